Background: an optimization exercise with open tools, aiming at small area. Do not read the settings as production practice. Where RTL was checked, it was by simulation tests only, not by an equivalence proof against the original. The runs stand in the order in which they began. Some may have run side by side, so a run need not build on the results above it, and the first need not be the original design. The series may have gaps, and a smaller design here may also do less where the tests do not look. The RTL of run 15 was laid out without a check of its function.

==> flow/design.v <==
module axi4_slave #(
    parameter int          NUM_REGS   = 4     ,
    parameter integer      ID_WIDTH   = 4     ,
    parameter integer      ADDR_WIDTH = 32    ,
    parameter integer      DATA_WIDTH = 32    ,
    parameter logic [31:0] BASE_ADDR  = 32'h0
)(
    input  logic                     ACLK,
    input  logic                     ARESETN,
    input  logic [ID_WIDTH-1:0]       S_AXI_AWID     ,
    input  logic [ADDR_WIDTH-1:0]     S_AXI_AWADDR   ,
    input  logic [7:0]                S_AXI_AWLEN    ,
    input  logic [2:0]                S_AXI_AWSIZE   ,
    input  logic [1:0]                S_AXI_AWBURST  ,
    input  logic                      S_AXI_AWVALID  ,
    output logic                      S_AXI_AWREADY  ,
    input  logic [DATA_WIDTH-1:0]     S_AXI_WDATA    ,
    input  logic [(DATA_WIDTH/8)-1:0] S_AXI_WSTRB    ,
    input  logic                      S_AXI_WLAST    ,
    input  logic                      S_AXI_WVALID   ,
    output logic                      S_AXI_WREADY   ,
    output logic [ID_WIDTH-1:0]       S_AXI_BID      ,
    output logic [1:0]                S_AXI_BRESP    ,
    output logic                      S_AXI_BVALID   ,
    input  logic                      S_AXI_BREADY   ,
    input  logic [ID_WIDTH-1:0  ]     S_AXI_ARID     ,
    input  logic [ADDR_WIDTH-1:0]     S_AXI_ARADDR   ,
    input  logic [7:0]                S_AXI_ARLEN    ,
    input  logic [2:0]                S_AXI_ARSIZE   ,
    input  logic [1:0]                S_AXI_ARBURST  ,
    input  logic                      S_AXI_ARVALID  ,
    output logic                      S_AXI_ARREADY  ,
    output logic [ID_WIDTH-1:0  ]     S_AXI_RID      ,
    output logic [DATA_WIDTH-1:0]     S_AXI_RDATA    ,
    output logic [1:0]                S_AXI_RRESP    ,
    output logic                      S_AXI_RLAST    ,
    output logic                      S_AXI_RVALID   ,
    input  logic                      S_AXI_RREADY   ,
    output logic                      write_en        ,
    output logic                      read_en
);
localparam ADDR_LSB     = $clog2(DATA_WIDTH / 8);
localparam ADDR_INDEX_W = $clog2(NUM_REGS);
logic [DATA_WIDTH-1:0] regfile [NUM_REGS-1:0];  
logic [ADDR_INDEX_W-1:0] write_ptr;
typedef enum logic [1:0] {
    WR_IDLE,     
    WR_WAIT,     
    WR_DATA,     
    WR_RESP      
} wr_state_t;
wr_state_t wr_state, wr_next;
logic awc_hs, wc_hs; 
logic [ADDR_WIDTH-1:0]      addr_latch     ;
logic [ID_WIDTH-1:0]        awid_latch     ;
logic [7:0]  awlen_latch    ;
logic [2:0]  awsize_latch   ;
logic [1:0]  awburst_latch  ;
logic [DATA_WIDTH-1:0]      wdata_latch    ; 
logic [(DATA_WIDTH/8)-1:0]  wstrb_latch    ;
logic                       wlast_latch    ;
logic [ADDR_WIDTH-1:0]      awaddr_latch   ;
logic [11:0] wr_transfer_size, wr_wrap_start, wr_transfer_size_latch, wr_wrap_start_latch, wr_wrap_end, wr_wrap_end_latch;
assign wr_transfer_size = (awlen_latch + 1)*(2**awsize_latch);
assign wr_wrap_start    = (S_AXI_AWADDR/ wr_transfer_size) * wr_transfer_size;
assign wr_wrap_end      = wr_wrap_start + wr_transfer_size;
logic [7:0] wr_beat_count;  
logic awaddr_err, wstrb_err, wr_burst_err;
always_comb begin
    wr_next = wr_state;  
    case(wr_state)
        WR_IDLE : if (S_AXI_AWVALID || S_AXI_WVALID)                          wr_next = WR_WAIT;
        WR_WAIT : if (awc_hs && wc_hs)                                        wr_next = WR_DATA;
        WR_DATA : if (S_AXI_WLAST || wstrb_err || awaddr_err || wr_burst_err) wr_next = WR_RESP;
        WR_RESP : if (S_AXI_BREADY)                                           wr_next = WR_IDLE;
    endcase
end
always_ff @(posedge ACLK or negedge ARESETN) begin
    if (!ARESETN)
        wr_state <= WR_IDLE;
    else
        wr_state <= wr_next;
end
always_ff @(posedge ACLK or negedge ARESETN) begin
    if (!ARESETN) begin
        S_AXI_AWREADY          <=  0    ;
        awc_hs                 <= '0    ;
        awid_latch             <= '0    ;
        awlen_latch            <= '0    ;
        awsize_latch           <= '0    ;
        awburst_latch          <= '0    ;
        awaddr_err             <= '0    ;
        wr_burst_err           <= '0    ;
        S_AXI_WREADY           <=  0    ;
        wr_beat_count          <=  0    ;
        write_ptr              <= '0    ;  
        wc_hs                  <= '0    ;
        wr_transfer_size_latch <= '0    ;
        wr_wrap_start_latch    <= '0    ;
        wr_wrap_end_latch      <= '0    ;
        wstrb_err              <= '0    ;
        S_AXI_BID              <= '0    ;
        S_AXI_BVALID           <= '0    ;
        S_AXI_BRESP            <= 2'b00 ;
        for (int r = 0; r < NUM_REGS; r++)
            regfile[r]         <= '0    ;
    end
    else begin
        case(wr_state)
            WR_IDLE: begin
                S_AXI_AWREADY          <= '0;
                S_AXI_WREADY           <= '0;
                awc_hs                 <= '0;
                awid_latch             <= '0;
                awlen_latch            <= '0;
                awsize_latch           <= '0;
                awburst_latch          <= '0;
                write_ptr              <= '0;
                wr_transfer_size_latch <= '0;
                wr_wrap_start_latch    <= '0;
                wr_wrap_end_latch      <= '0;
                S_AXI_BID              <= '0;
                S_AXI_BRESP            <= '0;
                S_AXI_BVALID           <= '0;
                awaddr_err             <= '0;
                wr_burst_err           <= '0;
                wstrb_err              <= '0;
            end
            WR_WAIT: begin
                if(S_AXI_AWVALID) begin
                    S_AXI_AWREADY          <= 1'b1              ;
                    awc_hs                 <= 1'b1              ;
                    awid_latch             <= S_AXI_AWID        ;
                    awlen_latch            <= S_AXI_AWLEN       ;
                    awsize_latch           <= S_AXI_AWSIZE      ;
                    awburst_latch          <= S_AXI_AWBURST     ;
                    awaddr_latch           <= S_AXI_AWADDR      ;
                    write_ptr              <= S_AXI_AWADDR[4:2] ;
                    wr_transfer_size_latch <= wr_transfer_size  ;
                    wr_wrap_start_latch    <= wr_wrap_start     ;
                    wr_wrap_end_latch      <= wr_wrap_end       ;
                end
                S_AXI_WREADY <= 1'b1;
                if(S_AXI_WVALID) begin
                    wc_hs        <= 1'b1;
                end
            end
            WR_DATA: begin
                S_AXI_AWREADY <= 1'b0;  
                if(!(wstrb_err || awaddr_err || wr_burst_err) && wr_beat_count < awlen_latch + 1) begin
                    for (int i = 0; i < DATA_WIDTH/8; i++) begin
                        if (S_AXI_WSTRB[i])
                            regfile[write_ptr][8*i +: 8] <= S_AXI_WDATA[8*i +: 8];
                    end
                    wr_beat_count <= wr_beat_count + 1;
                    case(awburst_latch)  
                        2'b00: write_ptr <= write_ptr;       
                        2'b01: begin
                            if(write_ptr >= awlen_latch) begin
                                awaddr_err <= 1'b1;
                            end
                            else begin
                                write_ptr <= write_ptr + 1;   
                            end
                        end
                        2'b10: begin                         
                            if (write_ptr + 1 == wr_wrap_end_latch) begin
                                write_ptr <= wr_wrap_start_latch;
                            end
                            else begin
                                write_ptr <= write_ptr + 1;
                            end
                        end
                        2'b11:  wr_burst_err <= 1'b1;   
                    endcase
                end
                if(S_AXI_WSTRB == '0) begin
                    wstrb_err <= 1'b1;
                end
                if (wr_beat_count == 0) begin
                    if(!(awaddr_latch[1:0] == 2'b00)) begin
                        awaddr_err <= 1'b1;
                    end
                end
                if(wr_beat_count > 0) begin
                    if (write_ptr < awaddr_latch[ADDR_LSB +: ADDR_INDEX_W] || write_ptr > awaddr_latch[ADDR_LSB +: ADDR_INDEX_W] + (1 << ADDR_INDEX_W) - 1) begin
                        awaddr_err <=1'b1;
                    end
                end
            end
            WR_RESP: begin
                wr_beat_count <= '0;
                S_AXI_WREADY  <= 1'b0;
                S_AXI_BVALID  <= 1'b1;
                S_AXI_BID     <= awid_latch;
                S_AXI_BRESP  <= (awaddr_err)                ? 2'b11 :   
                                (wstrb_err || wr_burst_err) ? 2'b10 :   
                                                              2'b00 ;   
                if (S_AXI_BREADY && S_AXI_BVALID) begin
                    awc_hs        <= 1'b0;
                    wc_hs         <= 1'b0;
                    S_AXI_BVALID  <= 1'b0;
                    write_ptr     <= '0;
                end
            end
        endcase
    end
end
typedef enum logic [1:0] {
    RD_IDLE,     
    RD_WAIT,     
    RD_DATA      
} rd_state_t;
rd_state_t rd_state, rd_next;
logic ar_hs;
logic [7:0] rd_beat_count;
logic ar_err, r_burst_err;
always_comb begin
    rd_next = rd_state;
    case(rd_state)
        RD_IDLE: if (S_AXI_ARVALID)                               rd_next = RD_WAIT;
        RD_WAIT: if (ar_hs )                                      rd_next = RD_DATA;
        RD_DATA: if (rd_beat_count == 0 || ar_err || r_burst_err) rd_next = RD_IDLE;
    endcase
end
always_ff @(posedge ACLK or negedge ARESETN) begin
    if(!ARESETN) begin
        rd_state <= RD_IDLE;
    end
    else begin
        rd_state <= rd_next;
    end
end
logic [ADDR_INDEX_W-1:0] read_ptr;
logic [ADDR_WIDTH-1:0]  arid_latch    ;
logic [7:0]             arlen_latch   ;
logic [2:0]             arsize_latch  ;
logic [ADDR_WIDTH-1:0]  araddr_latch  ;
logic [1:0]             arburst_latch ;
logic                   rd_complete   ;
logic [11:0] rd_transfer_size, rd_wrap_start, rd_transfer_size_latch, rd_wrap_start_latch, rd_wrap_end, rd_wrap_end_latch;
assign rd_transfer_size = (arlen_latch + 1)*(2**arsize_latch);
assign rd_wrap_start    = (S_AXI_ARADDR/ rd_transfer_size) * rd_transfer_size;
assign rd_wrap_end      = rd_wrap_start + rd_transfer_size;
always_ff @(posedge ACLK or negedge ARESETN) begin
    if(!ARESETN) begin
        S_AXI_ARREADY <=  0   ;
        S_AXI_RID     <= '0   ;
        S_AXI_RDATA   <= '0   ;
        S_AXI_RRESP   <= 2'b00;
        S_AXI_RLAST   <=  0   ;
        S_AXI_RVALID  <=  0   ;
        read_ptr      <= '0   ;
        ar_hs         <=  0   ;
    end
    else begin
        case(rd_state)
            RD_IDLE: begin
                S_AXI_ARREADY          <=  0;
                S_AXI_RLAST            <=  0;
                S_AXI_RVALID           <=  0;
                ar_hs                  <=  0;
                arid_latch             <= '0;
                arlen_latch            <= '0;
                arsize_latch           <= '0;
                araddr_latch           <= '0;
                r_burst_err            <= '0;
                ar_err                 <= '0;
                arburst_latch          <= '0;
                read_ptr               <= '0;
                rd_beat_count          <= '0;
                rd_transfer_size_latch <= '0;
                rd_wrap_start_latch    <= '0;
                rd_wrap_end_latch      <= '0;
            end
            RD_WAIT: begin
                S_AXI_ARREADY          <= 1'b1              ;
                ar_hs                  <= 1'b1              ;
                arid_latch             <= S_AXI_ARID        ;
                arlen_latch            <= S_AXI_ARLEN       ;
                araddr_latch           <= S_AXI_ARADDR      ;
                arsize_latch           <= S_AXI_ARSIZE      ;
                arburst_latch          <= S_AXI_ARBURST     ;
                read_ptr               <= S_AXI_ARADDR[4:2] ;
                rd_beat_count          <= arlen_latch + 1   ;
                rd_transfer_size_latch <= rd_transfer_size  ;
                rd_wrap_start_latch    <= rd_wrap_start     ;   
                rd_wrap_end_latch      <= rd_wrap_end       ;
            end
            RD_DATA: begin
                S_AXI_ARREADY          <= 1'b0;
                if (rd_beat_count == arlen_latch + 1 && !(araddr_latch[1:0] == 2'b00)) begin
                    ar_err <= 1'b1;
                    if (S_AXI_RREADY) begin
                        S_AXI_RVALID <= 1'b1;
                        S_AXI_RLAST  <= 1'b1;
                        S_AXI_RID    <= arid_latch;
                        S_AXI_RRESP  <= 2'b11;
                    end
                end
                else if (rd_beat_count == arlen_latch && (read_ptr < araddr_latch[4:2] || read_ptr > araddr_latch[4:2] + 7)) begin
                    ar_err <= 1'b1;
                    if (S_AXI_RREADY) begin
                        S_AXI_RVALID <= 1'b1;
                        S_AXI_RLAST  <= 1'b1;
                        S_AXI_RID    <= arid_latch;
                        S_AXI_RRESP  <= 2'b11;
                    end
                end
                else if (arburst_latch == 2'b11) begin
                    r_burst_err <= 1'b1;
                    if (S_AXI_RREADY) begin
                        S_AXI_RVALID <= 1'b1;
                        S_AXI_RLAST  <= 1'b1;
                        S_AXI_RID    <= arid_latch;
                        S_AXI_RRESP  <= 2'b01;
                    end
                end
                else begin
                    if(rd_beat_count > 1 && S_AXI_RREADY) begin
                        S_AXI_RVALID <= 1'b1;
                        S_AXI_RDATA  <= regfile[read_ptr];
                        S_AXI_RID    <= arid_latch;
                        case(arburst_latch)
                            2'b00: read_ptr <= read_ptr;         
                            2'b01: 
                                if(read_ptr >= arlen_latch) begin
                                    ar_err <= 1'b1;
                                end
                                else begin 
                                read_ptr <= read_ptr + 1;     
                                end
                            2'b10:                               
                                if (read_ptr + 1 == rd_wrap_end_latch) begin
                                    read_ptr <= rd_wrap_start_latch;
                                end
                                else begin
                                    read_ptr <= read_ptr + 1;
                                end
                        endcase
                        rd_beat_count <= rd_beat_count - 1;
                    end
                    else if (rd_beat_count == 1 && S_AXI_RREADY) begin
                        S_AXI_RVALID <= 1'b1;
                        S_AXI_RLAST  <= 1'b1;
                        S_AXI_RDATA  <= regfile[read_ptr];
                        S_AXI_RID    <= arid_latch;
                        S_AXI_RRESP  <= (ar_err)      ? 2'b11 :   
                                        (r_burst_err) ? 2'b10 :   
                                                        2'b00 ;   
                        rd_beat_count <= 0;
                    end
                end
            end
        endcase
    end
end
assign write_en = awc_hs && wc_hs;
assign read_en  = ar_hs;
endmodule
==> flow/run.sh <==
#!/bin/bash
# synth_recipe.tcl (not shown) runs the flow's synth.tcl, then flattens the netlist and writes it again
# the make line also repeats each setting of config.mk as NAME=value (left out here)
make -C /OpenROAD-flow-scripts/flow DESIGN_CONFIG=/design/flow/config.mk WORK_HOME=/design/flow/orfs CLKGATE_MAP_FILE= SYNTH_SCRIPT=/design/flow/synth_recipe.tcl finish
==> flow/config.mk <==
export PLATFORM = sky130hd
export DESIGN_NAME = axi4_slave
export DESIGN_NICKNAME = axi4_slave
export VERILOG_FILES = /design/flow/design.v
export SDC_FILE = /design/flow/constraint.sdc
export NUM_CORES = 4
export LEC_CHECK = 0
export CAP_MARGIN = 20
export CORE_MARGIN = 2
export CORE_UTILIZATION = 40
export PLACE_DENSITY = 0.6
export SLEW_MARGIN = 20
==> flow/constraint.sdc <==
create_clock -name core_clock -period 200.0 [get_ports {ACLK}]
set_input_delay 40.0000 -clock core_clock [delete_from_list [all_inputs] [get_ports {ACLK}]]
set_output_delay 40.0000 -clock core_clock [all_outputs]
set_load 0.01 [all_outputs]
==> results of run 1 <==
metrics by stage:
stage | cells | hold slack [ns]
after floorplan | 8209 | 0.434
after global placement | 10225 | 0.459
after detailed placement | 10225 | 0.470
after CTS | 10279 | 0.484
after global routing | 10282 | 0.495
final | 10285 | 0.478
kinds of logic after synthesis:
family                   synth area share
buffers and inverters              0.0475
AND/OR/NAND/NOR                     0.246
flip-flops                          0.116
AO/OA/AOI/OAI                       0.268
adder cells (fa/ha/maj)             0.208
XOR/XNOR                           0.0557
multiplexers                       0.0586
tightest hold or removal path, delay by kind of cell, from the launching register on:
family | cells | cell delay (ns)
flops | 1 | 0.34
compound gates | 1 | 0.06
simple gates | 1 | 0.04
how the worst min path moves through the flow:
stage | to | slack [ns] | start
3_3_place_gp | S_AXI_RID[3]$_DFFE_PN0P_ | 0.46 | arid_latch[3]$_SDFFCE_PN0P_
6_report | S_AXI_RDATA[9]$_DFFE_PN0P_ | 0.48 | S_AXI_RDATA[9]$_DFFE_PN0P_
2_1_floorplan | wr_wrap_end_latch[5]$_DFFE_PN0P_ | 0.43 | wr_wrap_end_latch[5]$_DFFE_PN0P_
3_5_place_dp | S_AXI_RID[0]$_DFFE_PN0P_ | 0.47 | arid_latch[0]$_SDFFCE_PN0P_
4_1_cts | S_AXI_RID[0]$_DFFE_PN0P_ | 0.48 | arid_latch[0]$_SDFFCE_PN0P_
cell usage in the layout (no fill, tap or decap), types with 50 or more instances in the layout:
master                            synthesis  final
sky130_fd_sc_hd__ha_1                   802    798
sky130_fd_sc_hd__nor2_1                 794    793
sky130_fd_sc_hd__nand2_1                770    770
sky130_fd_sc_hd__a21oi_1                516    515
sky130_fd_sc_hd__nor3_1                 497    495
sky130_fd_sc_hd__inv_1                  421    421
sky130_fd_sc_hd__o21a_1                 415    414
sky130_fd_sc_hd__o21ai_0                359    359
sky130_fd_sc_hd__xnor2_1                259    258
sky130_fd_sc_hd__mux2_2                 251    251
sky130_fd_sc_hd__dfrtp_1                231    231
sky130_fd_sc_hd__o31ai_1                202    202
sky130_fd_sc_hd__clkdlybuf4s50_1          0    192
sky130_fd_sc_hd__nand3_1                167    167
sky130_fd_sc_hd__fa_1                   150    150
sky130_fd_sc_hd__a21o_1                 138    138
sky130_fd_sc_hd__xor2_1                 131    131
sky130_fd_sc_hd__and2_1                 118    118
sky130_fd_sc_hd__or2_2                  113    112
sky130_fd_sc_hd__nand2b_1               102    100
sky130_fd_sc_hd__nand4_1                 83     83
sky130_fd_sc_hd__or3_1                   74     74
sky130_fd_sc_hd__mux2i_1                 73     73
sky130_fd_sc_hd__o211ai_1                67     67
sky130_fd_sc_hd__nor2b_1                 64     64
sky130_fd_sc_hd__a31oi_1                 64     64
sky130_fd_sc_hd__buf_4                   25     63
sky130_fd_sc_hd__and3_1                  62     62
sky130_fd_sc_hd__a211oi_1                58     58
sky130_fd_sc_hd__edfxtp_1                50     50
routing by layer:
metal | global-route usage | share of wire
met4 | 0.0436 | 0.017
met5 | 0 | 0.00033
met3 | 0.0193 | 0.052
met2 | 0.372 | 0.44
met1 | 0.336 | 0.49
sequential cells by signal, indices dropped and copies added, names as in the netlist, 8 cells and up:
signal,count
regfile,128
S_AXI_RDATA,32
rd_wrap_end_latch,12
wr_wrap_end_latch,12
arlen_latch,8
awlen_latch,8
rd_beat_count,8
wr_beat_count,8
area by class of cell:
type,count,share of cell area
Antenna cell,6,0.000222
Clock inverter,15,0.00311
Multi-Input combinational cell,7198,0.779
Tap cell,2058,0.0381
Sequential cell,281,0.108
Clock buffer,39,0.0122
Inverter,431,0.0239
Timing Repair Buffer,257,0.0360
==> metrics.md, run 1 <==
| Metric | Value |
|---|---|
| Run status | `complete, no violations` |
| Worst EP required | `200.41 ns` |
| Final RePlAce weighted congestion | `0.930` |
| Critical path destination | `rd_wrap_end_latch[11]$_SDFFCE_PN0P_` |
| Crit path time final | `151.81 ns` |
| Clock-pin slew on the worst setup and hold paths | `0.07 ns` |
| Area grow syn2layout | `7.61%` |
| HPWL after detailed placement | `152 mm` |
| Proportion of layout cells with a drive suffix above 1 | `0.0870` |
| Number of fill cells in the layout | `15792` |
| Combined area of the multi-input logic cells | `52600 sq um` |
| Number of nets still failing antenna checks after routing | `0` |
| Total core area | `156000 sq um` |
| Leftover overflow at the end of global routing | `0` |
| Vias in the first global route | `58952` |
| Starting density of the core | `0.403` |
| Type of the worst min-delay path | `flip-flop to flip-flop` |
| Cell area after placement | `66500 sq um` |
| Upper clock frequency limit | `6.59 MHz` |
| Total number of H-tree levels | `1` |
| Rel. slew slack | `0.253` |
| Proportion of netlist area held by the largest area contributor | `0.160` |
| Post-CTS setup buffer count | `0` |
| Final clock skew | `0.0243 ns` |
| Chip Width | `400 um` |
| Via count of the routed design | `61266` |
| Number of buffers inserted for hold repair after clock tree synthesis | `0` |
| Slowest cell on the critical path | `sky130_fd_sc_hd__nor3_2` |
| Reported max-cap violation count | `0` |
| Clock tree from TritonCTS | `yes` |
| Final Worst Setup Slack | `48.19 ns` |
| Share of flip-flops with an asynchronous set or reset after synthesis | `0.822` |
| Nature of the critical path startpoint | `input pin` |
| Net count of the finished layout | `9292` |
| Vias/cell | `5.96` |
| Skew-Pair Late Insertion Delay | `0.58 ns` |
| Initial drt markers | `4401` |
| IO Port Bufs | `193` |
| Actual slew at the worst max-slew pin | `1.10 ns` |
| Post-synthesis sequential element count | `281` |
| Category of cells accounting for the largest share of critical-path delay | `compound AO/OA/AOI/OAI gates` |
| Fin util | `0.433` |
| Maximum number of pins on one net before global-route repair | `125` |
| Kind of capture point of the worst setup path | `flip-flop` |
| Number of clock sinks | `281` |
| Drt drc | `0` |
| Fraction of the yosys area taken by sequential cells | `0.116` |
| Die area | `160000 sq um` |
| Synth Instances | `8209` |
| Total standard cell area after synthesis | `62800 sq um` |
| Number of stages on the worst setup path | `482` |
| Unrepaired setup endpoints after global routing | `no` |
| Critical path start-end classification | `input pin to flip-flop` |
| Largest stage delay on the critical path | `0.92 ns` |
| Number of hold violations in the final report | `0` |
| Final setup violation count | `0` |
| Max Fanout on Critical Path | `35` |
| Design Area, Final | `67600 sq um` |
| Library cell occupying the most area in the post-synthesis netlist | `sky130_fd_sc_hd__ha_1` |
| Bufs and invs on worst path | `23` |
| Routed WL | `191 mm` |
| I/O pins | `194` |
| Synth top area cells | `sky130_fd_sc_hd__ha_1 16%, sky130_fd_sc_hd__dfrtp_1 9.2%, sky130_fd_sc_hd__o21a_1 5.0%` |
| YS warnings | `2` |
| Wire length of the first global-routing pass | `313 mm` |
| R2R Path Start | `arlen_latch[0]$_SDFFCE_PN0P_` |
| Resized Gates After CTS | `0` |
| EDFF count, synth | `50` |
| Distinct cell type count after synthesis | `159` |
| Final setup TNS | `0 ns` |
| Avg Inst Size Synth | `7.65 sq um` |
| Net count after synthesis | `9303` |
| Top cell by count, worst path | `sky130_fd_sc_hd__o21a_1` |
| Buffer depth of the longest clock path | `3` |
| Final Max Tran Viols | `0` |
| Arrival time of data at the critical path endpoint | `152.22 ns` |
| Number of cells on the worst hold path | `2` |
| Sequential cell area | `7280 sq um` |
| R2r setup slk | `81.71 ns` |
| Worst reg2reg path depth | `499` |
| Row count | `145` |
| Most used flip-flop cell after synthesis | `sky130_fd_sc_hd__dfrtp_1` |
| Most frequent cells after synthesis | `802 x sky130_fd_sc_hd__ha_1, 794 x sky130_fd_sc_hd__nor2_1, 770 x sky130_fd_sc_hd__nand2_1` |
| Portion of the clock cycle consumed by the worst path in the final layout | `0.759` |
| Root Buffer | `sky130_fd_sc_hd__clkbuf_16` |
| Initial antenna violation count | `12` |
| First-pass detailed-route iteration total | `6` |
| Most numerous cell in the Yosys netlist | `sky130_fd_sc_hd__ha_1` |
| Die Span Y | `400 um` |
| Number of buffers created by CTS | `29` |
| WL per Instance | `18.6 um` |
| Overall global routing resource usage | `0.231` |
| Launching element of the worst setup path | `S_AXI_ARADDR[31]` |
| Pre-CTS setup slack | `48.95 ns` |
| Worst flop-to-flop path endpoint | `rd_wrap_end_latch[11]$_SDFFCE_PN0P_` |
Power of run 1 is left out: the tool's default activity adds up to more than one toggle a clock period on the data nets, which glitch-free logic cannot reach.
==> inputs of run 2 (changes only) <==
==> flow/design.v (replaced) <==
module axi4_slave #(
    parameter int          NUM_REGS   = 4     ,
    parameter integer      ID_WIDTH   = 4     ,
    parameter integer      ADDR_WIDTH = 32    ,
    parameter integer      DATA_WIDTH = 32    ,
    parameter logic [31:0] BASE_ADDR  = 32'h0
)(
    input  logic                     ACLK,
    input  logic                     ARESETN,
    input  logic [ID_WIDTH-1:0]       S_AXI_AWID     ,
    input  logic [ADDR_WIDTH-1:0]     S_AXI_AWADDR   ,
    input  logic [7:0]                S_AXI_AWLEN    ,
    input  logic [2:0]                S_AXI_AWSIZE   ,
    input  logic [1:0]                S_AXI_AWBURST  ,
    input  logic                      S_AXI_AWVALID  ,
    output logic                      S_AXI_AWREADY  ,
    input  logic [DATA_WIDTH-1:0]     S_AXI_WDATA    ,
    input  logic [(DATA_WIDTH/8)-1:0] S_AXI_WSTRB    ,
    input  logic                      S_AXI_WLAST    ,
    input  logic                      S_AXI_WVALID   ,
    output logic                      S_AXI_WREADY   ,
    output logic [ID_WIDTH-1:0]       S_AXI_BID      ,
    output logic [1:0]                S_AXI_BRESP    ,
    output logic                      S_AXI_BVALID   ,
    input  logic                      S_AXI_BREADY   ,
    input  logic [ID_WIDTH-1:0  ]     S_AXI_ARID     ,
    input  logic [ADDR_WIDTH-1:0]     S_AXI_ARADDR   ,
    input  logic [7:0]                S_AXI_ARLEN    ,
    input  logic [2:0]                S_AXI_ARSIZE   ,
    input  logic [1:0]                S_AXI_ARBURST  ,
    input  logic                      S_AXI_ARVALID  ,
    output logic                      S_AXI_ARREADY  ,
    output logic [ID_WIDTH-1:0  ]     S_AXI_RID      ,
    output logic [DATA_WIDTH-1:0]     S_AXI_RDATA    ,
    output logic [1:0]                S_AXI_RRESP    ,
    output logic                      S_AXI_RLAST    ,
    output logic                      S_AXI_RVALID   ,
    input  logic                      S_AXI_RREADY   ,
    output logic                      write_en        ,
    output logic                      read_en
);
function automatic [7:0] inc8(input [7:0] a);
    logic c;
    c = 1'b1;
    for (int k = 0; k < 8; k++) begin
        inc8[k] = a[k] ^ c;
        c = c & a[k];
    end
endfunction
function automatic [7:0] dec8(input [7:0] a);
    logic b;
    b = 1'b1;
    for (int k = 0; k < 8; k++) begin
        dec8[k] = a[k] ^ b;
        b = b & ~a[k];
    end
endfunction
function automatic gt8(input [7:0] a, input [7:0] b);
    logic g;
    g = 1'b0;
    for (int k = 0; k < 8; k++)
        g = (a[k] & ~b[k]) | (~(a[k] ^ b[k]) & g);
    gt8 = g;
endfunction
logic [31:0] regfile [4];
localparam logic [1:0] WR_IDLE = 2'd0, WR_WAIT = 2'd1, WR_DATA = 2'd2, WR_RESP = 2'd3;
logic [1:0] wr_state;
logic       awc_hs, wc_hs, b_out;
logic       awaddr_err, wstrb_err, wr_burst_err;
logic [3:0] awid_q;
logic [7:0] awlen_q;
logic [1:0] awsize_q, awburst_q;
logic [3:0] awaddr_q;
logic [1:0] write_ptr;
logic [2:0] wr_wend;
logic [1:0] wr_wstart;
logic [7:0] wr_beat;
wire w_idle = (wr_state == WR_IDLE);
wire w_wait = (wr_state == WR_WAIT);
wire w_data = (wr_state == WR_DATA);
wire w_resp = (wr_state == WR_RESP);
wire w_err  = awaddr_err | wstrb_err | wr_burst_err;
wire w_ok   = ~w_err & ~gt8(wr_beat, awlen_q);
wire w_lat  = w_wait & S_AXI_AWVALID;
logic [2:0] aw_wend;
logic [1:0] aw_wstart;
axi4_slave_wrap u_wwrap (
    .A(S_AXI_AWADDR), .L(awc_hs ? awlen_q : 8'd0), .S(awc_hs ? awsize_q : 2'd0),
    .wend(aw_wend), .wstart(aw_wstart)
);
always_ff @(posedge ACLK or negedge ARESETN) begin
    if (!ARESETN) begin
        wr_state      <= WR_IDLE;
        S_AXI_AWREADY <= 1'b0;
        S_AXI_WREADY  <= 1'b0;
        S_AXI_BVALID  <= 1'b0;
        awc_hs        <= 1'b0;
        wc_hs         <= 1'b0;
        b_out         <= 1'b0;
    end else begin
        b_out <= w_resp;
        case (wr_state)
            WR_IDLE: begin
                if (S_AXI_AWVALID || S_AXI_WVALID) wr_state <= WR_WAIT;
                S_AXI_AWREADY <= 1'b0;
                S_AXI_WREADY  <= 1'b0;
                S_AXI_BVALID  <= 1'b0;
                awc_hs        <= 1'b0;
            end
            WR_WAIT: begin
                if (awc_hs && wc_hs) wr_state <= WR_DATA;
                if (S_AXI_AWVALID) begin
                    S_AXI_AWREADY <= 1'b1;
                    awc_hs        <= 1'b1;
                end
                S_AXI_WREADY <= 1'b1;
                if (S_AXI_WVALID) wc_hs <= 1'b1;
            end
            WR_DATA: begin
                if (S_AXI_WLAST || w_err) wr_state <= WR_RESP;
                S_AXI_AWREADY <= 1'b0;
            end
            WR_RESP: begin
                if (S_AXI_BREADY) wr_state <= WR_IDLE;
                S_AXI_WREADY <= 1'b0;
                S_AXI_BVALID <= ~(S_AXI_BREADY & S_AXI_BVALID);
                if (S_AXI_BREADY && S_AXI_BVALID) begin
                    awc_hs <= 1'b0;
                    wc_hs  <= 1'b0;
                end
            end
        endcase
    end
end
always_ff @(posedge ACLK) begin
    if (w_idle) begin
        awaddr_err   <= 1'b0;
        wstrb_err    <= 1'b0;
        wr_burst_err <= 1'b0;
        wr_beat      <= 8'd0;
    end
    if (w_lat) begin
        awid_q    <= S_AXI_AWID;
        awlen_q   <= S_AXI_AWLEN;
        awsize_q  <= S_AXI_AWSIZE[1:0];
        awburst_q <= S_AXI_AWBURST;
        awaddr_q  <= S_AXI_AWADDR[3:0];
        write_ptr <= S_AXI_AWADDR[3:2];
        wr_wend   <= aw_wend;
        wr_wstart <= aw_wstart;
    end
    if (w_data) begin
        if (w_ok) begin
            wr_beat <= inc8(wr_beat);
            case (awburst_q)
                2'b01: begin
                    if (~gt8(awlen_q, {6'd0, write_ptr})) awaddr_err <= 1'b1;
                    else                              write_ptr  <= write_ptr + 2'd1;
                end
                2'b10: begin
                    if ({write_ptr == 2'd3, write_ptr + 2'd1} == wr_wend) write_ptr <= wr_wstart;
                    else                                     write_ptr <= write_ptr + 2'd1;
                end
                2'b11: wr_burst_err <= 1'b1;
                default: ;
            endcase
        end
        if (S_AXI_WSTRB == 4'd0) wstrb_err <= 1'b1;
        if (wr_beat == 8'd0) begin
            if (awaddr_q[1:0] != 2'b00) awaddr_err <= 1'b1;
        end else begin
            if ((~write_ptr[1] & awaddr_q[3]) | ((write_ptr[1] ~^ awaddr_q[3]) & ~write_ptr[0] & awaddr_q[2])) awaddr_err <= 1'b1;
        end
    end
end
always_ff @(posedge ACLK or negedge ARESETN) begin
    if (!ARESETN) begin
        for (int r = 0; r < 4; r++) regfile[r] <= '0;
    end else if (w_data && w_ok) begin
        for (int i = 0; i < 4; i++)
            if (S_AXI_WSTRB[i]) regfile[write_ptr][8*i +: 8] <= S_AXI_WDATA[8*i +: 8];
    end
end
assign S_AXI_BID   = b_out ? awid_q : 4'd0;
assign S_AXI_BRESP = ~b_out     ? 2'b00 :
                     awaddr_err ? 2'b11 :
                     (wstrb_err | wr_burst_err) ? 2'b10 : 2'b00;
assign write_en = awc_hs & wc_hs;
localparam logic [1:0] RD_IDLE = 2'd0, RD_WAIT = 2'd1, RD_DATA = 2'd2;
logic [1:0] rd_state;
logic       ar_hs;
logic [3:0] arid_q;
logic [7:0] arlen_q;
logic [1:0] arsize_q, arburst_q;
logic [4:0] araddr_q;
logic [1:0] read_ptr;
logic [2:0] rd_wend;
logic [1:0] rd_wstart;
logic [7:0] rd_beat;
logic       ar_err, r_burst_err;
wire r_idle = (rd_state == RD_IDLE);
wire r_wait = (rd_state == RD_WAIT);
wire r_data = (rd_state == RD_DATA);
wire c1 = (rd_beat == inc8(arlen_q)) && (arlen_q != 8'hff) && (araddr_q[1:0] != 2'b00);
wire c2 = ~c1 && (rd_beat == arlen_q) && (araddr_q[4] || (~read_ptr[1] & araddr_q[3]) | ((read_ptr[1] ~^ araddr_q[3]) & ~read_ptr[0] & araddr_q[2]));
wire c3 = ~c1 && ~c2 && (arburst_q == 2'b11);
wire cn = ~c1 && ~c2 && ~c3;
wire r_beat = cn && S_AXI_RREADY && (rd_beat != 8'd0);
logic [2:0] ar_wend;
logic [1:0] ar_wstart;
axi4_slave_wrap u_rwrap (
    .A(S_AXI_ARADDR), .L(arlen_q), .S(arsize_q),
    .wend(ar_wend), .wstart(ar_wstart)
);
always_ff @(posedge ACLK or negedge ARESETN) begin
    if (!ARESETN) begin
        rd_state      <= RD_IDLE;
        S_AXI_ARREADY <= 1'b0;
        ar_hs         <= 1'b0;
        S_AXI_RID     <= '0;
        S_AXI_RDATA   <= '0;
        S_AXI_RRESP   <= 2'b00;
        S_AXI_RLAST   <= 1'b0;
        S_AXI_RVALID  <= 1'b0;
    end else begin
        case (rd_state)
            RD_IDLE: begin
                if (S_AXI_ARVALID) rd_state <= RD_WAIT;
                S_AXI_ARREADY <= 1'b0;
                S_AXI_RLAST   <= 1'b0;
                S_AXI_RVALID  <= 1'b0;
                ar_hs         <= 1'b0;
            end
            RD_WAIT: begin
                if (ar_hs) rd_state <= RD_DATA;
                S_AXI_ARREADY <= 1'b1;
                ar_hs         <= 1'b1;
            end
            RD_DATA: begin
                if (rd_beat == 8'd0 || ar_err || r_burst_err) rd_state <= RD_IDLE;
                S_AXI_ARREADY <= 1'b0;
                if (S_AXI_RREADY) begin
                    if (c1 || c2 || c3) begin
                        S_AXI_RVALID <= 1'b1;
                        S_AXI_RLAST  <= 1'b1;
                        S_AXI_RID    <= arid_q;
                        S_AXI_RRESP  <= c3 ? 2'b01 : 2'b11;
                    end else if (rd_beat != 8'd0) begin
                        S_AXI_RVALID <= 1'b1;
                        S_AXI_RDATA  <= regfile[read_ptr];
                        S_AXI_RID    <= arid_q;
                        if (rd_beat == 8'd1) begin
                            S_AXI_RLAST <= 1'b1;
                            S_AXI_RRESP <= ar_err ? 2'b11 : r_burst_err ? 2'b10 : 2'b00;
                        end
                    end
                end
            end
            default: ;
        endcase
    end
end
always_ff @(posedge ACLK) begin
    if (r_idle) ar_err <= 1'b0;
    r_burst_err <= r_data && c3;
    if (r_wait) begin
        arid_q    <= S_AXI_ARID;
        arlen_q   <= S_AXI_ARLEN;
        araddr_q  <= S_AXI_ARADDR[4:0];
        arburst_q <= S_AXI_ARBURST;
        read_ptr  <= S_AXI_ARADDR[3:2];
        rd_beat   <= inc8(arlen_q);
        rd_wend   <= ar_wend;
        rd_wstart <= ar_wstart;
        if (!ar_hs) arsize_q <= S_AXI_ARSIZE[1:0];
    end
    if (r_data) begin
        if (c1 || c2) ar_err <= 1'b1;
        if (r_beat) begin
            rd_beat <= dec8(rd_beat);
            if (rd_beat != 8'd1) begin
                case (arburst_q)
                    2'b01: begin
                        if (~gt8(arlen_q, {6'd0, read_ptr})) ar_err   <= 1'b1;
                        else                             read_ptr <= read_ptr + 2'd1;
                    end
                    2'b10: begin
                        if ({read_ptr == 2'd3, read_ptr + 2'd1} == rd_wend) read_ptr <= rd_wstart;
                        else                                    read_ptr <= read_ptr + 2'd1;
                    end
                    default: ;
                endcase
            end
        end
    end
end
assign read_en = ar_hs;
endmodule
module axi4_slave_wrap (
    input  logic [31:0] A,
    input  logic [7:0]  L,
    input  logic [1:0]  S,
    output logic [2:0]  wend,
    output logic [1:0]  wstart
);
    function automatic [7:0] dstep(input [7:0] R, input b, input [7:0] Lv, input integer w);
        logic [8:0] R2, s, nl;
        logic c;
        R2 = {R, b};
        for (int k = 0; k < 9; k++)
            if (k > w) R2[k] = 1'b0;
        nl = ~{1'b0, Lv};
        c  = 1'b0;                        
        for (int k = 0; k < 9; k++) begin
            s[k] = R2[k] ^ nl[k] ^ c;
            c    = (R2[k] & nl[k]) | (R2[k] & c) | (nl[k] & c);
        end
        dstep = c ? s[7:0] : R2[7:0];     
        for (int k = 0; k < 8; k++)
            if (k > w) dstep[k] = 1'b0;
    endfunction
    logic [7:0] r [0:30];
    always_comb begin
        r[0] = 8'd0;
        for (int i = 0; i < 30; i++)
            r[i+1] = dstep(r[i], A[31-i], L, i);
    end
    wire [7:0] r1 = dstep(r[30], A[1], L, 8);
    wire [7:0] r0 = dstep(r1, A[0], L, 8);
    wire [7:0] rm = (S == 2'd0) ? r0 : (S == 2'd1) ? r1 : r[30];
    wire [11:0] X  = (S == 2'd0) ? A[11:0] : (S == 2'd1) ? {1'b0, A[11:1]} : {2'b0, A[11:2]};
    logic [11:0] Y;
    logic [7:0]  n;
    always_comb begin
        logic c;
        logic [7:0] nr;
        nr = ~rm;
        c  = 1'b1;
        for (int k = 0; k < 8; k++) begin           
            n[k] = L[k] ^ nr[k] ^ c;
            c    = (L[k] & nr[k]) | (L[k] & c) | (nr[k] & c);
        end
        c = 1'b1;
        for (int k = 0; k < 12; k++) begin          
            logic nk;
            nk   = (k < 8) ? n[k] : 1'b0;
            Y[k] = X[k] ^ nk ^ c;
            c    = (X[k] & nk) | (X[k] & c) | (nk & c);
        end
    end
    wire [1:0] Z = X[1:0] - rm[1:0];
    always_comb begin
        wend   = 3'd0;
        wstart = 2'd0;
        case (S)
            2'd0: if (Y[11:3] == 9'd0 && Y[2:0] != 3'd0 && (Y[2:0] == 3'd4 || !Y[2]))
                                                     begin wend = Y[2:0];         wstart = Z; end
            2'd1: if (Y[10:2] == 9'd0 && Y[1:0] != 2'd0 && Y[1:0] != 2'd3)
                                                     begin wend = {Y[1:0], 1'b0}; wstart = {Z[0], 1'b0}; end
            default: if (Y[9:0] == 10'd1)            begin wend = 3'd4;           wstart = 2'd0; end
        endcase
    end
endmodule
==> run 2 against run 1 <==
  * Core utilization grew 2.1 points
  * Area after synthesis shrank 51%
  * Design area shrank 48%
  * Sequential share of layout area grew 7.9 points
  * Synthesized cell count shrank 64%
  * Critical path depth shrank 99
  * Register-to-register slack gained 19 ns
  * Cell count shrank 59%
  * First-iteration DRC count shrank 74%
  * Global-route usage shrank 3.7 points
  * Via count shrank 62%
  * Critical endpoint is now rd_wstart[1]$_DFFE_PP_
==> metrics.md, run 2 <==
| Metric | Value |
|---|---|
| Crit path time final | `138.88 ns` |
| Net count after synthesis | `3675` |
| Leftover overflow at the end of global routing | `0` |
| Number of nets still failing antenna checks after routing | `0` |
| Total standard cell area after synthesis | `31000 sq um` |
| Worst reg2reg path depth | `383` |
| Synth Instances | `2985` |
| Post-synthesis sequential element count | `256` |
| Area grow syn2layout | `12.7%` |
| Total number of H-tree levels | `1` |
| Actual slew at the worst max-slew pin | `0.989 ns` |
| Synth top area cells | `sky130_fd_sc_hd__fa_1 27%, sky130_fd_sc_hd__dfrtp_1 15%, sky130_fd_sc_hd__mux2_2 11%` |
| Die area | `79800 sq um` |
| Chip Width | `283 um` |
| Drt drc | `0` |
| Startpoint of the tightest hold check path | `wr_burst_err$_DFF_P_` |
| R2r setup slk | `100.33 ns` |
| Routed wl met2 | `37.3 mm` |
| Nature of the critical path startpoint | `input pin` |
| Net count of the finished layout | `3833` |
| EDFF count, synth | `51` |
| Largest stage delay on the critical path | `0.61 ns` |
| Most common cell after layout, fill and taps aside | `sky130_fd_sc_hd__fa_1` |
| Overall global routing resource usage | `0.194` |
| Fraction of the yosys area taken by sequential cells | `0.211` |
| Worst flop-to-flop path endpoint | `rd_wstart[1]$_DFFE_PP_` |
| Rel. slew slack | `0.341` |
| Skew-Pair Late Insertion Delay | `0.58 ns` |
| Clock-pin slew on the worst setup and hold paths | `0.06 ns` |
| Final clock skew | `0.0298 ns` |
| YS warnings | `4` |
| Critical path start-end classification | `input pin to flip-flop` |
| Proportion of netlist area held by the largest area contributor | `0.270` |
| Root Buffer | `sky130_fd_sc_hd__clkbuf_16` |
| Worst EP required | `200.41 ns` |
| Highest routed layer | `met5` |
| HPWL after detailed placement | `58.0 mm` |
| Hold path endpoint | `wr_burst_err$_DFF_P_` |
| IO Port Bufs | `191` |
| Vias/cell | `5.51` |
| WL per Instance | `18.1 um` |
| Final RePlAce weighted congestion | `0.855` |
| Top cell by count, worst path | `sky130_fd_sc_hd__fa_1` |
| Most frequent cells after synthesis | `418 x sky130_fd_sc_hd__fa_1, 297 x sky130_fd_sc_hd__mux2_2, 294 x sky130_fd_sc_hd__nand2_1` |
| Total core area | `77100 sq um` |
| Max reg flops | `128` |
| Vias in the first global route | `23641` |
| Library cell occupying the most area in the post-synthesis netlist | `sky130_fd_sc_hd__fa_1` |
| Share of flip-flops with an asynchronous set or reset after synthesis | `0.703` |
| Number of buffers inserted for hold repair after clock tree synthesis | `0` |
| Final Max Tran Viols | `0` |
| Buffer depth of the longest clock path | `3` |
| Row count | `102` |
| Commonest cells after routing, fill and taps aside | `418 x sky130_fd_sc_hd__fa_1, 297 x sky130_fd_sc_hd__mux2_2, 292 x sky130_fd_sc_hd__nand2_1, 242 x sky130_fd_sc_hd__inv_1, 192 x sky130_fd_sc_hd__nor2_1` |
| Post-CTS setup buffer count | `0` |
| Slowest cell on the critical path | `sky130_fd_sc_hd__or4_1` |
| Register containing the most flip-flops in the final layout | `regfile` |
| Kind of capture point of the worst setup path | `flip-flop` |
| Clock tree from TritonCTS | `yes` |
| Distinct cell type count after synthesis | `127` |
| Number of hold violations in the final report | `0` |
| Most used flip-flop cell after synthesis | `sky130_fd_sc_hd__dfrtp_1` |
| Number of cells on the worst hold path | `2` |
| Max Fanout on Critical Path | `19` |
| Portion of the clock cycle consumed by the worst path in the final layout | `0.694` |
| Most numerous cell in the Yosys netlist | `sky130_fd_sc_hd__fa_1` |
| Reported max-cap violation count | `0` |
| Upper clock frequency limit | `7.20 MHz` |
| Final setup TNS | `0 ns` |
| Avg Inst Size Synth | `10.4 sq um` |
| Type of the worst min-delay path | `flip-flop to flip-flop` |
| Starting density of the core | `0.403` |
| Initial antenna violation count | `7` |
| Initial drt markers | `1158` |
| R2R Path Start | `arlen_q[4]$_DFFE_PP_` |
| I/O pins | `194` |
| First-pass detailed-route iteration total | `6` |
| Arrival time of data at the critical path endpoint | `139.29 ns` |
| Run status | `complete, no violations` |
| DRT met1 WL | `34.1 mm` |
| Number of clock sinks | `256` |
| Final setup violation count | `0` |
| Unrepaired setup endpoints after global routing | `no` |
| Proportion of layout cells with a drive suffix above 1 | `0.161` |
| Routed WL | `76.0 mm` |
| Largest registers | `regfile x128, S_AXI_RDATA x32` |
| Via count of the routed design | `23163` |
| Maximum number of pins on one net before global-route repair | `110` |
| Die Span Y | `283 um` |
| Number of buffers created by CTS | `28` |
| Resized Gates After CTS | `0` |
| Wire length of the first global-routing pass | `126 mm` |
| Detail Route met3 WL | `3.35 mm` |
[run 2: layer usage]
metal	GRT usage	vias up
li1	-	10990
met1	0.264	11649
met2	0.332	429
met3	0.0268	87
met4	0.0330	8
met5	0	-
[run 2: cell type report]
| cell class | instances | area (sq um) |
|---|---|---|
| tap | 1040 | 1300 |
| inverter | 253 | 951 |
| clock inverter | 5 | 58.8 |
| fill | 7470 | 42100 |
| clock buffer | 45 | 805 |
| antenna | 3 | 7.51 |
| multi-input combinational | 2374 | 23100 |
| sequential | 256 | 6540 |
| timing repair buffer | 230 | 2210 |
[run 2: how the worst max path moves through the flow]
stage | from | endpoint | slack [ns]
2_1_floorplan | S_AXI_ARADDR[31] | rd_wstart[1]$_DFFE_PP_ | 67.40
3_3_place_gp | S_AXI_ARADDR[31] | rd_wstart[1]$_DFFE_PP_ | 60.97
3_5_place_dp | S_AXI_ARADDR[31] | rd_wstart[1]$_DFFE_PP_ | 60.46
4_1_cts | S_AXI_ARADDR[31] | rd_wstart[1]$_DFFE_PP_ | 60.84
5_1_grt | S_AXI_ARADDR[31] | rd_wstart[1]$_DFFE_PP_ | 55.45
6_report | S_AXI_ARADDR[31] | rd_wstart[1]$_DFFE_PP_ | 61.12
[run 2: cells by family after synthesis]
kind of cell | share of synthesized area
AO/OA/AOI/OAI | 0.151
XOR/XNOR | 0.00988
adder cells (fa/ha/maj) | 0.322
buffers and inverters | 0.0455
flip-flops | 0.211
multiplexers | 0.142
AND/OR/NAND/NOR | 0.119
[run 2: critical path, delay by kind of cell]
family	cells	cell delay (ns)
AO/OA/AOI/OAI	42	7.38
buffers and inverters	64	5.39
AND/OR/NAND/NOR	46	8.99
adder cells (fa/ha/maj)	206	69.98
multiplexers	25	7.45
[run 2: per-stage QoR]
step | instances | instance area (sq um) | utilization | worst slack (ns) | hold WS, ns
3_5_place_dp | 4153 | 34100 | 0.442 | 60.46 | 0.449
6_report | 4206 | 35000 | 0.454 | 61.12 | 0.458
5_1_grt | 4206 | 35000 | 0.454 | 55.45 | 0.490
3_3_place_gp | 4153 | 34100 | 0.442 | 60.97 | 0.442
4_1_cts | 4203 | 35000 | 0.454 | 60.84 | 0.456
2_1_floorplan | 2985 | 31000 | - | 67.40 | 0.430
Power of run 2 is left out for the same reason.
==> inputs of run 3 (changes only) <==
--- a/flow/design.v
+++ b/flow/design.v
@@ -71,8 +71,6 @@
 logic [7:0] awlen_q;
 logic [1:0] awsize_q, awburst_q;
-logic [3:0] awaddr_q;
+logic [11:0] awaddr_q;
 logic [1:0] write_ptr;
-logic [2:0] wr_wend;
-logic [1:0] wr_wstart;
 logic [7:0] wr_beat;
 wire w_idle = (wr_state == WR_IDLE);
@@ -83,9 +81,10 @@
 wire w_ok   = ~w_err & ~gt8(wr_beat, awlen_q);
 wire w_lat  = w_wait & S_AXI_AWVALID;
-logic [2:0] aw_wend;
-logic [1:0] aw_wstart;
+logic [2:0] wr_wend;
+logic [1:0] wr_wstart;
 axi4_slave_wrap u_wwrap (
+    .ACLK(ACLK), .load(w_lat), .first(w_wait),
     .A(S_AXI_AWADDR), .L(awc_hs ? awlen_q : 8'd0), .S(awc_hs ? awsize_q : 2'd0),
-    .wend(aw_wend), .wstart(aw_wstart)
+    .A_q(awaddr_q), .wend(wr_wend), .wstart(wr_wstart)
 );
 always_ff @(posedge ACLK or negedge ARESETN) begin
@@ -145,8 +144,5 @@
         awsize_q  <= S_AXI_AWSIZE[1:0];
         awburst_q <= S_AXI_AWBURST;
-        awaddr_q  <= S_AXI_AWADDR[3:0];
         write_ptr <= S_AXI_AWADDR[3:2];
-        wr_wend   <= aw_wend;
-        wr_wstart <= aw_wstart;
     end
     if (w_data) begin
@@ -193,8 +189,6 @@
 logic [7:0] arlen_q;
 logic [1:0] arsize_q, arburst_q;
-logic [4:0] araddr_q;
+logic [11:0] araddr_q;
 logic [1:0] read_ptr;
-logic [2:0] rd_wend;
-logic [1:0] rd_wstart;
 logic [7:0] rd_beat;
 logic       ar_err, r_burst_err;
@@ -207,9 +201,10 @@
 wire cn = ~c1 && ~c2 && ~c3;
 wire r_beat = cn && S_AXI_RREADY && (rd_beat != 8'd0);
-logic [2:0] ar_wend;
-logic [1:0] ar_wstart;
+logic [2:0] rd_wend;
+logic [1:0] rd_wstart;
 axi4_slave_wrap u_rwrap (
+    .ACLK(ACLK), .load(r_wait), .first(r_wait),
     .A(S_AXI_ARADDR), .L(arlen_q), .S(arsize_q),
-    .wend(ar_wend), .wstart(ar_wstart)
+    .A_q(araddr_q), .wend(rd_wend), .wstart(rd_wstart)
 );
 always_ff @(posedge ACLK or negedge ARESETN) begin
@@ -267,10 +262,7 @@
         arid_q    <= S_AXI_ARID;
         arlen_q   <= S_AXI_ARLEN;
-        araddr_q  <= S_AXI_ARADDR[4:0];
         arburst_q <= S_AXI_ARBURST;
         read_ptr  <= S_AXI_ARADDR[3:2];
         rd_beat   <= inc8(arlen_q);
-        rd_wend   <= ar_wend;
-        rd_wstart <= ar_wstart;
         if (!ar_hs) arsize_q <= S_AXI_ARSIZE[1:0];
     end
@@ -298,7 +290,11 @@
 endmodule
 module axi4_slave_wrap (
+    input  logic        ACLK,
+    input  logic        load,
+    input  logic        first,
     input  logic [31:0] A,
     input  logic [7:0]  L,
     input  logic [1:0]  S,
+    output logic [11:0] A_q,
     output logic [2:0]  wend,
     output logic [1:0]  wstart
@@ -320,14 +316,30 @@
             if (k > w) dstep[k] = 1'b0;
     endfunction
-    logic [7:0] r [0:30];
+    logic [7:0] R_q, L_q;
+    logic [1:0] S_q;
+    logic [7:0] h [0:8];
+    always_comb begin
+        h[0] = 8'd0;
+        for (int i = 0; i < 8; i++)
+            h[i+1] = dstep(h[i], A[31-i], L, i);
+    end
+    wire [11:0] bits = first ? A[23:12] : A_q;
+    wire [7:0]  Lsel = first ? L : L_q;
+    logic [7:0] r [0:12];
     always_comb begin
-        r[0] = 8'd0;
-        for (int i = 0; i < 30; i++)
-            r[i+1] = dstep(r[i], A[31-i], L, i);
-    end
-    wire [7:0] r1 = dstep(r[30], A[1], L, 8);
-    wire [7:0] r0 = dstep(r1, A[0], L, 8);
-    wire [7:0] rm = (S == 2'd0) ? r0 : (S == 2'd1) ? r1 : r[30];
-    wire [11:0] X  = (S == 2'd0) ? A[11:0] : (S == 2'd1) ? {1'b0, A[11:1]} : {2'b0, A[11:2]};
+        r[0] = first ? h[8] : R_q;
+        for (int i = 0; i < 12; i++)
+            r[i+1] = dstep(r[i], bits[11-i], Lsel, 8);
+    end
+    always_ff @(posedge ACLK) begin
+        if (load) begin
+            R_q <= r[12];
+            A_q <= A[11:0];
+            L_q <= L;
+            S_q <= S;
+        end
+    end
+    wire [7:0]  rm = (S_q == 2'd0) ? r[12] : (S_q == 2'd1) ? r[11] : r[10];
+    wire [11:0] X  = (S_q == 2'd0) ? A_q : (S_q == 2'd1) ? {1'b0, A_q[11:1]} : {2'b0, A_q[11:2]};
     logic [11:0] Y;
     logic [7:0]  n;
@@ -338,6 +350,6 @@
         c  = 1'b1;
         for (int k = 0; k < 8; k++) begin           
-            n[k] = L[k] ^ nr[k] ^ c;
-            c    = (L[k] & nr[k]) | (L[k] & c) | (nr[k] & c);
+            n[k] = L_q[k] ^ nr[k] ^ c;
+            c    = (L_q[k] & nr[k]) | (L_q[k] & c) | (nr[k] & c);
         end
         c = 1'b1;
@@ -353,5 +365,5 @@
         wend   = 3'd0;
         wstart = 2'd0;
-        case (S)
+        case (S_q)
             2'd0: if (Y[11:3] == 9'd0 && Y[2:0] != 3'd0 && (Y[2:0] == 3'd4 || !Y[2]))
                                                      begin wend = Y[2:0];         wstart = Z; end
==> run 3 against run 2 <==
  * Non-clock buffer count fell by 9
  * Worst hold slack worse by 0.040 ns
  * Critical path depth fell by 153
  * Clock-buffer cell count is 12 higher
  * Die area decreased by 16%
  * Worst setup slack improved by 30 ns
  * Sequential share of layout area rose by 6.9 points
  * Critical path type unchanged
  * Highest routed layer unchanged
  * Still clean on timing, DRC and antenna
  * Area after synthesis is 16% lower
  * Flip-flop and latch count is 41 higher
==> metrics.md, run 3 <==
| Metric | Value |
|---|---|
| Run status | `complete, no violations` |
| Most common cell after layout, fill and taps aside | `sky130_fd_sc_hd__fa_1` |
| HPWL after detailed placement | `51.6 mm` |
| Clock-pin slew on the worst setup and hold paths | `0.06 ns` |
| EDFF count, synth | `84` |
| Proportion of layout cells with a drive suffix above 1 | `0.152` |
| Root Buffer | `sky130_fd_sc_hd__clkbuf_16` |
| Number of buffers created by CTS | `37` |
| Post-CTS setup buffer count | `0` |
| Chip Width | `259 um` |
| Critical path start-end classification | `input pin to flip-flop` |
| Number of clock sinks | `297` |
| Rel. slew slack | `0.323` |
| Initial drt markers | `1168` |
| Number of buffers inserted for hold repair after clock tree synthesis | `0` |
| Maximum number of pins on one net before global-route repair | `100` |
| Vias/cell | `5.53` |
| Type of the worst min-delay path | `flip-flop to flip-flop` |
| Largest stage delay on the critical path | `0.83 ns` |
| Overall global routing resource usage | `0.205` |
| Net count after synthesis | `2974` |
| Kind of capture point of the worst setup path | `flip-flop` |
| Synth top area cells | `sky130_fd_sc_hd__fa_1 19%, sky130_fd_sc_hd__dfrtp_1 17%, sky130_fd_sc_hd__mux2_2 10%` |
| Commonest cells after routing, fill and taps aside | `248 x sky130_fd_sc_hd__fa_1, 233 x sky130_fd_sc_hd__nand2_1, 233 x sky130_fd_sc_hd__mux2_2, 210 x sky130_fd_sc_hd__inv_1, 190 x sky130_fd_sc_hd__clkdlybuf4s50_1` |
| Largest registers | `regfile x128, S_AXI_RDATA x32` |
| Final setup TNS | `0 ns` |
| Synth Instances | `2478` |
| Nature of the critical path startpoint | `input pin` |
| Area grow syn2layout | `15.9%` |
| Clock tree from TritonCTS | `yes` |
| Max reg flops | `128` |
| Die area | `66900 sq um` |
| Most numerous cell in the Yosys netlist | `sky130_fd_sc_hd__fa_1` |
| Number of fill cells in the layout | `6003` |
| Leftover overflow at the end of global routing | `0` |
| Wire length of the first global-routing pass | `110 mm` |
| Row count | `93` |
| Final setup violation count | `0` |
| Placed insts | `3454` |
| Final RePlAce weighted congestion | `0.886` |
| First-pass detailed-route iteration total | `8` |
| Post-synthesis sequential element count | `297` |
| Non-filler instance count after layout | `3522` |
| Skew-Pair Late Insertion Delay | `0.56 ns` |
| I/O pins | `194` |
| Max Fanout on Critical Path | `15` |
| Fraction of the yosys area taken by sequential cells | `0.296` |
| Total number of H-tree levels | `2` |
| Worst EP required | `200.42 ns` |
| Starting density of the core | `0.404` |
| Most frequent cells after synthesis | `248 x sky130_fd_sc_hd__fa_1, 233 x sky130_fd_sc_hd__mux2_2, 233 x sky130_fd_sc_hd__nand2_1` |
| Slowest cell on the critical path | `sky130_fd_sc_hd__nor4_1` |
| WL per Instance | `19.4 um` |
| Buffer depth of the longest clock path | `3` |
| Actual slew at the worst max-slew pin | `1.01 ns` |
| Library cell occupying the most area in the post-synthesis netlist | `sky130_fd_sc_hd__fa_1` |
| Most used flip-flop cell after synthesis | `sky130_fd_sc_hd__dfrtp_1` |
| Avg Inst Size Synth | `10.5 sq um` |
| Routed WL | `68.2 mm` |
| Arrival time of data at the critical path endpoint | `109.28 ns` |
| Reported max-cap violation count | `0` |
| Top cell by count, worst path | `sky130_fd_sc_hd__fa_1` |
| Upper clock frequency limit | `9.19 MHz` |
| IO Port Bufs | `191` |
| Die Span Y | `259 um` |
| Total standard cell area after synthesis | `25900 sq um` |
| Proportion of netlist area held by the largest area contributor | `0.191` |
| Drt drc | `0` |
| Total core area | `64200 sq um` |
| Number of hold violations in the final report | `0` |
| Initial antenna violation count | `4` |
| Share of flip-flops with an asynchronous set or reset after synthesis | `0.606` |
| Unrepaired setup endpoints after global routing | `no` |
| Resized Gates After CTS | `0` |
| Vias in the first global route | `20376` |
| YS warnings | `5` |
| Portion of the clock cycle consumed by the worst path in the final layout | `0.544` |
| Cell area after placement | `28800 sq um` |
| Design Area, Final | `30100 sq um` |
| Crit path time final | `108.86 ns` |
| Number of nets still failing antenna checks after routing | `0` |
| Register containing the most flip-flops in the final layout | `regfile` |
| Net count of the finished layout | `3134` |
| Final clock skew | `0.0259 ns` |
| Via count of the routed design | `19470` |
| Final Max Tran Viols | `0` |
| Distinct cell type count after synthesis | `114` |
run 3: routing by layer:
layer	vias to the layer above	share of wire	routed length (um)	global-route usage
li1	9131	-	-	-
met1	9749	0.45	30400	0.274
met2	457	0.48	32500	0.341
met3	127	0.044	2980	0.0290
met4	6	0.034	2310	0.0745
met5	-	0.00050	34	0
run 3: cell families (layout without fill, tap and decap cells):
family | count (synthesis) | after routing | synth area share
buffers and inverters | 314 | 502 | 0.0476
adder cells (fa/ha/maj) | 356 | 356 | 0.243
multiplexers | 344 | 344 | 0.145
AND/OR/NAND/NOR | 606 | 606 | 0.109
flip-flops | 297 | 297 | 0.296
XOR/XNOR | 36 | 36 | 0.0122
AO/OA/AOI/OAI | 525 | 525 | 0.147
other | 0 | 1 | 0
run 3: layout make-up:
cell class	instances	area, sq um	area share
Antenna cell	1	2.50	0.0000833
Clock buffer	57	1080	0.0361
Clock inverter	10	184	0.00612
Inverter	214	805	0.0268
Multi-Input combinational cell	1867	17100	0.568
Sequential cell	297	7690	0.256
Tap cell	855	1070	0.0356
Timing Repair Buffer	221	2140	0.0713
run 3: per-stage QoR:
step                setup slack, ns  hold WS (ns)   util
detailed placement            90.69         0.405  0.448
finish                        91.14         0.418  0.468
global placement              91.45         0.406  0.448
global route                  86.96         0.425  0.468
CTS                           91.08         0.417  0.468
floorplan                     97.54         0.400      -
run 3: path summary, 6_finish.rpt:
kind                                            start                          end  slack, ns  depth (start not counted)
worst min-delay path            arsize_q[1]$_DFFE_PP_     u_rwrap.S_q[1]$_DFFE_PP_       0.42                          0
worst max-delay path                 S_AXI_AWADDR[31]         write_ptr[1]$_DFF_P_      91.14                        230
min in group asynchronous                     ARESETN  S_AXI_RDATA[13]$_DFFE_PN0P_      39.54                          1
max in group asynchronous                     ARESETN   regfile[2][21]$_DFFE_PN0P_     159.21                          2
worst min register to register  arsize_q[1]$_DFFE_PP_     u_rwrap.S_q[1]$_DFFE_PP_       0.42                          0
worst max register to register     awc_hs$_DFFE_PN0P_         write_ptr[1]$_DFF_P_     129.60                        230
run 3: critical path, delay by kind of cell:
| kind | cells | cell delay [ns] |
|---|---|---|
| simple gates | 27 | 6.53 |
| buf+inv | 30 | 2.53 |
| fa+ha+maj | 125 | 45.80 |
| mux | 16 | 5.24 |
| compound gates | 32 | 9.03 |
Power of run 3 is left out for the same reason.
==> inputs of run 4 (changes only) <==
--- a/flow/design.v
+++ b/flow/design.v
@@ -63,15 +63,23 @@
     gt8 = g;
 endfunction
+function automatic lt2(input [1:0] a, input [1:0] b);
+    lt2 = (~a[1] & b[1]) | ((a[1] ~^ b[1]) & ~a[0] & b[0]);
+endfunction
 logic [31:0] regfile [4];
+logic [3:0]  reg_ok;
 localparam logic [1:0] WR_IDLE = 2'd0, WR_WAIT = 2'd1, WR_DATA = 2'd2, WR_RESP = 2'd3;
-logic [1:0] wr_state;
-logic       awc_hs, wc_hs, b_out;
-logic       awaddr_err, wstrb_err, wr_burst_err;
-logic [3:0] awid_q;
-logic [7:0] awlen_q;
-logic [1:0] awsize_q, awburst_q;
+logic [1:0]  wr_state;
+logic        awc_hs, wc_hs, b_out;
+logic        awaddr_err, wstrb_err, wr_burst_err;
+logic [3:0]  awid_q;
+logic [7:0]  awlen_q;        
+logic [1:0]  awsize_q, awburst_q;
+logic [7:0]  wdiv_l;         
+logic [1:0]  wdiv_s;         
 logic [11:0] awaddr_q;
-logic [1:0] write_ptr;
-logic [7:0] wr_beat;
+logic [1:0]  write_ptr;
+logic [7:0]  wr_beat;
+logic [2:0]  wr_wend;
+logic [1:0]  wr_wstart;
 wire w_idle = (wr_state == WR_IDLE);
 wire w_wait = (wr_state == WR_WAIT);
@@ -81,9 +89,10 @@
 wire w_ok   = ~w_err & ~gt8(wr_beat, awlen_q);
 wire w_lat  = w_wait & S_AXI_AWVALID;
-logic [2:0] wr_wend;
-logic [1:0] wr_wstart;
+wire w_we   = w_data & w_ok;
+wire [7:0] aw_l = awc_hs ? awlen_q  : 8'd0;
+wire [1:0] aw_s = awc_hs ? awsize_q : 2'd0;
 axi4_slave_wrap u_wwrap (
     .ACLK(ACLK), .load(w_lat), .first(w_wait),
-    .A(S_AXI_AWADDR), .L(awc_hs ? awlen_q : 8'd0), .S(awc_hs ? awsize_q : 2'd0),
+    .A(S_AXI_AWADDR), .L(w_wait ? aw_l : wdiv_l), .S(wdiv_s),
     .A_q(awaddr_q), .wend(wr_wend), .wstart(wr_wstart)
 );
@@ -144,4 +153,6 @@
         awsize_q  <= S_AXI_AWSIZE[1:0];
         awburst_q <= S_AXI_AWBURST;
+        wdiv_l    <= aw_l;
+        wdiv_s    <= aw_s;
         write_ptr <= S_AXI_AWADDR[3:2];
     end
@@ -152,9 +163,9 @@
                 2'b01: begin
                     if (~gt8(awlen_q, {6'd0, write_ptr})) awaddr_err <= 1'b1;
-                    else                              write_ptr  <= write_ptr + 2'd1;
+                    else                                  write_ptr  <= write_ptr + 2'd1;
                 end
                 2'b10: begin
                     if ({write_ptr == 2'd3, write_ptr + 2'd1} == wr_wend) write_ptr <= wr_wstart;
-                    else                                     write_ptr <= write_ptr + 2'd1;
+                    else                                                  write_ptr <= write_ptr + 2'd1;
                 end
                 2'b11: wr_burst_err <= 1'b1;
@@ -166,14 +177,17 @@
             if (awaddr_q[1:0] != 2'b00) awaddr_err <= 1'b1;
         end else begin
-            if ((~write_ptr[1] & awaddr_q[3]) | ((write_ptr[1] ~^ awaddr_q[3]) & ~write_ptr[0] & awaddr_q[2])) awaddr_err <= 1'b1;
+            if (lt2(write_ptr, awaddr_q[3:2])) awaddr_err <= 1'b1;
         end
     end
 end
 always_ff @(posedge ACLK or negedge ARESETN) begin
-    if (!ARESETN) begin
-        for (int r = 0; r < 4; r++) regfile[r] <= '0;
-    end else if (w_data && w_ok) begin
+    if (!ARESETN)  reg_ok            <= 4'd0;
+    else if (w_we) reg_ok[write_ptr] <= 1'b1;
+end
+always_ff @(posedge ACLK) begin
+    if (w_we) begin
         for (int i = 0; i < 4; i++)
-            if (S_AXI_WSTRB[i]) regfile[write_ptr][8*i +: 8] <= S_AXI_WDATA[8*i +: 8];
+            if (S_AXI_WSTRB[i] || !reg_ok[write_ptr])
+                regfile[write_ptr][8*i +: 8] <= S_AXI_WSTRB[i] ? S_AXI_WDATA[8*i +: 8] : 8'h00;
     end
 end
@@ -184,23 +198,24 @@
 assign write_en = awc_hs & wc_hs;
 localparam logic [1:0] RD_IDLE = 2'd0, RD_WAIT = 2'd1, RD_DATA = 2'd2;
-logic [1:0] rd_state;
-logic       ar_hs;
-logic [3:0] arid_q;
-logic [7:0] arlen_q;
-logic [1:0] arsize_q, arburst_q;
+logic [1:0]  rd_state;
+logic        ar_hs;
+logic [3:0]  arid_q;
+logic [7:0]  arlen_q;        
+logic [7:0]  arlen2_q;       
+logic [1:0]  arsize_q, arburst_q;
 logic [11:0] araddr_q;
-logic [1:0] read_ptr;
-logic [7:0] rd_beat;
-logic       ar_err, r_burst_err;
+logic [1:0]  read_ptr;
+logic [2:0]  rd_wend;
+logic [1:0]  rd_wstart;
+logic [7:0]  rd_beat;
+logic        ar_err, r_burst_err;
 wire r_idle = (rd_state == RD_IDLE);
 wire r_wait = (rd_state == RD_WAIT);
 wire r_data = (rd_state == RD_DATA);
-wire c1 = (rd_beat == inc8(arlen_q)) && (arlen_q != 8'hff) && (araddr_q[1:0] != 2'b00);
-wire c2 = ~c1 && (rd_beat == arlen_q) && (araddr_q[4] || (~read_ptr[1] & araddr_q[3]) | ((read_ptr[1] ~^ araddr_q[3]) & ~read_ptr[0] & araddr_q[2]));
+wire c1 = (rd_beat == inc8(arlen2_q)) && (arlen2_q != 8'hff) && (araddr_q[1:0] != 2'b00);
+wire c2 = ~c1 && (rd_beat == arlen2_q) && (araddr_q[4] || lt2(read_ptr, araddr_q[3:2]));
 wire c3 = ~c1 && ~c2 && (arburst_q == 2'b11);
 wire cn = ~c1 && ~c2 && ~c3;
 wire r_beat = cn && S_AXI_RREADY && (rd_beat != 8'd0);
-logic [2:0] rd_wend;
-logic [1:0] rd_wstart;
 axi4_slave_wrap u_rwrap (
     .ACLK(ACLK), .load(r_wait), .first(r_wait),
@@ -208,4 +223,5 @@
     .A_q(araddr_q), .wend(rd_wend), .wstart(rd_wstart)
 );
+wire [31:0] rd_word = reg_ok[read_ptr] ? regfile[read_ptr] : 32'd0;
 always_ff @(posedge ACLK or negedge ARESETN) begin
     if (!ARESETN) begin
@@ -243,5 +259,5 @@
                     end else if (rd_beat != 8'd0) begin
                         S_AXI_RVALID <= 1'b1;
-                        S_AXI_RDATA  <= regfile[read_ptr];
+                        S_AXI_RDATA  <= rd_word;
                         S_AXI_RID    <= arid_q;
                         if (rd_beat == 8'd1) begin
@@ -261,9 +277,13 @@
     if (r_wait) begin
         arid_q    <= S_AXI_ARID;
-        arlen_q   <= S_AXI_ARLEN;
         arburst_q <= S_AXI_ARBURST;
         read_ptr  <= S_AXI_ARADDR[3:2];
-        rd_beat   <= inc8(arlen_q);
-        if (!ar_hs) arsize_q <= S_AXI_ARSIZE[1:0];
+        if (!ar_hs) begin
+            arlen_q  <= S_AXI_ARLEN;
+            arsize_q <= S_AXI_ARSIZE[1:0];
+        end else begin
+            arlen2_q <= S_AXI_ARLEN;
+            rd_beat  <= inc8(arlen_q);
+        end
     end
     if (r_data) begin
@@ -274,10 +294,10 @@
                 case (arburst_q)
                     2'b01: begin
-                        if (~gt8(arlen_q, {6'd0, read_ptr})) ar_err   <= 1'b1;
-                        else                             read_ptr <= read_ptr + 2'd1;
+                        if (~gt8(arlen2_q, {6'd0, read_ptr})) ar_err   <= 1'b1;
+                        else                                  read_ptr <= read_ptr + 2'd1;
                     end
                     2'b10: begin
                         if ({read_ptr == 2'd3, read_ptr + 2'd1} == rd_wend) read_ptr <= rd_wstart;
-                        else                                    read_ptr <= read_ptr + 2'd1;
+                        else                                                read_ptr <= read_ptr + 2'd1;
                     end
                     default: ;
@@ -316,6 +336,5 @@
             if (k > w) dstep[k] = 1'b0;
     endfunction
-    logic [7:0] R_q, L_q;
-    logic [1:0] S_q;
+    logic [7:0] R_q;
     logic [7:0] h [0:8];
     always_comb begin
@@ -325,10 +344,9 @@
     end
     wire [11:0] bits = first ? A[23:12] : A_q;
-    wire [7:0]  Lsel = first ? L : L_q;
     logic [7:0] r [0:12];
     always_comb begin
         r[0] = first ? h[8] : R_q;
         for (int i = 0; i < 12; i++)
-            r[i+1] = dstep(r[i], bits[11-i], Lsel, 8);
+            r[i+1] = dstep(r[i], bits[11-i], L, 8);
     end
     always_ff @(posedge ACLK) begin
@@ -336,10 +354,8 @@
             R_q <= r[12];
             A_q <= A[11:0];
-            L_q <= L;
-            S_q <= S;
         end
     end
-    wire [7:0]  rm = (S_q == 2'd0) ? r[12] : (S_q == 2'd1) ? r[11] : r[10];
-    wire [11:0] X  = (S_q == 2'd0) ? A_q : (S_q == 2'd1) ? {1'b0, A_q[11:1]} : {2'b0, A_q[11:2]};
+    wire [7:0]  rm = (S == 2'd0) ? r[12] : (S == 2'd1) ? r[11] : r[10];
+    wire [11:0] X  = (S == 2'd0) ? A_q : (S == 2'd1) ? {1'b0, A_q[11:1]} : {2'b0, A_q[11:2]};
     logic [11:0] Y;
     logic [7:0]  n;
@@ -350,6 +366,6 @@
         c  = 1'b1;
         for (int k = 0; k < 8; k++) begin           
-            n[k] = L_q[k] ^ nr[k] ^ c;
-            c    = (L_q[k] & nr[k]) | (L_q[k] & c) | (nr[k] & c);
+            n[k] = L[k] ^ nr[k] ^ c;
+            c    = (L[k] & nr[k]) | (L[k] & c) | (nr[k] & c);
         end
         c = 1'b1;
@@ -365,5 +381,5 @@
         wend   = 3'd0;
         wstart = 2'd0;
-        case (S_q)
+        case (S)
             2'd0: if (Y[11:3] == 9'd0 && Y[2:0] != 3'd0 && (Y[2:0] == 3'd4 || !Y[2]))
                                                      begin wend = Y[2:0];         wstart = Z; end
==> flow/flow/run.sh (new file) <==
#!/bin/bash
# Standard layout, logged.
bash standard.sh > standard.log 2>&1
==> flow/standard.sh (new file) <==
#!/bin/bash
# synth_recipe.tcl (not shown) runs the flow's synth.tcl, then flattens the netlist and writes it again
# the make line also repeats each setting of config.mk as NAME=value (left out here)
make -C /OpenROAD-flow-scripts/flow DESIGN_CONFIG=/design/flow/config.mk WORK_HOME=/design/flow/orfs CLKGATE_MAP_FILE= SYNTH_SCRIPT=/design/flow/synth_recipe.tcl "${@:-finish}"
removed: flow/run.sh
==> run 4 against run 3 <==
  * Still clean
  * Flip-flop and latch count increased by 2
  * Register-to-register slack improved by 4.6 ns
  * Clock skew fell by 0.0078 ns
  * Global-route usage decreased by 0.36 points
  * Synthesized cell count decreased by 4.9%
  * Sequential share of layout area is 2.8 points higher
  * Worst hold slack improved by 0.056 ns
  * Wire length fell by 1.9%
  * Cell count down 3.0%
  * Worst setup slack gained 5.1 ns
  * Largest cell class unchanged
==> metrics.md, run 4 <==
| Metric | Value |
|---|---|
| Run status | `complete, no violations` |
| Multiplexer area fraction after synthesis | `0.113` |
| Slowest cell on the critical path | `sky130_fd_sc_hd__or3_1` |
| Reported max-cap violation count | `0` |
| Initial drt markers | `1320` |
| R2r setup slk | `134.23 ns` |
| Final Max Tran Viols | `0` |
| Die area | `66700 sq um` |
| Arrival time of data at the critical path endpoint | `104.21 ns` |
| WL per Instance | `19.6 um` |
| Fraction of the yosys area taken by sequential cells | `0.327` |
| Distinct cell type count after synthesis | `108` |
| Overall global routing resource usage | `0.202` |
| Share of flip-flops with an asynchronous set or reset after synthesis | `0.187` |
| Initial antenna violation count | `9` |
| R2R Path Start | `wr_state[1]$_DFFE_PN0P_` |
| Wire length of the first global-routing pass | `107 mm` |
| Max reg flops | `128` |
| Resized Gates After CTS | `0` |
| Final setup violation count | `0` |
| Nature of the critical path startpoint | `input pin` |
| Vias/cell | `5.57` |
| Routed WL | `66.9 mm` |
| IO Port Bufs | `191` |
| Net count after synthesis | `2856` |
| Critical path start-end classification | `input pin to flip-flop` |
| Final RePlAce weighted congestion | `0.885` |
| Worst flop-to-flop path endpoint | `write_ptr[1]$_DFF_P_` |
| YS warnings | `4` |
| Root Buffer | `sky130_fd_sc_hd__clkbuf_16` |
| Proportion of netlist area held by the largest area contributor | `0.253` |
| Maximum number of pins on one net before global-route repair | `65` |
| Number of clock sinks | `299` |
| Net count of the finished layout | `3030` |
| Synthesized-area fraction occupied by ao, oa, aoi and oai cells | `0.136` |
| Most used flip-flop cell after synthesis | `sky130_fd_sc_hd__edfxtp_1` |
| Synthesized-area fraction occupied by xor and xnor cells | `0.0115` |
| Register containing the most flip-flops in the final layout | `regfile` |
| Drt drc | `0` |
| Combinational family with the most area after synthesis | `adder cells` |
| Skew-Pair Late Insertion Delay | `0.56 ns` |
| Row count | `93` |
| Library cell occupying the most area in the post-synthesis netlist | `sky130_fd_sc_hd__edfxtp_1` |
| Rel. slew slack | `0.253` |
| Number of fill cells in the layout | `5987` |
| Number of buffers inserted for hold repair after clock tree synthesis | `0` |
| Via count of the routed design | `19027` |
| I/O pins | `194` |
| Avg Inst Size Synth | `11.0 sq um` |
| Max Fanout on Critical Path | `17` |
| Number of stages on the worst setup path | `239` |
| Type of the worst min-delay path | `flip-flop to flip-flop` |
| Bufs and invs on worst path | `36` |
| Die Span Y | `258 um` |
| Final setup TNS | `0 ns` |
| Upper clock frequency limit | `9.64 MHz` |
| Worst reg2reg path depth | `242` |
| Number of buffers created by CTS | `34` |
| Most numerous cell in the Yosys netlist | `sky130_fd_sc_hd__fa_1` |
| Post-CTS setup buffer count | `0` |
| Launching element of the worst setup path | `S_AXI_AWADDR[31]` |
| Proportion of layout cells with a drive suffix above 1 | `0.120` |
| Largest stage delay on the critical path | `0.63 ns` |
| Worst EP required | `200.43 ns` |
| Leftover overflow at the end of global routing | `0` |
| First-pass detailed-route iteration total | `5` |
| Area grow syn2layout | `15.3%` |
| Number of hold violations in the final report | `0` |
| Buffer depth of the longest clock path | `3` |
| Synth top area cells | `sky130_fd_sc_hd__edfxtp_1 25%, sky130_fd_sc_hd__fa_1 19%, sky130_fd_sc_hd__dfrtp_1 5.4%` |
| HPWL after detailed placement | `51.7 mm` |
| Unrepaired setup endpoints after global routing | `no` |
| Portion of the clock cycle consumed by the worst path in the final layout | `0.519` |
| Adder-cell share of the synthesized area | `0.245` |
| Final clock skew | `0.0181 ns` |
| EDFF count, synth | `218` |
| Total number of H-tree levels | `2` |
| Commonest cells after routing, fill and taps aside | `249 x sky130_fd_sc_hd__fa_1, 242 x sky130_fd_sc_hd__nand2_1, 218 x sky130_fd_sc_hd__edfxtp_1, 190 x sky130_fd_sc_hd__clkdlybuf4s50_1, 182 x sky130_fd_sc_hd__inv_1` |
| Sequential cell area | `8450 sq um` |
| Kind of capture point of the worst setup path | `flip-flop` |
| Actual slew at the worst max-slew pin | `1.12 ns` |
| Largest registers | `regfile x128, S_AXI_RDATA x32` |
| Clock tree from TritonCTS | `yes` |
| Most frequent cells after synthesis | `249 x sky130_fd_sc_hd__fa_1, 242 x sky130_fd_sc_hd__nand2_1, 218 x sky130_fd_sc_hd__edfxtp_1` |
| Combined area of the multi-input logic cells | `16400 sq um` |
| Starting density of the core | `0.402` |
| Crit path time final | `103.78 ns` |
| Post-synthesis sequential element count | `299` |
| Vias in the first global route | `19449` |
| Critical path destination | `write_ptr[1]$_DFF_P_` |
| Synth Instances | `2357` |
| Category of cells accounting for the largest share of critical-path delay | `adder cells` |
| Basic-gate share of the synthesized area counting and, or, nand and nor cells | `0.127` |
| Total core area | `64200 sq um` |
| Number of nets still failing antenna checks after routing | `0` |
| Most common cell after layout, fill and taps aside | `sky130_fd_sc_hd__fa_1` |
| Chip Width | `258 um` |
| Total standard cell area after synthesis | `25900 sq um` |
| Top cell by count, worst path | `sky130_fd_sc_hd__fa_1` |
| Clock-pin slew on the worst setup and hold paths | `0.06 ns` |
==> run 4: changes by cell type after synthesis, moves of 14 or more <==
cell / previous run / this run
sky130_fd_sc_hd__a21oi_1: 108 / 79
sky130_fd_sc_hd__a222oi_1: 32 / 0
sky130_fd_sc_hd__and2_1: 20 / 56
sky130_fd_sc_hd__clkbuf_1: 71 / 54
sky130_fd_sc_hd__dfrtp_1: 180 / 56
sky130_fd_sc_hd__edfxtp_1: 84 / 218
sky130_fd_sc_hd__inv_1: 211 / 183
sky130_fd_sc_hd__mux2_2: 233 / 116
sky130_fd_sc_hd__mux2i_1: 106 / 83
sky130_fd_sc_hd__mux4_2: 0 / 34
sky130_fd_sc_hd__nor2_1: 162 / 127
sky130_fd_sc_hd__o31ai_1: 6 / 20
==> run 4: worst min-delay path, stage by stage (launching register included) <==
cell	delay, ns
sky130_fd_sc_hd__dfxtp_1	0.31
sky130_fd_sc_hd__inv_1	0.05
sky130_fd_sc_hd__o21ai_0	0.06
==> run 4: logic make-up (layout without fill, tap and decap cells) <==
group | after synthesis | in the layout
AO/OA/AOI/OAI | 496 | 496
other | 0 | 3
multiplexers | 234 | 234
AND/OR/NAND/NOR | 668 | 668
XOR/XNOR | 34 | 34
adder cells (fa/ha/maj) | 358 | 358
flip-flops | 299 | 299
buffers and inverters | 268 | 468
==> run 4: metal layers <==
| metal | vias up | global-route usage | wire (um) |
|---|---|---|---|
| met4 | 6 | 0.0519 | 1450 |
| met2 | 490 | 0.329 | 31500 |
| met5 | - | 0 | 38 |
| met3 | 94 | 0.0361 | 3950 |
| li1 | 8877 | - | - |
| met1 | 9560 | 0.279 | 29900 |
==> run 4: cell type report <==
type	count	area share
well taps	855	0.0359
clock inverters	13	0.00474
inverters	185	0.0233
repair buffers	221	0.0715
clock buffers	49	0.0318
multi-input cells	1790	0.549
flip-flops and latches	299	0.283
diodes	3	0.000252
==> run 4: worst min path at each step <==
stage / startpoint / end / depth (start not counted)
5_1_grt: ar_err$_DFF_P_ / S_AXI_RRESP[0]$_DFFE_PN0P_ / 2
6_report: wstrb_err$_DFF_P_ / wstrb_err$_DFF_P_ / 2
3_5_place_dp: wstrb_err$_DFF_P_ / wstrb_err$_DFF_P_ / 2
4_1_cts: wstrb_err$_DFF_P_ / wstrb_err$_DFF_P_ / 2
2_1_floorplan: wstrb_err$_DFF_P_ / wstrb_err$_DFF_P_ / 2
3_3_place_gp: wr_burst_err$_DFF_P_ / wr_burst_err$_DFF_P_ / 2
==> run 4: through the flow <==
stage          setup WS [ns]  hold WS, ns   util  cells  instance area, sq um
2_1_floorplan         101.54        0.430      -   2357                 25900
3_3_place_gp           96.65        0.448  0.447   3350                 28700
3_5_place_dp           96.01        0.466  0.447   3350                 28700
4_1_cts                96.48        0.477  0.464   3412                 29800
5_1_grt                92.74        0.496  0.464   3412                 29800
6_report               96.22        0.474  0.464   3415                 29800
Power of run 4 is left out for the same reason.
==> inputs of run 5 (changes only) <==
==> flow/flow/run.sh (replaced) <==
#!/bin/bash
# Standard layout, with the smallest buffer on each port.
export BUFFER_PORTS_ARGS="-buffer_cell sky130_fd_sc_hd__buf_1"
bash standard.sh > standard.log 2>&1
==> run 5 against run 4 <==
  * Still clean on timing, DRC and antenna
  * Design area decreased by 4.0%
  * Critical path depth unchanged
  * Maximum frequency increased by 0.46%
  * First-iteration DRC count decreased by 2.1%
  * Core utilization decreased by 1.8 points
  * Global-route usage increased by 0.17 points
  * Cell count about the same
  * Clock skew increased by 0.0069 ns
  * Largest cell class unchanged
==> metrics.md, run 5 <==
| Metric | Value |
|---|---|
| Run status | `complete, no violations` |
| Row count | `93` |
| Via count of the routed design | `19119` |
| Final setup violation count | `0` |
| Starting density of the core | `0.402` |
| Resized Gates After CTS | `0` |
| Largest registers | `regfile x128, S_AXI_RDATA x32` |
| Most common cell after layout, fill and taps aside | `sky130_fd_sc_hd__fa_1` |
| Clock-pin slew on the worst setup and hold paths | `0.06 ns` |
| Buffer depth of the longest clock path | `3` |
| Most used flip-flop cell after synthesis | `sky130_fd_sc_hd__edfxtp_1` |
| Net count after synthesis | `2856` |
| Post-CTS setup buffer count | `0` |
| Worst flop-to-flop path endpoint | `write_ptr[1]$_DFF_P_` |
| Fraction of the yosys area taken by sequential cells | `0.327` |
| Reported max-cap violation count | `0` |
| Root Buffer | `sky130_fd_sc_hd__clkbuf_16` |
| Clock tree from TritonCTS | `yes` |
| Hold path endpoint | `wr_burst_err$_DFF_P_` |
| Startpoint of the tightest hold check path | `wr_burst_err$_DFF_P_` |
| Commonest cells after routing, fill and taps aside | `249 x sky130_fd_sc_hd__fa_1, 242 x sky130_fd_sc_hd__nand2_1, 218 x sky130_fd_sc_hd__edfxtp_1, 190 x sky130_fd_sc_hd__buf_1, 182 x sky130_fd_sc_hd__inv_1` |
| Die Span Y | `258 um` |
| Crit path time final | `103.31 ns` |
| Overall global routing resource usage | `0.203` |
| I/O pins | `194` |
| Actual slew at the worst max-slew pin | `1.03 ns` |
| Synth Instances | `2357` |
| Vias/cell | `5.60` |
| Final RePlAce weighted congestion | `0.900` |
| Rel. slew slack | `0.312` |
| Number of buffers created by CTS | `34` |
| Final setup TNS | `0 ns` |
| Total standard cell area after synthesis | `25900 sq um` |
| Nature of the critical path startpoint | `input pin` |
| IO Port Bufs | `191` |
| Largest stage delay on the critical path | `0.63 ns` |
| Placed insts | `3349` |
| Drt drc | `0` |
| Chip Width | `258 um` |
| EDFF count, synth | `218` |
| Arrival time of data at the critical path endpoint | `103.73 ns` |
| Final clock skew | `0.0250 ns` |
| Total core area | `64200 sq um` |
| Post-synthesis sequential element count | `299` |
| Most frequent cells after synthesis | `249 x sky130_fd_sc_hd__fa_1, 242 x sky130_fd_sc_hd__nand2_1, 218 x sky130_fd_sc_hd__edfxtp_1` |
| Fin util | `0.446` |
| Skew-Pair Late Insertion Delay | `0.56 ns` |
| Kind of capture point of the worst setup path | `flip-flop` |
| Leftover overflow at the end of global routing | `0` |
| Bufs and invs on worst path | `36` |
| Number of nets still failing antenna checks after routing | `0` |
| Category of cells accounting for the largest share of critical-path delay | `adder cells` |
| Max Fanout on Critical Path | `17` |
| WL per Instance | `19.7 um` |
| Number of stages on the worst setup path | `239` |
| Register containing the most flip-flops in the final layout | `regfile` |
| R2R Path Start | `wr_state[1]$_DFFE_PN0P_` |
| Final Max Tran Viols | `0` |
| Routed WL | `67.3 mm` |
| Portion of the clock cycle consumed by the worst path in the final layout | `0.517` |
| First-pass detailed-route iteration total | `5` |
| Worst reg2reg path depth | `242` |
| Worst EP required | `200.42 ns` |
| Type of the worst min-delay path | `flip-flop to flip-flop` |
| Wire length of the first global-routing pass | `109 mm` |
| Vias in the first global route | `19962` |
| Max reg flops | `128` |
| Synth top area cells | `sky130_fd_sc_hd__edfxtp_1 25%, sky130_fd_sc_hd__fa_1 19%, sky130_fd_sc_hd__dfrtp_1 5.4%` |
| Initial antenna violation count | `4` |
| Number of cells on the worst hold path | `2` |
| Net count of the finished layout | `3029` |
| Critical path start-end classification | `input pin to flip-flop` |
| Proportion of layout cells with a drive suffix above 1 | `0.120` |
| Total number of H-tree levels | `2` |
| Area grow syn2layout | `10.7%` |
| R2r setup slk | `134.05 ns` |
| Number of fill cells in the layout | `6087` |
| Die area | `66700 sq um` |
| Top cell by count, worst path | `sky130_fd_sc_hd__fa_1` |
| Most numerous cell in the Yosys netlist | `sky130_fd_sc_hd__fa_1` |
| Share of flip-flops with an asynchronous set or reset after synthesis | `0.187` |
| Library cell occupying the most area in the post-synthesis netlist | `sky130_fd_sc_hd__edfxtp_1` |
| Distinct cell type count after synthesis | `108` |
| Avg Inst Size Synth | `11.0 sq um` |
| Initial drt markers | `1292` |
| Upper clock frequency limit | `9.68 MHz` |
| Non-filler instance count after layout | `3412` |
| Unrepaired setup endpoints after global routing | `no` |
| YS warnings | `4` |
| Maximum number of pins on one net before global-route repair | `84` |
| Number of hold violations in the final report | `0` |
| Slowest cell on the critical path | `sky130_fd_sc_hd__or4_1` |
| Proportion of netlist area held by the largest area contributor | `0.253` |
| Number of buffers inserted for hold repair after clock tree synthesis | `0` |
| HPWL after detailed placement | `51.6 mm` |
| Number of clock sinks | `299` |
## run 5: cell counts after synthesis
Identical to the previous run, type by type.
## run 5: through the flow
step | area (sq um) | hold slack (ns) | worst slack [ns]
after floorplan | 25900 | 0.430 | 101.54
after global placement | 27500 | 0.444 | 97.22
after detailed placement | 27500 | 0.456 | 96.46
after CTS | 28600 | 0.465 | 96.92
after global routing | 28600 | 0.501 | 93.29
final | 28600 | 0.461 | 96.69
## run 5: cell families (layout without fill, tap and decap cells)
kind of cell	count (synthesis)	count (layout)	share of synthesized area
and+or+nand+nor	668	668	0.127
AOI/OAI and AO/OA	496	496	0.136
adders and majority gates	358	358	0.245
DFF	299	299	0.327
buffers and inverters	268	467	0.0408
muxes	234	234	0.113
xor gates and xnor gates	34	34	0.0115
other	0	1	0
## run 5: worst register-to-register path: cells and delay by family (launching register included)
family                   cells  cell delay (ns)
AND/OR/NAND/NOR             30             7.41
AO/OA/AOI/OAI               34             8.10
flip-flops                   1             0.42
buffers and inverters       37             3.13
adder cells (fa/ha/maj)    123            41.19
multiplexers                17             5.43
XOR/XNOR                     1             0.15
## run 5: how the worst max path moves through the flow
stage / endpoint / slack (ns) / start
global placement: write_ptr[1]$_DFF_P_ / 97.22 / S_AXI_AWADDR[31]
detailed placement: write_ptr[1]$_DFF_P_ / 96.46 / S_AXI_AWADDR[31]
global route: write_ptr[1]$_DFF_P_ / 93.29 / S_AXI_AWADDR[31]
finish: write_ptr[1]$_DFF_P_ / 96.69 / S_AXI_AWADDR[31]
CTS: write_ptr[1]$_DFF_P_ / 96.92 / S_AXI_AWADDR[31]
floorplan: write_ptr[1]$_DFF_P_ / 101.54 / S_AXI_AWADDR[31]
## run 5: routing by layer
layer	share of wire	GRT usage	wire length (um)
met2	0.47	0.328	31400
met4	0.030	0.0620	2010
met1	0.44	0.281	29900
met3	0.059	0.0357	4010
met5	0.00039	0	26
## run 5: area by class of cell
class	instances	area (sq um)	area share
Clock buffer	54	1020	0.0356
Inverter	185	696	0.0243
Timing Repair Buffer	220	936	0.0327
Multi-Input combinational cell	1790	16400	0.572
Tap cell	855	1070	0.0374
Sequential cell	299	8450	0.295
Clock inverter	8	88.8	0.00310
Antenna cell	1	2.50	0.0000874
Power of run 5 is left out for the same reason.
==> inputs of run 6 (changes only) <==
==> flow/flow/run.sh (replaced) <==
#!/bin/bash
# Standard ORFS layout with three changes, each tool logging to its own file:
#  - synthesis maps the logic with an area-oriented ABC script (flow/abc_area.script)
#    instead of ORFS's delay-oriented one; everything else in synthesis is unchanged,
#    so the registers are the standard synthesis's;
#  - each port gets the smallest buffer (buf_1) instead of clkdlybuf4s50_1;
#  - the clock tree uses smaller clock buffers and no dummy loads.
set -e
HERE=$(pwd)
rm -rf scripts_area
cp -r "$FLOW_HOME/scripts" scripts_area
cp flow/abc_area.script scripts_area/abc_speed.script
export SCRIPTS_DIR=$HERE/scripts_area
export BUFFER_PORTS_ARGS="-buffer_cell sky130_fd_sc_hd__buf_1"
export CTS_ARGS="-sink_clustering_enable -repair_clock_nets -dont_use_dummy_load -buf_list sky130_fd_sc_hd__clkbuf_8 -sink_clustering_size 20 -sink_clustering_max_diameter 60"
bash standard.sh > standard.log 2>&1
==> flow/flow/abc_area.script (new file) <==
strash
balance
rewrite
refactor
balance
rewrite
rewrite -z
balance
refactor -z
rewrite -z
balance
dch -f
amap -m
topo
==> run 6 against run 5 <==
  * Design area shrank 16%
  * Synthesized cell count shrank 23%
  * Die area shrank 16%
  * Via count shrank 16%
  * Core utilization grew 0.15 points
  * Critical path depth shrank 8
  * First-iteration DRC count shrank 26%
  * Clock skew grew 0.096 ns
  * Area after synthesis shrank 16%
==> metrics.md, run 6 <==
| Metric | Value |
|---|---|
| Top cell by count, worst path | `sky130_fd_sc_hd__fa_1` |
| Total standard cell area after synthesis | `21700 sq um` |
| Root Buffer | `sky130_fd_sc_hd__clkbuf_8` |
| Kind of capture point of the worst setup path | `flip-flop` |
| Final setup violation count | `0` |
| R2r setup slk | `137.09 ns` |
| Proportion of layout cells with a drive suffix above 1 | `0.0394` |
| Total core area | `53700 sq um` |
| Buffer depth of the longest clock path | `3` |
| Synth top area cells | `sky130_fd_sc_hd__edfxtp_1 30%, sky130_fd_sc_hd__fa_1 23%, sky130_fd_sc_hd__dfrtp_1 6.5%` |
| Library cell occupying the most area in the post-synthesis netlist | `sky130_fd_sc_hd__edfxtp_1` |
| Post-CTS setup buffer count | `0` |
| Type of the worst min-delay path | `flip-flop to flip-flop` |
| Max Fanout on Critical Path | `10` |
| Number of nets still failing antenna checks after routing | `0` |
| Critical path destination | `write_ptr[0]$_DFF_P_` |
| Die Span Y | `237 um` |
| First-pass detailed-route iteration total | `7` |
| Multiplexer area fraction after synthesis | `0.00104` |
| Nature of the critical path startpoint | `input pin` |
| Fraction of met2 tracks used by global routing | `0.341` |
| Most frequent cells after synthesis | `249 x sky130_fd_sc_hd__fa_1, 238 x sky130_fd_sc_hd__clkinv_1, 218 x sky130_fd_sc_hd__edfxtp_1` |
| Register containing the most flip-flops in the final layout | `regfile` |
| Actual slew at the worst max-slew pin | `1.07 ns` |
| Max reg flops | `128` |
| Basic-gate share of the synthesized area counting and, or, nand and nor cells | `0.0691` |
| Net count of the finished layout | `2580` |
| Slowest cell on the critical path | `sky130_fd_sc_hd__a2111oi_0` |
| Clock-pin slew on the worst setup and hold paths | `0.09 ns` |
| EDFF count, synth | `218` |
| Reported max-cap violation count | `0` |
| Vias in the first global route | `16620` |
| R2R Path Start | `wr_state[1]$_DFFE_PN0P_` |
| Overall global routing resource usage | `0.201` |
| Number of cells on the worst hold path | `2` |
| Worst EP required | `200.55 ns` |
| Total number of H-tree levels | `1` |
| Via count of the routed design | `16040` |
| Wire length of the first global-routing pass | `90.0 mm` |
| Net count after synthesis | `2316` |
| Drt drc | `0` |
| Worst reg2reg path depth | `234` |
| Starting density of the core | `0.403` |
| I/O pins | `194` |
| Number of buffers created by CTS | `29` |
| Run status | `complete, no violations` |
| Global routing met1 resource utilization | `0.268` |
| Final setup TNS | `0 ns` |
| Upper clock frequency limit | `10.1 MHz` |
| Area grow syn2layout | `10.8%` |
| Skew-Pair Late Insertion Delay | `0.67 ns` |
| Commonest cells after routing, fill and taps aside | `249 x sky130_fd_sc_hd__fa_1, 235 x sky130_fd_sc_hd__clkinv_1, 218 x sky130_fd_sc_hd__edfxtp_1, 190 x sky130_fd_sc_hd__buf_1, 131 x sky130_fd_sc_hd__nor2_1` |
| Routing usage on met3 | `0.0329` |
| Adder-cell share of the synthesized area | `0.292` |
| Global route hottest layer | `met2` |
| Largest stage delay on the critical path | `0.67 ns` |
| Leftover overflow at the end of global routing | `0` |
| Number of hold violations in the final report | `0` |
| Routed WL | `55.2 mm` |
| Most common cell after layout, fill and taps aside | `sky130_fd_sc_hd__fa_1` |
| Vias/cell | `5.77` |
| Number of fill cells in the layout | `4963` |
| Synthesized-area fraction occupied by ao, oa, aoi and oai cells | `0.206` |
| Resized Gates After CTS | `0` |
| Clock tree from TritonCTS | `yes` |
| Initial drt markers | `952` |
| IO Port Bufs | `191` |
| Post-synthesis sequential element count | `299` |
| HPWL after detailed placement | `40.6 mm` |
| Chip Width | `237 um` |
| Worst flop-to-flop path endpoint | `write_ptr[0]$_DFF_P_` |
| Launching element of the worst setup path | `S_AXI_AWADDR[31]` |
| Final Max Tran Viols | `0` |
| Avg Inst Size Synth | `11.9 sq um` |
| Final RePlAce weighted congestion | `0.870` |
| Cell area after placement | `23600 sq um` |
| Row count | `85` |
| WL per Instance | `19.9 um` |
| Final clock skew | `0.121 ns` |
| Share of flip-flops with an asynchronous set or reset after synthesis | `0.187` |
| Design Area, Final | `24000 sq um` |
| Distinct cell type count after synthesis | `52` |
| Maximum number of pins on one net before global-route repair | `71` |
| Unrepaired setup endpoints after global routing | `no` |
| Number of clock sinks | `299` |
| Fraction of the yosys area taken by sequential cells | `0.390` |
| Portion of the clock cycle consumed by the worst path in the final layout | `0.497` |
| Combined area of the multi-input logic cells | `12400 sq um` |
| Critical path start-end classification | `input pin to flip-flop` |
| Arrival time of data at the critical path endpoint | `99.86 ns` |
| Sequential cell area | `8450 sq um` |
| Most used flip-flop cell after synthesis | `sky130_fd_sc_hd__edfxtp_1` |
| Proportion of netlist area held by the largest area contributor | `0.302` |
| Most numerous cell in the Yosys netlist | `sky130_fd_sc_hd__fa_1` |
| Initial antenna violation count | `8` |
| Synth Instances | `1817` |
| Number of buffers inserted for hold repair after clock tree synthesis | `0` |
| YS warnings | `4` |
| Die area | `56000 sq um` |
| Largest registers | `regfile x128, S_AXI_RDATA x32` |
| Crit path time final | `99.31 ns` |
| Fin util | `0.447` |
| Combinational family with the most area after synthesis | `adder cells` |
| Synthesized-area fraction occupied by xor and xnor cells | `0.000808` |
| Rel. slew slack | `0.285` |
[run 6: critical path, delay by kind of cell]
kind / cells / cell delay, ns
fa+ha+maj: 123 / 39.76
compound gates: 38 / 8.17
buf+inv: 53 / 6.43
simple gates: 16 / 5.06
mux: 1 / 0.38
[run 6: how the worst min path moves through the flow]
stage                                from                         end  slack (ns)
6_report       S_AXI_RDATA[4]$_DFFE_PN0P_  S_AXI_RDATA[4]$_DFFE_PN0P_        0.48
5_1_grt        S_AXI_RDATA[4]$_DFFE_PN0P_  S_AXI_RDATA[4]$_DFFE_PN0P_        0.51
4_1_cts        S_AXI_RDATA[4]$_DFFE_PN0P_  S_AXI_RDATA[4]$_DFFE_PN0P_        0.49
3_5_place_dp   S_AXI_RDATA[4]$_DFFE_PN0P_  S_AXI_RDATA[4]$_DFFE_PN0P_        0.46
3_3_place_gp          arid_q[1]$_DFFE_PP_    S_AXI_RID[1]$_DFFE_PN0P_        0.46
2_1_floorplan           wstrb_err$_DFF_P_           wstrb_err$_DFF_P_        0.44
[run 6: cell type report]
type	instances	share of cell area
Multi-Input combinational cell	1280	0.515
Sequential cell	299	0.352
Timing Repair Buffer	233	0.0428
Inverter	238	0.0372
Tap cell	696	0.0363
Clock buffer	29	0.0166
Antenna cell	3	0.000313
[run 6: cell families after synthesis]
group                    after synthesis
AO/OA/AOI/OAI                        586
XOR/XNOR                               2
adder cells (fa/ha/maj)              357
buffers and inverters                238
flip-flops                           299
multiplexers                           2
AND/OR/NAND/NOR                      333
[run 6: stage by stage]
stage | instances | hold WS (ns) | setup WS, ns
floorplan | 1817 | 0.443 | 103.20
CTS | 2773 | 0.486 | 100.75
detailed placement | 2744 | 0.463 | 100.22
global placement | 2744 | 0.458 | 101.22
finish | 2778 | 0.479 | 100.69
global route | 2778 | 0.506 | 96.89
[run 6: per-layer routing]
metal / routed length, um / share of wire / vias up
li1: - / - / 7467
met1: 23700 / 0.43 / 8032
met2: 27100 / 0.49 / 441
met3: 2930 / 0.053 / 90
met4: 1350 / 0.024 / 10
met5: 69 / 0.0012 / -
Power of run 6 is left out for the same reason.
==> inputs of run 7 (changes only) <==
--- a/flow/design.v
+++ b/flow/design.v
@@ -213,5 +213,6 @@
 wire r_wait = (rd_state == RD_WAIT);
 wire r_data = (rd_state == RD_DATA);
-wire c1 = (rd_beat == inc8(arlen2_q)) && (arlen2_q != 8'hff) && (araddr_q[1:0] != 2'b00);
+wire [7:0] rd_beat_m1 = dec8(rd_beat);
+wire c1 = (rd_beat_m1 == arlen2_q) && (rd_beat != 8'd0) && (araddr_q[1:0] != 2'b00);
 wire c2 = ~c1 && (rd_beat == arlen2_q) && (araddr_q[4] || lt2(read_ptr, araddr_q[3:2]));
 wire c3 = ~c1 && ~c2 && (arburst_q == 2'b11);
@@ -290,5 +291,5 @@
         if (c1 || c2) ar_err <= 1'b1;
         if (r_beat) begin
-            rd_beat <= dec8(rd_beat);
+            rd_beat <= rd_beat_m1;
             if (rd_beat != 8'd1) begin
                 case (arburst_q)
@@ -356,11 +357,12 @@
         end
     end
-    wire [7:0]  rm = (S == 2'd0) ? r[12] : (S == 2'd1) ? r[11] : r[10];
-    wire [11:0] X  = (S == 2'd0) ? A_q : (S == 2'd1) ? {1'b0, A_q[11:1]} : {2'b0, A_q[11:2]};
-    logic [11:0] Y;
-    logic [7:0]  n;
+    wire [7:0] rm = (S == 2'd0) ? r[12] : (S == 2'd1) ? r[11] : r[10];
+    wire [7:0] X8 = (S == 2'd0) ? A_q[7:0] : (S == 2'd1) ? A_q[8:1] : A_q[9:2];
+    wire hz = (S == 2'd0) ? (A_q[11:8] == 4'h0) : (S == 2'd1) ? (A_q[11:9] == 3'h0) : (A_q[11:10] == 2'h0);
+    wire ho = (S == 2'd0) ? (A_q[11:8] == 4'hf) : (S == 2'd1) ? (A_q[11:9] == 3'h7) : (A_q[11:10] == 2'h3);
+    logic [8:0] s9;
     always_comb begin
         logic c;
-        logic [7:0] nr;
+        logic [7:0] n, nr;
         nr = ~rm;
         c  = 1'b1;
@@ -370,22 +372,26 @@
         end
         c = 1'b1;
-        for (int k = 0; k < 12; k++) begin          
-            logic nk;
-            nk   = (k < 8) ? n[k] : 1'b0;
-            Y[k] = X[k] ^ nk ^ c;
-            c    = (X[k] & nk) | (X[k] & c) | (nk & c);
+        for (int k = 0; k < 8; k++) begin           
+            s9[k] = X8[k] ^ n[k] ^ c;
+            c     = (X8[k] & n[k]) | (X8[k] & c) | (n[k] & c);
         end
+        s9[8] = c;
     end
-    wire [1:0] Z = X[1:0] - rm[1:0];
+    wire lo_ok = (s9[7:3] == 5'd0) &&
+                 ((S == 2'd0) ? (s9[2:0] != 3'd0 && (!s9[2] || s9[1:0] == 2'd0)) :
+                  (S == 2'd1) ? (!s9[2] && s9[1:0] != 2'd0 && s9[1:0] != 2'd3) :
+                                (s9[2:0] == 3'd1));
+    wire hit = lo_ok && ((hz && !s9[8]) || (ho && s9[8]));
+    wire [1:0] Z = X8[1:0] - rm[1:0];
     always_comb begin
         wend   = 3'd0;
         wstart = 2'd0;
-        case (S)
-            2'd0: if (Y[11:3] == 9'd0 && Y[2:0] != 3'd0 && (Y[2:0] == 3'd4 || !Y[2]))
-                                                     begin wend = Y[2:0];         wstart = Z; end
-            2'd1: if (Y[10:2] == 9'd0 && Y[1:0] != 2'd0 && Y[1:0] != 2'd3)
-                                                     begin wend = {Y[1:0], 1'b0}; wstart = {Z[0], 1'b0}; end
-            default: if (Y[9:0] == 10'd1)            begin wend = 3'd4;           wstart = 2'd0; end
-        endcase
+        if (hit) begin
+            case (S)
+                2'd0:    begin wend = s9[2:0];         wstart = Z;            end
+                2'd1:    begin wend = {s9[1:0], 1'b0}; wstart = {Z[0], 1'b0}; end
+                default: begin wend = 3'd4;            wstart = 2'd0;         end
+            endcase
+        end
     end
 endmodule
--- a/flow/flow/run.sh
+++ b/flow/flow/run.sh
@@ -13,4 +13,4 @@
 export SCRIPTS_DIR=$HERE/scripts_area
 export BUFFER_PORTS_ARGS="-buffer_cell sky130_fd_sc_hd__buf_1"
-export CTS_ARGS="-sink_clustering_enable -repair_clock_nets -dont_use_dummy_load -buf_list sky130_fd_sc_hd__clkbuf_8 -sink_clustering_size 20 -sink_clustering_max_diameter 60"
+export CTS_ARGS="-sink_clustering_enable -repair_clock_nets -dont_use_dummy_load -buf_list sky130_fd_sc_hd__clkbuf_16 -sink_clustering_size 40 -sink_clustering_max_diameter 60"
 bash standard.sh > standard.log 2>&1
==> run 7 against run 6 <==
  * Worst setup slack improved by 0.21 ns
  * Flip-flop and latch count unchanged
  * Worst hold slack worse by 0.0035 ns
  * Clock skew decreased by 0.038 ns
  * Sequential share of layout area increased by 0.17 points
  * Clock-buffer cell count decreased by 5
  * Synthesized cell count shrank 3.7%
  * Via count shrank 1.6%
  * Cell count shrank 2.8%
  * Register-to-register slack improved by 1.3 ns
  * Maximum frequency is 0.21% higher
  * Critical path type unchanged
  * Critical endpoint is now write_ptr[1]$_DFF_P_
==> metrics.md, run 7 <==
| Metric | Value |
|---|---|
| Run status | `complete, no violations` |
| Die area | `55200 sq um` |
| Largest stage delay on the critical path | `0.83 ns` |
| Total number of H-tree levels | `1` |
| Routing usage on met3 | `0.0263` |
| Fraction of met2 tracks used by global routing | `0.332` |
| Global routing met1 resource utilization | `0.274` |
| Most numerous cell in the Yosys netlist | `sky130_fd_sc_hd__fa_1` |
| Proportion of netlist area held by the largest area contributor | `0.307` |
| Initial antenna violation count | `5` |
| Register containing the most flip-flops in the final layout | `regfile` |
| Number of nets still failing antenna checks after routing | `0` |
| Library cell occupying the most area in the post-synthesis netlist | `sky130_fd_sc_hd__edfxtp_1` |
| Drt drc | `0` |
| Upper clock frequency limit | `10.1 MHz` |
| Top cell by count, worst path | `sky130_fd_sc_hd__fa_1` |
| Initial drt markers | `1059` |
| Max reg flops | `128` |
| Multiplexer area fraction after synthesis | `0.000527` |
| Wire length of the first global-routing pass | `88.9 mm` |
| WL per Instance | `20.4 um` |
| Global route hottest layer | `met2` |
| Total standard cell area after synthesis | `21400 sq um` |
| Max Fanout on Critical Path | `10` |
| I/O pins | `194` |
| Synthesized-area fraction occupied by ao, oa, aoi and oai cells | `0.213` |
| Reported max-cap violation count | `0` |
| Final setup TNS | `0 ns` |
| Post-synthesis sequential element count | `299` |
| Final Max Tran Viols | `0` |
| Type of the worst min-delay path | `flip-flop to flip-flop` |
| Unrepaired setup endpoints after global routing | `no` |
| Buffer depth of the longest clock path | `3` |
| Cell area after placement | `23300 sq um` |
| Post-CTS setup buffer count | `0` |
| Distinct cell type count after synthesis | `47` |
| Crit path time final | `99.10 ns` |
| Slowest cell on the critical path | `sky130_fd_sc_hd__a2111oi_0` |
| Basic-gate share of the synthesized area counting and, or, nand and nor cells | `0.0611` |
| Design Area, Final | `23900 sq um` |
| Overall global routing resource usage | `0.199` |
| Actual slew at the worst max-slew pin | `1.13 ns` |
| Die Span Y | `235 um` |
| Synth top area cells | `sky130_fd_sc_hd__edfxtp_1 31%, sky130_fd_sc_hd__fa_1 23%, sky130_fd_sc_hd__dfrtp_1 6.6%` |
| Rel. slew slack | `0.249` |
| Area grow syn2layout | `11.9%` |
| Category of cells accounting for the largest share of critical-path delay | `adder cells` |
| Fin Hold WS | `0.476 ns` |
| Total core area | `52700 sq um` |
| Starting density of the core | `0.405` |
| Final clock skew | `0.0826 ns` |
| Largest registers | `regfile x128, S_AXI_RDATA x32` |
| Number of hold violations in the final report | `0` |
| Portion of the clock cycle consumed by the worst path in the final layout | `0.496` |
| IO Port Bufs | `191` |
| Vias in the first global route | `15968` |
| Share of flip-flops with an asynchronous set or reset after synthesis | `0.187` |
| Maximum number of pins on one net before global-route repair | `71` |
| Nature of the critical path startpoint | `input pin` |
| Number of buffers inserted for hold repair after clock tree synthesis | `0` |
| Kind of capture point of the worst setup path | `flip-flop` |
| EDFF count, synth | `218` |
| First-pass detailed-route iteration total | `6` |
| Routed WL | `55.0 mm` |
| Clock-pin slew on the worst setup and hold paths | `0.08 ns` |
| Fraction of the yosys area taken by sequential cells | `0.396` |
| Critical path start-end classification | `input pin to flip-flop` |
| Root Buffer | `sky130_fd_sc_hd__clkbuf_16` |
| Leftover overflow at the end of global routing | `0` |
| Most used flip-flop cell after synthesis | `sky130_fd_sc_hd__edfxtp_1` |
| Net count after synthesis | `2239` |
| Resized Gates After CTS | `0` |
| Via count of the routed design | `15779` |
| Clock tree from TritonCTS | `yes` |
| Row count | `84` |
| Bufs and invs on worst path | `49` |
| Proportion of layout cells with a drive suffix above 1 | `0.0384` |
| Commonest cells after routing, fill and taps aside | `249 x sky130_fd_sc_hd__fa_1, 218 x sky130_fd_sc_hd__edfxtp_1, 216 x sky130_fd_sc_hd__clkinv_1, 190 x sky130_fd_sc_hd__buf_1, 121 x sky130_fd_sc_hd__o22a_1` |
| Final setup violation count | `0` |
| HPWL after detailed placement | `40.5 mm` |
| Most frequent cells after synthesis | `249 x sky130_fd_sc_hd__fa_1, 219 x sky130_fd_sc_hd__clkinv_1, 218 x sky130_fd_sc_hd__edfxtp_1` |
| Synth Instances | `1750` |
| Synthesized-area fraction occupied by xor and xnor cells | `0.000410` |
| Chip Width | `235 um` |
| Avg Inst Size Synth | `12.2 sq um` |
| YS warnings | `4` |
| Adder-cell share of the synthesized area | `0.291` |
| Combinational family with the most area after synthesis | `adder cells` |
| Number of fill cells in the layout | `4819` |
| Net count of the finished layout | `2498` |
| Most common cell after layout, fill and taps aside | `sky130_fd_sc_hd__fa_1` |
| Vias/cell | `5.85` |
| Worst EP required | `200.46 ns` |
| Number of buffers created by CTS | `24` |
| Arrival time of data at the critical path endpoint | `99.56 ns` |
| Number of clock sinks | `299` |
| Skew-Pair Late Insertion Delay | `0.58 ns` |
| Final RePlAce weighted congestion | `0.907` |
run 7: logic make-up after synthesis:
group,Yosys count
flops,299
mux,1
buf+inv,219
fa+ha+maj,347
compound gates,592
xor+xnor,1
simple gates,291
run 7: through the flow:
step / cells / util / setup WS (ns)
2_1_floorplan: 1750 / - / 104.00
3_3_place_gp: 2668 / 0.442 / 101.74
3_5_place_dp: 2668 / 0.442 / 100.37
4_1_cts: 2692 / 0.453 / 100.80
5_1_grt: 2698 / 0.454 / 97.17
6_report: 2699 / 0.454 / 100.90
run 7: area by class of cell:
type / instances / area [sq um] / share of cell area
antenna: 4 / 10.0 / 0.000419
clock buffer: 24 / 601 / 0.0251
inverter: 219 / 822 / 0.0344
multi-input combinational: 1232 / 12100 / 0.508
sequential: 299 / 8450 / 0.354
tap: 688 / 861 / 0.0360
timing repair buffer: 233 / 1030 / 0.0429
run 7: worst paths after layout:
| check | start | to | slack, ns | depth (start not counted) |
|---|---|---|---|---|
| setup / recovery | S_AXI_AWADDR[31] | write_ptr[1]$_DFF_P_ | 100.90 | 226 |
| hold reg to reg | S_AXI_RDATA[7]$_DFFE_PN0P_ | S_AXI_RDATA[7]$_DFFE_PN0P_ | 0.48 | 2 |
| min in group asynchronous | ARESETN | S_AXI_RDATA[13]$_DFFE_PN0P_ | 39.62 | 2 |
| setup reg to reg | wr_state[1]$_DFFE_PN0P_ | write_ptr[1]$_DFF_P_ | 138.44 | 230 |
| hold / removal | S_AXI_RDATA[7]$_DFFE_PN0P_ | S_AXI_RDATA[7]$_DFFE_PN0P_ | 0.48 | 2 |
| max in group asynchronous | ARESETN | S_AXI_RDATA[28]$_DFFE_PN0P_ | 159.75 | 2 |
run 7: worst reg2reg max path, delay by kind of cell (launching register included):
kind	cells	cell delay, ns
adders and majority gates	121	38.10
AOI/OAI and AO/OA	42	10.61
buffers and inverters	52	6.88
and+or+nand+nor	14	5.02
DFF	1	0.41
muxes	1	0.39
run 7: per-layer routing:
layer  wire length [um]  vias to the layer above
li1                   -                     7273
met1              24000                     7948
met2              26600                      479
met3               2950                       77
met4               1390                        2
met5                 13                        -
Power of run 7 is left out for the same reason.
==> inputs of run 8 (changes only) <==
--- a/flow/flow/run.sh
+++ b/flow/flow/run.sh
@@ -13,4 +13,4 @@
 export SCRIPTS_DIR=$HERE/scripts_area
 export BUFFER_PORTS_ARGS="-buffer_cell sky130_fd_sc_hd__buf_1"
-export CTS_ARGS="-sink_clustering_enable -repair_clock_nets -dont_use_dummy_load -buf_list sky130_fd_sc_hd__clkbuf_16 -sink_clustering_size 40 -sink_clustering_max_diameter 60"
+export CTS_ARGS="-sink_clustering_enable -repair_clock_nets -dont_use_dummy_load -buf_list sky130_fd_sc_hd__clkbuf_8 -sink_clustering_size 20 -sink_clustering_max_diameter 60"
 bash standard.sh > standard.log 2>&1
==> run 8 against run 7 <==
  * Critical path depth did not move
  * Flip-flop and latch count did not move
  * Worst hold slack improved by 0.0089 ns
  * Still clean
  * Clock-buffer cell count rose by 1
==> metrics.md, run 8 <==
| Metric | Value |
|---|---|
| Run status | `complete, no violations` |
| Number of hold violations in the final report | `0` |
| Crit path time final | `99.09 ns` |
| First-pass detailed-route iteration total | `6` |
| Number of clock sinks | `299` |
| Overall global routing resource usage | `0.199` |
| Critical path destination | `write_ptr[1]$_DFF_P_` |
| Pre-CTS setup slack | `100.37 ns` |
| R2r setup slk | `138.36 ns` |
| Worst flop-to-flop path endpoint | `write_ptr[1]$_DFF_P_` |
| Avg Inst Size Synth | `12.2 sq um` |
| Most numerous cell in the Yosys netlist | `sky130_fd_sc_hd__fa_1` |
| Largest stage delay on the critical path | `0.85 ns` |
| WL per Instance | `20.3 um` |
| Synth top area cells | `sky130_fd_sc_hd__edfxtp_1 31%, sky130_fd_sc_hd__fa_1 23%, sky130_fd_sc_hd__dfrtp_1 6.6%` |
| Final setup violation count | `0` |
| Top cell by count, worst path | `sky130_fd_sc_hd__fa_1` |
| Drt drc | `0` |
| Actual slew at the worst max-slew pin | `1.15 ns` |
| Arrival time of data at the critical path endpoint | `99.64 ns` |
| I/O pins | `194` |
| Total core area | `52700 sq um` |
| Buffer depth of the longest clock path | `3` |
| Fraction of the yosys area taken by sequential cells | `0.396` |
| Wire length of the first global-routing pass | `89.0 mm` |
| Number of fill cells in the layout | `4844` |
| Distinct cell type count after synthesis | `47` |
| Max reg flops | `128` |
| Post-synthesis sequential element count | `299` |
| Final Worst Setup Slack | `100.91 ns` |
| Via count of the routed design | `15695` |
| Number of buffers inserted for hold repair after clock tree synthesis | `0` |
| Share of flip-flops with an asynchronous set or reset after synthesis | `0.187` |
| Largest registers | `regfile x128, S_AXI_RDATA x32` |
| Die area | `55200 sq um` |
| R2R Path Start | `wr_state[1]$_DFFE_PN0P_` |
| Leftover overflow at the end of global routing | `0` |
| Final clock skew | `0.116 ns` |
| Nature of the critical path startpoint | `input pin` |
| Max Fanout on Critical Path | `10` |
| Proportion of layout cells with a drive suffix above 1 | `0.0388` |
| Row count | `84` |
| Proportion of netlist area held by the largest area contributor | `0.307` |
| Initial drt markers | `1106` |
| Most used flip-flop cell after synthesis | `sky130_fd_sc_hd__edfxtp_1` |
| Starting density of the core | `0.405` |
| Clock tree from TritonCTS | `yes` |
| Launching element of the worst setup path | `S_AXI_AWADDR[31]` |
| Clock-pin slew on the worst setup and hold paths | `0.11 ns` |
| Resized Gates After CTS | `0` |
| Kind of capture point of the worst setup path | `flip-flop` |
| Net count of the finished layout | `2499` |
| IO Port Bufs | `191` |
| Upper clock frequency limit | `10.1 MHz` |
| Final RePlAce weighted congestion | `0.907` |
| Unrepaired setup endpoints after global routing | `no` |
| Reported max-cap violation count | `0` |
| Final setup TNS | `0 ns` |
| Root Buffer | `sky130_fd_sc_hd__clkbuf_8` |
| YS warnings | `4` |
| Synth Instances | `1750` |
| Post-CTS setup buffer count | `0` |
| Most frequent cells after synthesis | `249 x sky130_fd_sc_hd__fa_1, 219 x sky130_fd_sc_hd__clkinv_1, 218 x sky130_fd_sc_hd__edfxtp_1` |
| Maximum number of pins on one net before global-route repair | `71` |
| Critical path start-end classification | `input pin to flip-flop` |
| Number of nets still failing antenna checks after routing | `0` |
| Worst reg2reg path depth | `230` |
| Final Max Tran Viols | `0` |
| Register containing the most flip-flops in the final layout | `regfile` |
| Vias/cell | `5.81` |
| Rel. slew slack | `0.235` |
| Chip Width | `235 um` |
| Vias in the first global route | `15976` |
| Portion of the clock cycle consumed by the worst path in the final layout | `0.495` |
| Total standard cell area after synthesis | `21400 sq um` |
| EDFF count, synth | `218` |
| Skew-Pair Late Insertion Delay | `0.65 ns` |
| Library cell occupying the most area in the post-synthesis netlist | `sky130_fd_sc_hd__edfxtp_1` |
| Type of the worst min-delay path | `flip-flop to flip-flop` |
| Number of buffers created by CTS | `25` |
| Startpoint of the tightest hold check path | `S_AXI_RDATA[29]$_DFFE_PN0P_` |
| Commonest cells after routing, fill and taps aside | `249 x sky130_fd_sc_hd__fa_1, 218 x sky130_fd_sc_hd__edfxtp_1, 216 x sky130_fd_sc_hd__clkinv_1, 190 x sky130_fd_sc_hd__buf_1, 121 x sky130_fd_sc_hd__o22a_1` |
| Total number of H-tree levels | `1` |
| Most common cell after layout, fill and taps aside | `sky130_fd_sc_hd__fa_1` |
| Net count after synthesis | `2239` |
| Area grow syn2layout | `10.7%` |
| Slowest cell on the critical path | `sky130_fd_sc_hd__a221oi_1` |
| Routed WL | `54.9 mm` |
| HPWL after detailed placement | `40.5 mm` |
| Worst EP required | `200.54 ns` |
| Die Span Y | `235 um` |
| Initial antenna violation count | `4` |
## run 8: routing by layer
layer  global-route usage  vias to the layer above  routed length, um
li1                     -                     7262                  -
met1                0.274                     7875              23900
met2                0.331                      472              26500
met3               0.0280                       84               2980
met4               0.0552                        2               1440
met5                    0                        -                 13
## run 8: worst max-delay path, delay by kind of cell
| kind | cells | cell delay [ns] |
|---|---|---|
| AOI/OAI and AO/OA | 41 | 10.15 |
| adders and majority gates | 121 | 38.08 |
| buffers and inverters | 49 | 6.11 |
| muxes | 1 | 0.39 |
| and+or+nand+nor | 14 | 4.82 |
## run 8: how the worst min path moves through the flow
| stage | to | slack, ns | depth (start not counted) |
|---|---|---|---|
| CTS | S_AXI_RDATA[29]$_DFFE_PN0P_ | 0.48 | 2 |
| global route | S_AXI_RDATA[26]$_DFFE_PN0P_ | 0.50 | 2 |
| global placement | wstrb_err$_DFF_P_ | 0.45 | 1 |
| detailed placement | S_AXI_RDATA[29]$_DFFE_PN0P_ | 0.46 | 2 |
| finish | S_AXI_RDATA[29]$_DFFE_PN0P_ | 0.48 | 2 |
| floorplan | wstrb_err$_DFF_P_ | 0.44 | 1 |
## run 8: cell type report
class                      count  area, sq um  share of cell area
antenna                        4         10.0            0.000423
multi-input combinational   1232        12100               0.513
sequential                   299         8450               0.357
inverter                     219          822              0.0348
timing repair buffer         233         1030              0.0434
tap                          688          861              0.0364
clock buffer                  25          344              0.0146
## run 8: through the flow
stage | std cells | hold WS [ns] | cell area (sq um) | util
2_1_floorplan | 1750 | 0.443 | 21400 | -
3_3_place_gp | 2668 | 0.454 | 23300 | 0.442
3_5_place_dp | 2668 | 0.459 | 23300 | 0.442
4_1_cts | 2693 | 0.485 | 23600 | 0.448
5_1_grt | 2698 | 0.502 | 23600 | 0.449
6_report | 2700 | 0.485 | 23600 | 0.449
## run 8: cell families after synthesis
family          after synthesis  synth area share
compound gates              592             0.213
xor+xnor                      1          0.000410
fa+ha+maj                   347             0.291
buf+inv                     219            0.0385
flops                       299             0.396
mux                           1          0.000527
simple gates                291            0.0611
Power of run 8 is left out for the same reason.
==> inputs of run 9 (changes only) <==
--- a/flow/config.mk
+++ b/flow/config.mk
@@ -9,4 +9,5 @@
 export CORE_MARGIN = 2
 export CORE_UTILIZATION = 40
+export GPL_TIMING_DRIVEN = 0
 export PLACE_DENSITY = 0.6
 export SLEW_MARGIN = 20
==> run 9 against run 8 <==
  * Still clean
  * Register-to-register slack got worse by 3.5 ns
  * Non-clock buffer count decreased by 15
  * Core utilization rose by 0.39 points
  * Synthesized cell count unchanged
  * Critical path type unchanged
  * Highest routed layer unchanged
==> metrics.md, run 9 <==
| Metric | Value |
|---|---|
| Routed WL | `54.8 mm` |
| Die area | `55200 sq um` |
| Reported max-cap violation count | `0` |
| Overall global routing resource usage | `0.200` |
| Row count | `84` |
| Drt drc | `0` |
| Final setup TNS | `0 ns` |
| Total number of H-tree levels | `1` |
| Max reg flops | `128` |
| Type of the worst min-delay path | `flip-flop to flip-flop` |
| Post-CTS setup buffer count | `0` |
| Top cell by count, worst path | `sky130_fd_sc_hd__fa_1` |
| Largest stage delay on the critical path | `0.87 ns` |
| Largest registers | `regfile x128, S_AXI_RDATA x32` |
| Share of flip-flops with an asynchronous set or reset after synthesis | `0.187` |
| Library cell occupying the most area in the post-synthesis netlist | `sky130_fd_sc_hd__edfxtp_1` |
| Nature of the critical path startpoint | `input pin` |
| Number of clock sinks | `299` |
| Leftover overflow at the end of global routing | `0` |
| Final Max Tran Viols | `0` |
| Kind of capture point of the worst setup path | `flip-flop` |
| Fin Hold WS | `0.473 ns` |
| Max Fanout on Critical Path | `10` |
| Vias in the first global route | `16195` |
| Synth top area cells | `sky130_fd_sc_hd__edfxtp_1 31%, sky130_fd_sc_hd__fa_1 23%, sky130_fd_sc_hd__dfrtp_1 6.6%` |
| IO Port Bufs | `191` |
| Number of fill cells in the layout | `4842` |
| Portion of the clock cycle consumed by the worst path in the final layout | `0.509` |
| Via count of the routed design | `15653` |
| HPWL after detailed placement | `41.5 mm` |
| Most common cell after layout, fill and taps aside | `sky130_fd_sc_hd__fa_1` |
| Final setup violation count | `0` |
| Resized Gates After CTS | `0` |
| Maximum number of pins on one net before global-route repair | `71` |
| Fraction of the yosys area taken by sequential cells | `0.396` |
| Worst EP required | `200.51 ns` |
| Number of buffers inserted for hold repair after clock tree synthesis | `0` |
| Rel. slew slack | `0.271` |
| Synth Instances | `1750` |
| Skew-Pair Late Insertion Delay | `0.65 ns` |
| Initial drt markers | `936` |
| Net count after synthesis | `2239` |
| Upper clock frequency limit | `9.83 MHz` |
| Most numerous cell in the Yosys netlist | `sky130_fd_sc_hd__fa_1` |
| Register containing the most flip-flops in the final layout | `regfile` |
| Proportion of layout cells with a drive suffix above 1 | `0.0371` |
| Arrival time of data at the critical path endpoint | `102.25 ns` |
| Die Span Y | `235 um` |
| Chip Width | `235 um` |
| Run status | `complete, no violations` |
| Total standard cell area after synthesis | `21400 sq um` |
| Buffer depth of the longest clock path | `3` |
| Final RePlAce weighted congestion | `0.874` |
| Unrepaired setup endpoints after global routing | `no` |
| Vias/cell | `5.83` |
| Number of nets still failing antenna checks after routing | `0` |
| WL per Instance | `20.4 um` |
| Post-synthesis sequential element count | `299` |
| Final clock skew | `0.117 ns` |
| Actual slew at the worst max-slew pin | `1.09 ns` |
| Slowest cell on the critical path | `sky130_fd_sc_hd__a2111oi_0` |
| Most used flip-flop cell after synthesis | `sky130_fd_sc_hd__edfxtp_1` |
| Distinct cell type count after synthesis | `47` |
| Total core area | `52700 sq um` |
| Proportion of netlist area held by the largest area contributor | `0.307` |
| Area grow syn2layout | `11.7%` |
| Critical path start-end classification | `input pin to flip-flop` |
| EDFF count, synth | `218` |
| YS warnings | `4` |
| Commonest cells after routing, fill and taps aside | `249 x sky130_fd_sc_hd__fa_1, 218 x sky130_fd_sc_hd__edfxtp_1, 210 x sky130_fd_sc_hd__clkinv_1, 190 x sky130_fd_sc_hd__buf_1, 121 x sky130_fd_sc_hd__o22a_1` |
| Clock-pin slew on the worst setup and hold paths | `0.08 ns` |
| Initial antenna violation count | `7` |
| Wire length of the first global-routing pass | `89.2 mm` |
| I/O pins | `194` |
| Net count of the finished layout | `2486` |
| Root Buffer | `sky130_fd_sc_hd__clkbuf_8` |
| Most frequent cells after synthesis | `249 x sky130_fd_sc_hd__fa_1, 219 x sky130_fd_sc_hd__clkinv_1, 218 x sky130_fd_sc_hd__edfxtp_1` |
| Clock tree from TritonCTS | `yes` |
| Number of buffers created by CTS | `27` |
| Starting density of the core | `0.405` |
| First-pass detailed-route iteration total | `8` |
| Number of hold violations in the final report | `0` |
| Avg Inst Size Synth | `12.2 sq um` |
| Crit path time final | `101.75 ns` |
-- run 9: cell counts after synthesis --
Identical to the previous run, type by type.
-- run 9: cell families (layout without fill, tap and decap cells) --
group | after synthesis | after routing | synth area share
fa+ha+maj | 347 | 347 | 0.291
buf+inv | 219 | 464 | 0.0385
flops | 299 | 299 | 0.396
compound gates | 592 | 592 | 0.213
mux | 1 | 1 | 0.000527
simple gates | 291 | 291 | 0.0611
other cells | 0 | 3 | 0
xor+xnor | 1 | 1 | 0.000410
-- run 9: worst max-delay path: cells and delay by family --
kind	cells	cell delay, ns
AND/OR/NAND/NOR	12	4.57
AO/OA/AOI/OAI	43	14.59
buffers and inverters	48	7.66
adder cells (fa/ha/maj)	121	34.95
multiplexers	1	0.39
-- run 9: worst paths after layout --
check                                       startpoint  slack, ns  cells past startpoint                     endpoint
max                                   S_AXI_AWADDR[31]      98.25                    225         write_ptr[1]$_DFF_P_
min                        S_AXI_RDATA[31]$_DFFE_PN0P_       0.47                      2  S_AXI_RDATA[31]$_DFFE_PN0P_
max reg2reg                    wr_state[1]$_DFFE_PN0P_     134.83                    229         write_ptr[1]$_DFF_P_
min reg2reg                S_AXI_RDATA[31]$_DFFE_PN0P_       0.47                      2  S_AXI_RDATA[31]$_DFFE_PN0P_
max in group asynchronous                      ARESETN     160.03                      3  S_AXI_RDATA[30]$_DFFE_PN0P_
min in group asynchronous                      ARESETN      39.24                      1   S_AXI_RRESP[1]$_DFFE_PN0P_
-- run 9: cell type report --
type / count / area, sq um / area share
Clock buffer: 27 / 372 / 0.0156
Tap cell: 688 / 861 / 0.0361
Antenna cell: 3 / 7.51 / 0.000315
Timing Repair Buffer: 218 / 1160 / 0.0487
Inverter: 219 / 836 / 0.0350
Sequential cell: 299 / 8450 / 0.354
Multi-Input combinational cell: 1232 / 12200 / 0.510
-- run 9: through the flow --
stage | cell area, sq um | worst slack, ns | cells | utilization
2_1_floorplan | 21400 | 104.00 | 1750 | -
3_3_place_gp | 22900 | 97.50 | 2629 | 0.435
3_5_place_dp | 23400 | 96.61 | 2648 | 0.445
4_1_cts | 23800 | 97.09 | 2675 | 0.452
5_1_grt | 23800 | 94.00 | 2685 | 0.453
6_report | 23800 | 98.25 | 2686 | 0.453
-- run 9: routing by layer --
metal | GRT usage | up-vias | routed length [um]
li1 | - | 7246 | -
met1 | 0.272 | 7935 | 24000
met2 | 0.334 | 386 | 26900
met3 | 0.0285 | 80 | 2450
met4 | 0.0560 | 6 | 1430
met5 | 0 | - | 37
Power of run 9 is left out for the same reason.
==> inputs of run 10 (changes only) <==
--- a/flow/config.mk
+++ b/flow/config.mk
@@ -6,8 +6,7 @@
 export NUM_CORES = 4
 export LEC_CHECK = 0
-export CAP_MARGIN = 20
+export CAP_MARGIN = 5
 export CORE_MARGIN = 2
 export CORE_UTILIZATION = 40
-export GPL_TIMING_DRIVEN = 0
 export PLACE_DENSITY = 0.6
-export SLEW_MARGIN = 20
+export SLEW_MARGIN = 5
==> run 10 against run 9 <==
  * Critical path type unchanged
  * Design area shrank 0.97%
  * Synthesized cell count unchanged
  * Still clean
  * Critical path depth unchanged
  * Via count grew 0.35%
  * Register-to-register slack better by 3.3 ns
  * Global-route usage fell by 0.052 points
  * Clock-buffer cell count shrank 2
==> metrics.md, run 10 <==
| Metric | Value |
|---|---|
| Register containing the most flip-flops in the final layout | `regfile` |
| Root Buffer | `sky130_fd_sc_hd__clkbuf_8` |
| Unrepaired setup endpoints after global routing | `no` |
| IO Port Bufs | `191` |
| Total number of H-tree levels | `1` |
| Final setup violation count | `0` |
| Most numerous cell in the Yosys netlist | `sky130_fd_sc_hd__fa_1` |
| Share of flip-flops with an asynchronous set or reset after synthesis | `0.187` |
| Bufs and invs on worst path | `48` |
| Worst EP required | `200.54 ns` |
| Skew-Pair Late Insertion Delay | `0.64 ns` |
| Sequential cell area | `8450 sq um` |
| Vias/cell | `5.82` |
| Post-synthesis sequential element count | `299` |
| Max Fanout on Critical Path | `10` |
| Synth Instances | `1750` |
| Number of clock sinks | `299` |
| YS warnings | `4` |
| Clock tree from TritonCTS | `yes` |
| Worst reg2reg path depth | `229` |
| Routed WL | `54.9 mm` |
| Final setup TNS | `0 ns` |
| WL per Instance | `20.4 um` |
| Final clock skew | `0.113 ns` |
| I/O pins | `194` |
| Detail Route met3 WL | `3.06 mm` |
| Kind of capture point of the worst setup path | `flip-flop` |
| R2R Path Start | `wr_state[1]$_DFFE_PN0P_` |
| Post-CTS setup buffer count | `0` |
| Largest registers | `regfile x128, S_AXI_RDATA x32` |
| Most used flip-flop cell after synthesis | `sky130_fd_sc_hd__edfxtp_1` |
| HPWL after detailed placement | `40.5 mm` |
| First-pass detailed-route iteration total | `7` |
| Hold path endpoint | `S_AXI_RID[2]$_DFFE_PN0P_` |
| Die Span Y | `235 um` |
| Starting density of the core | `0.405` |
| Top cell by count, worst path | `sky130_fd_sc_hd__fa_1` |
| Chip Width | `235 um` |
| Avg Inst Size Synth | `12.2 sq um` |
| Most common cell after layout, fill and taps aside | `sky130_fd_sc_hd__fa_1` |
| Via count of the routed design | `15708` |
| Portion of the clock cycle consumed by the worst path in the final layout | `0.497` |
| Run status | `complete, no violations` |
| Vias in the first global route | `15976` |
| Commonest cells after routing, fill and taps aside | `249 x sky130_fd_sc_hd__fa_1, 218 x sky130_fd_sc_hd__edfxtp_1, 216 x sky130_fd_sc_hd__clkinv_1, 190 x sky130_fd_sc_hd__buf_1, 121 x sky130_fd_sc_hd__o22a_1` |
| Number of buffers inserted for hold repair after clock tree synthesis | `0` |
| Critical path start-end classification | `input pin to flip-flop` |
| Crit path time final | `99.35 ns` |
| Fraction of the yosys area taken by sequential cells | `0.396` |
| Overall global routing resource usage | `0.199` |
| Area grow syn2layout | `10.6%` |
| Category of cells accounting for the largest share of critical-path delay | `adder cells` |
| Number of fill cells in the layout | `4847` |
| Final RePlAce weighted congestion | `0.907` |
| DRT met1 WL | `23.9 mm` |
| Slowest cell on the critical path | `sky130_fd_sc_hd__a221oi_1` |
| Max reg flops | `128` |
| Maximum number of pins on one net before global-route repair | `71` |
| Proportion of netlist area held by the largest area contributor | `0.307` |
| Initial antenna violation count | `4` |
| Initial drt markers | `1147` |
| Actual slew at the worst max-slew pin | `1.15 ns` |
| Largest stage delay on the critical path | `0.90 ns` |
| Net count after synthesis | `2239` |
| Most frequent cells after synthesis | `249 x sky130_fd_sc_hd__fa_1, 219 x sky130_fd_sc_hd__clkinv_1, 218 x sky130_fd_sc_hd__edfxtp_1` |
| Nature of the critical path startpoint | `input pin` |
| R2r setup slk | `138.08 ns` |
| Number of hold violations in the final report | `0` |
| Row count | `84` |
| Rel. slew slack | `0.235` |
| Die area | `55200 sq um` |
| Highest routed layer | `met5` |
| Drt drc | `0` |
| Final Max Tran Viols | `0` |
| Number of buffers created by CTS | `25` |
| Upper clock frequency limit | `10.1 MHz` |
| Type of the worst min-delay path | `flip-flop to flip-flop` |
| Routed wl met2 | `26.6 mm` |
| Leftover overflow at the end of global routing | `0` |
| Number of cells on the worst hold path | `1` |
| Buffer depth of the longest clock path | `3` |
| EDFF count, synth | `218` |
| Net count of the finished layout | `2496` |
| Library cell occupying the most area in the post-synthesis netlist | `sky130_fd_sc_hd__edfxtp_1` |
| Distinct cell type count after synthesis | `47` |
| Combined area of the multi-input logic cells | `12100 sq um` |
| Synth top area cells | `sky130_fd_sc_hd__edfxtp_1 31%, sky130_fd_sc_hd__fa_1 23%, sky130_fd_sc_hd__dfrtp_1 6.6%` |
| Worst flop-to-flop path endpoint | `write_ptr[1]$_DFF_P_` |
| Number of nets still failing antenna checks after routing | `0` |
| Resized Gates After CTS | `0` |
| Proportion of layout cells with a drive suffix above 1 | `0.0374` |
| Arrival time of data at the critical path endpoint | `99.89 ns` |
| Total core area | `52700 sq um` |
| Wire length of the first global-routing pass | `89.0 mm` |
| Startpoint of the tightest hold check path | `arid_q[2]$_DFFE_PP_` |
| Reported max-cap violation count | `0` |
| Clock-pin slew on the worst setup and hold paths | `0.12 ns` |
| Total standard cell area after synthesis | `21400 sq um` |
run 10: logic make-up after synthesis:
family,synth area share
XOR/XNOR,0.000410
adder cells (fa/ha/maj),0.291
multiplexers,0.000527
flip-flops,0.396
AND/OR/NAND/NOR,0.0611
buffers and inverters,0.0385
AO/OA/AOI/OAI,0.213
run 10: metal layers:
metal | GRT usage | vias to the layer above
li1 | - | 7262
met1 | 0.274 | 7870
met2 | 0.331 | 492
met3 | 0.0280 | 82
met4 | 0.0552 | 2
met5 | 0 | -
run 10: layout make-up:
type / count / area share
multi-input cells: 1232 / 0.513
flip-flops and latches: 299 / 0.358
clock buffers: 25 / 0.0146
inverters: 219 / 0.0348
well taps: 688 / 0.0364
diodes: 4 / 0.000424
repair buffers: 230 / 0.0428
run 10: per-stage QoR:
| stage | cell area [sq um] | std cells | hold slack, ns | util | setup WS, ns |
|---|---|---|---|---|---|
| floorplan | 21400 | 1750 | 0.443 | - | 104.00 |
| global placement | 23300 | 2668 | 0.454 | 0.442 | 101.74 |
| detailed placement | 23300 | 2668 | 0.459 | 0.442 | 100.37 |
| CTS | 23600 | 2693 | 0.485 | 0.448 | 100.90 |
| global route | 23600 | 2695 | 0.502 | 0.448 | 96.82 |
| finish | 23600 | 2697 | 0.487 | 0.449 | 100.65 |
run 10: worst max-delay path by stage:
stage | start | end | slack, ns | cells past startpoint
2_1_floorplan | S_AXI_AWADDR[31] | write_ptr[1]$_DFF_P_ | 104.00 | 221
3_3_place_gp | S_AXI_AWADDR[31] | write_ptr[1]$_DFF_P_ | 101.74 | 225
3_5_place_dp | S_AXI_AWADDR[31] | write_ptr[1]$_DFF_P_ | 100.37 | 225
4_1_cts | S_AXI_AWADDR[31] | write_ptr[1]$_DFF_P_ | 100.90 | 225
5_1_grt | S_AXI_AWADDR[31] | write_ptr[1]$_DFF_P_ | 96.82 | 227
6_report | S_AXI_AWADDR[31] | write_ptr[1]$_DFF_P_ | 100.65 | 225
run 10: worst reg2reg max path, delay by kind of cell, from the launching register on:
kind / cells / cell delay [ns]
fa+ha+maj: 121 / 36.29
mux: 1 / 0.39
flops: 1 / 0.42
simple gates: 14 / 5.05
compound gates: 42 / 12.63
buf+inv: 51 / 7.04
Power of run 10 is left out for the same reason.
==> inputs of run 11 (changes only) <==
--- a/flow/flow/run.sh
+++ b/flow/flow/run.sh
@@ -13,4 +13,4 @@
 export SCRIPTS_DIR=$HERE/scripts_area
 export BUFFER_PORTS_ARGS="-buffer_cell sky130_fd_sc_hd__buf_1"
-export CTS_ARGS="-sink_clustering_enable -repair_clock_nets -dont_use_dummy_load -buf_list sky130_fd_sc_hd__clkbuf_8 -sink_clustering_size 20 -sink_clustering_max_diameter 60"
+export CTS_ARGS="-sink_clustering_enable -repair_clock_nets -dont_use_dummy_load -buf_list sky130_fd_sc_hd__clkbuf_4 -sink_clustering_size 10 -sink_clustering_max_diameter 40"
 bash standard.sh > standard.log 2>&1
==> run 11 against run 10 <==
  * Critical path depth unchanged
  * First-iteration DRC count down 4.8%
  * Wire length up 0.75%
  * Worst hold slack worse by 0.0024 ns
  * Maximum frequency about the same
  * Global-route usage up 0.27 points
  * Die area unchanged
  * Synthesized cell count unchanged
  * Design area about the same
  * Cell count up 0.82%
  * Critical endpoint unchanged
==> metrics.md, run 11 <==
| Metric | Value |
|---|---|
| Largest stage delay on the critical path | `0.89 ns` |
| Net count after synthesis | `2239` |
| Max reg flops | `128` |
| Area grow syn2layout | `10.6%` |
| IO Port Bufs | `191` |
| Portion of the clock cycle consumed by the worst path in the final layout | `0.496` |
| Max Fanout on Critical Path | `10` |
| Maximum number of pins on one net before global-route repair | `71` |
| Clock-pin slew on the worst setup and hold paths | `0.09 ns` |
| Share of flip-flops with an asynchronous set or reset after synthesis | `0.187` |
| Number of buffers inserted for hold repair after clock tree synthesis | `0` |
| Adder-cell share of the synthesized area | `0.291` |
| Most numerous cell in the Yosys netlist | `sky130_fd_sc_hd__fa_1` |
| Via count of the routed design | `15872` |
| Crit path time final | `99.26 ns` |
| Overall global routing resource usage | `0.202` |
| Rel. slew slack | `0.242` |
| Synth Instances | `1750` |
| I/O pins | `194` |
| Leftover overflow at the end of global routing | `0` |
| Vias/cell | `5.84` |
| Chip Width | `235 um` |
| HPWL after detailed placement | `40.5 mm` |
| Synthesized-area fraction occupied by xor and xnor cells | `0.000410` |
| Number of hold violations in the final report | `0` |
| Net count of the finished layout | `2516` |
| Slowest cell on the critical path | `sky130_fd_sc_hd__a221oi_1` |
| Unrepaired setup endpoints after global routing | `no` |
| Clock tree from TritonCTS | `yes` |
| Cell area after placement | `23300 sq um` |
| Post-synthesis sequential element count | `299` |
| Die Span Y | `235 um` |
| Run status | `complete, no violations` |
| Final Worst Setup Slack | `100.74 ns` |
| Top cell by count, worst path | `sky130_fd_sc_hd__fa_1` |
| Total number of H-tree levels | `2` |
| Most frequent cells after synthesis | `249 x sky130_fd_sc_hd__fa_1, 219 x sky130_fd_sc_hd__clkinv_1, 218 x sky130_fd_sc_hd__edfxtp_1` |
| Distinct cell type count after synthesis | `47` |
| Worst EP required | `200.63 ns` |
| Combinational family with the most area after synthesis | `adder cells` |
| Starting density of the core | `0.405` |
| Library cell occupying the most area in the post-synthesis netlist | `sky130_fd_sc_hd__edfxtp_1` |
| Reported max-cap violation count | `0` |
| Root Buffer | `sky130_fd_sc_hd__clkbuf_4` |
| Proportion of layout cells with a drive suffix above 1 | `0.0469` |
| Synth top area cells | `sky130_fd_sc_hd__edfxtp_1 31%, sky130_fd_sc_hd__fa_1 23%, sky130_fd_sc_hd__dfrtp_1 6.6%` |
| Initial antenna violation count | `6` |
| EDFF count, synth | `218` |
| First-pass detailed-route iteration total | `6` |
| Die area | `55200 sq um` |
| Nature of the critical path startpoint | `input pin` |
| Arrival time of data at the critical path endpoint | `99.90 ns` |
| Register containing the most flip-flops in the final layout | `regfile` |
| Routed WL | `55.4 mm` |
| Number of buffers created by CTS | `45` |
| Largest registers | `regfile x128, S_AXI_RDATA x32` |
| Fraction of the yosys area taken by sequential cells | `0.396` |
| Multiplexer area fraction after synthesis | `0.000527` |
| YS warnings | `4` |
| Critical path start-end classification | `input pin to flip-flop` |
| Skew-Pair Late Insertion Delay | `0.75 ns` |
| Post-CTS setup buffer count | `0` |
| Synthesized-area fraction occupied by ao, oa, aoi and oai cells | `0.213` |
| Final setup violation count | `0` |
| Number of clock sinks | `299` |
| Row count | `84` |
| Kind of capture point of the worst setup path | `flip-flop` |
| Upper clock frequency limit | `10.1 MHz` |
| Number of nets still failing antenna checks after routing | `0` |
| Initial drt markers | `1092` |
| Wire length of the first global-routing pass | `89.5 mm` |
| Vias in the first global route | `16154` |
| Commonest cells after routing, fill and taps aside | `249 x sky130_fd_sc_hd__fa_1, 218 x sky130_fd_sc_hd__edfxtp_1, 216 x sky130_fd_sc_hd__clkinv_1, 190 x sky130_fd_sc_hd__buf_1, 121 x sky130_fd_sc_hd__o22a_1` |
| Total core area | `52700 sq um` |
| Avg Inst Size Synth | `12.2 sq um` |
| Buffer depth of the longest clock path | `3` |
| Final Max Tran Viols | `0` |
| Type of the worst min-delay path | `flip-flop to flip-flop` |
| Proportion of netlist area held by the largest area contributor | `0.307` |
| Final RePlAce weighted congestion | `0.907` |
| Pre-CTS setup slack | `100.37 ns` |
| Total standard cell area after synthesis | `21400 sq um` |
| WL per Instance | `20.4 um` |
| Actual slew at the worst max-slew pin | `1.14 ns` |
| Final setup TNS | `0 ns` |
| Drt drc | `0` |
| Final clock skew | `0.120 ns` |
| Basic-gate share of the synthesized area counting and, or, nand and nor cells | `0.0611` |
| Resized Gates After CTS | `0` |
| Most common cell after layout, fill and taps aside | `sky130_fd_sc_hd__fa_1` |
| Design Area, Final | `23600 sq um` |
| Most used flip-flop cell after synthesis | `sky130_fd_sc_hd__edfxtp_1` |
==> run 11: changes by cell type in the layout (fill, tap and decap cells not counted) <==
| cell | before | now |
|---|---|---|
| sky130_fd_sc_hd__clkbuf_4 | 0 | 45 |
| sky130_fd_sc_hd__clkbuf_8 | 25 | 0 |
| sky130_fd_sc_hd__diode_2 | 4 | 6 |
==> run 11: cell families after synthesis <==
family / after synthesis
AOI/OAI and AO/OA: 592
and+or+nand+nor: 291
buffers and inverters: 219
DFF: 299
xor gates and xnor gates: 1
muxes: 1
adders and majority gates: 347
==> run 11: critical path, delay by kind of cell <==
| kind | cells | cell delay, ns |
|---|---|---|
| fa+ha+maj | 121 | 36.25 |
| compound gates | 41 | 12.10 |
| buf+inv | 48 | 6.25 |
| mux | 1 | 0.39 |
| simple gates | 14 | 4.82 |
==> run 11: stage by stage <==
step	utilization	hold WS (ns)	instances
after global placement	0.442	0.454	2668
after floorplan	-	0.443	1750
after detailed placement	0.442	0.459	2668
final	0.449	0.485	2719
after CTS	0.448	0.485	2713
after global routing	0.448	0.502	2717
==> run 11: final cells by class <==
| cell class | instances | area, sq um |
|---|---|---|
| fill | 4869 | 29000 |
| multi-input combinational | 1232 | 12100 |
| sequential | 299 | 8450 |
| timing repair buffer | 230 | 1010 |
| tap | 688 | 861 |
| inverter | 219 | 822 |
| clock buffer | 45 | 338 |
| antenna | 6 | 15.0 |
==> run 11: worst paths after layout <==
path,start,end,slack (ns),cells past startpoint
worst max-delay path,S_AXI_AWADDR[31],write_ptr[1]$_DFF_P_,100.74,225
worst min-delay path,S_AXI_RDATA[29]$_DFFE_PN0P_,S_AXI_RDATA[29]$_DFFE_PN0P_,0.48,2
worst max register to register,wr_state[1]$_DFFE_PN0P_,write_ptr[1]$_DFF_P_,138.08,229
worst min register to register,S_AXI_RDATA[29]$_DFFE_PN0P_,S_AXI_RDATA[29]$_DFFE_PN0P_,0.48,2
max in group asynchronous,ARESETN,S_AXI_RDATA[31]$_DFFE_PN0P_,159.89,2
min in group asynchronous,ARESETN,S_AXI_RDATA[26]$_DFFE_PN0P_,39.44,2
==> run 11: layer usage <==
metal,GRT usage,wire (um),up-vias
met4,0.0683,1410,2
li1,-,-,7335
met1,0.274,24000,7949
met3,0.0314,3060,89
met5,0,13,-
met2,0.331,26900,497
Power of run 11 is left out for the same reason.
==> inputs of run 12 (changes only) <==
--- a/flow/flow/run.sh
+++ b/flow/flow/run.sh
@@ -13,4 +13,4 @@
 export SCRIPTS_DIR=$HERE/scripts_area
 export BUFFER_PORTS_ARGS="-buffer_cell sky130_fd_sc_hd__buf_1"
-export CTS_ARGS="-sink_clustering_enable -repair_clock_nets -dont_use_dummy_load -buf_list sky130_fd_sc_hd__clkbuf_4 -sink_clustering_size 10 -sink_clustering_max_diameter 40"
+export CTS_ARGS="-sink_clustering_enable -repair_clock_nets -dont_use_dummy_load -buf_list sky130_fd_sc_hd__clkbuf_8 -sink_clustering_size 20 -sink_clustering_max_diameter 60"
 bash standard.sh > standard.log 2>&1
--- a/flow/config.mk
+++ b/flow/config.mk
@@ -8,5 +8,5 @@
 export CAP_MARGIN = 5
 export CORE_MARGIN = 2
-export CORE_UTILIZATION = 40
-export PLACE_DENSITY = 0.6
+export CORE_UTILIZATION = 65
+export PLACE_DENSITY = 0.75
 export SLEW_MARGIN = 5
==> run 12 against run 11 <==
  * Die area down 38%
  * Clock-buffer cell count decreased by 17
  * Register-to-register slack worse by 2.3 ns
  * Still clean
  * Critical endpoint unchanged
==> metrics.md, run 12 <==
| Metric | Value |
|---|---|
| Root Buffer | `sky130_fd_sc_hd__clkbuf_8` |
| Worst reg2reg path depth | `228` |
| Number of cells on the worst hold path | `1` |
| Wire length of the first global-routing pass | `83.6 mm` |
| Portion of the clock cycle consumed by the worst path in the final layout | `0.505` |
| Resized Gates After CTS | `0` |
| Final setup TNS | `0 ns` |
| Post-CTS setup buffer count | `0` |
| Buffer depth of the longest clock path | `3` |
| Leftover overflow at the end of global routing | `0` |
| Final Max Tran Viols | `0` |
| Number of clock sinks | `299` |
| Die area | `34300 sq um` |
| Kind of capture point of the worst setup path | `flip-flop` |
| R2R Path Start | `wr_state[1]$_DFFE_PN0P_` |
| Most numerous cell in the Yosys netlist | `sky130_fd_sc_hd__fa_1` |
| Actual slew at the worst max-slew pin | `1.14 ns` |
| Final clock skew | `0.122 ns` |
| Most common cell after layout, fill and taps aside | `sky130_fd_sc_hd__fa_1` |
| Fraction of the yosys area taken by sequential cells | `0.396` |
| Post-synthesis sequential element count | `299` |
| Hold path endpoint | `S_AXI_RID[2]$_DFFE_PN0P_` |
| Via count of the routed design | `15957` |
| Total standard cell area after synthesis | `21400 sq um` |
| First-pass detailed-route iteration total | `7` |
| Reported max-cap violation count | `0` |
| Initial drt markers | `1171` |
| Arrival time of data at the critical path endpoint | `101.46 ns` |
| Chip Width | `185 um` |
| Number of hold violations in the final report | `0` |
| Vias in the first global route | `16355` |
| Clock tree from TritonCTS | `yes` |
| Worst EP required | `200.55 ns` |
| YS warnings | `4` |
| Run status | `complete, no violations` |
| Drt drc | `0` |
| Top cell by count, worst path | `sky130_fd_sc_hd__fa_1` |
| Most used flip-flop cell after synthesis | `sky130_fd_sc_hd__edfxtp_1` |
| Upper clock frequency limit | `9.91 MHz` |
| Pre-CTS setup slack | `99.06 ns` |
| Largest registers | `regfile x128, S_AXI_RDATA x32` |
| Routed WL | `51.6 mm` |
| Skew-Pair Late Insertion Delay | `0.65 ns` |
| Max Fanout on Critical Path | `10` |
| Max reg flops | `128` |
| Nature of the critical path startpoint | `input pin` |
| R2r setup slk | `135.79 ns` |
| Crit path time final | `100.92 ns` |
| Library cell occupying the most area in the post-synthesis netlist | `sky130_fd_sc_hd__edfxtp_1` |
| Type of the worst min-delay path | `flip-flop to flip-flop` |
| Avg Inst Size Synth | `12.2 sq um` |
| Commonest cells after routing, fill and taps aside | `249 x sky130_fd_sc_hd__fa_1, 218 x sky130_fd_sc_hd__edfxtp_1, 217 x sky130_fd_sc_hd__clkinv_1, 190 x sky130_fd_sc_hd__buf_1, 121 x sky130_fd_sc_hd__o22a_1` |
| Startpoint of the tightest hold check path | `arid_q[2]$_DFFE_PP_` |
| Final Worst Setup Slack | `99.08 ns` |
| Number of fill cells in the layout | `2385` |
| Final RePlAce weighted congestion | `0.912` |
| Worst flop-to-flop path endpoint | `write_ptr[1]$_DFF_P_` |
| Vias/cell | `6.52` |
| EDFF count, synth | `218` |
| Maximum number of pins on one net before global-route repair | `71` |
| Number of nets still failing antenna checks after routing | `0` |
| Rel. slew slack | `0.240` |
| Register containing the most flip-flops in the final layout | `regfile` |
| Distinct cell type count after synthesis | `47` |
| Net count of the finished layout | `2497` |
| Largest stage delay on the critical path | `0.88 ns` |
| Die Span Y | `185 um` |
| I/O pins | `194` |
| Number of buffers inserted for hold repair after clock tree synthesis | `0` |
| Total core area | `32500 sq um` |
| Synth Instances | `1750` |
| Synth top area cells | `sky130_fd_sc_hd__edfxtp_1 31%, sky130_fd_sc_hd__fa_1 23%, sky130_fd_sc_hd__dfrtp_1 6.6%` |
| Unrepaired setup endpoints after global routing | `no` |
| Overall global routing resource usage | `0.310` |
| HPWL after detailed placement | `37.9 mm` |
| Share of flip-flops with an asynchronous set or reset after synthesis | `0.187` |
| Total number of H-tree levels | `1` |
| Clock-pin slew on the worst setup and hold paths | `0.11 ns` |
| Area grow syn2layout | `9.26%` |
| Number of buffers created by CTS | `28` |
| Net count after synthesis | `2239` |
| Final setup violation count | `0` |
| Starting density of the core | `0.658` |
| Slowest cell on the critical path | `sky130_fd_sc_hd__a221oi_1` |
| Initial antenna violation count | `1` |
| WL per Instance | `21.1 um` |
| Row count | `66` |
| Proportion of netlist area held by the largest area contributor | `0.307` |
| IO Port Bufs | `191` |
| Most frequent cells after synthesis | `249 x sky130_fd_sc_hd__fa_1, 219 x sky130_fd_sc_hd__clkinv_1, 218 x sky130_fd_sc_hd__edfxtp_1` |
| Critical path start-end classification | `input pin to flip-flop` |
| Proportion of layout cells with a drive suffix above 1 | `0.0374` |
==> run 12: cell counts after synthesis <==
No cell type changed its count.
==> run 12: per-layer routing <==
layer / GRT usage / wire (um)
met5: 0 / 0
met3: 0.0340 / 3080
met1: 0.434 / 22000
met2: 0.509 / 24800
met4: 0.110 / 1650
==> run 12: area by class of cell <==
type                       instances  area, sq um  share of cell area
antenna                            1         2.50            0.000107
tap                              442          553              0.0237
inverter                         219          822              0.0352
multi-input combinational       1232        12100               0.520
sequential                       299         8450               0.362
timing repair buffer             228          996              0.0427
clock buffer                      28          385              0.0165
==> run 12: worst max-delay path by stage <==
stage	to	startpoint	cells past startpoint
2_1_floorplan	write_ptr[1]$_DFF_P_	S_AXI_AWADDR[31]	221
3_3_place_gp	write_ptr[1]$_DFF_P_	S_AXI_AWADDR[31]	225
3_5_place_dp	write_ptr[1]$_DFF_P_	S_AXI_AWADDR[31]	225
4_1_cts	write_ptr[1]$_DFF_P_	S_AXI_AWADDR[31]	225
5_1_grt	write_ptr[1]$_DFF_P_	S_AXI_AWADDR[31]	225
6_report	write_ptr[1]$_DFF_P_	S_AXI_AWADDR[31]	225
==> run 12: kinds of logic (layout without fill, tap and decap cells) <==
| kind of cell | count (synthesis) | after routing | share of synthesized area |
|---|---|---|---|
| buffers and inverters | 219 | 475 | 0.0385 |
| AO/OA/AOI/OAI | 592 | 592 | 0.213 |
| XOR/XNOR | 1 | 1 | 0.000410 |
| other | 0 | 1 | 0 |
| adder cells (fa/ha/maj) | 347 | 347 | 0.291 |
| flip-flops | 299 | 299 | 0.396 |
| AND/OR/NAND/NOR | 291 | 291 | 0.0611 |
| multiplexers | 1 | 1 | 0.000527 |
==> run 12: critical path, delay by kind of cell <==
| kind | cells | cell delay (ns) |
|---|---|---|
| mux | 1 | 0.39 |
| compound gates | 41 | 14.13 |
| simple gates | 14 | 4.92 |
| buf+inv | 48 | 7.48 |
| fa+ha+maj | 121 | 34.50 |
==> run 12: metrics by stage <==
step	hold WS (ns)	util	cell area, sq um	instances
floorplan	0.443	-	21400	1750
global placement	0.455	0.707	22900	2420
detailed placement	0.459	0.707	22900	2420
CTS	0.445	0.719	23300	2448
global route	0.494	0.719	23300	2449
finish	0.440	0.719	23300	2449
Power of run 12 is left out for the same reason.
==> inputs of run 13 (changes only) <==
--- a/flow/design.v
+++ b/flow/design.v
@@ -338,24 +338,22 @@
     endfunction
     logic [7:0] R_q;
-    logic [7:0] h [0:8];
-    always_comb begin
-        h[0] = 8'd0;
-        for (int i = 0; i < 8; i++)
-            h[i+1] = dstep(h[i], A[31-i], L, i);
+    wire [8*9-1:0] h;
+    assign h[7:0] = 8'd0;
+    for (genvar i = 0; i < 8; i++) begin : g_hi
+        assign h[8*(i+1) +: 8] = dstep(h[8*i +: 8], A[31-i], L, i);
     end
     wire [11:0] bits = first ? A[23:12] : A_q;
-    logic [7:0] r [0:12];
-    always_comb begin
-        r[0] = first ? h[8] : R_q;
-        for (int i = 0; i < 12; i++)
-            r[i+1] = dstep(r[i], bits[11-i], L, 8);
+    wire [8*13-1:0] r;
+    assign r[7:0] = first ? h[8*8 +: 8] : R_q;
+    for (genvar i = 0; i < 12; i++) begin : g_lo
+        assign r[8*(i+1) +: 8] = dstep(r[8*i +: 8], bits[11-i], L, 8);
     end
     always_ff @(posedge ACLK) begin
         if (load) begin
-            R_q <= r[12];
+            R_q <= r[8*12 +: 8];
             A_q <= A[11:0];
         end
     end
-    wire [7:0] rm = (S == 2'd0) ? r[12] : (S == 2'd1) ? r[11] : r[10];
+    wire [7:0] rm = (S == 2'd0) ? r[8*12 +: 8] : (S == 2'd1) ? r[8*11 +: 8] : r[8*10 +: 8];
     wire [7:0] X8 = (S == 2'd0) ? A_q[7:0] : (S == 2'd1) ? A_q[8:1] : A_q[9:2];
     wire hz = (S == 2'd0) ? (A_q[11:8] == 4'h0) : (S == 2'd1) ? (A_q[11:9] == 3'h0) : (A_q[11:10] == 2'h0);
--- a/flow/flow/run.sh
+++ b/flow/flow/run.sh
@@ -13,4 +13,4 @@
 export SCRIPTS_DIR=$HERE/scripts_area
 export BUFFER_PORTS_ARGS="-buffer_cell sky130_fd_sc_hd__buf_1"
-export CTS_ARGS="-sink_clustering_enable -repair_clock_nets -dont_use_dummy_load -buf_list sky130_fd_sc_hd__clkbuf_8 -sink_clustering_size 20 -sink_clustering_max_diameter 60"
+export CTS_ARGS="-sink_clustering_enable -repair_clock_nets -dont_use_dummy_load -buf_list sky130_fd_sc_hd__clkbuf_4 -sink_clustering_size 10 -sink_clustering_max_diameter 40"
 bash standard.sh > standard.log 2>&1
--- a/flow/config.mk
+++ b/flow/config.mk
@@ -8,5 +8,5 @@
 export CAP_MARGIN = 5
 export CORE_MARGIN = 2
-export CORE_UTILIZATION = 65
-export PLACE_DENSITY = 0.75
+export CORE_UTILIZATION = 40
+export PLACE_DENSITY = 0.6
 export SLEW_MARGIN = 5
==> run 13 against run 12 <==
  * Still clean on timing, DRC and antenna
  * Wire length up 8.3%
  * Non-clock buffer count down 1
  * Critical path depth down 2
  * Cell count up 10%
==> metrics.md, run 13 <==
| Metric | Value |
|---|---|
| Reported max-cap violation count | `0` |
| Number of buffers created by CTS | `46` |
| Maximum number of pins on one net before global-route repair | `72` |
| Total number of H-tree levels | `2` |
| Fraction of the yosys area taken by sequential cells | `0.396` |
| Most numerous cell in the Yosys netlist | `sky130_fd_sc_hd__fa_1` |
| Number of cells on the worst hold path | `1` |
| Worst EP required | `200.61 ns` |
| Distinct cell type count after synthesis | `46` |
| Share of flip-flops with an asynchronous set or reset after synthesis | `0.187` |
| Routed WL | `55.9 mm` |
| Final setup violation count | `0` |
| Largest stage delay on the critical path | `0.92 ns` |
| Run status | `complete, no violations` |
| Number of clock sinks | `299` |
| Largest registers | `regfile x128, S_AXI_RDATA x32` |
| Crit path time final | `100.01 ns` |
| Proportion of netlist area held by the largest area contributor | `0.307` |
| Starting density of the core | `0.405` |
| I/O pins | `194` |
| Net count of the finished layout | `2504` |
| Chip Width | `235 um` |
| Number of nets still failing antenna checks after routing | `0` |
| Top cell by count, worst path | `sky130_fd_sc_hd__fa_1` |
| Row count | `84` |
| Type of the worst min-delay path | `flip-flop to flip-flop` |
| Register containing the most flip-flops in the final layout | `regfile` |
| Commonest cells after routing, fill and taps aside | `249 x sky130_fd_sc_hd__fa_1, 218 x sky130_fd_sc_hd__edfxtp_1, 215 x sky130_fd_sc_hd__clkinv_1, 190 x sky130_fd_sc_hd__buf_1, 121 x sky130_fd_sc_hd__o22a_1` |
| Via count of the routed design | `15940` |
| Proportion of layout cells with a drive suffix above 1 | `0.0462` |
| Actual slew at the worst max-slew pin | `1.17 ns` |
| Final clock skew | `0.153 ns` |
| Post-CTS setup buffer count | `0` |
| Die Span Y | `235 um` |
| Worst flop-to-flop path endpoint | `write_ptr[1]$_DFF_P_` |
| Total core area | `52700 sq um` |
| Initial antenna violation count | `3` |
| Buffer depth of the longest clock path | `3` |
| First-pass detailed-route iteration total | `5` |
| Synth top area cells | `sky130_fd_sc_hd__edfxtp_1 31%, sky130_fd_sc_hd__fa_1 23%, sky130_fd_sc_hd__dfrtp_1 6.6%` |
| R2R Path Start | `wr_state[1]$_DFFE_PN0P_` |
| Leftover overflow at the end of global routing | `0` |
| Max Fanout on Critical Path | `10` |
| Skew-Pair Late Insertion Delay | `0.81 ns` |
| Library cell occupying the most area in the post-synthesis netlist | `sky130_fd_sc_hd__edfxtp_1` |
| IO Port Bufs | `191` |
| Clock tree from TritonCTS | `yes` |
| Worst reg2reg path depth | `227` |
| Number of fill cells in the layout | `4918` |
| Overall global routing resource usage | `0.204` |
| Slowest cell on the critical path | `sky130_fd_sc_hd__a221oi_1` |
| Resized Gates After CTS | `0` |
| Initial drt markers | `998` |
| Avg Inst Size Synth | `12.3 sq um` |
| Net count after synthesis | `2229` |
| Max reg flops | `128` |
| Final RePlAce weighted congestion | `0.840` |
| Number of buffers inserted for hold repair after clock tree synthesis | `0` |
| Pre-CTS setup slack | `99.58 ns` |
| Synth Instances | `1740` |
| Wire length of the first global-routing pass | `90.4 mm` |
| Upper clock frequency limit | `10.0 MHz` |
| Critical path destination | `write_ptr[1]$_DFF_P_` |
| Unrepaired setup endpoints after global routing | `no` |
| Post-synthesis sequential element count | `299` |
| R2r setup slk | `137.34 ns` |
| Nature of the critical path startpoint | `input pin` |
| Most frequent cells after synthesis | `249 x sky130_fd_sc_hd__fa_1, 218 x sky130_fd_sc_hd__clkinv_1, 218 x sky130_fd_sc_hd__edfxtp_1` |
| Vias in the first global route | `16505` |
| Vias/cell | `5.90` |
| Launching element of the worst setup path | `S_AXI_AWADDR[31]` |
| HPWL after detailed placement | `40.9 mm` |
| Kind of capture point of the worst setup path | `flip-flop` |
| Most used flip-flop cell after synthesis | `sky130_fd_sc_hd__edfxtp_1` |
| Final Max Tran Viols | `0` |
| WL per Instance | `20.7 um` |
| Portion of the clock cycle consumed by the worst path in the final layout | `0.500` |
| Critical path start-end classification | `input pin to flip-flop` |
| Drt drc | `0` |
| EDFF count, synth | `218` |
| Area grow syn2layout | `10.5%` |
| Most common cell after layout, fill and taps aside | `sky130_fd_sc_hd__fa_1` |
| Total standard cell area after synthesis | `21300 sq um` |
| Root Buffer | `sky130_fd_sc_hd__clkbuf_4` |
| Final setup TNS | `0 ns` |
| Number of hold violations in the final report | `0` |
| YS warnings | `2` |
| Rel. slew slack | `0.220` |
| Die area | `55200 sq um` |
| Final Worst Setup Slack | `99.99 ns` |
| Arrival time of data at the critical path endpoint | `100.62 ns` |
| Clock-pin slew on the worst setup and hold paths | `0.10 ns` |
==> run 13: changes by cell type in the layout (fill, tap and decap cells not counted), sizes merged, moves of 2 or more <==
cell / delta
clkbuf: +17
nand3: +5
nand4b: +2
nor2: -6
o21ai: -6
nand2: -5
clkinv: -2
a21oi: -2
o221ai: +3
a211oi: +2
nor3: +3
==> run 13: worst min-delay path by stage <==
stage                                start                     endpoint  slack [ns]
6_report               arid_q[2]$_DFFE_PP_     S_AXI_RID[2]$_DFFE_PN0P_        0.47
5_1_grt                arid_q[2]$_DFFE_PP_     S_AXI_RID[2]$_DFFE_PN0P_        0.49
4_1_cts                arid_q[2]$_DFFE_PP_     S_AXI_RID[2]$_DFFE_PN0P_        0.47
3_5_place_dp   S_AXI_RDATA[27]$_DFFE_PN0P_  S_AXI_RDATA[27]$_DFFE_PN0P_        0.47
3_3_place_gp             wstrb_err$_DFF_P_            wstrb_err$_DFF_P_        0.45
2_1_floorplan            wstrb_err$_DFF_P_            wstrb_err$_DFF_P_        0.44
==> run 13: layout make-up <==
type                    count  area [sq um]  area share
clock buffers              46           345      0.0146
flip-flops and latches    299          8450       0.358
inverters                 218           818      0.0347
well taps                 688           861      0.0365
repair buffers            227           988      0.0419
multi-input cells        1223         12100       0.514
diodes                      1          2.50    0.000106
==> run 13: layer usage <==
metal / global-route usage / part of all wire
met1: 0.279 / 0.44
met2: 0.342 / 0.49
met3: 0.0288 / 0.052
met4: 0.0562 / 0.023
met5: 0 / 0.00023
==> run 13: worst max-delay path, delay by kind of cell <==
family	cells	cell delay [ns]
compound gates	40	12.85
fa+ha+maj	121	36.12
buf+inv	47	6.70
mux	1	0.39
simple gates	14	4.51
==> run 13: cells by family (layout without fill, tap and decap cells) <==
logic type                 count (synthesis)  in the layout  synth area share
and+or+nand+nor                          284            284            0.0602
DFF                                      299            299             0.396
xor gates and xnor gates                   2              2          0.000821
muxes                                      2              2           0.00106
buffers and inverters                    218            491            0.0383
other                                      0              1                 0
AOI/OAI and AO/OA                        588            588             0.213
adders and majority gates                347            347             0.291
==> run 13: per-stage QoR <==
step                       util  hold WS [ns]  cell area (sq um)  std cells
after floorplan               -         0.443              21300       1740
after global placement    0.441         0.453              23200       2655
after detailed placement  0.441         0.467              23200       2655
after global routing      0.448         0.487              23600       2702
after CTS                 0.448         0.474              23600       2701
final                     0.448         0.466              23600       2702
Power of run 13 is left out for the same reason.
==> inputs of run 14 (changes only) <==
--- a/flow/design.v
+++ b/flow/design.v
@@ -185,10 +185,15 @@
     else if (w_we) reg_ok[write_ptr] <= 1'b1;
 end
+logic [3:0] reg_be [4];
+always_comb begin
+    for (int r = 0; r < 4; r++)
+        for (int i = 0; i < 4; i++)
+            reg_be[r][i] = w_we && (write_ptr == 2'(r)) && (S_AXI_WSTRB[i] || !reg_ok[r]);
+end
 always_ff @(posedge ACLK) begin
-    if (w_we) begin
+    for (int r = 0; r < 4; r++)
         for (int i = 0; i < 4; i++)
-            if (S_AXI_WSTRB[i] || !reg_ok[write_ptr])
-                regfile[write_ptr][8*i +: 8] <= S_AXI_WSTRB[i] ? S_AXI_WDATA[8*i +: 8] : 8'h00;
-    end
+            regfile[r][8*i +: 8] <= ({8{reg_be[r][i]}} & S_AXI_WDATA[8*i +: 8] & {8{S_AXI_WSTRB[i]}})
+                                  | ({8{~reg_be[r][i]}} & regfile[r][8*i +: 8]);
 end
 assign S_AXI_BID   = b_out ? awid_q : 4'd0;
==> run 14 against run 13 <==
  * Wire length up 5.9%
  * Worst hold slack improved by 0.0027 ns
  * Cell count grew 9.3%
  * Synthesized cell count rose by 14%
  * Core utilization increased by 0.13 points
  * Design area is 0.12% lower
  * Maximum frequency grew 0.84%
  * Clock-buffer cell count up 4
  * Still clean
  * Largest cell class unchanged
==> metrics.md, run 14 <==
| Metric | Value |
|---|---|
| Run status | `complete, no violations` |
| Worst EP required | `200.61 ns` |
| Actual slew at the worst max-slew pin | `1.12 ns` |
| I/O pins | `194` |
| Final setup TNS | `0 ns` |
| Initial drt markers | `1165` |
| Die Span Y | `234 um` |
| Largest stage delay on the critical path | `0.89 ns` |
| Maximum number of pins on one net before global-route repair | `59` |
| Upper clock frequency limit | `10.1 MHz` |
| Critical path destination | `read_ptr[1]$_DFF_P_` |
| Worst flop-to-flop path endpoint | `write_ptr[1]$_DFF_P_` |
| WL per Instance | `20.0 um` |
| Arrival time of data at the critical path endpoint | `99.80 ns` |
| First-pass detailed-route iteration total | `7` |
| Clock-pin slew on the worst setup and hold paths | `0.08 ns` |
| Final RePlAce weighted congestion | `0.873` |
| Final clock skew | `0.0974 ns` |
| Vias in the first global route | `17885` |
| Root Buffer | `sky130_fd_sc_hd__clkbuf_4` |
| Slowest cell on the critical path | `sky130_fd_sc_hd__a221oi_1` |
| Routed WL | `59.2 mm` |
| Wire length of the first global-routing pass | `96.3 mm` |
| Commonest cells after routing, fill and taps aside | `339 x sky130_fd_sc_hd__clkinv_1, 261 x sky130_fd_sc_hd__o22ai_1, 249 x sky130_fd_sc_hd__fa_1, 190 x sky130_fd_sc_hd__buf_1, 153 x sky130_fd_sc_hd__dfxtp_1` |
| EDFF count, synth | `90` |
| Most numerous cell in the Yosys netlist | `sky130_fd_sc_hd__clkinv_1` |
| Total standard cell area after synthesis | `21200 sq um` |
| Fraction of the yosys area taken by sequential cells | `0.338` |
| Proportion of netlist area held by the largest area contributor | `0.235` |
| Portion of the clock cycle consumed by the worst path in the final layout | `0.496` |
| Number of clock sinks | `299` |
| Category of cells accounting for the largest share of critical-path delay | `adder cells` |
| Chip Width | `234 um` |
| Cell area after placement | `23200 sq um` |
| Top cell by count, worst path | `sky130_fd_sc_hd__fa_1` |
| Number of nets still failing antenna checks after routing | `0` |
| Nature of the critical path startpoint | `input pin` |
| Most used flip-flop cell after synthesis | `sky130_fd_sc_hd__dfxtp_1` |
| HPWL after detailed placement | `42.9 mm` |
| Most frequent cells after synthesis | `339 x sky130_fd_sc_hd__clkinv_1, 264 x sky130_fd_sc_hd__o22ai_1, 249 x sky130_fd_sc_hd__fa_1` |
| Via count of the routed design | `17310` |
| Avg Inst Size Synth | `10.7 sq um` |
| YS warnings | `4` |
| Buffer depth of the longest clock path | `3` |
| Leftover overflow at the end of global routing | `0` |
| Kind of capture point of the worst setup path | `flip-flop` |
| Launching element of the worst setup path | `S_AXI_ARADDR[31]` |
| IO Port Bufs | `191` |
| Skew-Pair Late Insertion Delay | `0.79 ns` |
| Final Max Tran Viols | `0` |
| Net count of the finished layout | `2756` |
| Number of stages on the worst setup path | `223` |
| Row count | `84` |
| Number of hold violations in the final report | `0` |
| Area grow syn2layout | `11.0%` |
| Drt drc | `0` |
| Reported max-cap violation count | `0` |
| R2R Path Start | `wr_state[1]$_DFFE_PN0P_` |
| R2r setup slk | `138.33 ns` |
| Starting density of the core | `0.404` |
| Register containing the most flip-flops in the final layout | `regfile` |
| Synth Instances | `1976` |
| Crit path time final | `99.18 ns` |
| Distinct cell type count after synthesis | `47` |
| Design Area, Final | `23500 sq um` |
| Net count after synthesis | `2469` |
| Number of buffers inserted for hold repair after clock tree synthesis | `0` |
| Share of flip-flops with an asynchronous set or reset after synthesis | `0.187` |
| Vias/cell | `5.86` |
| Total core area | `52400 sq um` |
| Library cell occupying the most area in the post-synthesis netlist | `sky130_fd_sc_hd__fa_1` |
| Die area | `54900 sq um` |
| Clock tree from TritonCTS | `yes` |
| Largest registers | `regfile x128, S_AXI_RDATA x32` |
| Max Fanout on Critical Path | `10` |
| Initial antenna violation count | `8` |
| Type of the worst min-delay path | `flip-flop to flip-flop` |
| Unrepaired setup endpoints after global routing | `no` |
| Bufs and invs on worst path | `49` |
| Post-synthesis sequential element count | `299` |
| Critical path start-end classification | `input pin to flip-flop` |
| Number of buffers created by CTS | `50` |
| Post-CTS setup buffer count | `0` |
| Worst reg2reg path depth | `233` |
| Most common cell after layout, fill and taps aside | `sky130_fd_sc_hd__clkinv_1` |
| Proportion of layout cells with a drive suffix above 1 | `0.0456` |
| Resized Gates After CTS | `0` |
| Synth top area cells | `sky130_fd_sc_hd__fa_1 24%, sky130_fd_sc_hd__dfxtp_1 14%, sky130_fd_sc_hd__edfxtp_1 13%` |
| Overall global routing resource usage | `0.221` |
| Fin util | `0.449` |
| Total number of H-tree levels | `2` |
| Rel. slew slack | `0.251` |
| Final setup violation count | `0` |
| Max reg flops | `128` |
[run 14: metal layers]
metal  vias to the layer above  wire (um)  GRT usage  share of wire
met5                         -         68          0         0.0011
met4                        10        957     0.0518          0.016
met3                        86       3890     0.0434          0.066
met2                       518      28400      0.364           0.48
met1                      8640      25800      0.299           0.44
li1                       8056          -          -              -
[run 14: through the flow]
stage / instances / worst slack, ns / hold slack [ns]
5_1_grt: 2953 / 97.01 / 0.486
6_report: 2954 / 100.82 / 0.469
3_3_place_gp: 2899 / 101.68 / 0.452
4_1_cts: 2949 / 100.98 / 0.470
3_5_place_dp: 2899 / 100.37 / 0.457
2_1_floorplan: 1976 / 104.24 / 0.441
[run 14: worst min-delay path by stage]
stage                           start                endpoint  slack, ns  cells after the start
2_1_floorplan       wstrb_err$_DFF_P_       wstrb_err$_DFF_P_       0.44                      1
3_3_place_gp   regfile[3][28]$_DFF_P_  regfile[3][28]$_DFF_P_       0.45                      2
3_5_place_dp    regfile[3][4]$_DFF_P_   regfile[3][4]$_DFF_P_       0.46                      2
4_1_cts         regfile[3][4]$_DFF_P_   regfile[3][4]$_DFF_P_       0.47                      2
5_1_grt        regfile[0][10]$_DFF_P_  regfile[0][10]$_DFF_P_       0.49                      2
6_report       regfile[1][26]$_DFF_P_  regfile[1][26]$_DFF_P_       0.47                      2
[run 14: kinds of logic (layout without fill, tap and decap cells)]
group	Yosys count	after routing	synth area share
flip-flops	299	299	0.338
adder cells (fa/ha/maj)	351	351	0.295
other	0	5	0
buffers and inverters	339	624	0.0600
AO/OA/AOI/OAI	721	721	0.252
XOR/XNOR	2	2	0.000826
AND/OR/NAND/NOR	263	263	0.0536
multiplexers	1	1	0.000531
[run 14: final cells by class]
| class | count | area, sq um |
|---|---|---|
| inverters | 339 | 1270 |
| well taps | 688 | 861 |
| multi-input cells | 1338 | 12800 |
| fillers | 5003 | 28900 |
| flip-flops and latches | 299 | 7170 |
| diodes | 5 | 12.5 |
| clock buffers | 50 | 375 |
| repair buffers | 235 | 1050 |
[run 14: worst register-to-register path, delay by kind of cell, from the launching register on]
kind,cells,cell delay [ns]
fa+ha+maj,122,39.64
compound gates,40,8.66
buf+inv,56,7.84
simple gates,15,4.99
flops,1,0.42
Power of run 14 is left out for the same reason.
==> inputs of run 15 (changes only) <==
--- a/flow/design.v
+++ b/flow/design.v
@@ -185,15 +185,10 @@
     else if (w_we) reg_ok[write_ptr] <= 1'b1;
 end
-logic [3:0] reg_be [4];
-always_comb begin
-    for (int r = 0; r < 4; r++)
-        for (int i = 0; i < 4; i++)
-            reg_be[r][i] = w_we && (write_ptr == 2'(r)) && (S_AXI_WSTRB[i] || !reg_ok[r]);
-end
 always_ff @(posedge ACLK) begin
-    for (int r = 0; r < 4; r++)
+    if (w_we) begin
         for (int i = 0; i < 4; i++)
-            regfile[r][8*i +: 8] <= ({8{reg_be[r][i]}} & S_AXI_WDATA[8*i +: 8] & {8{S_AXI_WSTRB[i]}})
-                                  | ({8{~reg_be[r][i]}} & regfile[r][8*i +: 8]);
+            if (S_AXI_WSTRB[i] || !reg_ok[write_ptr])
+                regfile[write_ptr][8*i +: 8] <= S_AXI_WSTRB[i] ? S_AXI_WDATA[8*i +: 8] : 8'h00;
+    end
 end
 assign S_AXI_BID   = b_out ? awid_q : 4'd0;
@@ -202,7 +197,6 @@
                      (wstrb_err | wr_burst_err) ? 2'b10 : 2'b00;
 assign write_en = awc_hs & wc_hs;
-localparam logic [1:0] RD_IDLE = 2'd0, RD_WAIT = 2'd1, RD_DATA = 2'd2;
-logic [1:0]  rd_state;
 logic        ar_hs;
+logic        rd_x;
 logic [3:0]  arid_q;
 logic [7:0]  arlen_q;        
@@ -215,7 +209,7 @@
 logic [7:0]  rd_beat;
 logic        ar_err, r_burst_err;
-wire r_idle = (rd_state == RD_IDLE);
-wire r_wait = (rd_state == RD_WAIT);
-wire r_data = (rd_state == RD_DATA);
+wire r_idle = ~rd_x & ~S_AXI_ARREADY;
+wire r_wait = (~ar_hs & rd_x) | (S_AXI_ARREADY & ~rd_x);
+wire r_data = ar_hs & rd_x;
 wire [7:0] rd_beat_m1 = dec8(rd_beat);
 wire c1 = (rd_beat_m1 == arlen2_q) && (rd_beat != 8'd0) && (araddr_q[1:0] != 2'b00);
@@ -232,5 +226,5 @@
 always_ff @(posedge ACLK or negedge ARESETN) begin
     if (!ARESETN) begin
-        rd_state      <= RD_IDLE;
+        rd_x          <= 1'b0;
         S_AXI_ARREADY <= 1'b0;
         ar_hs         <= 1'b0;
@@ -241,39 +235,29 @@
         S_AXI_RVALID  <= 1'b0;
     end else begin
-        case (rd_state)
-            RD_IDLE: begin
-                if (S_AXI_ARVALID) rd_state <= RD_WAIT;
-                S_AXI_ARREADY <= 1'b0;
-                S_AXI_RLAST   <= 1'b0;
-                S_AXI_RVALID  <= 1'b0;
-                ar_hs         <= 1'b0;
-            end
-            RD_WAIT: begin
-                if (ar_hs) rd_state <= RD_DATA;
-                S_AXI_ARREADY <= 1'b1;
-                ar_hs         <= 1'b1;
-            end
-            RD_DATA: begin
-                if (rd_beat == 8'd0 || ar_err || r_burst_err) rd_state <= RD_IDLE;
-                S_AXI_ARREADY <= 1'b0;
-                if (S_AXI_RREADY) begin
-                    if (c1 || c2 || c3) begin
-                        S_AXI_RVALID <= 1'b1;
-                        S_AXI_RLAST  <= 1'b1;
-                        S_AXI_RID    <= arid_q;
-                        S_AXI_RRESP  <= c3 ? 2'b01 : 2'b11;
-                    end else if (rd_beat != 8'd0) begin
-                        S_AXI_RVALID <= 1'b1;
-                        S_AXI_RDATA  <= rd_word;
-                        S_AXI_RID    <= arid_q;
-                        if (rd_beat == 8'd1) begin
-                            S_AXI_RLAST <= 1'b1;
-                            S_AXI_RRESP <= ar_err ? 2'b11 : r_burst_err ? 2'b10 : 2'b00;
-                        end
-                    end
+        ar_hs         <= ~r_idle;
+        S_AXI_ARREADY <= r_wait;
+        rd_x          <= r_idle ? S_AXI_ARVALID :
+                         r_wait ? ar_hs :
+                                  ~(rd_beat == 8'd0 || ar_err || r_burst_err);
+        if (r_idle) begin
+            S_AXI_RLAST  <= 1'b0;
+            S_AXI_RVALID <= 1'b0;
+        end
+        if (r_data && S_AXI_RREADY) begin
+            if (c1 || c2 || c3) begin
+                S_AXI_RVALID <= 1'b1;
+                S_AXI_RLAST  <= 1'b1;
+                S_AXI_RID    <= arid_q;
+                S_AXI_RRESP  <= c3 ? 2'b01 : 2'b11;
+            end else if (rd_beat != 8'd0) begin
+                S_AXI_RVALID <= 1'b1;
+                S_AXI_RDATA  <= rd_word;
+                S_AXI_RID    <= arid_q;
+                if (rd_beat == 8'd1) begin
+                    S_AXI_RLAST <= 1'b1;
+                    S_AXI_RRESP <= ar_err ? 2'b11 : r_burst_err ? 2'b10 : 2'b00;
                 end
             end
-            default: ;
-        endcase
+        end
     end
 end
==> run 15 against run 14 <==
  * Still clean on timing, DRC and antenna
  * Maximum frequency shrank 0.21%
  * Wire length down 7.3%
  * Synthesized cell count fell by 12%
  * Critical path depth did not move
  * Highest routed layer unchanged
==> metrics.md, run 15 <==
| Metric | Value |
|---|---|
| Run status | `complete, no violations` |
| Net count after synthesis | `2215` |
| YS warnings | `2` |
| Slowest cell on the critical path | `sky130_fd_sc_hd__a221oi_1` |
| Critical path destination | `write_ptr[1]$_DFF_P_` |
| Most common cell after layout, fill and taps aside | `sky130_fd_sc_hd__fa_1` |
| Starting density of the core | `0.404` |
| Final clock skew | `0.0842 ns` |
| Number of buffers inserted for hold repair after clock tree synthesis | `0` |
| Max Fanout on Critical Path | `10` |
| Critical path start-end classification | `input pin to flip-flop` |
| Synth Instances | `1730` |
| WL per Instance | `20.4 um` |
| Portion of the clock cycle consumed by the worst path in the final layout | `0.497` |
| HPWL after detailed placement | `40.0 mm` |
| Most used flip-flop cell after synthesis | `sky130_fd_sc_hd__edfxtp_1` |
| Crit path time final | `99.40 ns` |
| Post-synthesis sequential element count | `298` |
| Resized Gates After CTS | `0` |
| Root Buffer | `sky130_fd_sc_hd__clkbuf_4` |
| Max reg flops | `128` |
| Basic-gate share of the synthesized area counting and, or, nand and nor cells | `0.0631` |
| Number of nets still failing antenna checks after routing | `0` |
| Final Max Tran Viols | `0` |
| Fraction of the yosys area taken by sequential cells | `0.397` |
| First-pass detailed-route iteration total | `5` |
| I/O pins | `194` |
| Number of clock sinks | `298` |
| Multiplexer area fraction after synthesis | `0.000530` |
| Nature of the critical path startpoint | `input pin` |
| Register containing the most flip-flops in the final layout | `regfile` |
| Final setup TNS | `0 ns` |
| Routed WL | `54.8 mm` |
| Most frequent cells after synthesis | `249 x sky130_fd_sc_hd__fa_1, 218 x sky130_fd_sc_hd__edfxtp_1, 208 x sky130_fd_sc_hd__clkinv_1` |
| Top cell by count, worst path | `sky130_fd_sc_hd__fa_1` |
| Die Span Y | `234 um` |
| Actual slew at the worst max-slew pin | `1.13 ns` |
| Final setup violation count | `0` |
| Number of cells on the worst hold path | `1` |
| Routed wl met2 | `26.8 mm` |
| Worst flop-to-flop path endpoint | `write_ptr[1]$_DFF_P_` |
| Wire length of the first global-routing pass | `87.9 mm` |
| Most numerous cell in the Yosys netlist | `sky130_fd_sc_hd__fa_1` |
| Launching element of the worst setup path | `S_AXI_AWADDR[31]` |
| Distinct cell type count after synthesis | `49` |
| Type of the worst min-delay path | `flip-flop to flip-flop` |
| Unrepaired setup endpoints after global routing | `no` |
| Share of flip-flops with an asynchronous set or reset after synthesis | `0.185` |
| Synthesized-area fraction occupied by ao, oa, aoi and oai cells | `0.212` |
| IO Port Bufs | `191` |
| Final RePlAce weighted congestion | `0.891` |
| Upper clock frequency limit | `10.1 MHz` |
| Overall global routing resource usage | `0.202` |
| Net count of the finished layout | `2491` |
| Die area | `55000 sq um` |
| Number of hold violations in the final report | `0` |
| Worst reg2reg path depth | `227` |
| Kind of capture point of the worst setup path | `flip-flop` |
| Rel. slew slack | `0.246` |
| Buffer depth of the longest clock path | `3` |
| Arrival time of data at the critical path endpoint | `99.99 ns` |
| Reported max-cap violation count | `0` |
| Commonest cells after routing, fill and taps aside | `249 x sky130_fd_sc_hd__fa_1, 218 x sky130_fd_sc_hd__edfxtp_1, 205 x sky130_fd_sc_hd__clkinv_1, 190 x sky130_fd_sc_hd__buf_1, 128 x sky130_fd_sc_hd__o22a_1` |
| Synthesized-area fraction occupied by xor and xnor cells | `0.000825` |
| Area grow syn2layout | `10.6%` |
| Initial antenna violation count | `3` |
| Avg Inst Size Synth | `12.3 sq um` |
| Clock-pin slew on the worst setup and hold paths | `0.11 ns` |
| Via count of the routed design | `15828` |
| Leftover overflow at the end of global routing | `0` |
| Number of buffers created by CTS | `46` |
| Post-CTS setup buffer count | `0` |
| Skew-Pair Late Insertion Delay | `0.73 ns` |
| Vias/cell | `5.88` |
| Clock tree from TritonCTS | `yes` |
| Detail Route met3 WL | `2.97 mm` |
| Adder-cell share of the synthesized area | `0.290` |
| Worst EP required | `200.59 ns` |
| Row count | `84` |
| Synth top area cells | `sky130_fd_sc_hd__edfxtp_1 31%, sky130_fd_sc_hd__fa_1 23%, sky130_fd_sc_hd__dfrtp_1 6.5%` |
| Largest registers | `regfile x128, S_AXI_RDATA x32` |
| Proportion of netlist area held by the largest area contributor | `0.308` |
| Largest stage delay on the critical path | `0.89 ns` |
| Proportion of layout cells with a drive suffix above 1 | `0.0469` |
| DRT met1 WL | `23.7 mm` |
| Highest routed layer | `met5` |
| Drt drc | `0` |
| Total number of H-tree levels | `2` |
| R2r setup slk | `138.10 ns` |
| Maximum number of pins on one net before global-route repair | `74` |
| R2R Path Start | `wr_state[1]$_DFFE_PN0P_` |
| Total core area | `52600 sq um` |
| Chip Width | `234 um` |
| Vias in the first global route | `16239` |
| Combinational family with the most area after synthesis | `adder cells` |
| Library cell occupying the most area in the post-synthesis netlist | `sky130_fd_sc_hd__edfxtp_1` |
| Initial drt markers | `1072` |
| Number of fill cells in the layout | `4948` |
| EDFF count, synth | `218` |
| Total standard cell area after synthesis | `21200 sq um` |
## run 15: cell types whose count changed in the layout (fill, tap and decap cells not counted), sizes merged, moves of 33 or more
cell / previous run / this run
edfxtp: 90 / 218
nor2b: 11 / 44
dfxtp: 153 / 25
clkinv: 339 / 205
a221oi: 31 / 97
o22ai: 264 / 101
## run 15: through the flow
step | util | worst slack, ns | hold WS (ns) | area [sq um] | cells
floorplan | - | 104.28 | 0.441 | 21200 | 1730
global placement | 0.440 | 101.41 | 0.457 | 23100 | 2646
detailed placement | 0.440 | 100.17 | 0.460 | 23100 | 2646
CTS | 0.447 | 100.75 | 0.430 | 23500 | 2692
global route | 0.447 | 96.53 | 0.428 | 23500 | 2693
finish | 0.447 | 100.61 | 0.433 | 23500 | 2693
## run 15: worst min-delay path by stage
stage	end	startpoint
global route	S_AXI_RID[3]$_DFFE_PN0P_	arid_q[3]$_DFFE_PP_
detailed placement	S_AXI_RID[3]$_DFFE_PN0P_	arid_q[3]$_DFFE_PP_
CTS	S_AXI_RID[3]$_DFFE_PN0P_	arid_q[3]$_DFFE_PP_
floorplan	wstrb_err$_DFF_P_	wstrb_err$_DFF_P_
finish	S_AXI_RID[3]$_DFFE_PN0P_	arid_q[3]$_DFFE_PP_
global placement	S_AXI_RID[0]$_DFFE_PN0P_	arid_q[0]$_DFFE_PP_
## run 15: worst max-delay path, delay by kind of cell
family          cells  cell delay, ns
xor+xnor            1            0.12
mux                 1            0.39
simple gates       15            5.11
buf+inv            47            6.43
fa+ha+maj         121           36.28
compound gates     38           11.59
## run 15: layout make-up
class	count	area [sq um]	share of cell area
Sequential cell	298	8420	0.359
Inverter	208	781	0.0332
Tap cell	688	861	0.0367
Multi-Input combinational cell	1224	12100	0.514
Clock buffer	46	345	0.0147
Timing Repair Buffer	228	996	0.0424
Antenna cell	1	2.50	0.000107
## run 15: cells by family after synthesis
| family | after synthesis |
|---|---|
| adders and majority gates | 343 |
| buffers and inverters | 208 |
| DFF | 298 |
| and+or+nand+nor | 301 |
| muxes | 1 |
| AOI/OAI and AO/OA | 577 |
| xor gates and xnor gates | 2 |
## run 15: metal layers
metal  vias up  track usage
li1       7254            -
met1      7989        0.276
met2       475        0.340
met3       108       0.0294
met4         2       0.0523
met5         -            0
Power of run 15 is left out for the same reason.
==> inputs of run 16 (changes only) <==
--- a/flow/design.v
+++ b/flow/design.v
@@ -185,10 +185,15 @@
     else if (w_we) reg_ok[write_ptr] <= 1'b1;
 end
+logic [3:0] reg_be [4];
+always_comb begin
+    for (int r = 0; r < 4; r++)
+        for (int i = 0; i < 4; i++)
+            reg_be[r][i] = w_we && (write_ptr == 2'(r)) && (S_AXI_WSTRB[i] || !reg_ok[r]);
+end
 always_ff @(posedge ACLK) begin
-    if (w_we) begin
+    for (int r = 0; r < 4; r++)
         for (int i = 0; i < 4; i++)
-            if (S_AXI_WSTRB[i] || !reg_ok[write_ptr])
-                regfile[write_ptr][8*i +: 8] <= S_AXI_WSTRB[i] ? S_AXI_WDATA[8*i +: 8] : 8'h00;
-    end
+            regfile[r][8*i +: 8] <= ({8{reg_be[r][i]}} & S_AXI_WDATA[8*i +: 8] & {8{S_AXI_WSTRB[i]}})
+                                  | ({8{~reg_be[r][i]}} & regfile[r][8*i +: 8]);
 end
 assign S_AXI_BID   = b_out ? awid_q : 4'd0;
==> run 16 against run 15 <==
  * Still clean
  * Area after synthesis fell by 0.77%
  * Via count grew 9.4%
  * Clock-buffer cell count fell by 2
  * Worst hold slack better by 0.035 ns
  * First-iteration DRC count up 36%
  * Wire length is 7.1% higher
  * Design area decreased by 0.51%
  * Critical endpoint is now read_ptr[1]$_DFF_P_
  * Highest routed layer is now met4
==> metrics.md, run 16 <==
| Metric | Value |
|---|---|
| Number of buffers inserted for hold repair after clock tree synthesis | `0` |
| YS warnings | `4` |
| Most common cell after layout, fill and taps aside | `sky130_fd_sc_hd__clkinv_1` |
| Proportion of layout cells with a drive suffix above 1 | `0.0433` |
| Largest registers | `regfile x128, S_AXI_RDATA x32` |
| Avg Inst Size Synth | `10.7 sq um` |
| EDFF count, synth | `90` |
| Routed wl met2 | `27.5 mm` |
| Starting density of the core | `0.403` |
| Wire length of the first global-routing pass | `96.2 mm` |
| Arrival time of data at the critical path endpoint | `99.70 ns` |
| Final Max Tran Viols | `0` |
| Overall global routing resource usage | `0.221` |
| Most used flip-flop cell after synthesis | `sky130_fd_sc_hd__dfxtp_1` |
| Number of fill cells in the layout | `5046` |
| Row count | `84` |
| Chip Width | `234 um` |
| Worst EP required | `200.58 ns` |
| Leftover overflow at the end of global routing | `0` |
| Final clock skew | `0.101 ns` |
| Slowest cell on the critical path | `sky130_fd_sc_hd__a221oi_1` |
| Type of the worst min-delay path | `flip-flop to flip-flop` |
| Synthesized-area fraction occupied by ao, oa, aoi and oai cells | `0.254` |
| Share of flip-flops with an asynchronous set or reset after synthesis | `0.185` |
| IO Port Bufs | `191` |
| Total number of H-tree levels | `2` |
| Die Span Y | `234 um` |
| Number of nets still failing antenna checks after routing | `0` |
| Unrepaired setup endpoints after global routing | `no` |
| Resized Gates After CTS | `0` |
| Crit path time final | `99.12 ns` |
| Critical path start-end classification | `input pin to flip-flop` |
| Final setup violation count | `0` |
| HPWL after detailed placement | `42.6 mm` |
| Number of clock sinks | `298` |
| Routed WL | `58.7 mm` |
| Clock-pin slew on the worst setup and hold paths | `0.06 ns` |
| First-pass detailed-route iteration total | `7` |
| Combinational family with the most area after synthesis | `adder cells` |
| Basic-gate share of the synthesized area counting and, or, nand and nor cells | `0.0524` |
| Clock tree from TritonCTS | `yes` |
| WL per Instance | `20.0 um` |
| Number of hold violations in the final report | `0` |
| Multiplexer area fraction after synthesis | `0` |
| Die area | `54500 sq um` |
| Vias in the first global route | `18152` |
| Distinct cell type count after synthesis | `45` |
| Synthesized-area fraction occupied by xor and xnor cells | `0` |
| Nature of the critical path startpoint | `input pin` |
| Largest stage delay on the critical path | `0.89 ns` |
| Actual slew at the worst max-slew pin | `1.18 ns` |
| Fin util | `0.446` |
| Drt drc | `0` |
| Final setup TNS | `0 ns` |
| Reported max-cap violation count | `0` |
| Top cell by count, worst path | `sky130_fd_sc_hd__fa_1` |
| Via count of the routed design | `17317` |
| Synth top area cells | `sky130_fd_sc_hd__fa_1 24%, sky130_fd_sc_hd__dfxtp_1 15%, sky130_fd_sc_hd__edfxtp_1 13%` |
| Register containing the most flip-flops in the final layout | `regfile` |
| Max Fanout on Critical Path | `10` |
| Fraction of the yosys area taken by sequential cells | `0.339` |
| Highest routed layer | `met4` |
| Fin Hold WS | `0.468 ns` |
| Total core area | `52300 sq um` |
| Library cell occupying the most area in the post-synthesis netlist | `sky130_fd_sc_hd__fa_1` |
| Combined area of the multi-input logic cells | `12700 sq um` |
| Initial antenna violation count | `2` |
| Max reg flops | `128` |
| DRT met1 WL | `26.2 mm` |
| Rel. slew slack | `0.193` |
| Post-synthesis sequential element count | `298` |
| Net count of the finished layout | `2732` |
| Detail Route met3 WL | `3.07 mm` |
| Most numerous cell in the Yosys netlist | `sky130_fd_sc_hd__clkinv_1` |
| Net count after synthesis | `2451` |
| Adder-cell share of the synthesized area | `0.295` |
| Total standard cell area after synthesis | `21100 sq um` |
| Area grow syn2layout | `10.9%` |
| Skew-Pair Late Insertion Delay | `0.78 ns` |
| Number of buffers created by CTS | `44` |
| Final RePlAce weighted congestion | `0.881` |
| Post-CTS setup buffer count | `0` |
| Most frequent cells after synthesis | `339 x sky130_fd_sc_hd__clkinv_1, 265 x sky130_fd_sc_hd__o22ai_1, 249 x sky130_fd_sc_hd__fa_1` |
| Buffer depth of the longest clock path | `3` |
| Proportion of netlist area held by the largest area contributor | `0.236` |
| Initial drt markers | `1462` |
| Portion of the clock cycle consumed by the worst path in the final layout | `0.496` |
| Maximum number of pins on one net before global-route repair | `56` |
| I/O pins | `194` |
| Synth Instances | `1962` |
| Kind of capture point of the worst setup path | `flip-flop` |
| Run status | `complete, no violations` |
| Upper clock frequency limit | `10.1 MHz` |
| Commonest cells after routing, fill and taps aside | `339 x sky130_fd_sc_hd__clkinv_1, 262 x sky130_fd_sc_hd__o22ai_1, 249 x sky130_fd_sc_hd__fa_1, 190 x sky130_fd_sc_hd__buf_1, 153 x sky130_fd_sc_hd__dfxtp_1` |
| Vias/cell | `5.91` |
| Root Buffer | `sky130_fd_sc_hd__clkbuf_4` |
| Sequential cell area | `7140 sq um` |
run 16: per-stage QoR:
stage	cell area, sq um	setup slack [ns]	cells
final	23400	100.88	2931
after global routing	23400	96.86	2931
after CTS	23400	100.99	2929
after detailed placement	23000	100.38	2885
after global placement	23000	101.63	2885
after floorplan	21100	104.43	1962
run 16: area by class of cell:
type                            count  share of cell area
Clock buffer                       44              0.0141
Antenna cell                        2            0.000214
Tap cell                          688              0.0368
Inverter                          339              0.0545
Sequential cell                   298               0.306
Multi-Input combinational cell   1325               0.544
Timing Repair Buffer              235              0.0449
run 16: layer usage:
layer  vias to the layer above  track usage
li1                       7983            -
met4                         0       0.0906
met1                      8701        0.302
met3                       111       0.0297
met5                         -            0
met2                       522        0.354
run 16: logic make-up (layout without fill, tap and decap cells):
| kind of cell | count (synthesis) | count (layout) |
|---|---|---|
| other | 0 | 2 |
| buffers and inverters | 339 | 618 |
| adders and majority gates | 347 | 347 |
| and+or+nand+nor | 257 | 257 |
| DFF | 298 | 298 |
| AOI/OAI and AO/OA | 721 | 721 |
run 16: final timing paths:
path	cells after the start	endpoint	slack [ns]	from
setup / recovery	221	read_ptr[1]$_DFF_P_	100.88	S_AXI_ARADDR[31]
hold / removal	2	regfile[1][13]$_DFF_P_	0.47	regfile[1][13]$_DFF_P_
setup reg to reg	234	write_ptr[1]$_DFF_P_	138.08	wr_state[1]$_DFFE_PN0P_
hold reg to reg	2	regfile[1][13]$_DFF_P_	0.47	regfile[1][13]$_DFF_P_
max in group asynchronous	2	reg_ok[0]$_DFFE_PN0P_	159.99	ARESETN
min in group asynchronous	2	S_AXI_RDATA[11]$_DFFE_PN0P_	39.37	ARESETN
run 16: worst max-delay path: cells and delay by family:
family          cells  cell delay (ns)
fa+ha+maj         122            37.90
compound gates     40            11.56
simple gates       11             4.15
buf+inv            48             6.03
Power of run 16 is left out for the same reason.
==> inputs of run 17 (changes only) <==
--- a/flow/config.mk
+++ b/flow/config.mk
@@ -6,7 +6,7 @@
 export NUM_CORES = 4
 export LEC_CHECK = 0
-export CAP_MARGIN = 5
+export CAP_MARGIN = 0
 export CORE_MARGIN = 2
 export CORE_UTILIZATION = 40
 export PLACE_DENSITY = 0.6
-export SLEW_MARGIN = 5
+export SLEW_MARGIN = 0
==> run 17 against run 16 <==
  * Design area unchanged
  * Critical path depth unchanged
  * Global-route usage unchanged
  * Non-clock buffer count unchanged
  * Worst setup slack unchanged
  * Area after synthesis unchanged
  * Sequential share of layout area unchanged
  * Cell count unchanged
  * Synthesized cell count unchanged
  * Clock skew unchanged
  * Via count unchanged
  * Worst hold slack unchanged
  * Critical endpoint unchanged
  * Highest routed layer unchanged
==> metrics.md, run 17 <==
| Metric | Value |
|---|---|
| Upper clock frequency limit | `10.1 MHz` |
| R2R Path Start | `wr_state[1]$_DFFE_PN0P_` |
| Area grow syn2layout | `10.9%` |
| R2r setup slk | `138.08 ns` |
| WL per Instance | `20.0 um` |
| Kind of capture point of the worst setup path | `flip-flop` |
| Run status | `complete, no violations` |
| First-pass detailed-route iteration total | `7` |
| Skew-Pair Late Insertion Delay | `0.78 ns` |
| Crit path time final | `99.12 ns` |
| Type of the worst min-delay path | `flip-flop to flip-flop` |
| EDFF count, synth | `90` |
| Clock-pin slew on the worst setup and hold paths | `0.06 ns` |
| Final RePlAce weighted congestion | `0.881` |
| Library cell occupying the most area in the post-synthesis netlist | `sky130_fd_sc_hd__fa_1` |
| Chip Width | `234 um` |
| Number of nets still failing antenna checks after routing | `0` |
| Register containing the most flip-flops in the final layout | `regfile` |
| Die Span Y | `234 um` |
| Proportion of layout cells with a drive suffix above 1 | `0.0433` |
| Largest stage delay on the critical path | `0.89 ns` |
| Synth top area cells | `sky130_fd_sc_hd__fa_1 24%, sky130_fd_sc_hd__dfxtp_1 15%, sky130_fd_sc_hd__edfxtp_1 13%` |
| Hold path endpoint | `regfile[1][13]$_DFF_P_` |
| Fraction of the yosys area taken by sequential cells | `0.339` |
| Portion of the clock cycle consumed by the worst path in the final layout | `0.496` |
| Leftover overflow at the end of global routing | `0` |
| Distinct cell type count after synthesis | `45` |
| Critical path start-end classification | `input pin to flip-flop` |
| Max Fanout on Critical Path | `10` |
| Post-CTS setup buffer count | `0` |
| Final setup violation count | `0` |
| Arrival time of data at the critical path endpoint | `99.70 ns` |
| Number of buffers inserted for hold repair after clock tree synthesis | `0` |
| Initial drt markers | `1462` |
| YS warnings | `4` |
| Post-synthesis sequential element count | `298` |
| Maximum number of pins on one net before global-route repair | `56` |
| Proportion of netlist area held by the largest area contributor | `0.236` |
| Worst EP required | `200.58 ns` |
| Buffer depth of the longest clock path | `3` |
| Most used flip-flop cell after synthesis | `sky130_fd_sc_hd__dfxtp_1` |
| Number of cells on the worst hold path | `2` |
| Vias in the first global route | `18152` |
| Reported max-cap violation count | `0` |
| Net count after synthesis | `2451` |
| Most frequent cells after synthesis | `339 x sky130_fd_sc_hd__clkinv_1, 265 x sky130_fd_sc_hd__o22ai_1, 249 x sky130_fd_sc_hd__fa_1` |
| Rel. slew slack | `0.193` |
| Via count of the routed design | `17317` |
| Final clock skew | `0.101 ns` |
| HPWL after detailed placement | `42.6 mm` |
| Overall global routing resource usage | `0.221` |
| Total number of H-tree levels | `2` |
| Total core area | `52300 sq um` |
| Worst flop-to-flop path endpoint | `write_ptr[1]$_DFF_P_` |
| Avg Inst Size Synth | `10.7 sq um` |
| Row count | `84` |
| Unrepaired setup endpoints after global routing | `no` |
| Top cell by count, worst path | `sky130_fd_sc_hd__fa_1` |
| Share of flip-flops with an asynchronous set or reset after synthesis | `0.185` |
| Actual slew at the worst max-slew pin | `1.18 ns` |
| Launching element of the worst setup path | `S_AXI_ARADDR[31]` |
| Net count of the finished layout | `2732` |
| Routed WL | `58.7 mm` |
| Nature of the critical path startpoint | `input pin` |
| Vias/cell | `5.91` |
| Clock tree from TritonCTS | `yes` |
| Initial antenna violation count | `2` |
| Resized Gates After CTS | `0` |
| I/O pins | `194` |
| Drt drc | `0` |
| Commonest cells after routing, fill and taps aside | `339 x sky130_fd_sc_hd__clkinv_1, 262 x sky130_fd_sc_hd__o22ai_1, 249 x sky130_fd_sc_hd__fa_1, 190 x sky130_fd_sc_hd__buf_1, 153 x sky130_fd_sc_hd__dfxtp_1` |
| Total standard cell area after synthesis | `21100 sq um` |
| Most numerous cell in the Yosys netlist | `sky130_fd_sc_hd__clkinv_1` |
| Final setup TNS | `0 ns` |
| Slowest cell on the critical path | `sky130_fd_sc_hd__a221oi_1` |
| Die area | `54500 sq um` |
| Wire length of the first global-routing pass | `96.2 mm` |
| Number of clock sinks | `298` |
| Final Max Tran Viols | `0` |
| Starting density of the core | `0.403` |
| Largest registers | `regfile x128, S_AXI_RDATA x32` |
| Max reg flops | `128` |
| Worst reg2reg path depth | `234` |
| Number of buffers created by CTS | `44` |
| IO Port Bufs | `191` |
| Root Buffer | `sky130_fd_sc_hd__clkbuf_4` |
| Number of hold violations in the final report | `0` |
| Most common cell after layout, fill and taps aside | `sky130_fd_sc_hd__clkinv_1` |
| Synth Instances | `1962` |
| Startpoint of the tightest hold check path | `regfile[1][13]$_DFF_P_` |
-- run 17: final cells by class --
class                      count  area (sq um)
fill                        5046         29000
multi-input combinational   1325         12700
sequential                   298          7140
inverter                     339          1270
timing repair buffer         235          1050
tap                          688           861
clock buffer                  44           330
antenna                        2          5.00
-- run 17: routing by layer --
layer,up-vias,wire [um],part of all wire,track usage
met3,111,3070,0.052,0.0297
met2,522,27500,0.47,0.354
li1,7983,-,-,-
met5,-,0,0,0
met1,8701,26200,0.45,0.302
met4,0,1970,0.033,0.0906
-- run 17: cell families after synthesis --
kind of cell / share of synthesized area
AOI/OAI and AO/OA: 0.254
adders and majority gates: 0.295
buffers and inverters: 0.0604
DFF: 0.339
and+or+nand+nor: 0.0524
-- run 17: worst max-delay path: cells and delay by family --
family          cells  cell delay, ns
fa+ha+maj         122           37.90
compound gates     40           11.56
buf+inv            48            6.03
simple gates       11            4.15
-- run 17: how the worst max path moves through the flow --
stage,to,slack [ns]
after global routing,read_ptr[1]$_DFF_P_,96.86
after global placement,read_ptr[1]$_DFF_P_,101.63
after CTS,read_ptr[1]$_DFF_P_,100.99
after floorplan,read_ptr[1]$_DFF_P_,104.43
after detailed placement,read_ptr[1]$_DFF_P_,100.38
final,read_ptr[1]$_DFF_P_,100.88
-- run 17: stage by stage --
stage	utilization	setup slack, ns	cell area (sq um)	hold WS [ns]	cells
2_1_floorplan	-	104.43	21100	0.441	1962
3_3_place_gp	0.440	101.63	23000	0.452	2885
3_5_place_dp	0.440	100.38	23000	0.459	2885
4_1_cts	0.446	100.99	23400	0.470	2929
5_1_grt	0.446	96.86	23400	0.483	2931
6_report	0.446	100.88	23400	0.468	2931
Power of run 17 is left out for the same reason.
==> inputs of run 18 (changes only) <==
--- a/flow/flow/run.sh
+++ b/flow/flow/run.sh
@@ -13,4 +13,4 @@
 export SCRIPTS_DIR=$HERE/scripts_area
 export BUFFER_PORTS_ARGS="-buffer_cell sky130_fd_sc_hd__buf_1"
-export CTS_ARGS="-sink_clustering_enable -repair_clock_nets -dont_use_dummy_load -buf_list sky130_fd_sc_hd__clkbuf_4 -sink_clustering_size 10 -sink_clustering_max_diameter 40"
+export CTS_ARGS="-sink_clustering_enable -repair_clock_nets -dont_use_dummy_load -buf_list sky130_fd_sc_hd__clkbuf_16 -sink_clustering_size 32 -sink_clustering_max_diameter 100"
 bash standard.sh > standard.log 2>&1
--- a/flow/config.mk
+++ b/flow/config.mk
@@ -6,7 +6,7 @@
 export NUM_CORES = 4
 export LEC_CHECK = 0
-export CAP_MARGIN = 0
+export CAP_MARGIN = 5
 export CORE_MARGIN = 2
 export CORE_UTILIZATION = 40
 export PLACE_DENSITY = 0.6
-export SLEW_MARGIN = 0
+export SLEW_MARGIN = 5
==> run 18 against run 17 <==
  * Global-route usage decreased by 0.32 points
  * Cell count decreased by 1.1%
  * Non-clock buffer count unchanged
  * Area after synthesis unchanged
  * Via count decreased by 0.86%
  * Maximum frequency decreased by 0.22%
  * Synthesized cell count unchanged
  * Worst hold slack improved by 0.0059 ns
  * Worst setup slack got worse by 0.22 ns
  * Die area unchanged
  * Largest cell class unchanged
==> metrics.md, run 18 <==
| Metric | Value |
|---|---|
| Skew-Pair Late Insertion Delay | `0.53 ns` |
| Wire length of the first global-routing pass | `95.5 mm` |
| Routed WL | `58.3 mm` |
| Worst EP required | `200.41 ns` |
| Via count of the routed design | `17168` |
| Top cell by count, worst path | `sky130_fd_sc_hd__fa_1` |
| Run status | `complete, no violations` |
| Final setup violation count | `0` |
| Synth Instances | `1962` |
| Net count of the finished layout | `2702` |
| Total core area | `52300 sq um` |
| Number of clock sinks | `298` |
| YS warnings | `4` |
| Chip Width | `234 um` |
| IO Port Bufs | `191` |
| Most numerous cell in the Yosys netlist | `sky130_fd_sc_hd__clkinv_1` |
| Leftover overflow at the end of global routing | `0` |
| Maximum number of pins on one net before global-route repair | `56` |
| Upper clock frequency limit | `10.1 MHz` |
| Drt drc | `0` |
| Worst reg2reg path depth | `234` |
| Synth top area cells | `sky130_fd_sc_hd__fa_1 24%, sky130_fd_sc_hd__dfxtp_1 15%, sky130_fd_sc_hd__edfxtp_1 13%` |
| Initial antenna violation count | `1` |
| R2r setup slk | `138.16 ns` |
| Vias/cell | `5.92` |
| Critical path start-end classification | `input pin to flip-flop` |
| WL per Instance | `20.1 um` |
| Pre-CTS setup slack | `100.38 ns` |
| Worst flop-to-flop path endpoint | `write_ptr[1]$_DFF_P_` |
| Row count | `84` |
| Unrepaired setup endpoints after global routing | `no` |
| Final Worst Setup Slack | `100.66 ns` |
| Die area | `54500 sq um` |
| Final setup TNS | `0 ns` |
| Proportion of netlist area held by the largest area contributor | `0.236` |
| I/O pins | `194` |
| Most frequent cells after synthesis | `339 x sky130_fd_sc_hd__clkinv_1, 265 x sky130_fd_sc_hd__o22ai_1, 249 x sky130_fd_sc_hd__fa_1` |
| Clock tree from TritonCTS | `yes` |
| Portion of the clock cycle consumed by the worst path in the final layout | `0.497` |
| Nature of the critical path startpoint | `input pin` |
| Total number of H-tree levels | `1` |
| Number of nets still failing antenna checks after routing | `0` |
| Most common cell after layout, fill and taps aside | `sky130_fd_sc_hd__clkinv_1` |
| Overall global routing resource usage | `0.218` |
| Commonest cells after routing, fill and taps aside | `339 x sky130_fd_sc_hd__clkinv_1, 262 x sky130_fd_sc_hd__o22ai_1, 249 x sky130_fd_sc_hd__fa_1, 190 x sky130_fd_sc_hd__buf_1, 153 x sky130_fd_sc_hd__dfxtp_1` |
| First-pass detailed-route iteration total | `6` |
| Arrival time of data at the critical path endpoint | `99.75 ns` |
| Final Max Tran Viols | `0` |
| Max reg flops | `128` |
| Number of buffers inserted for hold repair after clock tree synthesis | `0` |
| Type of the worst min-delay path | `flip-flop to flip-flop` |
| Largest stage delay on the critical path | `0.89 ns` |
| Register containing the most flip-flops in the final layout | `regfile` |
| Critical path destination | `read_ptr[1]$_DFF_P_` |
| Launching element of the worst setup path | `S_AXI_ARADDR[31]` |
| Share of flip-flops with an asynchronous set or reset after synthesis | `0.185` |
| Avg Inst Size Synth | `10.7 sq um` |
| Resized Gates After CTS | `0` |
| Fraction of the yosys area taken by sequential cells | `0.339` |
| Largest registers | `regfile x128, S_AXI_RDATA x32` |
| Crit path time final | `99.34 ns` |
| Initial drt markers | `1392` |
| Kind of capture point of the worst setup path | `flip-flop` |
| Area grow syn2layout | `11.0%` |
| Die Span Y | `234 um` |
| Proportion of layout cells with a drive suffix above 1 | `0.0303` |
| Startpoint of the tightest hold check path | `regfile[0][9]$_DFF_P_` |
| Net count after synthesis | `2451` |
| Most used flip-flop cell after synthesis | `sky130_fd_sc_hd__dfxtp_1` |
| Vias in the first global route | `17896` |
| Actual slew at the worst max-slew pin | `1.21 ns` |
| Post-CTS setup buffer count | `0` |
| Library cell occupying the most area in the post-synthesis netlist | `sky130_fd_sc_hd__fa_1` |
| Number of buffers created by CTS | `14` |
| Buffer depth of the longest clock path | `3` |
| Number of fill cells in the layout | `5024` |
| Final clock skew | `0.0516 ns` |
| Total standard cell area after synthesis | `21100 sq um` |
| EDFF count, synth | `90` |
| Post-synthesis sequential element count | `298` |
| Slowest cell on the critical path | `sky130_fd_sc_hd__a221oi_1` |
| Final RePlAce weighted congestion | `0.881` |
| Rel. slew slack | `0.174` |
| Max Fanout on Critical Path | `10` |
| R2R Path Start | `wr_state[1]$_DFFE_PN0P_` |
| Clock-pin slew on the worst setup and hold paths | `0.12 ns` |
| Distinct cell type count after synthesis | `45` |
| Starting density of the core | `0.403` |
| Reported max-cap violation count | `0` |
| Root Buffer | `sky130_fd_sc_hd__clkbuf_16` |
| Number of hold violations in the final report | `0` |
| HPWL after detailed placement | `42.6 mm` |
## run 18: area by class of cell
type	instances	area (sq um)	area share
inverter	339	1270	0.0544
antenna	1	2.50	0.000107
timing repair buffer	235	1050	0.0448
sequential	298	7140	0.305
tap	688	861	0.0368
clock buffer	14	350	0.0150
multi-input combinational	1325	12700	0.543
## run 18: cell families after synthesis
logic type,after synthesis,synth area share
compound gates,721,0.254
fa+ha+maj,347,0.295
buf+inv,339,0.0604
flops,298,0.339
simple gates,257,0.0524
## run 18: per-stage QoR
| step | util | instances | hold WS (ns) | instance area [sq um] |
|---|---|---|---|---|
| 3_3_place_gp | 0.440 | 2885 | 0.452 | 23000 |
| 3_5_place_dp | 0.440 | 2885 | 0.459 | 23000 |
| 2_1_floorplan | - | 1962 | 0.441 | 21100 |
| 5_1_grt | 0.447 | 2900 | 0.487 | 23400 |
| 6_report | 0.447 | 2900 | 0.474 | 23400 |
| 4_1_cts | 0.447 | 2899 | 0.475 | 23400 |
## run 18: how the worst min path moves through the flow
stage / to / depth (start not counted) / slack [ns]
global placement: regfile[2][22]$_DFF_P_ / 2 / 0.45
CTS: regfile[0][24]$_DFF_P_ / 2 / 0.48
detailed placement: regfile[3][4]$_DFF_P_ / 2 / 0.46
floorplan: wstrb_err$_DFF_P_ / 1 / 0.44
finish: regfile[0][9]$_DFF_P_ / 2 / 0.47
global route: regfile[1][30]$_DFF_P_ / 2 / 0.49
## run 18: critical path: cells and delay by family
family | cells | cell delay [ns]
simple gates | 11 | 4.16
buf+inv | 48 | 6.04
compound gates | 40 | 11.56
fa+ha+maj | 122 | 37.88
## run 18: per-layer routing
metal,GRT usage,part of all wire
met5,0,0
met1,0.304,0.45
met2,0.355,0.47
met3,0.0226,0.052
met4,0.0722,0.030
Power of run 18 is left out for the same reason.
==> inputs of run 19 (changes only) <==
--- a/flow/flow/run.sh
+++ b/flow/flow/run.sh
@@ -13,4 +13,4 @@
 export SCRIPTS_DIR=$HERE/scripts_area
 export BUFFER_PORTS_ARGS="-buffer_cell sky130_fd_sc_hd__buf_1"
-export CTS_ARGS="-sink_clustering_enable -repair_clock_nets -dont_use_dummy_load -buf_list sky130_fd_sc_hd__clkbuf_16 -sink_clustering_size 32 -sink_clustering_max_diameter 100"
+export CTS_ARGS="-sink_clustering_enable -repair_clock_nets -dont_use_dummy_load -buf_list sky130_fd_sc_hd__clkbuf_8 -sink_clustering_size 16 -sink_clustering_max_diameter 100"
 bash standard.sh > standard.log 2>&1
==> run 19 against run 18 <==
  * Still clean on timing, DRC and antenna
  * Wire length is 0.35% higher
  * Maximum frequency hardly changed
  * First-iteration DRC count is 6.7% higher
  * Worst setup slack better by 0.092 ns
  * Critical endpoint unchanged
==> metrics.md, run 19 <==
| Metric | Value |
|---|---|
| Die area | `54500 sq um` |
| Chip Width | `234 um` |
| Number of buffers created by CTS | `22` |
| Nature of the critical path startpoint | `input pin` |
| Unrepaired setup endpoints after global routing | `no` |
| Design Area, Final | `23300 sq um` |
| Vias in the first global route | `17977` |
| Upper clock frequency limit | `10.1 MHz` |
| Final clock skew | `0.0164 ns` |
| Total number of H-tree levels | `1` |
| Rel. slew slack | `0.171` |
| Resized Gates After CTS | `0` |
| Initial antenna violation count | `2` |
| Die Span Y | `234 um` |
| Routed WL | `58.5 mm` |
| Multiplexer area fraction after synthesis | `0` |
| WL per Instance | `20.1 um` |
| Post-CTS setup buffer count | `0` |
| Basic-gate share of the synthesized area counting and, or, nand and nor cells | `0.0524` |
| Distinct cell type count after synthesis | `45` |
| Most common cell after layout, fill and taps aside | `sky130_fd_sc_hd__clkinv_1` |
| Register containing the most flip-flops in the final layout | `regfile` |
| Row count | `84` |
| Run status | `complete, no violations` |
| Bufs and invs on worst path | `48` |
| Combinational family with the most area after synthesis | `adder cells` |
| Vias/cell | `5.90` |
| Buffer depth of the longest clock path | `3` |
| Max Fanout on Critical Path | `10` |
| Largest stage delay on the critical path | `0.89 ns` |
| IO Port Bufs | `191` |
| Critical path start-end classification | `input pin to flip-flop` |
| Synth Instances | `1962` |
| Synthesized-area fraction occupied by ao, oa, aoi and oai cells | `0.254` |
| Final setup violation count | `0` |
| Share of flip-flops with an asynchronous set or reset after synthesis | `0.185` |
| Type of the worst min-delay path | `flip-flop to flip-flop` |
| Reported max-cap violation count | `0` |
| EDFF count, synth | `90` |
| Via count of the routed design | `17161` |
| Worst EP required | `200.48 ns` |
| Skew-Pair Late Insertion Delay | `0.58 ns` |
| Root Buffer | `sky130_fd_sc_hd__clkbuf_8` |
| HPWL after detailed placement | `42.6 mm` |
| Proportion of layout cells with a drive suffix above 1 | `0.0338` |
| Cell area after placement | `23000 sq um` |
| Actual slew at the worst max-slew pin | `1.21 ns` |
| Number of hold violations in the final report | `0` |
| Largest registers | `regfile x128, S_AXI_RDATA x32` |
| YS warnings | `4` |
| Area grow syn2layout | `10.7%` |
| Avg Inst Size Synth | `10.7 sq um` |
| Category of cells accounting for the largest share of critical-path delay | `adder cells` |
| Commonest cells after routing, fill and taps aside | `339 x sky130_fd_sc_hd__clkinv_1, 262 x sky130_fd_sc_hd__o22ai_1, 249 x sky130_fd_sc_hd__fa_1, 190 x sky130_fd_sc_hd__buf_1, 153 x sky130_fd_sc_hd__dfxtp_1` |
| Initial drt markers | `1485` |
| Slowest cell on the critical path | `sky130_fd_sc_hd__a221oi_1` |
| Proportion of netlist area held by the largest area contributor | `0.236` |
| Arrival time of data at the critical path endpoint | `99.73 ns` |
| Total standard cell area after synthesis | `21100 sq um` |
| Most used flip-flop cell after synthesis | `sky130_fd_sc_hd__dfxtp_1` |
| Adder-cell share of the synthesized area | `0.295` |
| Max reg flops | `128` |
| Wire length of the first global-routing pass | `96.2 mm` |
| First-pass detailed-route iteration total | `7` |
| Top cell by count, worst path | `sky130_fd_sc_hd__fa_1` |
| Net count after synthesis | `2451` |
| Total core area | `52300 sq um` |
| Maximum number of pins on one net before global-route repair | `56` |
| Overall global routing resource usage | `0.219` |
| Leftover overflow at the end of global routing | `0` |
| I/O pins | `194` |
| Final setup TNS | `0 ns` |
| Synthesized-area fraction occupied by xor and xnor cells | `0` |
| Number of clock sinks | `298` |
| Synth top area cells | `sky130_fd_sc_hd__fa_1 24%, sky130_fd_sc_hd__dfxtp_1 15%, sky130_fd_sc_hd__edfxtp_1 13%` |
| Number of buffers inserted for hold repair after clock tree synthesis | `0` |
| Clock-pin slew on the worst setup and hold paths | `0.10 ns` |
| Final RePlAce weighted congestion | `0.881` |
| Number of nets still failing antenna checks after routing | `0` |
| Starting density of the core | `0.403` |
| Fraction of the yosys area taken by sequential cells | `0.339` |
| Crit path time final | `99.25 ns` |
| Post-synthesis sequential element count | `298` |
| Kind of capture point of the worst setup path | `flip-flop` |
| Most numerous cell in the Yosys netlist | `sky130_fd_sc_hd__clkinv_1` |
| Final Max Tran Viols | `0` |
| Clock tree from TritonCTS | `yes` |
| Number of fill cells in the layout | `5039` |
| Library cell occupying the most area in the post-synthesis netlist | `sky130_fd_sc_hd__fa_1` |
| Drt drc | `0` |
| Portion of the clock cycle consumed by the worst path in the final layout | `0.496` |
| Net count of the finished layout | `2710` |
| Most frequent cells after synthesis | `339 x sky130_fd_sc_hd__clkinv_1, 265 x sky130_fd_sc_hd__o22ai_1, 249 x sky130_fd_sc_hd__fa_1` |
run 19: cell counts after synthesis:
Identical to the previous run, type by type.
run 19: path summary, 6_finish.rpt:
kind | slack, ns | cells past startpoint | from | end
min reg2reg | 0.47 | 2 | regfile[0][9]$_DFF_P_ | regfile[0][9]$_DFF_P_
max in group asynchronous | 159.87 | 2 | ARESETN | S_AXI_AWREADY$_DFFE_PN0P_
min | 0.47 | 2 | regfile[0][9]$_DFF_P_ | regfile[0][9]$_DFF_P_
max | 100.75 | 221 | S_AXI_ARADDR[31] | read_ptr[1]$_DFF_P_
min in group asynchronous | 39.58 | 2 | ARESETN | S_AXI_RDATA[8]$_DFFE_PN0P_
max reg2reg | 138.08 | 234 | wr_state[1]$_DFFE_PN0P_ | write_ptr[1]$_DFF_P_
run 19: cells by family after synthesis:
family | Yosys count
AOI/OAI and AO/OA | 721
adders and majority gates | 347
buffers and inverters | 339
DFF | 298
and+or+nand+nor | 257
run 19: cell type report:
type,count,area [sq um],area share
multi-input combinational,1325,12700,0.545
antenna,2,5.00,0.000214
inverter,339,1270,0.0545
sequential,298,7140,0.306
tap,688,861,0.0369
clock buffer,22,303,0.0130
timing repair buffer,235,1050,0.0449
run 19: through the flow:
| step | worst slack [ns] | utilization | hold WS, ns | std cells |
|---|---|---|---|---|
| after floorplan | 104.43 | - | 0.441 | 1962 |
| after global placement | 101.63 | 0.440 | 0.452 | 2885 |
| after detailed placement | 100.38 | 0.440 | 0.459 | 2885 |
| after CTS | 100.81 | 0.446 | 0.473 | 2907 |
| after global routing | 96.71 | 0.446 | 0.484 | 2908 |
| final | 100.75 | 0.446 | 0.471 | 2909 |
run 19: worst reg2reg max path, delay by kind of cell, from the launching register on:
kind            cells  cell delay, ns
fa+ha+maj         122           39.72
compound gates     44            9.92
buf+inv            56            7.87
simple gates       12            3.82
flops               1            0.43
run 19: per-layer routing:
metal	track usage	wire (um)	vias up
met4	0.0639	1450	2
met2	0.361	27800	504
met5	0	11	-
met1	0.304	26200	8647
met3	0.0239	2950	89
li1	-	-	7919
Power of run 19 is left out for the same reason.
==> inputs of run 20 (changes only) <==
--- a/flow/design.v
+++ b/flow/design.v
@@ -66,5 +66,5 @@
     lt2 = (~a[1] & b[1]) | ((a[1] ~^ b[1]) & ~a[0] & b[0]);
 endfunction
-logic [31:0] regfile [4];
+logic [31:0] regfile_n [4];
 logic [3:0]  reg_ok;
 localparam logic [1:0] WR_IDLE = 2'd0, WR_WAIT = 2'd1, WR_DATA = 2'd2, WR_RESP = 2'd3;
@@ -194,6 +194,7 @@
     for (int r = 0; r < 4; r++)
         for (int i = 0; i < 4; i++)
-            regfile[r][8*i +: 8] <= ({8{reg_be[r][i]}} & S_AXI_WDATA[8*i +: 8] & {8{S_AXI_WSTRB[i]}})
-                                  | ({8{~reg_be[r][i]}} & regfile[r][8*i +: 8]);
+            regfile_n[r][8*i +: 8] <= ({8{reg_be[r][i]}} & ~S_AXI_WDATA[8*i +: 8])
+                                    | {8{reg_be[r][i] & ~S_AXI_WSTRB[i]}}
+                                    | ({8{~reg_be[r][i]}} & regfile_n[r][8*i +: 8]);
 end
 assign S_AXI_BID   = b_out ? awid_q : 4'd0;
@@ -228,5 +229,5 @@
     .A_q(araddr_q), .wend(rd_wend), .wstart(rd_wstart)
 );
-wire [31:0] rd_word = reg_ok[read_ptr] ? regfile[read_ptr] : 32'd0;
+wire [31:0] rd_word = reg_ok[read_ptr] ? ~regfile_n[read_ptr] : 32'd0;
 always_ff @(posedge ACLK or negedge ARESETN) begin
     if (!ARESETN) begin
--- a/flow/flow/run.sh
+++ b/flow/flow/run.sh
@@ -13,4 +13,4 @@
 export SCRIPTS_DIR=$HERE/scripts_area
 export BUFFER_PORTS_ARGS="-buffer_cell sky130_fd_sc_hd__buf_1"
-export CTS_ARGS="-sink_clustering_enable -repair_clock_nets -dont_use_dummy_load -buf_list sky130_fd_sc_hd__clkbuf_8 -sink_clustering_size 16 -sink_clustering_max_diameter 100"
+export CTS_ARGS="-sink_clustering_enable -repair_clock_nets -dont_use_dummy_load -buf_list sky130_fd_sc_hd__clkbuf_4 -sink_clustering_size 10 -sink_clustering_max_diameter 40"
 bash standard.sh > standard.log 2>&1
==> run 20 against run 19 <==
  * Core utilization increased by 0.61 points
  * Global-route usage increased by 0.27 points
  * Design area decreased by 0.25%
  * Worst hold slack improved by 0.010 ns
  * Highest routed layer unchanged
  * Critical path type unchanged
  * Non-clock buffer count decreased by 4
  * Area after synthesis decreased by 0.59%
  * Register-to-register slack improved by 0.83 ns
  * Synthesized cell count increased by 0.76%
  * Wire length about the same
  * Clock skew increased by 0.064 ns
==> metrics.md, run 20 <==
| Metric | Value |
|---|---|
| Run status | `complete, no violations` |
| Global route hottest layer | `met2` |
| Final RePlAce weighted congestion | `0.860` |
| Die area | `54200 sq um` |
| Resized Gates After CTS | `0` |
| Share of flip-flops with an asynchronous set or reset after synthesis | `0.185` |
| Skew-Pair Late Insertion Delay | `0.81 ns` |
| Total core area | `51500 sq um` |
| Drt drc | `0` |
| Portion of the clock cycle consumed by the worst path in the final layout | `0.495` |
| Row count | `83` |
| Chip Width | `233 um` |
| Number of nets still failing antenna checks after routing | `0` |
| IO Port Bufs | `191` |
| WL per Instance | `19.8 um` |
| Distinct cell type count after synthesis | `46` |
| Vias/cell | `5.83` |
| Via count of the routed design | `17183` |
| Actual slew at the worst max-slew pin | `1.09 ns` |
| Category of cells accounting for the largest share of critical-path delay | `adder cells` |
| Reported max-cap violation count | `0` |
| Root Buffer | `sky130_fd_sc_hd__clkbuf_4` |
| Total standard cell area after synthesis | `21000 sq um` |
| Number of clock sinks | `298` |
| Fraction of the yosys area taken by sequential cells | `0.341` |
| Max reg flops | `128` |
| Leftover overflow at the end of global routing | `0` |
| Critical path start-end classification | `input pin to flip-flop` |
| First-pass detailed-route iteration total | `10` |
| Number of hold violations in the final report | `0` |
| Final setup TNS | `0 ns` |
| Final Max Tran Viols | `0` |
| Final clock skew | `0.0804 ns` |
| Number of fill cells in the layout | `4956` |
| Bufs and invs on worst path | `51` |
| Fraction of met2 tracks used by global routing | `0.352` |
| Largest registers | `regfile_n x128, S_AXI_RDATA x32` |
| Maximum number of pins on one net before global-route repair | `65` |
| Commonest cells after routing, fill and taps aside | `274 x sky130_fd_sc_hd__nor2_1, 249 x sky130_fd_sc_hd__fa_1, 208 x sky130_fd_sc_hd__clkinv_1, 208 x sky130_fd_sc_hd__a21oi_1, 190 x sky130_fd_sc_hd__buf_1` |
| Area grow syn2layout | `11.1%` |
| Vias in the first global route | `17654` |
| Most common cell after layout, fill and taps aside | `sky130_fd_sc_hd__nor2_1` |
| Most used flip-flop cell after synthesis | `sky130_fd_sc_hd__dfxtp_1` |
| Initial drt markers | `1415` |
| Die Span Y | `233 um` |
| Starting density of the core | `0.407` |
| Upper clock frequency limit | `10.1 MHz` |
| Clock-pin slew on the worst setup and hold paths | `0.10 ns` |
| Proportion of layout cells with a drive suffix above 1 | `0.0456` |
| Most numerous cell in the Yosys netlist | `sky130_fd_sc_hd__nor2_1` |
| Slowest cell on the critical path | `sky130_fd_sc_hd__a2111oi_0` |
| Worst EP required | `200.64 ns` |
| Post-CTS setup buffer count | `0` |
| Initial antenna violation count | `11` |
| Nature of the critical path startpoint | `input pin` |
| Kind of capture point of the worst setup path | `flip-flop` |
| Largest stage delay on the critical path | `0.77 ns` |
| Net count of the finished layout | `2752` |
| Synth Instances | `1977` |
| Proportion of netlist area held by the largest area contributor | `0.238` |
| Arrival time of data at the critical path endpoint | `99.55 ns` |
| YS warnings | `4` |
| Unrepaired setup endpoints after global routing | `no` |
| R2r setup slk | `138.91 ns` |
| Rel. slew slack | `0.270` |
| Overall global routing resource usage | `0.222` |
| Avg Inst Size Synth | `10.6 sq um` |
| Global routing met1 resource utilization | `0.299` |
| Routed WL | `58.4 mm` |
| Total number of H-tree levels | `2` |
| Routing usage on met3 | `0.0540` |
| Crit path time final | `98.91 ns` |
| Clock tree from TritonCTS | `yes` |
| HPWL after detailed placement | `42.9 mm` |
| Buffer depth of the longest clock path | `3` |
| Most frequent cells after synthesis | `274 x sky130_fd_sc_hd__nor2_1, 249 x sky130_fd_sc_hd__fa_1, 209 x sky130_fd_sc_hd__a21oi_1, 209 x sky130_fd_sc_hd__clkinv_1, 153 x sky130_fd_sc_hd__dfxtp_1` |
| Net count after synthesis | `2466` |
| I/O pins | `194` |
| Max Fanout on Critical Path | `10` |
| Library cell occupying the most area in the post-synthesis netlist | `sky130_fd_sc_hd__fa_1` |
| EDFF count, synth | `90` |
| Type of the worst min-delay path | `flip-flop to flip-flop` |
| Synth top area cells | `sky130_fd_sc_hd__fa_1 24%, sky130_fd_sc_hd__dfxtp_1 15%, sky130_fd_sc_hd__edfxtp_1 13%` |
| Number of buffers created by CTS | `53` |
| Final setup violation count | `0` |
| Wire length of the first global-routing pass | `95.3 mm` |
| Number of buffers inserted for hold repair after clock tree synthesis | `0` |
| Register containing the most flip-flops in the final layout | `regfile_n` |
| Post-synthesis sequential element count | `298` |
| Top cell by count, worst path | `sky130_fd_sc_hd__fa_1` |
==> run 20: stage by stage <==
| stage | utilization | hold WS, ns | std cells | instance area [sq um] | worst slack, ns |
|---|---|---|---|---|---|
| final | 0.452 | 0.481 | 2945 | 23300 | 101.10 |
| after global routing | 0.452 | 0.498 | 2944 | 23300 | 97.38 |
| after CTS | 0.452 | 0.488 | 2941 | 23300 | 101.33 |
| after detailed placement | 0.444 | 0.471 | 2888 | 22900 | 100.71 |
| after global placement | 0.444 | 0.457 | 2888 | 22900 | 101.79 |
| after floorplan | - | 0.442 | 1977 | 21000 | 103.94 |
==> run 20: worst reg2reg max path, delay by kind of cell, from the launching register on <==
kind                       cells  cell delay (ns)
and+or+nand+nor               12             3.96
AOI/OAI and AO/OA             43             9.91
buffers and inverters         58             7.66
DFF                            1             0.42
adders and majority gates    122            39.05
==> run 20: per-layer routing <==
layer  share of wire  wire [um]
met4           0.029       1680
met1            0.44      25600
met3           0.066       3840
met2            0.47      27200
met5          0.0018        105
==> run 20: final timing paths <==
check / from / to / depth (start not counted)
worst max register to register: wr_state[1]$_DFFE_PN0P_ / write_ptr[1]$_DFF_P_ / 235
worst min-delay path: arid_q[2]$_DFFE_PP_ / S_AXI_RID[2]$_DFFE_PN0P_ / 1
worst min register to register: arid_q[2]$_DFFE_PP_ / S_AXI_RID[2]$_DFFE_PN0P_ / 1
min in group asynchronous: ARESETN / rd_x$_DFF_PN0_ / 2
worst max-delay path: S_AXI_ARADDR[31] / read_ptr[1]$_DFF_P_ / 225
max in group asynchronous: ARESETN / wc_hs$_DFFE_PN0P_ / 2
==> run 20: cell type report <==
| class | instances | area, sq um | share of cell area |
|---|---|---|---|
| Inverter | 209 | 785 | 0.0337 |
| Tap cell | 680 | 851 | 0.0365 |
| Timing Repair Buffer | 231 | 1020 | 0.0437 |
| Clock buffer | 53 | 398 | 0.0171 |
| Antenna cell | 4 | 10.0 | 0.000430 |
| Sequential cell | 298 | 7140 | 0.307 |
| Multi-Input combinational cell | 1470 | 13100 | 0.562 |
==> run 20: kinds of logic (layout without fill, tap and decap cells) <==
family	count (synthesis)	after routing	synth area share
compound gates	716	716	0.245
simple gates	406	406	0.0800
fa+ha+maj	347	347	0.296
flops	298	298	0.341
buf+inv	209	493	0.0374
mux	1	1	0.000537
other cells	0	4	0
Power of run 20 is left out for the same reason.

## separate check: timing with driven ports
How much do the figures lean on ideal ports? The routed layouts below were timed once more, with nothing changed but the port constraints. Step 1 sets driving cells, clkbuf_16 on the clock port and buf_2 on the other inputs (assumed; they add their load-dependent delay and slew). Step 2, shift: input delay + t, output delay - t, t = (earliest + latest rising clock arrival at the registers) / 2. This alone moves slack from input paths to output paths. a / b / c = ideal ports / drivers / drivers and shift; a / b = the first two.
run | t, ns | setup slack, ns | latest minus earliest clock arrival (ns) | worst slew at a driven data input, ns
run 1 | 0.617 | 48.189 / 48.214 / 47.597 | 0.026 / 0.025 | 0.14
run 2 | 0.614 | 61.122 / 61.119 / 60.505 | 0.032 / 0.032 | 0.12
run 3 | 0.605 | 91.139 / 91.173 / 90.569 | 0.026 / 0.027 | 0.11
run 4 | 0.603 | 96.217 / 96.246 / 95.643 | 0.019 / 0.019 | 0.12
run 5 | 0.592 | 96.688 / 96.719 / 96.127 | 0.032 / 0.032 | 0.12
run 6 | 0.657 | 100.689 / 100.673 / 100.015 | 0.129 / 0.130 | 0.12
run 7 | 0.582 | 100.896 / 100.868 / 100.286 | 0.093 / 0.092 | 0.13
run 8 | 0.627 | 100.906 / 100.871 / 100.243 | 0.130 / 0.131 | 0.13
run 9 | 0.635 | 98.255 / 98.230 / 97.595 | 0.118 / 0.118 | 0.12
run 10 | 0.625 | 100.650 / 100.611 / 99.986 | 0.128 / 0.128 | 0.13
run 11 | 0.741 | 100.738 / 100.707 / 99.966 | 0.125 / 0.124 | 0.13
run 12 | 0.644 | 99.081 / 99.105 / 98.461 | 0.127 / 0.127 | 0.09
run 13 | 0.778 | 99.987 / 100.005 / 99.226 | 0.161 / 0.161 | 0.13
run 14 | 0.790 | 100.817 / 100.843 / 100.053 | 0.099 / 0.098 | 0.12
run 15 | 0.715 | 100.605 / 100.615 / 99.900 | 0.115 / 0.114 | 0.13
run 16 | 0.774 | 100.880 / 100.906 / 100.132 | 0.109 / 0.110 | 0.10
run 17 | 0.774 | 100.880 / 100.906 / 100.132 | 0.109 / 0.110 | 0.10
run 18 | 0.561 | 100.657 / 100.690 / 100.128 | 0.054 / 0.055 | 0.10
run 19 | 0.623 | 100.749 / 100.775 / 100.151 | 0.026 / 0.027 | 0.10
run 20 | 0.820 | 101.095 / 101.087 / 100.268 | 0.095 / 0.095 | 0.09
After both steps every run listed still meets setup and hold. The setup slack of run 20, which loses most, moves by -0.008 ns with the drivers and by -0.827 ns with both steps.
